This design comes from an exercise in tuning for small area, a short achievable clock period and few clock cycles per item on the open sky130 flow, not from production work.
RTL that was checked went through simulation tests only; none was proved equivalent to the original.
Runs are listed by start time; runs that overlapped did not see each other's results, and the first one shown may already differ from the original design.
The series may have gaps, and a smaller design here may also do less where the tests do not look.
Function not checked in runs 2 to 6, 8, 10, 11, 13, 16 to 20 and 25: the RTL went through the layout flow alone.

## design.v

```verilog
typedef enum logic [2:0] {
  SEW8=0,
  SEW16=1,
  SEW32=2,
  SEW64=3
} RVVSEW;
typedef enum logic [2:0] {
  LMUL1=0,
  LMUL2=1,
  LMUL4=2,
  LMUL8=3,
  LMULRESERVED=4,
  LMUL1_8=5,  
  LMUL1_4=6,  
  LMUL1_2=7   
} RVVLMUL;
typedef enum logic [1:0] {
  RNU = 0,
  RNE = 1,
  RDN = 2,
  ROD = 3
} RVVXRM;
typedef struct packed {
  logic [$clog2(128)+1-1:0]         vl;        
  logic [$clog2(128)-1:0]     vstart;
  logic [1-1:0]  ma;         
  logic [1-1:0]  ta;         
  RVVXRM                        xrm;       
  RVVSEW                        sew;
  RVVLMUL                       lmul;
} RVVConfigState;
typedef enum logic [1:0] {
  LOAD=0,
  STORE=1,
  RVV=2
} RVVOpCode;
typedef struct packed {
  RVVOpCode             opcode;    
  logic [24:0]          bits;      
} RVVInstruction;
typedef struct packed {
  RVVOpCode             opcode;
  logic [24:0]          bits;
  logic [31:0]          rs1;
  RVVConfigState        arch_state;
} RVVCmd;
typedef enum logic [2:0] {
  ALU,
  MUL,
  MAC,
  PMT,
  RDT,
  CMP,
  DIV,
  LSU
} EXE_UNIT_e;
  parameter  OPIVV=3'b000;       
  parameter  OPFVV=3'b001;       
  parameter  OPMVV=3'b010;       
  parameter  OPIVI=3'b011;       
  parameter  OPIVX=3'b100;       
  parameter  OPFVF=3'b101;       
  parameter  OPMVX=3'b110;       
  parameter  OPCFG=3'b111;       
  parameter VADD            =   6'b000_000;
  parameter VSUB            =   6'b000_010;
  parameter VRSUB           =   6'b000_011;
  parameter VMINU           =   6'b000_100;
  parameter VMIN            =   6'b000_101;
  parameter VMAXU           =   6'b000_110;
  parameter VMAX            =   6'b000_111;
  parameter VAND            =   6'b001_001;
  parameter VOR             =   6'b001_010;
  parameter VXOR            =   6'b001_011;
  parameter VRGATHER        =   6'b001_100;
  parameter VSLIDEUP_RGATHEREI16    =   6'b001_110;
  parameter VSLIDEDOWN      =   6'b001_111;
  parameter VADC            =   6'b010_000;
  parameter VMADC           =   6'b010_001;
  parameter VSBC            =   6'b010_010;
  parameter VMSBC           =   6'b010_011;
  parameter VMERGE_VMV      =   6'b010_111;      
  parameter VMSEQ           =   6'b011_000;
  parameter VMSNE           =   6'b011_001;
  parameter VMSLTU          =   6'b011_010;
  parameter VMSLT           =   6'b011_011;
  parameter VMSLEU          =   6'b011_100;
  parameter VMSLE           =   6'b011_101;
  parameter VMSGTU          =   6'b011_110;
  parameter VMSGT           =   6'b011_111;
  parameter VSADDU          =   6'b100_000;
  parameter VSADD           =   6'b100_001;
  parameter VSSUBU          =   6'b100_010;
  parameter VSSUB           =   6'b100_011;
  parameter VSLL            =   6'b100_101;
  parameter VSMUL_VMVNRR    =   6'b100_111;      
  parameter VSRL            =   6'b101_000;
  parameter VSRA            =   6'b101_001;
  parameter VSSRL           =   6'b101_010;
  parameter VSSRA           =   6'b101_011;
  parameter VNSRL           =   6'b101_100;
  parameter VNSRA           =   6'b101_101;
  parameter VNCLIPU         =   6'b101_110;
  parameter VNCLIP          =   6'b101_111;
  parameter VWREDSUMU       =   6'b110_000;
  parameter VWREDSUM        =   6'b110_001;   
  parameter VREDSUM         =   6'b000_000;
  parameter VREDAND         =   6'b000_001;
  parameter VREDOR          =   6'b000_010;
  parameter VREDXOR         =   6'b000_011;
  parameter VREDMINU        =   6'b000_100;
  parameter VREDMIN         =   6'b000_101;
  parameter VREDMAXU        =   6'b000_110;
  parameter VREDMAX         =   6'b000_111;
  parameter VAADDU          =   6'b001_000;
  parameter VAADD           =   6'b001_001;
  parameter VASUBU          =   6'b001_010;
  parameter VASUB           =   6'b001_011;
  parameter VSLIDE1UP       =   6'b001_110;
  parameter VSLIDE1DOWN     =   6'b001_111;
  parameter VWXUNARY0       =   6'b010_000;      
  parameter VXUNARY0        =   6'b010_010;      
  parameter VMUNARY0        =   6'b010_100;      
  parameter VCOMPRESS       =   6'b010_111;
  parameter VMANDN          =   6'b011_000;
  parameter VMAND           =   6'b011_001;
  parameter VMOR            =   6'b011_010;
  parameter VMXOR           =   6'b011_011;
  parameter VMORN           =   6'b011_100;
  parameter VMNAND          =   6'b011_101;
  parameter VMNOR           =   6'b011_110;
  parameter VMXNOR          =   6'b011_111;
  parameter VDIVU           =   6'b100_000;
  parameter VDIV            =   6'b100_001;
  parameter VREMU           =   6'b100_010;
  parameter VREM            =   6'b100_011;
  parameter VMULHU          =   6'b100_100;
  parameter VMUL            =   6'b100_101;
  parameter VMULHSU         =   6'b100_110;
  parameter VMULH           =   6'b100_111;
  parameter VMADD           =   6'b101_001;
  parameter VNMSUB          =   6'b101_011;
  parameter VMACC           =   6'b101_101;
  parameter VNMSAC          =   6'b101_111;
  parameter VWADDU          =   6'b110_000;
  parameter VWADD           =   6'b110_001;
  parameter VWSUBU          =   6'b110_010;
  parameter VWSUB           =   6'b110_011;
  parameter VWADDU_W        =   6'b110_100;
  parameter VWADD_W         =   6'b110_101;
  parameter VWSUBU_W        =   6'b110_110;
  parameter VWSUB_W         =   6'b110_111;
  parameter VWMULU          =   6'b111_000;
  parameter VWMULSU         =   6'b111_010;
  parameter VWMUL           =   6'b111_011;
  parameter VWMACCU         =   6'b111_100;
  parameter VWMACC          =   6'b111_101;
  parameter VWMACCUS        =   6'b111_110;
  parameter VWMACCSU        =   6'b111_111;  
  parameter VMV_X_S         =   5'b00000;
  parameter VCPOP           =   5'b10000;
  parameter VFIRST          =   5'b10001;
  parameter VMV_S_X         =   5'b00000;   
  parameter VZEXT_VF4       =   5'b00100;
  parameter VSEXT_VF4       =   5'b00101;
  parameter VZEXT_VF2       =   5'b00110;
  parameter VSEXT_VF2       =   5'b00111;
  parameter VMSBF           =   5'b00001;
  parameter VMSOF           =   5'b00010;
  parameter VMSIF           =   5'b00011;
  parameter VIOTA           =   5'b10000;
  parameter VID             =   5'b10001;
typedef enum logic [1:0] {
  US,          
  IU,          
  CS,          
  IO           
} LSU_MOP_e;
typedef enum logic [1:0] {
  US_US,          
  US_WR,          
  US_MK,          
  US_FF           
} LSU_UMOP_e;
  parameter  UNIT_STRIDE       = 3'b000;
  parameter  UNORDERED_INDEX   = 3'b001;
  parameter  CONSTANT_STRIDE   = 3'b010;
  parameter  ORDERED_INDEX     = 3'b011;
  parameter  US_REGULAR        = 5'b00000;
  parameter  US_WHOLE_REGISTER = 5'b01000;
  parameter  US_MASK           = 5'b01011;
  parameter  US_FAULT_FIRST    = 5'b10000;
typedef enum logic [0:0] {
  IS_LOAD,        
  IS_STORE        
} LSU_IS_STORE_e;
typedef enum logic [0:0] {
  IS_SEGMENT,
  NONE      
} LSU_IS_SEG_e;
typedef struct packed {
  LSU_MOP_e         lsu_mop;
  LSU_UMOP_e        lsu_umop;
  LSU_IS_STORE_e    lsu_is_store;
  LSU_IS_SEG_e      lsu_is_seg;
} LSU_TYPE_t;
typedef union packed {
  logic   [6-1:0]         ari_funct6;
  LSU_TYPE_t                          lsu_funct6;
} FUNCT6_u;
typedef enum logic [2:0] {
  VVV,
  XVV,
  VVX,
  VXX,
  XVX,
  XXV,
  XXX
} UOP_CLASS_e;
typedef enum logic [3:0] {
  EMUL1,
  EMUL2,
  EMUL3,
  EMUL4,
  EMUL5,
  EMUL6,
  EMUL7,
  EMUL8,
  EMUL_NONE      
} EMUL_e;
typedef enum logic [2:0] {
  EEW_NONE,     
  EEW1,
  EEW8, 
  EEW16,
  EEW32
} EEW_e;
  parameter NREG1 = 3'b000;  
  parameter NREG2 = 3'b001;
  parameter NREG4 = 3'b011;
  parameter NREG8 = 3'b111;
  parameter NF1 = 3'b000;  
  parameter NF2 = 3'b001;
  parameter NF3 = 3'b010;
  parameter NF4 = 3'b011;
  parameter NF5 = 3'b100;
  parameter NF6 = 3'b101;
  parameter NF7 = 3'b110;
  parameter NF8 = 3'b111;
typedef struct packed {
  logic   [3-1:0]         uop_funct3;
  FUNCT6_u                            uop_funct6;
  EXE_UNIT_e                          uop_exe_unit; 
  UOP_CLASS_e                         uop_class;   
  RVVConfigState                      vector_csr;  
  logic   [$clog2(128)+1-1:0]             vs_evl;              
  logic                               ignore_vma;
  logic                               ignore_vta;
  logic                               force_vma_agnostic;  
  logic                               force_vta_agnostic;  
  logic                               vm;                  
  logic                               v0_valid;            
  logic   [5-1:0]  vd_index;            
  EEW_e                               vd_eew;  
  logic                               vd_valid;
  logic                               vs3_valid;           
  logic   [5-1:0]  vs1;              
  EEW_e                               vs1_eew;            
  logic                               vs1_index_valid;
  logic                               vs1_opcode_valid;
  logic   [5-1:0]  vs2_index; 	         
  EEW_e                               vs2_eew;
  logic                               vs2_valid;
  logic   [5-1:0]  rd_index; 	         
  logic                               rd_index_valid; 
  logic   [32-1:0] 	              rs1_data;            
  logic        	                      rs1_data_valid;                                
  logic   [$clog2(8)-1:0]      uop_index;           
  logic                               first_uop_valid;     
  logic                               last_uop_valid;      
  logic   [$clog2(8)-1:0]      seg_field_index;     
} UOP_QUEUE_t;    
typedef enum logic [1:0] {
  NOT_CHANGE = 2'b00,          
  TAIL       = 2'b01,          
  BODY_INACTIVE = 2'b10,       
  BODY_ACTIVE   = 2'b11        
} BYTE_TYPE_e;
typedef enum logic [0:0] {
  VRF,
  XRF
} W_DATA_TYPE_e;
typedef enum logic [1:0] {
  TRAP_DECODE,              
  TRAP_LSU,                 
  TRAP_LSU_FF               
} TRAP_INFO_e;
typedef BYTE_TYPE_e [(128/8)-1:0]      BYTE_TYPE_t;
typedef struct packed {
  logic   [$clog2(8)-1:0]      rob_entry;
  FUNCT6_u                            uop_funct6;  
  logic   [3-1:0]         uop_funct3;
  logic   [$clog2(128)-1:0]         vstart;
  logic   [$clog2(128)+1-1:0]             vl;       
  logic                               vm;               
  RVVXRM                              vxrm;       
  logic   [128-1:0]                 v0_data;
  logic                               v0_data_valid;
  logic   [128-1:0]                 vd_data;
  logic                               vd_data_valid;
  EEW_e                               vd_eew;  
  logic   [5-1:0]  vs1;              
  logic   [128-1:0]                 vs1_data;           
  logic                               vs1_data_valid; 
  logic   [128-1:0]                 vs2_data;	        
  logic                               vs2_data_valid;  
  EEW_e                               vs2_eew;
  logic   [32-1:0] 	              rs1_data;        
  logic        	                      rs1_data_valid;                                   
  logic   [$clog2(8)-1:0]      uop_index;      
} ALU_RS_t;    
typedef struct packed {
  logic   [$clog2(8)-1:0]      rob_entry;
  FUNCT6_u                            uop_funct6;
  logic   [3-1:0]         uop_funct3;
  logic   [128-1:0]                 vs1_data;           
  logic                               vs1_data_valid; 
  logic   [128-1:0]                 vs2_data;	        
  logic                               vs2_data_valid;  
  EEW_e                               vs2_eew;
  logic   [32-1:0] 	              rs1_data;     
  logic        	                      rs1_data_valid;                                   
} DIV_RS_t; 
typedef struct packed {   
  logic   [$clog2(8)-1:0]      rob_entry;
  FUNCT6_u                            uop_funct6;
  logic   [3-1:0]         uop_funct3;
  RVVXRM                              vxrm;       
  logic   [128-1:0]                 vs1_data;           
  logic                               vs1_data_valid; 
  logic   [128-1:0]                 vs2_data;	        
  logic                               vs2_data_valid; 
  EEW_e                               vs2_eew;  
  logic   [128-1:0]                 vs3_data;	 
  logic                               vs3_data_valid; 
  logic   [32-1:0] 	              rs1_data;          
  logic          	                    rs1_data_valid;   
  logic   [$clog2(8)-1:0]      uop_index; 
} MUL_RS_t;    
typedef struct packed {   
  logic   [$clog2(8)-1:0]      rob_entry;
  EXE_UNIT_e                          uop_exe_unit; 
  FUNCT6_u                            uop_funct6;
  logic   [3-1:0]         uop_funct3;
  logic   [$clog2(128)-1:0]         vstart;
  logic   [$clog2(128)+1-1:0]             vl;       
  logic   [$clog2(128)+1-1:0]             vlmax;       
  logic                               vm;               
  logic   [128-1:0]                 v0_data;
  logic                               v0_data_valid;
  logic   [128-1:0]                 vs1_data;          
  EEW_e                               vs1_eew;
  logic                               vs1_data_valid; 
  logic   [128-1:0]                 vs2_data;	        
  EEW_e                               vs2_eew;
  BYTE_TYPE_t                         vs2_type;
  logic                               vs2_data_valid; 
  logic   [128-1:0]                 vs3_data;	 
  logic                               vs3_data_valid; 
  logic   [32-1:0] 	              rs1_data;         
  logic        	                      rs1_data_valid;
  logic                               first_uop_valid;     
  logic                               last_uop_valid;     
  logic   [$clog2(8)-1:0]      uop_index;      
} PMT_RDT_RS_t;    
typedef struct packed {   
  logic                               vidx_valid; 
  logic   [5-1:0]  vidx_addr;
  logic   [128-1:0]                 vidx_data;             
  logic                               vregfile_read_valid; 
  logic   [5-1:0]  vregfile_read_addr;
  logic   [128-1:0]                 vregfile_read_data;    
  logic                               v0_valid;
  logic   [(128/8)-1:0]                v0_data;               
} UOP_RVV2LSU_t;    
typedef struct packed {
  logic   [$clog2(8)-1:0]      rob_entry;
  logic   [128-1:0]                 w_data;              
  logic                               w_valid;
  logic   [(128/8)-1:0]                vsaturate;
} PU2ROB_t;  
typedef struct packed {   
  logic                               valid;
  logic   [$clog2(8)-1:0]      rob_entry;
  LSU_IS_STORE_e                      lsu_class; 
  logic	[5-1:0] 	  vregfile_write_addr;  
} LSU_MAP_INFO_t; 
typedef struct packed {   
  logic                               vregfile_write_valid;
  logic	[5-1:0] 	  vregfile_write_addr;  
  logic	[128-1:0] 			          	vregfile_write_data;  	 
  logic                               lsu_vstore_last;
} UOP_LSU2RVV_t;  
typedef struct packed {
  logic                               w_valid;             
  logic [128-1:0]                   w_data;              
  logic [(128/8)-1:0]                  vsaturate;
} RES_ROB_t;
typedef struct packed {
  logic   [5-1:0]  w_index;             
  W_DATA_TYPE_e                       w_type;              
  BYTE_TYPE_t                         byte_type;           
  RVVConfigState                      vector_csr;          
  logic                               last_uop_valid;
} DP2ROB_t;
typedef struct packed {
  logic                               valid;               
  logic                               w_valid;             
  logic   [5-1:0]  w_index;             
  W_DATA_TYPE_e                       w_type;              
  logic   [128-1:0]                 w_data;              
  BYTE_TYPE_t                         byte_type;           
  RVVConfigState                      vector_csr;          
} ROB2DP_t;
typedef struct packed {
  logic                               w_valid;             
  logic   [5-1:0]  w_index;             
  logic   [128-1:0]                 w_data;              
  W_DATA_TYPE_e                       w_type;              
  BYTE_TYPE_t                         vd_type;             
  logic                               trap_flag;           
  RVVConfigState                      vector_csr;          
  logic   [(128/8)-1:0]                vxsaturate;          
} ROB2RT_t;  
typedef struct packed {
  logic                               valid;               
  DP2ROB_t                            uop_info;            
  RES_ROB_t                           uop_res;             
  logic                               uop_done;            
  logic                               trap;
} ROB_t;
typedef struct packed {
  logic   [5-1:0]  rt_index; 
  logic   [32-1:0]                 rt_data; 
}RT2XRF_t;
typedef struct packed {
  logic   [5-1:0]  rt_index; 
  logic   [128-1:0]                 rt_data;
  logic   [(128/8)-1:0]                rt_strobe; 
}RT2VRF_t;
typedef struct packed {
  logic   [$clog2(8)-1:0]      trap_uop_rob_entry;
} TRAP_t;  
typedef enum logic [0:0]{
  DIV_SIGN, 
  DIV_ZERO
} DIV_SIGN_SRC_e;   
module edff (q, en, d, clk, rst_n
);
  parameter WIDTH = 1;
  parameter INIT  = '0;
  output logic [WIDTH-1:0] q;
  input  logic             en;
  input  logic [WIDTH-1:0] d;
  input  logic             clk;
  input  logic             rst_n;
  always @(posedge clk or negedge rst_n)
    if (!rst_n)   q <= INIT;
    else if (en)  q <= d;
endmodule
module rvv_backend_div_unit_divider
(
  clk,
  rst_n,
  div_valid,
  opcode,
  src2_dividend,
  src1_divisor,
  result_quotient,
  result_remainder,
  result_valid,
  result_ready
);
  parameter DIV_WIDTH = 32;
  input   logic                 clk;
  input   logic                 rst_n;
  input   DIV_SIGN_SRC_e        opcode;
  input   logic                 div_valid;
  input   logic [DIV_WIDTH-1:0] src2_dividend;
  input   logic [DIV_WIDTH-1:0] src1_divisor;
  output  logic [DIV_WIDTH-1:0] result_quotient;
  output  logic [DIV_WIDTH-1:0] result_remainder;
  output  logic                 result_valid;
  input   logic                 result_ready;
  enum  logic [1:0] {DIV_IDLE, DIV_WORKING, DIV_PRINT, DIV_UNREACHABLE}
      state, next_state;
  logic [$clog2(DIV_WIDTH):0]   cnt_clzb;
  logic [$clog2(DIV_WIDTH):0]   clzb;
  logic [$clog2(DIV_WIDTH):0]   count_shift;
  logic [DIV_WIDTH-1:0]         quotient_r1;
  logic [DIV_WIDTH-1:0]         quotient_r2;
  logic [DIV_WIDTH-1:0]         quotient_r3;
  logic [DIV_WIDTH-1:0]         remainder_r1;
  logic [DIV_WIDTH-1:0]         remainder_r2;
  logic [DIV_WIDTH-1:0]         remainder_r3;
  logic [$clog2(DIV_WIDTH):0]   count_r1;
  logic [$clog2(DIV_WIDTH):0]   count_r2;
  logic [$clog2(DIV_WIDTH):0]   count_r3;
  logic                         dividend_en;
  logic [DIV_WIDTH-1:0]         dividend_d;
  logic [DIV_WIDTH-1:0]         dividend_q;
  logic                         divisor_en;
  logic [DIV_WIDTH-1:0]         divisor_d;
  logic [DIV_WIDTH-1:0]         divisor_q;
  logic                         quotient_en;
  logic [DIV_WIDTH-1:0]         quotient_d;
  logic [DIV_WIDTH-1:0]         quotient_q;
  logic                         remainder_en;
  logic [DIV_WIDTH-1:0]         remainder_d;
  logic [DIV_WIDTH-1:0]         remainder_q;
  logic                         count_en;
  logic [$clog2(DIV_WIDTH):0]   count_d;
  logic [$clog2(DIV_WIDTH):0]   count_q;
  logic                         q_sgn_en;
  logic                         q_sgn_d;
  logic                         q_sgn_q;
  logic                         r_sgn_en;
  logic                         r_sgn_d;
  logic                         r_sgn_q;
  edff
  #(
  .WIDTH    (DIV_WIDTH)
  )
  dividend
  (
    .clk    (clk),
    .rst_n  (rst_n),
    .en     (dividend_en),
    .d      (dividend_d),
    .q      (dividend_q)
  );
  edff
  #(
  .WIDTH    (DIV_WIDTH)
  )
  divisor
  (
    .clk    (clk),
    .rst_n  (rst_n),
    .en     (divisor_en),
    .d      (divisor_d),
    .q      (divisor_q)
  );
  edff
  #(
  .WIDTH    (DIV_WIDTH)
  )
  quotient
  (
    .clk    (clk),
    .rst_n  (rst_n),
    .en     (quotient_en),
    .d      (quotient_d),
    .q      (quotient_q)
  );
  edff
  #(
  .WIDTH    (DIV_WIDTH)
  )
  remainder
  (
    .clk    (clk),
    .rst_n  (rst_n),
    .en     (remainder_en),
    .d      (remainder_d),
    .q      (remainder_q)
  );
  edff
  #(
  .WIDTH    ($clog2(DIV_WIDTH)+1)
  )
  count
  (
    .clk    (clk),
    .rst_n  (rst_n),
    .en     (count_en),
    .d      (count_d),
    .q      (count_q)
  );
  edff
  #(
  .WIDTH    (1)
  )
  q_sgn
  (
    .clk    (clk),
    .rst_n  (rst_n),
    .en     (q_sgn_en),
    .d      (q_sgn_d),
    .q      (q_sgn_q)
  );
  edff
  #(
  .WIDTH    (1)
  )
  r_sgn
  (
    .clk    (clk),
    .rst_n  (rst_n),
    .en     (r_sgn_en),
    .d      (r_sgn_d),
    .q      (r_sgn_q)
  );
  always_ff @(posedge clk, negedge rst_n) begin
    if (rst_n=='b0) 
      state <= DIV_IDLE;
    else 
      state <= next_state;
  end
  always_comb begin
    next_state = state;
    case(state)
      DIV_IDLE: begin
        if(div_valid) begin
          if ((count_en=='b1)&(count_d=='b1))
            next_state = DIV_PRINT;
          else
            next_state = DIV_WORKING;
        end
      end
      DIV_WORKING: begin
        if(div_valid) begin
          if ((count_en=='b1)&(count_d=='b1))
            next_state = DIV_PRINT;
          else
            next_state = DIV_WORKING;
        end
      end
      DIV_PRINT: begin
        if ((div_valid)&(result_ready))
          next_state = DIV_IDLE;
        else
          next_state = DIV_PRINT;
      end
      DIV_UNREACHABLE: begin
        next_state = DIV_IDLE;
      end
      default: begin
        next_state = DIV_IDLE;
      end
    endcase
  end
  generate 
    if (DIV_WIDTH==32) begin
      assign clzb = f_clzb32(dividend_d);
      assign count_shift = 'd33 - clzb;            
    end
    else if (DIV_WIDTH==16) begin
      assign clzb = f_clzb16(dividend_d);
      assign count_shift = 'd17 - clzb;            
    end
    else if (DIV_WIDTH==8) begin
      assign clzb = f_clzb8(dividend_d);
      assign count_shift = 'd9 - clzb;            
    end
  endgenerate
  always_comb begin
    dividend_en      = 'b0;
    dividend_d       = 'b0;
    divisor_en       = 'b0;
    divisor_d        = 'b0;
    quotient_en      = 'b0;
    quotient_d       = 'b0;
    remainder_en     = 'b0;
    remainder_d      = 'b0;
    count_en         = 'b0;
    count_d          = 'b0;
    q_sgn_en         = 'b0;
    q_sgn_d          = 'b0;         
    r_sgn_en         = 'b0;
    r_sgn_d          = 'b0;
    cnt_clzb         = 'b0;
    quotient_r1      = 'b0;
    quotient_r2      = 'b0;
    quotient_r3      = 'b0;
    remainder_r1     = 'b0;
    remainder_r2     = 'b0;
    remainder_r3     = 'b0;
    count_r1         = 'b0;
    count_r2         = 'b0;
    count_r3         = 'b0;
    result_quotient  = 'b0;
    result_remainder = 'b0;
    result_valid     = 'b0;
    case(state)
      DIV_IDLE: begin
        if(div_valid) begin
          if(src1_divisor=='b0) begin
            dividend_en = 'b1;
            dividend_d  = 'b0;
            divisor_en = 'b1;
            divisor_d  = 'b0;
            quotient_en = 'b1;
            quotient_d  = '1;
            remainder_en = 'b1;
            remainder_d  = src2_dividend;
            q_sgn_en = 'b1;
            q_sgn_d  = 'b0;
            r_sgn_en = 'b1;
            r_sgn_d  = 'b0;
            count_en = 'b1;
            count_d  = 'b1;
          end
          else if ((opcode==DIV_SIGN)&(src2_dividend=={1'b1,{(DIV_WIDTH-1){1'b0}}})&(src1_divisor=='1)) begin
            dividend_en = 'b1;
            dividend_d  = 'b0;
            divisor_en = 'b1;
            divisor_d  = 'b0;
            quotient_en = 'b1;
            quotient_d  = {1'b1,{(DIV_WIDTH-1){1'b0}}};
            remainder_en = 'b1;
            remainder_d  = 'b0;
            q_sgn_en = 'b1;
            q_sgn_d  = 'b0;
            r_sgn_en = 'b1;
            r_sgn_d  = 'b0;
            count_en = 'b1;
            count_d  = 'b1;
          end
          else begin
            if(opcode==DIV_SIGN) begin
              dividend_d  = src2_dividend[DIV_WIDTH-1] ? (~(src2_dividend)+1) : src2_dividend;
              divisor_d  = src1_divisor[DIV_WIDTH-1] ? (~(src1_divisor )+1) : src1_divisor;
              q_sgn_d   = src2_dividend[DIV_WIDTH-1]^src1_divisor[DIV_WIDTH-1];
              r_sgn_d   = src2_dividend[DIV_WIDTH-1];
            end
            else begin
              dividend_d  = src2_dividend;
              divisor_d  = src1_divisor;
              q_sgn_d  = 'b0;
              r_sgn_d  = 'b0;
            end
            if ((dividend_d==dividend_q)&(divisor_d==divisor_q)&(q_sgn_d==q_sgn_q)&(r_sgn_d==r_sgn_q)) begin
              dividend_en = 'b0; 
              divisor_en = 'b0;
              q_sgn_en  = 'b0;
              r_sgn_en  = 'b0;
              count_en = 'b1;
              count_d  = 'b1;
            end
            else begin
              dividend_en = 'b1; 
              divisor_en = 'b1;
              q_sgn_en  = 'b1;
              r_sgn_en  = 'b1;
              cnt_clzb  = clzb;
              count_en  = 'b1;
              count_d   = count_shift;            
              quotient_en = 'b1;   
              quotient_d  = dividend_d<<cnt_clzb;
              remainder_en = 'b1;
              remainder_d  = 'b0;
            end
          end
        end
      end
      DIV_WORKING: begin
        if(div_valid) begin
          f_div_step (remainder_q ,quotient_q ,divisor_q,remainder_r1,quotient_r1);
          f_div_step (remainder_r1,quotient_r1,divisor_q,remainder_r2,quotient_r2);
          f_div_step (remainder_r2,quotient_r2,divisor_q,remainder_r3,quotient_r3);
          count_r1 = count_q - 'd1;
          count_r2 = count_q - 'd2;
          count_r3 = count_q - 'd3;
          quotient_en = 'b1;   
          remainder_en = 'b1;
          count_en = 'b1;
          case({{($clog2(DIV_WIDTH)-1){1'b0}},1'b1})
            count_r1: begin
              quotient_d  = quotient_r1;
              remainder_d = remainder_r1;
              count_d     = 'b1; 
            end
            count_r2: begin
              quotient_d  = quotient_r2;
              remainder_d = remainder_r2;
              count_d     = 'b1;            
            end
            default: begin
              quotient_d  = quotient_r3;
              remainder_d = remainder_r3;
              count_d     = count_r3;            
            end
          endcase
        end  
      end
      DIV_PRINT: begin
        result_valid = 'b1;
        result_quotient  = q_sgn_q ? ((~quotient_q )+'d1) : quotient_q;
        result_remainder = r_sgn_q ? ((~remainder_q)+'d1) : remainder_q;
        count_en = result_ready;
        count_d  = 'b0;
      end
    endcase
  end
  function [1:0] f_clzb2
  (   
    input logic [1:0] src
  );
    if (src==2'b00)
      f_clzb2 = 2'b10;
    else if (src==2'b01)
      f_clzb2 = 2'b01;
    else
      f_clzb2 = 2'b00;
  endfunction
  function [2:0] f_clzb4
  (
    input logic [3:0] src
  );
    logic [1:0] hi;
    logic [1:0] lo;
    hi = f_clzb2(src[3:2]);
    lo = f_clzb2(src[1:0]);
    if ((hi[1]==1'b1)&(lo[1]==1'b1))
      f_clzb4 = 3'b100;
    else if (hi[1]==1'b0)
      f_clzb4 = {1'b0,hi};
    else
      f_clzb4 = {2'b01,lo[0]};
  endfunction
  function [3:0] f_clzb8
  (
    input logic [7:0] src
  );
    logic [2:0] hi;
    logic [2:0] lo;
    hi = f_clzb4(src[7:4]);
    lo = f_clzb4(src[3:0]);
    if ((hi[2]==1'b1)&(lo[2]==1'b1))
      f_clzb8 = 4'b1000;
    else if (hi[2]==1'b0)
      f_clzb8 = {1'b0,hi};
    else
      f_clzb8 = {2'b01,lo[1:0]};
  endfunction
  function [4:0] f_clzb16
  (
    input logic [15:0] src
  );
    logic [3:0] hi;
    logic [3:0] lo;
    hi = f_clzb8(src[15:8]);
    lo = f_clzb8(src[7:0]);
    if ((hi[3]==1'b1)&(lo[3]==1'b1))
      f_clzb16 = 5'b1_0000;
    else if (hi[3]==1'b0)
      f_clzb16 = {1'b0,hi};
    else
      f_clzb16 = {2'b01,lo[2:0]};
  endfunction
  function [5:0] f_clzb32  
  (
    input logic [31:0] src
  );
    logic [4:0] hi;
    logic [4:0] lo;
    hi = f_clzb16(src[31:16]);
    lo = f_clzb16(src[15:0]);
    if ((hi[4]==1'b1)&(lo[4]==1'b1))
      f_clzb32 = 6'b10_0000;
    else if (hi[4]==1'b0)
      f_clzb32 = {1'b0,hi};
    else
      f_clzb32 = {2'b01,lo[3:0]};
  endfunction
  function void f_div_step
  (
    input  logic [DIV_WIDTH-1:0] remainder_in,
    input  logic [DIV_WIDTH-1:0] quotient_in,
    input  logic [DIV_WIDTH-1:0] divisor_in,
    output logic [DIV_WIDTH-1:0] remainder_out,
    output logic [DIV_WIDTH-1:0] quotient_out
  );
    logic [DIV_WIDTH-1:0] remainder_tmp;
    logic [DIV_WIDTH  :0] diff;
    remainder_tmp = {remainder_in[DIV_WIDTH-2:0],quotient_in[DIV_WIDTH-1]};
    diff = {1'b0,remainder_tmp} - {1'b0,divisor_in};
    if (diff[DIV_WIDTH]) begin
      remainder_out = remainder_tmp;
      quotient_out  = {quotient_in[DIV_WIDTH-2:0],1'b0};
    end
    else begin
      remainder_out = diff[DIV_WIDTH-1:0];
      quotient_out  = {quotient_in[DIV_WIDTH-2:0],1'b1};
    end
  endfunction
endmodule
module rvv_backend_div_unit
(
  clk,
  rst_n,
  div_uop_valid,
  div_uop,
  result_valid,
  result,
  result_ready
);
  input   logic     clk;
  input   logic     rst_n;
  input   logic     div_uop_valid;
  input   DIV_RS_t  div_uop;
  output  logic     result_valid;
  output  PU2ROB_t  result;
  input   logic     result_ready;
  logic   [$clog2(8)-1:0]  rob_entry;
  FUNCT6_u                        uop_funct6;
  logic   [3-1:0]     uop_funct3;
  logic   [128-1:0]             vs1_data;           
  logic                           vs1_data_valid; 
  logic   [128-1:0]             vs2_data;	        
  logic                           vs2_data_valid;  
  EEW_e                           vs2_eew;
  logic   [32-1:0] 	          rs1_data;        
  logic        	                  rs1_data_valid;
  logic                                                 uop_valid;
  logic   [(128/8)/2-1:0][8-1:0]               src2_data8;
  logic   [128/16/2-1:0][16-1:0]  src2_data16;
  logic   [128/32-1:0][32-1:0]      src2_data32;
  logic   [(128/8)/2-1:0][8-1:0]               src1_data8;
  logic   [128/16/2-1:0][16-1:0]  src1_data16;
  logic   [128/32-1:0][32-1:0]      src1_data32;
  logic   [(128/8)/2-1:0][8-1:0]               quotient8;
  logic   [128/16/2-1:0][16-1:0]  quotient16;
  logic   [128/32-1:0][32-1:0]      quotient32;
  logic   [(128/8)/2-1:0][8-1:0]               remainder8;
  logic   [128/16/2-1:0][16-1:0]  remainder16;
  logic   [128/32-1:0][32-1:0]      remainder32;
  logic   [(128/8)/2-1:0]                                result_valid8;
  logic   [128/16/2-1:0]                    result_valid16;
  logic   [128/32-1:0]                       result_valid32;
  logic   [128-1:0]                                   result_data; 
  logic                                                 result_all_valid; 
  DIV_SIGN_SRC_e                                        opcode;
  genvar                                                j;
  assign  rob_entry      = div_uop.rob_entry;
  assign  uop_funct6     = div_uop.uop_funct6;
  assign  uop_funct3     = div_uop.uop_funct3;
  assign  vs1_data       = div_uop.vs1_data;
  assign  vs1_data_valid = div_uop.vs1_data_valid;
  assign  vs2_data       = div_uop.vs2_data;
  assign  vs2_data_valid = div_uop.vs2_data_valid;
  assign  vs2_eew        = div_uop.vs2_eew;
  assign  rs1_data       = div_uop.rs1_data;
  assign  rs1_data_valid = div_uop.rs1_data_valid;
  always_comb begin
    uop_valid = 'b0;
    case(uop_funct3) 
      OPMVV: begin
        case(uop_funct6.ari_funct6)
          VDIVU,
          VDIV,
          VREMU,
          VREM: begin
            uop_valid = div_uop_valid&vs2_data_valid&vs1_data_valid;
          end
        endcase
      end
      OPMVX: begin
        case(uop_funct6.ari_funct6)
          VDIVU,
          VDIV,
          VREMU,
          VREM: begin
            uop_valid = div_uop_valid&vs2_data_valid&rs1_data_valid;
          end
        endcase
      end
    endcase
  end
  always_comb begin
    src2_data8   = 'b0;
    src2_data16  = 'b0;
    src2_data32  = 'b0;
    src1_data8   = 'b0;
    src1_data16  = 'b0;
    src1_data32  = 'b0;
    case(uop_funct3) 
      OPMVV: begin
        case(uop_funct6.ari_funct6)
          VDIVU,
          VREMU: begin
            case(vs2_eew)
              EEW8: begin
                for (int i=0;i<(128/8)/2;i++) begin
                  src2_data8[i] = vs2_data[i*8 +: 8];
                  src1_data8[i] = vs1_data[i*8 +: 8];
                end
                for (int i=(128/8)/2;i<(128/8)*3/4;i++) begin
                  src2_data16[i-(128/8)/2] = {8'b0,vs2_data[i*8 +: 8]};
                  src1_data16[i-(128/8)/2] = {8'b0,vs1_data[i*8 +: 8]};
                end
                for (int i=(128/8)*3/4;i<(128/8);i++) begin
                  src2_data32[i-(128/8)*3/4] = {24'b0,vs2_data[i*8 +: 8]};
                  src1_data32[i-(128/8)*3/4] = {24'b0,vs1_data[i*8 +: 8]};
                end
              end
              EEW16: begin
                for (int i=0;i<128/16/2;i++) begin
                  src2_data16[i] = vs2_data[i*16 +: 16];
                  src1_data16[i] = vs1_data[i*16 +: 16];
                end
                for (int i=128/16/2;i<128/16;i++) begin
                  src2_data32[i-128/16/2] = {16'b0,vs2_data[i*16 +: 16]};
                  src1_data32[i-128/16/2] = {16'b0,vs1_data[i*16 +: 16]};
                end
              end             
              EEW32: begin
                for (int i=0;i<128/32;i++) begin
                  src2_data32[i] = vs2_data[i*32 +: 32];
                  src1_data32[i] = vs1_data[i*32 +: 32];
                end             
              end
            endcase
          end
          VDIV,
          VREM: begin
            case(vs2_eew)
              EEW8: begin
                for (int i=0;i<(128/8)/2;i++) begin
                  src2_data8[i] = vs2_data[i*8 +: 8];
                  src1_data8[i] = vs1_data[i*8 +: 8];
                end
                for (int i=(128/8)/2;i<(128/8)*3/4;i++) begin
                  src2_data16[i-(128/8)/2] = {{8{vs2_data[(i+1)*8-1]}},vs2_data[i*8 +: 8]};
                  src1_data16[i-(128/8)/2] = {{8{vs1_data[(i+1)*8-1]}},vs1_data[i*8 +: 8]};
                end
                for (int i=(128/8)*3/4;i<(128/8);i++) begin
                  src2_data32[i-(128/8)*3/4] = {{24{vs2_data[(i+1)*8-1]}},vs2_data[i*8 +: 8]};
                  src1_data32[i-(128/8)*3/4] = {{24{vs1_data[(i+1)*8-1]}},vs1_data[i*8 +: 8]};
                end
              end
              EEW16: begin
                for (int i=0;i<128/16/2;i++) begin
                  src2_data16[i] = vs2_data[i*16 +: 16];
                  src1_data16[i] = vs1_data[i*16 +: 16];
                end
                for (int i=128/16/2;i<128/16;i++) begin
                  src2_data32[i-128/16/2] = {{16{vs2_data[(i+1)*16-1]}},vs2_data[i*16 +: 16]};
                  src1_data32[i-128/16/2] = {{16{vs1_data[(i+1)*16-1]}},vs1_data[i*16 +: 16]};
                end
              end             
              EEW32: begin
                for (int i=0;i<128/32;i++) begin
                  src2_data32[i] = vs2_data[i*32 +: 32];
                  src1_data32[i] = vs1_data[i*32 +: 32];
                end             
              end
            endcase
          end
        endcase
      end
      OPMVX: begin
        case(uop_funct6.ari_funct6)
          VDIVU,
          VREMU: begin
            case(vs2_eew)
              EEW8: begin
                for (int i=0;i<(128/8)/2;i++) begin
                  src2_data8[i] = vs2_data[i*8 +: 8];
                  src1_data8[i] = rs1_data[0             +: 8];
                end
                for (int i=(128/8)/2;i<(128/8)*3/4;i++) begin
                  src2_data16[i-(128/8)/2] = {8'b0,vs2_data[i*8 +: 8]};
                  src1_data16[i-(128/8)/2] = {8'b0,rs1_data[0             +: 8]};
                end
                for (int i=(128/8)*3/4;i<(128/8);i++) begin
                  src2_data32[i-(128/8)*3/4] = {24'b0,vs2_data[i*8 +: 8]};
                  src1_data32[i-(128/8)*3/4] = {24'b0,rs1_data[0             +: 8]};
                end
              end
              EEW16: begin
                for (int i=0;i<128/16/2;i++) begin
                  src2_data16[i] = vs2_data[i*16 +: 16];
                  src1_data16[i] = rs1_data[0              +: 16];
                end
                for (int i=128/16/2;i<128/16;i++) begin
                  src2_data32[i-128/16/2] = {16'b0,vs2_data[i*16 +: 16]};
                  src1_data32[i-128/16/2] = {16'b0,rs1_data[0              +: 16]};
                end
              end             
              EEW32: begin
                for (int i=0;i<128/32;i++) begin
                  src2_data32[i] = vs2_data[i*32 +: 32];
                  src1_data32[i] = rs1_data[0             +: 32];
                end             
              end
            endcase
          end
          VDIV,
          VREM: begin
            case(vs2_eew)
              EEW8: begin
                for (int i=0;i<(128/8)/2;i++) begin
                  src2_data8[i] = vs2_data[i*8 +: 8];
                  src1_data8[i] = rs1_data[0             +: 8];
                end
                for (int i=(128/8)/2;i<(128/8)*3/4;i++) begin
                  src2_data16[i-(128/8)/2] = {{8{vs2_data[(i+1)*8-1]}},vs2_data[i*8 +: 8]};
                  src1_data16[i-(128/8)/2] = {{8{rs1_data[      8-1]}},rs1_data[0             +: 8]};
                end
                for (int i=(128/8)*3/4;i<(128/8);i++) begin
                  src2_data32[i-(128/8)*3/4] = {{24{vs2_data[(i+1)*8-1]}},vs2_data[i*8 +: 8]};
                  src1_data32[i-(128/8)*3/4] = {{24{rs1_data[      8-1]}},rs1_data[0             +: 8]};
                end
              end
              EEW16: begin
                for (int i=0;i<128/16/2;i++) begin
                  src2_data16[i] = vs2_data[i*16 +: 16];
                  src1_data16[i] = rs1_data[0              +: 16];
                end
                for (int i=128/16/2;i<128/16;i++) begin
                  src2_data32[i-128/16/2] = {{16{vs2_data[(i+1)*16-1]}},vs2_data[i*16 +: 16]};
                  src1_data32[i-128/16/2] = {{16{rs1_data[      16-1]}},rs1_data[0              +: 16]};
                end
              end             
              EEW32: begin
                for (int i=0;i<128/32;i++) begin
                  src2_data32[i] = vs2_data[i*32 +: 32];
                  src1_data32[i] = rs1_data[0             +: 32];
                end             
              end
            endcase
          end
        endcase
      end
    endcase
  end
  always_comb begin
    opcode = DIV_SIGN;
    case(uop_funct3) 
      OPMVV,
      OPMVX: begin
        case(uop_funct6.ari_funct6)    
          VDIV,
          VREM: begin
            opcode = DIV_SIGN;
          end
          VDIVU,
          VREMU: begin
            opcode = DIV_ZERO;
          end
        endcase
      end
    endcase
  end
  generate
    for(j=0;j<(128/8)/2;j++) begin: DIVIDER8
      rvv_backend_div_unit_divider
      #(
        .DIV_WIDTH          (8)
      )
      divider_8bit
      (
        .clk                (clk),
        .rst_n              (rst_n),
        .div_valid          (uop_valid&(vs2_eew==EEW8)),
        .opcode             (opcode), 
        .src2_dividend      (src2_data8[j]),
        .src1_divisor       (src1_data8[j]),
        .result_quotient    (quotient8[j]),
        .result_remainder   (remainder8[j]),
        .result_valid       (result_valid8[j]),
        .result_ready       (result_ready&result_valid)
      );     
    end
  endgenerate 
  generate
    for(j=0;j<128/16/2;j++) begin: DIVIDER16
      rvv_backend_div_unit_divider
      #(
        .DIV_WIDTH          (16)
      )
      divider_16bit
      (
        .clk                (clk),
        .rst_n              (rst_n),
        .div_valid          (uop_valid&(vs2_eew!=EEW32)),
        .opcode             (opcode), 
        .src2_dividend      (src2_data16[j]),
        .src1_divisor       (src1_data16[j]),
        .result_quotient    (quotient16[j]),
        .result_remainder   (remainder16[j]),
        .result_valid       (result_valid16[j]),
        .result_ready       (result_ready&result_valid)
      );     
    end
  endgenerate 
  generate
    for(j=0;j<128/32;j++) begin: DIVIDER32
      rvv_backend_div_unit_divider
      #(
        .DIV_WIDTH          (32)
      )
      divider_32bit
      (
        .clk                (clk),
        .rst_n              (rst_n),
        .div_valid          (uop_valid),
        .opcode             (opcode), 
        .src2_dividend      (src2_data32[j]),
        .src1_divisor       (src1_data32[j]),
        .result_quotient    (quotient32[j]),
        .result_remainder   (remainder32[j]),
        .result_valid       (result_valid32[j]),
        .result_ready       (result_ready&result_valid)
      );     
    end
  endgenerate
  always_comb begin
    result_all_valid = 'b0;
    case(vs2_eew)
      EEW8: begin
        result_all_valid = ({result_valid8,result_valid16,result_valid32}=='1);
      end
      EEW16: begin
        result_all_valid = ({result_valid16,result_valid32}=='1);
      end
      EEW32: begin
        result_all_valid = (result_valid32=='1);
      end
    endcase
  end
  always_comb begin
    result_data = 'b0;
    case(uop_funct3) 
      OPMVV,
      OPMVX: begin
        case(uop_funct6.ari_funct6)
          VDIVU,
          VDIV: begin
            case(vs2_eew)
              EEW8: begin
                for (int i=0;i<(128/8)/2;i++) begin
                  result_data[i*8 +: 8] = quotient8[i];
                end
                for (int i=(128/8)/2;i<(128/8)*3/4;i++) begin
                  result_data[i*8 +: 8] = quotient16[i-(128/8)/2][0 +: 8];
                end
                for (int i=(128/8)*3/4;i<(128/8);i++) begin
                  result_data[i*8 +: 8] = quotient32[i-(128/8)*3/4][0 +: 8];
                end
              end
              EEW16: begin
                for (int i=0;i<128/16/2;i++) begin
                  result_data[i*16 +: 16] = quotient16[i];
                end
                for (int i=128/16/2;i<128/16;i++) begin
                  result_data[i*16 +: 16] = quotient32[i-128/16/2][0 +: 16];
                end
              end             
              EEW32: begin
                for (int i=0;i<128/32;i++) begin
                  result_data[i*32 +: 32] = quotient32[i];
                end             
              end
            endcase
          end
          VREMU,
          VREM: begin
            case(vs2_eew)
              EEW8: begin
                for (int i=0;i<(128/8)/2;i++) begin
                  result_data[i*8 +: 8] = remainder8[i];
                end
                for (int i=(128/8)/2;i<(128/8)*3/4;i++) begin
                  result_data[i*8 +: 8] = remainder16[i-(128/8)/2][0 +: 8];
                end
                for (int i=(128/8)*3/4;i<(128/8);i++) begin
                  result_data[i*8 +: 8] = remainder32[i-(128/8)*3/4][0 +: 8];
                end
              end
              EEW16: begin
                for (int i=0;i<128/16/2;i++) begin
                  result_data[i*16 +: 16] = remainder16[i];
                end
                for (int i=128/16/2;i<128/16;i++) begin
                  result_data[i*16 +: 16] = remainder32[i-128/16/2][0 +: 16];
                end
              end             
              EEW32: begin
                for (int i=0;i<128/32;i++) begin
                  result_data[i*32 +: 32] = remainder32[i];
                end             
              end
            endcase
          end
        endcase
      end
    endcase
  end
  assign result.rob_entry = rob_entry;
  assign result.w_data = result_data;
  assign result_valid = result_all_valid;
  assign result.w_valid = result_all_valid;
  assign result.vsaturate = 'b0;
endmodule
module rvv_div (
  input  logic         clk,
  input  logic         rst_n,
  input  logic         in_valid,
  input  logic [2:0]   in_rob_entry,
  input  logic [5:0]   in_funct6,
  input  logic [2:0]   in_funct3,
  input  logic [2:0]   in_eew,
  input  logic [127:0] in_vs1,
  input  logic [127:0] in_vs2,
  input  logic [31:0]  in_rs1,
  output logic         out_valid,
  output logic [2:0]   out_rob_entry,
  output logic [127:0] out_data,
  input  logic         out_ready
);
  DIV_RS_t uop;
  PU2ROB_t res;
  always_comb begin
    uop = '0;
    uop.rob_entry             = in_rob_entry;
    uop.uop_funct6.ari_funct6 = in_funct6;
    uop.uop_funct3            = in_funct3;
    uop.vs1_data              = in_vs1;
    uop.vs1_data_valid        = 1'b1;
    uop.vs2_data              = in_vs2;
    uop.vs2_data_valid        = 1'b1;
    uop.vs2_eew               = EEW_e'(in_eew);
    uop.rs1_data              = in_rs1;
    uop.rs1_data_valid        = 1'b1;
  end
  rvv_backend_div_unit u_div (
    .clk           (clk),
    .rst_n         (rst_n),
    .div_uop_valid (in_valid),
    .div_uop       (uop),
    .result_valid  (out_valid),
    .result        (res),
    .result_ready  (out_ready)
  );
  assign out_rob_entry = res.rob_entry;
  assign out_data      = res.w_data;
endmodule
```

## run.sh

```bash
#!/bin/bash
# synth_recipe.tcl (not shown) runs the flow's synth.tcl, then flattens the netlist and writes it again
# the make line also repeats each setting of config.mk as NAME=value (left out here)
make -C /OpenROAD-flow-scripts/flow DESIGN_CONFIG=/design/flow/config.mk WORK_HOME=/design/flow/orfs CLKGATE_MAP_FILE= SYNTH_SCRIPT=/design/flow/synth_recipe.tcl finish
```

## config.mk

```make
export PLATFORM = sky130hd
export DESIGN_NAME = rvv_div
export DESIGN_NICKNAME = rvv_div
export VERILOG_FILES = /design/flow/design.v
export SDC_FILE = /design/flow/constraint.sdc
export NUM_CORES = 8
export LEC_CHECK = 0
export CAP_MARGIN = 40
export CORE_MARGIN = 2
export CORE_UTILIZATION = 45
export SETUP_SLACK_MARGIN = 0.5
export SLEW_MARGIN = 40
```

## constraint.sdc

```tcl
create_clock -name core_clock -period 11.5 [get_ports {clk}]
set_input_delay 2.3000 -clock core_clock [delete_from_list [all_inputs] [get_ports {clk}]]
set_output_delay 2.3000 -clock core_clock [all_outputs]
set_load 0.01 [all_outputs]
```

==> out/qor.txt, run 1 <==
FF+latch count, synth - 1164
total grt overflow - 0
Finished Layout Cells - 28900
vias per cell - 7.09
sequential share of the synthesized area - 17.5%
post-synthesis async set-or-reset flop share - 100%
number of synthesized flops with an enable pin - 0
core area - 369000 sq um
slowest CP cell - a221o_2
Hold Crit Depth - 2
Post-DP Area - 183000 sq um
WP data arrival - 11.47 ns
Synth Instances - 23100
Initial Util - 45.1%
cts bufs inserted - 166
Skew-Pair Late Insertion Delay - 1.01 ns
layout filler cell count - 36800
register area - 29100 sq um
DR iter-0 viols - 34100
fmax - 94.0 MHz
vias - 205000
clk sinks - 1164
area added between synthesis and finish - 14.6%
CTS tree - built
H-Tree Depth - 4
die height - 612 um
post-DR wirelength/cell - 36.6 um
post-layout instance area - 191000 sq um
Root Buffer - clkbuf_16
Final Hold Vio Count - 0
largest cells by area after synthesis - dfrtp_1 (18%), ha_1 (7.2%), xnor2_1 (6.6%)
die width - 612 um
share of cells above drive strength 1 - 11.3%
I/O pin count - 439
initial antenna violation count - 217
Synth cell types - 132
port bufs - 432
RePlAce Congestion - 1.16
Synthesized Nets - 24400
first-pass iteration count of the detailed router - 11
min Tclk post-route - 10.64 ns
dominant synthesized flop cell - dfrtp_1
fin nets - 24900
Warnings, synthesis - 12
Worst R2R Path Depth - 51
total track usage - 53.8%
Yosys top cell by area - dfrtp_1
drt drc - 0
placed cell count - 28400
RSZ-0062 raised after global routing - true
vias in the first global route - 183000
Final Skew - 0.0910 ns
Slew @ Worst Pin - 1.13 ns
final setup vio count - 0
final wirelength - 1060 mm
top cell type's share of synthesized area - 17.5%
detailed placement HPWL - 841 mm
Max FO, Critical Path - 11
startpoint types - flip-flop
Final period util - 92.5%
Hold Buf Count CTS - 0
area used by multi-input combinational logic - 129000 sq um
Worst EP required - 12.33 ns
setup ws final - 0.860 ns
die area - 375000 sq um
largest net degree at the start of global routing - 124
DP Worst Slack - -0.653 ns
worst hold path class - reg2reg
Util after Layout - 51.7%
first-pass GRT wire length - 1440 mm
Slew Limit Headroom - 24.7%
Worst path max stage delay - 0.48 ns
most frequent CP cell - buf_4
average size of a mapped cell - 7.19 sq um
synthesized cell area - 166000 sq um
row cnt - 223
Final Max Tran Viols - 0
Clock Pin Slew Worst Setup and Hold Paths - 0.06 ns
Longest Clk Path Bufs - 4
CP Class - reg2reg
CP Capture Type - flip-flop
max_cap viols - 0
outcome - finished clean
Detail Route Antenna Nets - 0
## cells in the mapped netlist, types with 58 or more instances
master / instances
nand2_1: 2814
nor2_1: 1997
o21ai_0: 1982
a21oi_1: 1860
xnor2_1: 1260
dfrtp_1: 1164
clkbuf_1: 1109
inv_1: 985
ha_1: 952
xor2_1: 692
mux2i_1: 578
nor3_1: 522
nand3_1: 467
o31ai_1: 371
a31oi_1: 358
a21o_1: 321
o211ai_1: 310
nand2b_1: 283
mux2_2: 269
a221oi_1: 259
a22oi_1: 254
o22ai_1: 233
a211oi_1: 230
buf_2: 223
nand4_1: 219
or3_1: 211
nor4_1: 206
nor2b_1: 202
and3_1: 157
and2_1: 155
o21a_1: 136
a22o_1: 133
buf_1: 118
o221ai_1: 113
a21boi_0: 102
or4_1: 99
o41ai_1: 96
o21bai_1: 91
or2_2: 87
a311oi_1: 76
a221o_1: 74
a222oi_1: 66
a32oi_1: 63
a2111oi_0: 58
## final timing paths
check,startpoint,endpoint,slack (ns)
hold reg to reg,u_div.DIVIDER8[7].divider_8bit.divisor.q[2],u_div.DIVIDER8[7].divider_8bit.divisor.q[2],0.48
hold / removal,u_div.DIVIDER8[7].divider_8bit.divisor.q[2],u_div.DIVIDER8[7].divider_8bit.divisor.q[2],0.48
setup / recovery,u_div.DIVIDER32[3].divider_32bit.quotient.q[31],u_div.DIVIDER32[3].divider_32bit.remainder.q[0],0.86
min in group asynchronous,rst_n,u_div.DIVIDER32[0].divider_32bit.remainder.q[21],1.22
setup reg to reg,u_div.DIVIDER32[3].divider_32bit.quotient.q[31],u_div.DIVIDER32[3].divider_32bit.remainder.q[0],0.86
max in group asynchronous,rst_n,u_div.DIVIDER8[5].divider_8bit.count.q[3],8.10
## worst max-delay path, delay by kind of cell (launching register included)
kind	cells	cell delay [ns]
AOI/OAI and AO/OA	28	5.66
adders and majority gates	4	1.10
buffers and inverters	11	1.57
DFF	1	0.38
muxes	2	0.46
and+or+nand+nor	6	1.34
## routing by layer
layer	vias up	GRT usage, %	routed length [um]	part of all wire, %
li1	86100	-	-	-
met1	98100	64.0	381000	36
met2	16300	72.6	404000	38
met3	4239	24.9	161000	15
met4	90	45.4	111000	11
met5	-	1.33	1200	0.11
## layout by cell type (no fill, tap or decap), types with 168 or more instances in the layout
master | synthesis | layout
a22oi_1 | 254 | 253
o22ai_1 | 233 | 227
nand2_1 | 2814 | 2795
xor2_1 | 692 | 672
clkbuf_16 | 0 | 168
a21oi_1 | 1860 | 1797
nand3_1 | 467 | 456
ha_1 | 952 | 952
a211oi_1 | 230 | 218
nor3_1 | 522 | 499
or3_1 | 211 | 206
inv_1 | 985 | 982
nor4_1 | 206 | 192
a31oi_1 | 358 | 346
nor2b_1 | 202 | 193
diode_2 | 0 | 186
dfrtp_1 | 1164 | 1163
o21ai_0 | 1982 | 1927
clkdlybuf4s50_1 | 0 | 413
a21o_1 | 321 | 320
xnor2_1 | 1260 | 1233
buf_4 | 47 | 1336
nand4_1 | 219 | 219
mux2_2 | 269 | 269
o211ai_1 | 310 | 310
nor2_1 | 1997 | 1954
o31ai_1 | 371 | 366
a221oi_1 | 259 | 257
nand2b_1 | 283 | 279
mux2i_1 | 578 | 566
## cell families after synthesis
logic type,synth area share (%)
compound gates,30.7
buf+inv,6.24
xor+xnor,10.8
fa+ha+maj,7.74
mux,5.39
simple gates,21.6
flops,17.5
## through the flow
stage	hold slack [ns]	setup TNS (ns)
after floorplan	0.449	0
after global placement	0.460	-2.25
after detailed placement	0.468	-3.75
after CTS	0.482	0
after global routing	0.501	0
final	0.477	0
## flip-flops by register name (all words and copies together), names as in the netlist, 64 cells and up
register and count:
u_div.DIVIDER8.divider_8bit.dividend.q 64, u_div.DIVIDER16.divider_16bit.dividend.q 64, u_div.DIVIDER32.divider_32bit.quotient.q 128, u_div.DIVIDER32.divider_32bit.divisor.q 128, u_div.DIVIDER32.divider_32bit.dividend.q 128, u_div.DIVIDER16.divider_16bit.remainder.q 64
u_div.DIVIDER8.divider_8bit.quotient.q 64, u_div.DIVIDER16.divider_16bit.divisor.q 64, u_div.DIVIDER16.divider_16bit.quotient.q 64, u_div.DIVIDER8.divider_8bit.remainder.q 64, u_div.DIVIDER8.divider_8bit.divisor.q 64, u_div.DIVIDER32.divider_32bit.remainder.q 128
## cell type report
class | instances | area share, %
Multi-Input combinational cell | 19400 | 67.9
Antenna cell | 186 | 0.244
Sequential cell | 1164 | 15.3
Inverter | 999 | 1.97
Tap cell | 4950 | 3.25
Clock inverter | 79 | 0.578
Clock buffer | 215 | 2.45
Timing Repair Buffer | 1868 | 8.34
## repair_timing
action / 4_1_cts / 5_1_grt
endpoints found under the setup margin: 132 / 200
cloned: 0 / 2
hold endpoints to repair: 0 / 0
buffers inserted: 8 / 15
pin swaps: 13 / 47
gates resized for setup: 28 / 151
Testbench counts, summed over its fixed seeds: cycles 268,954, uops 32,000.
Power of run 1 is not shown: the default activity estimate is doubtful for this run.
==> run 2, diff against run 1 <==
==> design.v (replaced) <==
typedef enum logic [2:0] {
  SEW8=0,
  SEW16=1,
  SEW32=2,
  SEW64=3
} RVVSEW;
typedef enum logic [2:0] {
  LMUL1=0,
  LMUL2=1,
  LMUL4=2,
  LMUL8=3,
  LMULRESERVED=4,
  LMUL1_8=5,  
  LMUL1_4=6,  
  LMUL1_2=7   
} RVVLMUL;
typedef enum logic [1:0] {
  RNU = 0,
  RNE = 1,
  RDN = 2,
  ROD = 3
} RVVXRM;
typedef struct packed {
  logic [$clog2(128)+1-1:0]         vl;        
  logic [$clog2(128)-1:0]     vstart;
  logic [1-1:0]  ma;         
  logic [1-1:0]  ta;         
  RVVXRM                        xrm;       
  RVVSEW                        sew;
  RVVLMUL                       lmul;
} RVVConfigState;
typedef enum logic [1:0] {
  LOAD=0,
  STORE=1,
  RVV=2
} RVVOpCode;
typedef struct packed {
  RVVOpCode             opcode;    
  logic [24:0]          bits;      
} RVVInstruction;
typedef struct packed {
  RVVOpCode             opcode;
  logic [24:0]          bits;
  logic [31:0]          rs1;
  RVVConfigState        arch_state;
} RVVCmd;
typedef enum logic [2:0] {
  ALU,
  MUL,
  MAC,
  PMT,
  RDT,
  CMP,
  DIV,
  LSU
} EXE_UNIT_e;
  parameter  OPIVV=3'b000;       
  parameter  OPFVV=3'b001;       
  parameter  OPMVV=3'b010;       
  parameter  OPIVI=3'b011;       
  parameter  OPIVX=3'b100;       
  parameter  OPFVF=3'b101;       
  parameter  OPMVX=3'b110;       
  parameter  OPCFG=3'b111;       
  parameter VADD            =   6'b000_000;
  parameter VSUB            =   6'b000_010;
  parameter VRSUB           =   6'b000_011;
  parameter VMINU           =   6'b000_100;
  parameter VMIN            =   6'b000_101;
  parameter VMAXU           =   6'b000_110;
  parameter VMAX            =   6'b000_111;
  parameter VAND            =   6'b001_001;
  parameter VOR             =   6'b001_010;
  parameter VXOR            =   6'b001_011;
  parameter VRGATHER        =   6'b001_100;
  parameter VSLIDEUP_RGATHEREI16    =   6'b001_110;
  parameter VSLIDEDOWN      =   6'b001_111;
  parameter VADC            =   6'b010_000;
  parameter VMADC           =   6'b010_001;
  parameter VSBC            =   6'b010_010;
  parameter VMSBC           =   6'b010_011;
  parameter VMERGE_VMV      =   6'b010_111;      
  parameter VMSEQ           =   6'b011_000;
  parameter VMSNE           =   6'b011_001;
  parameter VMSLTU          =   6'b011_010;
  parameter VMSLT           =   6'b011_011;
  parameter VMSLEU          =   6'b011_100;
  parameter VMSLE           =   6'b011_101;
  parameter VMSGTU          =   6'b011_110;
  parameter VMSGT           =   6'b011_111;
  parameter VSADDU          =   6'b100_000;
  parameter VSADD           =   6'b100_001;
  parameter VSSUBU          =   6'b100_010;
  parameter VSSUB           =   6'b100_011;
  parameter VSLL            =   6'b100_101;
  parameter VSMUL_VMVNRR    =   6'b100_111;      
  parameter VSRL            =   6'b101_000;
  parameter VSRA            =   6'b101_001;
  parameter VSSRL           =   6'b101_010;
  parameter VSSRA           =   6'b101_011;
  parameter VNSRL           =   6'b101_100;
  parameter VNSRA           =   6'b101_101;
  parameter VNCLIPU         =   6'b101_110;
  parameter VNCLIP          =   6'b101_111;
  parameter VWREDSUMU       =   6'b110_000;
  parameter VWREDSUM        =   6'b110_001;   
  parameter VREDSUM         =   6'b000_000;
  parameter VREDAND         =   6'b000_001;
  parameter VREDOR          =   6'b000_010;
  parameter VREDXOR         =   6'b000_011;
  parameter VREDMINU        =   6'b000_100;
  parameter VREDMIN         =   6'b000_101;
  parameter VREDMAXU        =   6'b000_110;
  parameter VREDMAX         =   6'b000_111;
  parameter VAADDU          =   6'b001_000;
  parameter VAADD           =   6'b001_001;
  parameter VASUBU          =   6'b001_010;
  parameter VASUB           =   6'b001_011;
  parameter VSLIDE1UP       =   6'b001_110;
  parameter VSLIDE1DOWN     =   6'b001_111;
  parameter VWXUNARY0       =   6'b010_000;      
  parameter VXUNARY0        =   6'b010_010;      
  parameter VMUNARY0        =   6'b010_100;      
  parameter VCOMPRESS       =   6'b010_111;
  parameter VMANDN          =   6'b011_000;
  parameter VMAND           =   6'b011_001;
  parameter VMOR            =   6'b011_010;
  parameter VMXOR           =   6'b011_011;
  parameter VMORN           =   6'b011_100;
  parameter VMNAND          =   6'b011_101;
  parameter VMNOR           =   6'b011_110;
  parameter VMXNOR          =   6'b011_111;
  parameter VDIVU           =   6'b100_000;
  parameter VDIV            =   6'b100_001;
  parameter VREMU           =   6'b100_010;
  parameter VREM            =   6'b100_011;
  parameter VMULHU          =   6'b100_100;
  parameter VMUL            =   6'b100_101;
  parameter VMULHSU         =   6'b100_110;
  parameter VMULH           =   6'b100_111;
  parameter VMADD           =   6'b101_001;
  parameter VNMSUB          =   6'b101_011;
  parameter VMACC           =   6'b101_101;
  parameter VNMSAC          =   6'b101_111;
  parameter VWADDU          =   6'b110_000;
  parameter VWADD           =   6'b110_001;
  parameter VWSUBU          =   6'b110_010;
  parameter VWSUB           =   6'b110_011;
  parameter VWADDU_W        =   6'b110_100;
  parameter VWADD_W         =   6'b110_101;
  parameter VWSUBU_W        =   6'b110_110;
  parameter VWSUB_W         =   6'b110_111;
  parameter VWMULU          =   6'b111_000;
  parameter VWMULSU         =   6'b111_010;
  parameter VWMUL           =   6'b111_011;
  parameter VWMACCU         =   6'b111_100;
  parameter VWMACC          =   6'b111_101;
  parameter VWMACCUS        =   6'b111_110;
  parameter VWMACCSU        =   6'b111_111;  
  parameter VMV_X_S         =   5'b00000;
  parameter VCPOP           =   5'b10000;
  parameter VFIRST          =   5'b10001;
  parameter VMV_S_X         =   5'b00000;   
  parameter VZEXT_VF4       =   5'b00100;
  parameter VSEXT_VF4       =   5'b00101;
  parameter VZEXT_VF2       =   5'b00110;
  parameter VSEXT_VF2       =   5'b00111;
  parameter VMSBF           =   5'b00001;
  parameter VMSOF           =   5'b00010;
  parameter VMSIF           =   5'b00011;
  parameter VIOTA           =   5'b10000;
  parameter VID             =   5'b10001;
typedef enum logic [1:0] {
  US,          
  IU,          
  CS,          
  IO           
} LSU_MOP_e;
typedef enum logic [1:0] {
  US_US,          
  US_WR,          
  US_MK,          
  US_FF           
} LSU_UMOP_e;
  parameter  UNIT_STRIDE       = 3'b000;
  parameter  UNORDERED_INDEX   = 3'b001;
  parameter  CONSTANT_STRIDE   = 3'b010;
  parameter  ORDERED_INDEX     = 3'b011;
  parameter  US_REGULAR        = 5'b00000;
  parameter  US_WHOLE_REGISTER = 5'b01000;
  parameter  US_MASK           = 5'b01011;
  parameter  US_FAULT_FIRST    = 5'b10000;
typedef enum logic [0:0] {
  IS_LOAD,        
  IS_STORE        
} LSU_IS_STORE_e;
typedef enum logic [0:0] {
  IS_SEGMENT,
  NONE      
} LSU_IS_SEG_e;
typedef struct packed {
  LSU_MOP_e         lsu_mop;
  LSU_UMOP_e        lsu_umop;
  LSU_IS_STORE_e    lsu_is_store;
  LSU_IS_SEG_e      lsu_is_seg;
} LSU_TYPE_t;
typedef union packed {
  logic   [6-1:0]         ari_funct6;
  LSU_TYPE_t                          lsu_funct6;
} FUNCT6_u;
typedef enum logic [2:0] {
  VVV,
  XVV,
  VVX,
  VXX,
  XVX,
  XXV,
  XXX
} UOP_CLASS_e;
typedef enum logic [3:0] {
  EMUL1,
  EMUL2,
  EMUL3,
  EMUL4,
  EMUL5,
  EMUL6,
  EMUL7,
  EMUL8,
  EMUL_NONE      
} EMUL_e;
typedef enum logic [2:0] {
  EEW_NONE,     
  EEW1,
  EEW8, 
  EEW16,
  EEW32
} EEW_e;
  parameter NREG1 = 3'b000;  
  parameter NREG2 = 3'b001;
  parameter NREG4 = 3'b011;
  parameter NREG8 = 3'b111;
  parameter NF1 = 3'b000;  
  parameter NF2 = 3'b001;
  parameter NF3 = 3'b010;
  parameter NF4 = 3'b011;
  parameter NF5 = 3'b100;
  parameter NF6 = 3'b101;
  parameter NF7 = 3'b110;
  parameter NF8 = 3'b111;
typedef struct packed {
  logic   [3-1:0]         uop_funct3;
  FUNCT6_u                            uop_funct6;
  EXE_UNIT_e                          uop_exe_unit; 
  UOP_CLASS_e                         uop_class;   
  RVVConfigState                      vector_csr;  
  logic   [$clog2(128)+1-1:0]             vs_evl;              
  logic                               ignore_vma;
  logic                               ignore_vta;
  logic                               force_vma_agnostic;  
  logic                               force_vta_agnostic;  
  logic                               vm;                  
  logic                               v0_valid;            
  logic   [5-1:0]  vd_index;            
  EEW_e                               vd_eew;  
  logic                               vd_valid;
  logic                               vs3_valid;           
  logic   [5-1:0]  vs1;              
  EEW_e                               vs1_eew;            
  logic                               vs1_index_valid;
  logic                               vs1_opcode_valid;
  logic   [5-1:0]  vs2_index; 	         
  EEW_e                               vs2_eew;
  logic                               vs2_valid;
  logic   [5-1:0]  rd_index; 	         
  logic                               rd_index_valid; 
  logic   [32-1:0] 	              rs1_data;            
  logic        	                      rs1_data_valid;                                
  logic   [$clog2(8)-1:0]      uop_index;           
  logic                               first_uop_valid;     
  logic                               last_uop_valid;      
  logic   [$clog2(8)-1:0]      seg_field_index;     
} UOP_QUEUE_t;    
typedef enum logic [1:0] {
  NOT_CHANGE = 2'b00,          
  TAIL       = 2'b01,          
  BODY_INACTIVE = 2'b10,       
  BODY_ACTIVE   = 2'b11        
} BYTE_TYPE_e;
typedef enum logic [0:0] {
  VRF,
  XRF
} W_DATA_TYPE_e;
typedef enum logic [1:0] {
  TRAP_DECODE,              
  TRAP_LSU,                 
  TRAP_LSU_FF               
} TRAP_INFO_e;
typedef BYTE_TYPE_e [(128/8)-1:0]      BYTE_TYPE_t;
typedef struct packed {
  logic   [$clog2(8)-1:0]      rob_entry;
  FUNCT6_u                            uop_funct6;  
  logic   [3-1:0]         uop_funct3;
  logic   [$clog2(128)-1:0]         vstart;
  logic   [$clog2(128)+1-1:0]             vl;       
  logic                               vm;               
  RVVXRM                              vxrm;       
  logic   [128-1:0]                 v0_data;
  logic                               v0_data_valid;
  logic   [128-1:0]                 vd_data;
  logic                               vd_data_valid;
  EEW_e                               vd_eew;  
  logic   [5-1:0]  vs1;              
  logic   [128-1:0]                 vs1_data;           
  logic                               vs1_data_valid; 
  logic   [128-1:0]                 vs2_data;	        
  logic                               vs2_data_valid;  
  EEW_e                               vs2_eew;
  logic   [32-1:0] 	              rs1_data;        
  logic        	                      rs1_data_valid;                                   
  logic   [$clog2(8)-1:0]      uop_index;      
} ALU_RS_t;    
typedef struct packed {
  logic   [$clog2(8)-1:0]      rob_entry;
  FUNCT6_u                            uop_funct6;
  logic   [3-1:0]         uop_funct3;
  logic   [128-1:0]                 vs1_data;           
  logic                               vs1_data_valid; 
  logic   [128-1:0]                 vs2_data;	        
  logic                               vs2_data_valid;  
  EEW_e                               vs2_eew;
  logic   [32-1:0] 	              rs1_data;     
  logic        	                      rs1_data_valid;                                   
} DIV_RS_t; 
typedef struct packed {   
  logic   [$clog2(8)-1:0]      rob_entry;
  FUNCT6_u                            uop_funct6;
  logic   [3-1:0]         uop_funct3;
  RVVXRM                              vxrm;       
  logic   [128-1:0]                 vs1_data;           
  logic                               vs1_data_valid; 
  logic   [128-1:0]                 vs2_data;	        
  logic                               vs2_data_valid; 
  EEW_e                               vs2_eew;  
  logic   [128-1:0]                 vs3_data;	 
  logic                               vs3_data_valid; 
  logic   [32-1:0] 	              rs1_data;          
  logic          	                    rs1_data_valid;   
  logic   [$clog2(8)-1:0]      uop_index; 
} MUL_RS_t;    
typedef struct packed {   
  logic   [$clog2(8)-1:0]      rob_entry;
  EXE_UNIT_e                          uop_exe_unit; 
  FUNCT6_u                            uop_funct6;
  logic   [3-1:0]         uop_funct3;
  logic   [$clog2(128)-1:0]         vstart;
  logic   [$clog2(128)+1-1:0]             vl;       
  logic   [$clog2(128)+1-1:0]             vlmax;       
  logic                               vm;               
  logic   [128-1:0]                 v0_data;
  logic                               v0_data_valid;
  logic   [128-1:0]                 vs1_data;          
  EEW_e                               vs1_eew;
  logic                               vs1_data_valid; 
  logic   [128-1:0]                 vs2_data;	        
  EEW_e                               vs2_eew;
  BYTE_TYPE_t                         vs2_type;
  logic                               vs2_data_valid; 
  logic   [128-1:0]                 vs3_data;	 
  logic                               vs3_data_valid; 
  logic   [32-1:0] 	              rs1_data;         
  logic        	                      rs1_data_valid;
  logic                               first_uop_valid;     
  logic                               last_uop_valid;     
  logic   [$clog2(8)-1:0]      uop_index;      
} PMT_RDT_RS_t;    
typedef struct packed {   
  logic                               vidx_valid; 
  logic   [5-1:0]  vidx_addr;
  logic   [128-1:0]                 vidx_data;             
  logic                               vregfile_read_valid; 
  logic   [5-1:0]  vregfile_read_addr;
  logic   [128-1:0]                 vregfile_read_data;    
  logic                               v0_valid;
  logic   [(128/8)-1:0]                v0_data;               
} UOP_RVV2LSU_t;    
typedef struct packed {
  logic   [$clog2(8)-1:0]      rob_entry;
  logic   [128-1:0]                 w_data;              
  logic                               w_valid;
  logic   [(128/8)-1:0]                vsaturate;
} PU2ROB_t;  
typedef struct packed {   
  logic                               valid;
  logic   [$clog2(8)-1:0]      rob_entry;
  LSU_IS_STORE_e                      lsu_class; 
  logic	[5-1:0] 	  vregfile_write_addr;  
} LSU_MAP_INFO_t; 
typedef struct packed {   
  logic                               vregfile_write_valid;
  logic	[5-1:0] 	  vregfile_write_addr;  
  logic	[128-1:0] 			          	vregfile_write_data;  	 
  logic                               lsu_vstore_last;
} UOP_LSU2RVV_t;  
typedef struct packed {
  logic                               w_valid;             
  logic [128-1:0]                   w_data;              
  logic [(128/8)-1:0]                  vsaturate;
} RES_ROB_t;
typedef struct packed {
  logic   [5-1:0]  w_index;             
  W_DATA_TYPE_e                       w_type;              
  BYTE_TYPE_t                         byte_type;           
  RVVConfigState                      vector_csr;          
  logic                               last_uop_valid;
} DP2ROB_t;
typedef struct packed {
  logic                               valid;               
  logic                               w_valid;             
  logic   [5-1:0]  w_index;             
  W_DATA_TYPE_e                       w_type;              
  logic   [128-1:0]                 w_data;              
  BYTE_TYPE_t                         byte_type;           
  RVVConfigState                      vector_csr;          
} ROB2DP_t;
typedef struct packed {
  logic                               w_valid;             
  logic   [5-1:0]  w_index;             
  logic   [128-1:0]                 w_data;              
  W_DATA_TYPE_e                       w_type;              
  BYTE_TYPE_t                         vd_type;             
  logic                               trap_flag;           
  RVVConfigState                      vector_csr;          
  logic   [(128/8)-1:0]                vxsaturate;          
} ROB2RT_t;  
typedef struct packed {
  logic                               valid;               
  DP2ROB_t                            uop_info;            
  RES_ROB_t                           uop_res;             
  logic                               uop_done;            
  logic                               trap;
} ROB_t;
typedef struct packed {
  logic   [5-1:0]  rt_index; 
  logic   [32-1:0]                 rt_data; 
}RT2XRF_t;
typedef struct packed {
  logic   [5-1:0]  rt_index; 
  logic   [128-1:0]                 rt_data;
  logic   [(128/8)-1:0]                rt_strobe; 
}RT2VRF_t;
typedef struct packed {
  logic   [$clog2(8)-1:0]      trap_uop_rob_entry;
} TRAP_t;  
typedef enum logic [0:0]{
  DIV_SIGN, 
  DIV_ZERO
} DIV_SIGN_SRC_e;   
module rvv_div #(
  parameter int K = 2             
) (
  input  logic         clk,
  input  logic         rst_n,
  input  logic         in_valid,
  input  logic [2:0]   in_rob_entry,
  input  logic [5:0]   in_funct6,
  input  logic [2:0]   in_funct3,
  input  logic [2:0]   in_eew,
  input  logic [127:0] in_vs1,
  input  logic [127:0] in_vs2,
  input  logic [31:0]  in_rs1,
  output logic         out_valid,
  output logic [2:0]   out_rob_entry,
  output logic [127:0] out_data,
  input  logic         out_ready
);
  localparam int CW = 5;          
  function automatic logic [127:0] seg_neg(input logic [127:0] x,
                                           input logic [15:0]  neg,
                                           input logic [15:0]  st);
    logic [15:0] lo;
    logic        p;
    for (int j = 0; j < 16; j++) begin
      if (st[j] || j == 0) lo[j] = 1'b0;
      else                 lo[j] = lo[j-1] | (|x[8*(j-1) +: 8]);
    end
    for (int j = 0; j < 16; j++) begin
      p = lo[j];
      for (int b = 0; b < 8; b++) begin
        seg_neg[8*j+b] = x[8*j+b] ^ (neg[j] & p);
        p = p | x[8*j+b];
      end
    end
  endfunction
  logic        i_e8, i_e16, i_sgn, i_rem, i_vx;
  logic [15:0] i_st;              
  logic [7:0]  i_b  [16];         
  logic [15:0] i_bnz;             
  logic [15:0] i_sa, i_sb;        
  logic [15:0] i_bz;              
  logic [15:0] i_ci, i_neg;
  logic [127:0] i_d, i_q;
  assign i_e8  = (in_eew == 3'd2);
  assign i_e16 = (in_eew == 3'd3);
  assign i_sgn = in_funct6[0];
  assign i_rem = in_funct6[1];
  assign i_vx  = in_funct3[2];
  always_comb begin
    for (int j = 0; j < 16; j++) begin
      i_st[j] = i_e8 | (i_e16 & (j % 2 == 0)) | (j % 4 == 0);
      if (i_vx) i_b[j] = i_e8 ? in_rs1[7:0] : i_e16 ? in_rs1[8*(j%2) +: 8] : in_rs1[8*(j%4) +: 8];
      else      i_b[j] = in_vs1[8*j +: 8];
      i_bnz[j] = |i_b[j];
    end
    for (int j = 0; j < 16; j++) begin
      i_sa[j] = i_sgn & (i_e8 ? in_vs2[8*j+7] : i_e16 ? in_vs2[8*(j|1)+7] : in_vs2[8*(j|3)+7]);
      i_sb[j] = i_sgn & (i_e8 ? i_b[j][7]     : i_e16 ? i_b[j|1][7]       : i_b[j|3][7]);
      i_bz[j] = i_e8  ? ~i_bnz[j] :
                i_e16 ? ~(i_bnz[j & ~1] | i_bnz[j | 1]) :
                        ~(|i_bnz[(j & ~3) +: 4]);
      i_ci[j]  = ~i_sb[j];
      i_neg[j] = i_rem ? i_sa[j] : (i_sa[j] ^ i_sb[j]) & ~i_bz[j];
      i_d[8*j +: 8] = i_sb[j] ? i_b[j] : ~i_b[j];
    end
  end
  assign i_q = seg_neg(in_vs2, i_sa, i_st);
  logic [127:0]  d_q;             
  logic [15:0]   ci_q;            
  logic [15:0]   neg_q;           
  logic          e8_q, e16_q, rem_q;
  logic [2:0]    rob_q;
  always_ff @(posedge clk) begin
    d_q   <= i_d;
    ci_q  <= i_ci;
    neg_q <= i_neg;
    e8_q  <= i_e8;
    e16_q <= i_e16;
    rem_q <= i_rem;
    rob_q <= in_rob_entry;
  end
  logic          run_q, done_q;
  logic [CW-1:0] cnt_q;
  logic [127:0]  q_q, r_q;        
  logic [127:0]  q_it, r_it;
  always_ff @(posedge clk or negedge rst_n) begin
    if (!rst_n) begin
      run_q  <= 1'b0;
      done_q <= 1'b0;
      cnt_q  <= '0;
    end else if (run_q) begin
      cnt_q <= cnt_q - 1'b1;
      if (cnt_q == '0) begin
        run_q  <= 1'b0;
        done_q <= 1'b1;
      end
    end else if (done_q) begin
      if (out_ready) done_q <= 1'b0;
    end else if (in_valid) begin
      run_q <= 1'b1;
      cnt_q <= i_e8 ? CW'(8/K - 1) : i_e16 ? CW'(16/K - 1) : CW'(32/K - 1);
    end
  end
  always_ff @(posedge clk) begin
    if (run_q) begin
      q_q <= q_it;
      r_q <= r_it;
    end else if (!done_q) begin
      q_q <= i_q;
      r_q <= '0;
    end
  end
  logic [15:0] st;
  always_comb
    for (int j = 0; j < 16; j++)
      st[j] = e8_q | (e16_q & (j % 2 == 0)) | (j % 4 == 0);
  logic [127:0] r, rt, sm;
  logic [15:0]  qin, co, acc;
  logic [15:0]  qb [K];
  logic [36:0]  ga, gb, gs;
  logic         x, y;
  always_comb begin
    r = r_q;
    for (int s = 0; s < K; s++) begin
      for (int j = 0; j < 16; j++)
        qin[j] = e8_q  ? q_q[8*j+7-s] :
                 e16_q ? q_q[8*(j|1)+7-s] : q_q[8*(j|3)+7-s];
      for (int i = 0; i < 128; i++)
        if (i % 8 == 0 && (i == 0 || st[i/8])) rt[i] = qin[i/8];
        else                                   rt[i] = r[i-1];
      for (int g = 0; g < 4; g++) begin
        ga = '0;
        gb = '0;
        ga[0] = 1'b1;
        gb[0] = ci_q[4*g];
        for (int k = 0; k < 4; k++) begin
          ga[1+9*k +: 8] = rt[32*g+8*k +: 8];
          gb[1+9*k +: 8] = d_q[32*g+8*k +: 8];
          if (k > 0) begin
            ga[9*k] = st[4*g+k] ? ci_q[4*g+k] : 1'b1;
            gb[9*k] = st[4*g+k] ? ci_q[4*g+k] : 1'b0;
          end
        end
        gs = ga + gb;
        for (int k = 0; k < 4; k++) begin
          sm[32*g+8*k +: 8] = gs[1+9*k +: 8];
          if (k < 3) co[4*g+k] = gs[9*(k+1)] ^ ga[9*(k+1)] ^ gb[9*(k+1)];
          else       co[4*g+k] = gs[36];
        end
      end
      for (int j = 0; j < 16; j++) begin
        acc[j] = e8_q ? co[j] : e16_q ? co[j|1] : co[j|3];
        r[8*j +: 8] = acc[j] ? sm[8*j +: 8] : rt[8*j +: 8];
      end
      qb[s] = acc;
    end
    r_it = r;
    for (int i = 0; i < 128; i++)
      if (i % 8 < K && (i < 8 || st[i/8])) q_it[i] = qb[K-1-(i%8)][i/8];
      else                                 q_it[i] = q_q[i-K];
  end
  assign out_valid     = done_q;
  assign out_rob_entry = rob_q;
  assign out_data      = seg_neg(rem_q ? r_q : q_q, neg_q, st);
endmodule
==> out/qor.txt, run 2 <==
most frequent cells in the layout - nand2_1 (580), o21ai_0 (447), clkdlybuf4s50_1 (428), a21oi_1 (389), nor2_1 (375)
commonest non-fill, non-tap cell in the layout - nand2_1
Final period util - 79.3%
clk sinks - 429
post-DR wirelength/cell - 26.0 um
final wirelength - 178 mm
fmax - 110 MHz
placed cell count - 6716
Warnings, synthesis - 11
Finished Layout Cells - 6836
Final Hold Vio Count - 0
Final Skew - 0.0171 ns
sequential share of the synthesized area - 26.5%
Root Buffer - clkbuf_16
total track usage - 35.8%
Final Max Tran Viols - 0
Synth Instances - 5175
die height - 310 um
vias - 42300
Max FO, Critical Path - 15
vias per cell - 6.19
post-synthesis async set-or-reset flop share - 1.63%
Yosys top cell by area - edfxtp_1
critical-path cell list - buf_4 > mux2i_1 > o21ai_0 > fa_1 > a211oi_1 > o21ai_0 > nand3_1 > a211oi_1 > o211ai_1 > a31oi_1 > or2_2 > mux2i_1 > mux2_2 > ha_1 > a21oi_1 > o21ai_0 > a311oi_1 > o2bb2ai_1 > a41oi_1 > o21ai_0 > and2_1 > o21ai_0 > and2_0 > a21o_1
row cnt - 112
Post-CTS Setup Inserts - 0
vias in the first global route - 39300
RePlAce Congestion - 0.994
Worst EP required - 11.89 ns
CP Class - reg2reg
Synthesized Nets - 5752
die width - 310 um
Hold Buf Count CTS - 0
DR iter-0 viols - 4518
min Tclk post-route - 9.12 ns
setup TNS - 0 ns
detailed placement HPWL - 139 mm
final setup vio count - 0
total grt overflow - 0
area added between synthesis and finish - 18.0%
slowest CP cell - dfxtp_2
core area - 93200 sq um
fin nets - 6097
count leader, synth - nand2_1
Initial Util - 45.4%
FF+latch count, synth - 429
first-pass GRT wire length - 256 mm
I/O pin count - 439
Slew @ Worst Pin - 0.962 ns
most frequent CP cell - o21ai_0
top cell type's share of synthesized area - 18.2%
Clock Pin Slew Worst Setup and Hold Paths - 0.07 ns
Post-synth top cells - nand2_1 (582), o21ai_0 (448), a21oi_1 (391)
Worst Hold Slack - 0.548 ns
Skew-Pair Late Insertion Delay - 0.63 ns
Slew Limit Headroom - 35.7%
port bufs - 432
Worst path max stage delay - 0.83 ns
DP Worst Slack - 2.58 ns
CTS tree - built
CP Capture Type - flip-flop
cts bufs inserted - 55
worst hold path class - reg2reg
startpoint types - flip-flop
number of synthesized flops with an enable pin - 256
die area - 96400 sq um
share of cells above drive strength 1 - 7.31%
max_cap viols - 0
synthesized cell area - 42300 sq um
dominant synthesized flop cell - edfxtp_1
post-CTS sizing - 0
outcome - finished clean
largest cells by area after synthesis - edfxtp_1 (18%), dfxtp_1 (7.9%), ha_1 (7.8%)
average size of a mapped cell - 8.17 sq um
Longest Clk Path Bufs - 3
drt drc - 0
setup ws final - 2.38 ns
largest net degree at the start of global routing - 129
H-Tree Depth - 2
RSZ-0062 raised after global routing - false
first-pass iteration count of the detailed router - 6
WP data arrival - 9.52 ns
Synth cell types - 98
Top Registers - d_q x128, q_q x128, r_q x128
initial antenna violation count - 20
Detail Route Antenna Nets - 0
run 2: cell count changes after synthesis, sizes merged, moves of 359 or more:
cell	previous run	this run
a21oi	1867	400
mux2i	580	221
buf	436	60
clkbuf	1111	159
xor2	694	292
nor2	2001	382
dfrtp	1164	7
ha	952	262
nor3	526	132
xnor2	1263	280
o21ai	2043	465
nand2	2816	582
inv	992	143
run 2: routing by layer:
layer / up-vias / global-route usage (%) / part of all wire [%] / wire length, um
li1: 19800 / - / - / -
met1: 20000 / 48.0 / 42 / 74900
met2: 2074 / 54.7 / 43 / 76000
met3: 339 / 9.82 / 11 / 19900
met4: 16 / 13.1 / 3.8 / 6780
met5: - / 0 / 0.059 / 105
run 2: cell families after synthesis:
group	after synthesis	synth area share, %
simple gates	1600	17.6
mux	327	8.08
xor+xnor	572	11.9
fa+ha+maj	270	8.13
buf+inv	364	3.40
compound gates	1613	24.5
flops	429	26.5
run 2: path summary, 6_finish.rpt:
check | startpoint | endpoint | slack, ns | depth (start not counted)
min | q_q[18] | q_q[20] | 0.55 | 2
min reg2reg | q_q[18] | q_q[20] | 0.55 | 2
min in group asynchronous | rst_n | cnt_q[0] | 1.94 | 1
max in group asynchronous | rst_n | run_q | 9.28 | 1
max | e16_q | r_q[85] | 2.38 | 24
max reg2reg | e16_q | r_q[85] | 2.38 | 24
run 2: critical path: cells and delay by family (launching register included):
kind / cells / cell delay, ns
compound gates: 14 / 4.16
simple gates: 4 / 1.80
flops: 1 / 0.83
mux: 3 / 0.82
fa+ha+maj: 2 / 0.81
buf+inv: 1 / 0.41
run 2: final cells by class:
cell class | instances | area, sq um
diodes | 16 | 40.0
clock buffers | 80 | 1640
clock inverters | 23 | 224
fillers | 8938 | 43300
inverters | 145 | 546
multi-input cells | 4382 | 29700
flip-flops and latches | 429 | 11200
well taps | 1254 | 1570
repair buffers | 507 | 4920
run 2: stage by stage:
stage | cell area [sq um] | util [%]
3_3_place_gp | 47900 | 51.3
3_5_place_dp | 47900 | 51.4
5_1_grt | 49800 | 53.5
4_1_cts | 49800 | 53.4
2_1_floorplan | 42300 | -
6_report | 49900 | 53.5
Power of run 2 is not shown: the default activity estimate is doubtful for this run.
==> run 3, diff against run 2 <==
--- a/design.v
+++ b/design.v
@@ -456,7 +456,8 @@
   DIV_ZERO
 } DIV_SIGN_SRC_e;   
 module rvv_div #(
-  parameter int K = 2             
+  parameter int K   = 2,          
+  parameter int ADD = 1           
 ) (
   input  logic         clk,
   input  logic         rst_n,
@@ -491,6 +492,40 @@
       end
     end
   endfunction
+  function automatic logic [71:0] add36(input logic [35:0] a, input logic [35:0] b);
+    logic [35:0] g, p, c;
+    if (ADD == 0) begin
+      logic [36:0] t;
+      t = {1'b0, a} + {1'b0, b};
+      c = {t[36], t[35:1] ^ a[35:1] ^ b[35:1]};
+      add36 = {c, t[35:0]};
+    end else begin
+      g = a & b;
+      p = a ^ b;
+      if (ADD == 1) begin
+        for (int l = 1; l < 36; l = l * 2)
+          for (int i = 2*l-1; i < 36; i = i + 2*l) begin
+            g[i] = g[i] | (p[i] & g[i-l]);
+            p[i] = p[i] & p[i-l];
+          end
+        for (int l = 16; l >= 1; l = l / 2)
+          for (int i = 3*l-1; i < 36; i = i + 2*l) begin
+            g[i] = g[i] | (p[i] & g[i-l]);
+            p[i] = p[i] & p[i-l];
+          end
+      end else if (ADD == 2) begin
+        for (int k = 0; k < 6; k++)
+          for (int i = 0; i < 36; i++)
+            if ((i >> k) & 1) begin
+              g[i] = g[i] | (p[i] & g[((i >> k) << k) - 1]);
+              p[i] = p[i] & p[((i >> k) << k) - 1];
+            end
+      end else begin
+        for (int i = 1; i < 36; i++) g[i] = g[i] | (p[i] & g[i-1]);
+      end
+      add36 = {g, a ^ b ^ {g[34:0], 1'b0}};
+    end
+  endfunction
   logic        i_e8, i_e16, i_sgn, i_rem, i_vx;
   logic [15:0] i_st;              
   logic [7:0]  i_b  [16];         
@@ -575,7 +610,8 @@
   logic [127:0] r, rt, sm;
   logic [15:0]  qin, co, acc;
   logic [15:0]  qb [K];
-  logic [36:0]  ga, gb, gs;
+  logic [35:0]  ga, gb;
+  logic [71:0]  gs;
   logic         x, y;
   always_comb begin
     r = r_q;
@@ -599,11 +635,10 @@
             gb[9*k] = st[4*g+k] ? ci_q[4*g+k] : 1'b0;
           end
         end
-        gs = ga + gb;
+        gs = add36(ga, gb);
         for (int k = 0; k < 4; k++) begin
           sm[32*g+8*k +: 8] = gs[1+9*k +: 8];
-          if (k < 3) co[4*g+k] = gs[9*(k+1)] ^ ga[9*(k+1)] ^ gb[9*(k+1)];
-          else       co[4*g+k] = gs[36];
+          co[4*g+k] = gs[36 + 9*(k+1) - 1];
         end
       end
       for (int j = 0; j < 16; j++) begin
--- a/config.mk
+++ b/config.mk
@@ -8,5 +8,5 @@
 export CAP_MARGIN = 40
 export CORE_MARGIN = 2
 export CORE_UTILIZATION = 45
-export SETUP_SLACK_MARGIN = 0.5
+export SETUP_SLACK_MARGIN = 5
 export SLEW_MARGIN = 40
==> out/qor.txt, run 3 <==
average size of a mapped cell - 8.78 sq um
I/O pin count - 439
Top Registers - d_q x128, q_q x128, r_q x128
number of synthesized flops with an enable pin - 256
RSZ-0062 raised after global routing - true
Clock Pin Slew Worst Setup and Hold Paths - 0.06 ns
post-synthesis async set-or-reset flop share - 1.63%
H-Tree Depth - 2
slowest CP cell - a221o_1
Final Max Tran Viols - 0
Synth cell types - 117
largest net degree at the start of global routing - 86
setup TNS - 0 ns
FF+latch count, synth - 429
worst hold path class - reg2reg
Worst path max stage delay - 0.40 ns
startpoint types - flip-flop
count leader, synth - nand2_1
DR iter-0 viols - 3549
drt drc - 0
die width - 304 um
sequential share of the synthesized area - 27.6%
Worst EP required - 12.01 ns
post-DR wirelength/cell - 25.6 um
vias per cell - 5.99
fin nets - 5931
initial antenna violation count - 17
Yosys top cell by area - edfxtp_1
Root Buffer - clkbuf_16
Final Hold Vio Count - 0
detailed placement HPWL - 119 mm
Slew @ Worst Pin - 0.884 ns
outcome - finished clean
largest cells by area after synthesis - edfxtp_1 (19%), dfxtp_1 (8.2%), ha_1 (7.7%)
Detail Route Antenna Nets - 0
Slew Limit Headroom - 40.9%
DP Worst Slack - 3.33 ns
fmax - 154 MHz
register area - 11200 sq um
Final period util - 56.4%
total track usage - 33.7%
dominant synthesized flop cell - edfxtp_1
Worst path top cell family by delay - compound AO/OA/AOI/OAI gates
total grt overflow - 0
Longest Clk Path Bufs - 3
share of cells above drive strength 1 - 17.4%
Util after Layout - 59.6%
die area - 92300 sq um
RePlAce Congestion - 0.963
setup ws final - 5.01 ns
port bufs - 432
vias in the first global route - 36500
final wirelength - 165 mm
CP Capture Type - flip-flop
Max FO, Critical Path - 9
die height - 304 um
clk sinks - 429
first-pass GRT wire length - 235 mm
Post-synth top cells - nand2_1 (453), o21ai_0 (365), nor2_1 (334)
final setup vio count - 0
layout filler cell count - 7801
synthesized cell area - 40500 sq um
Warnings, synthesis - 11
flop-to-flop setup slack - 5.01 ns
CTS tree - built
row cnt - 109
Skew-Pair Late Insertion Delay - 0.64 ns
core area - 88800 sq um
commonest non-fill, non-tap cell in the layout - nand2_1
Synth Instances - 4610
worst path buffer plus inverter count - 7
vias - 38700
Final Skew - 0.0186 ns
min Tclk post-route - 6.49 ns
first-pass iteration count of the detailed router - 9
most frequent cells in the layout - nand2_1 (439), clkdlybuf4s50_1 (412), o21ai_0 (320), nor2_1 (318), buf_4 (271)
WP data arrival - 7.00 ns
top cell type's share of synthesized area - 19.0%
max_cap viols - 0
Initial Util - 45.6%
cts bufs inserted - 53
area used by multi-input combinational logic - 29800 sq um
Synthesized Nets - 5299
CP Class - reg2reg
area added between synthesis and finish - 30.8%
==> run 3: changes by cell type after synthesis, sizes merged, moves of 43 or more <==
cell	change
a21o	-43
a21oi	-122
fa	+124
inv	+129
nand2	-128
nand3	-53
nor2	-47
o21ai	-78
xnor2	-54
==> run 3: kinds of logic (layout without fill, tap and decap cells) <==
group / after synthesis / in the layout / share of synthesized area, %
adders and majority gates: 382 / 382 / 14.3
buffers and inverters: 481 / 1152 / 4.81
xor gates and xnor gates: 479 / 479 / 10.4
other: 0 / 5 / 0
DFF: 429 / 429 / 27.6
AOI/OAI and AO/OA: 1231 / 1236 / 19.6
muxes: 315 / 316 / 8.07
and+or+nand+nor: 1293 / 1293 / 15.3
==> run 3: worst paths after layout <==
path,startpoint,endpoint,depth (start not counted)
setup / recovery,e16_q,r_q[79],29
hold / removal,cnt_q[0],cnt_q[0],1
setup reg to reg,e16_q,r_q[79],29
hold reg to reg,cnt_q[0],cnt_q[0],1
max in group asynchronous,rst_n,run_q,1
min in group asynchronous,rst_n,cnt_q[3],1
==> run 3: final cells by class <==
type                            instances  share of cell area, %
Inverter                              274                   1.95
Clock inverter                         23                  0.461
Sequential cell                       429                   21.2
Timing Repair Buffer                  778                   14.4
Multi-Input combinational cell       3706                   56.3
Clock buffer                           77                   2.87
Tap cell                             1165                   2.75
Antenna cell                            5                 0.0236
==> run 3: repair_timing <==
| item | in CTS | in global routing |
|---|---|---|
| cloned | 8 | 9 |
| pin swaps | 68 | 157 |
| buffers inserted | 102 | 164 |
| resized for setup | 188 | 321 |
| endpoints found under the setup margin | 235 | 168 |
| hold buffers | 0 | 0 |
==> run 3: through the flow <==
stage / cell area, sq um / std cells / hold slack, ns
2_1_floorplan: 40700 / 4610 / 0.470
3_3_place_gp: 46100 / 6069 / 0.492
3_5_place_dp: 46200 / 6069 / 0.498
4_1_cts: 50000 / 6279 / 0.510
5_1_grt: 52900 / 6453 / 0.536
6_report: 52900 / 6457 / 0.511
==> run 3: per-layer routing <==
metal  track usage (%)  wire [um]  vias to the layer above
met1              44.5      68300                    18800
met5                 0        171                        -
met2              52.7      72500                     1720
li1                  -          -                    17800
met3              7.78      16000                      381
met4              14.6       8360                       26
Power of run 3 is not shown: the default activity estimate is doubtful for this run.
==> run 4, diff against run 3 <==
--- a/design.v
+++ b/design.v
@@ -533,7 +533,7 @@
   logic [15:0] i_sa, i_sb;        
   logic [15:0] i_bz;              
   logic [15:0] i_ci, i_neg;
-  logic [127:0] i_d, i_q;
+  logic [127:0] i_d;
   assign i_e8  = (in_eew == 3'd2);
   assign i_e16 = (in_eew == 3'd3);
   assign i_sgn = in_funct6[0];
@@ -557,7 +557,6 @@
       i_d[8*j +: 8] = i_sb[j] ? i_b[j] : ~i_b[j];
     end
   end
-  assign i_q = seg_neg(in_vs2, i_sa, i_st);
   logic [127:0]  d_q;             
   logic [15:0]   ci_q;            
   logic [15:0]   neg_q;           
@@ -599,7 +598,7 @@
       q_q <= q_it;
       r_q <= r_it;
     end else if (!done_q) begin
-      q_q <= i_q;
+      q_q <= nx;
       r_q <= '0;
     end
   end
@@ -652,7 +651,12 @@
       if (i % 8 < K && (i < 8 || st[i/8])) q_it[i] = qb[K-1-(i%8)][i/8];
       else                                 q_it[i] = q_q[i-K];
   end
+  logic         idle;
+  logic [127:0] nx;
+  assign idle = ~run_q & ~done_q;
+  assign nx   = seg_neg(idle ? in_vs2 : rem_q ? r_q : q_q,
+                        idle ? i_sa : neg_q, idle ? i_st : st);
   assign out_valid     = done_q;
   assign out_rob_entry = rob_q;
-  assign out_data      = seg_neg(rem_q ? r_q : q_q, neg_q, st);
+  assign out_data      = nx;
 endmodule
==> out/qor.txt, run 4 <==
Slew Limit Headroom - 32.0%
synthesized cell area - 39300 sq um
drt drc - 0
total track usage - 35.4%
vias - 38800
Worst path max stage delay - 0.41 ns
final wirelength - 171 mm
number of synthesized flops with an enable pin - 256
largest net degree at the start of global routing - 109
first-pass iteration count of the detailed router - 7
slowest CP cell - or3b_4
Met3 Routed Length - 16.7 mm
post-synthesis async set-or-reset flop share - 1.63%
port bufs - 432
setup TNS - 0 ns
post-DR wirelength/cell - 26.8 um
share of cells above drive strength 1 - 30.6%
Warnings, synthesis - 9
outcome - finished clean
RSZ-0062 raised after global routing - true
count leader, synth - a21oi_1
Final Hold Vio Count - 0
fmax - 141 MHz
total grt overflow - 0
sequential share of the synthesized area - 28.5%
top cell type's share of synthesized area - 19.6%
commonest non-fill, non-tap cell in the layout - buf_4
die area - 89600 sq um
Synth Instances - 4336
WP data arrival - 4.78 ns
CTS tree - built
most frequent cells in the layout - buf_4 (417), nor2_1 (314), a21oi_1 (307), nand2_1 (304), inv_1 (263)
DR iter-0 viols - 3970
first-pass GRT wire length - 237 mm
CP Class - in2out
Top Registers - d_q x128, q_q x128, r_q x128
area added between synthesis and finish - 40.3%
Worst path top cell family by delay - buffers and inverters
Initial Util - 45.3%
critical-path cell list - buf_6 > buf_12 > or3b_4 > inv_8 > a21boi_4 > buf_12 > o21ai_4 > a21oi_4 > o31ai_4 > buf_4 > and4_4 > a21oi_2 > xnor2_2 > buf_2
metal1 wirelength - 70.6 mm
Hold Buf Count CTS - 0
Root Buffer - clkbuf_16
Post-synth top cells - a21oi_1 (401), nor2_1 (355), nand2_1 (345)
detailed placement HPWL - 116 mm
min Tclk post-route - 7.08 ns
Worst EP required - 9.20 ns
startpoint types - primary input
dominant synthesized flop cell - edfxtp_1
Slew @ Worst Pin - 1.02 ns
core area - 86600 sq um
Final Skew - 0.0289 ns
Clock Pin Slew Worst Setup and Hold Paths - 0.06 ns
vias in the first global route - 35800
Synthesized Nets - 5025
cts bufs inserted - 55
Yosys top cell by area - edfxtp_1
Synth cell types - 105
vias per cell - 6.07
largest cells by area after synthesis - edfxtp_1 (20%), dfxtp_1 (8.5%), ha_1 (8.0%)
row cnt - 108
layout filler cell count - 7146
Final period util - 61.5%
initial antenna violation count - 21
Detail Route Antenna Nets - 0
max_cap viols - 0
final setup vio count - 0
Longest Clk Path Bufs - 3
die height - 299 um
fin nets - 5855
H-Tree Depth - 2
I/O pin count - 439
FF+latch count, synth - 429
average size of a mapped cell - 9.05 sq um
met2 routed WL - 74.7 mm
clk sinks - 429
worst hold path class - reg2reg
worst path buffer plus inverter count - 6
Skew-Pair Late Insertion Delay - 0.66 ns
most frequent CP cell - buf_12
Max FO, Critical Path - 4
Max Used Layer - met5
RePlAce Congestion - 0.950
Final Max Tran Viols - 0
CP Capture Type - primary output
die width - 299 um
## run 4: cell count changes after synthesis, moves of 27 or more
| cell | before | now |
|---|---|---|
| nand2_1 | 453 | 345 |
| o21bai_1 | 46 | 19 |
| o21ai_0 | 365 | 250 |
| buf_2 | 32 | 61 |
| a21oi_1 | 274 | 401 |
| xor2_1 | 253 | 112 |
| nor3_1 | 106 | 78 |
| o31ai_1 | 42 | 8 |
| clkbuf_1 | 122 | 94 |
| mux2_2 | 64 | 185 |
## run 4: area by class of cell
type                    instances  area [sq um]  share of cell area (%)
multi-input cells            3428         30400                    55.2
clock buffers                  80          1640                    2.97
repair buffers                975          9040                    16.4
well taps                    1155          1450                    2.62
flip-flops and latches        429         11200                    20.3
diodes                         19          47.5                  0.0863
inverters                     277          1060                    1.93
clock inverters                24           236                   0.429
## run 4: worst register-to-register path, delay by kind of cell (launching register included)
family                     cells  cell delay (ns)
AOI/OAI and AO/OA             13             2.48
buffers and inverters          8             1.14
adders and majority gates      3             1.07
and+or+nand+nor                7             0.76
DFF                            1             0.42
muxes                          1             0.25
xor gates and xnor gates       1             0.16
## run 4: logic make-up after synthesis
| family | synth area share, % |
|---|---|
| compound gates | 18.2 |
| fa+ha+maj | 14.7 |
| flops | 28.5 |
| buf+inv | 5.09 |
| xor+xnor | 7.99 |
| simple gates | 12.7 |
| mux | 12.9 |
## run 4: timing repair
item                       4_1_cts  5_1_grt
hold endpoints to repair         0        0
setup endpoints to repair      268      254
gates resized for setup        909      624
gates cloned                    13        8
setup buffers                  237      237
pin swaps                      178      292
## run 4: worst paths after layout
path,start,cells past startpoint,to,slack (ns)
max,in_eew[0],14,out_data[61],4.42
min,cnt_q[0],1,cnt_q[0],0.51
max reg2reg,e16_q,33,r_q[123],4.95
min reg2reg,cnt_q[0],1,cnt_q[0],0.51
max in group asynchronous,rst_n,1,run_q,9.30
min in group asynchronous,rst_n,1,cnt_q[0],1.92
## run 4: layer usage
metal,vias up,track usage (%)
li1,17200,-
met1,19100,49.2
met2,1982,53.4
met3,429,7.07
met4,12,15.2
met5,-,0
## run 4: metrics by stage
| stage | setup slack, ns | cells | instance area (sq um) | hold WS (ns) | utilization, % |
|---|---|---|---|---|---|
| 3_5_place_dp | 2.96 | 5769 | 44800 | 0.495 | 51.8 |
| 4_1_cts | 4.34 | 6123 | 50600 | 0.509 | 58.4 |
| 2_1_floorplan | 4.34 | 4336 | 39500 | 0.470 | - |
| 3_3_place_gp | 2.95 | 5767 | 44700 | 0.493 | 51.6 |
| 6_report | 4.42 | 6387 | 55100 | 0.507 | 63.6 |
| 5_1_grt | 4.37 | 6378 | 55100 | 0.534 | 63.6 |
Power of run 4 is not shown: the default activity estimate is doubtful for this run.
==> run 5, diff against run 4 <==
--- a/design.v
+++ b/design.v
@@ -456,8 +456,9 @@
   DIV_ZERO
 } DIV_SIGN_SRC_e;   
 module rvv_div #(
-  parameter int K   = 2,          
-  parameter int ADD = 1           
+  parameter int K   = 1,          
+  parameter int ADD = 1,          
+  parameter int FIX = 1           
 ) (
   input  logic         clk,
   input  logic         rst_n,
@@ -571,21 +572,28 @@
     rem_q <= i_rem;
     rob_q <= in_rob_entry;
   end
-  logic          run_q, done_q;
+  logic          run_q, fix_q, done_q;
   logic [CW-1:0] cnt_q;
   logic [127:0]  q_q, r_q;        
   logic [127:0]  q_it, r_it;
+  logic          need_fix;
+  assign need_fix = (FIX != 0) & (rem_q | (|neg_q));
   always_ff @(posedge clk or negedge rst_n) begin
     if (!rst_n) begin
       run_q  <= 1'b0;
+      fix_q  <= 1'b0;
       done_q <= 1'b0;
       cnt_q  <= '0;
     end else if (run_q) begin
       cnt_q <= cnt_q - 1'b1;
       if (cnt_q == '0) begin
         run_q  <= 1'b0;
-        done_q <= 1'b1;
+        fix_q  <= need_fix;
+        done_q <= ~need_fix;
       end
+    end else if (fix_q) begin
+      fix_q  <= 1'b0;
+      done_q <= 1'b1;
     end else if (done_q) begin
       if (out_ready) done_q <= 1'b0;
     end else if (in_valid) begin
@@ -599,7 +607,7 @@
       r_q <= r_it;
     end else if (!done_q) begin
       q_q <= nx;
-      r_q <= '0;
+      if (!fix_q) r_q <= '0;
     end
   end
   logic [15:0] st;
@@ -653,10 +661,10 @@
   end
   logic         idle;
   logic [127:0] nx;
-  assign idle = ~run_q & ~done_q;
+  assign idle = ~run_q & ~fix_q & ~done_q;
   assign nx   = seg_neg(idle ? in_vs2 : rem_q ? r_q : q_q,
                         idle ? i_sa : neg_q, idle ? i_st : st);
   assign out_valid     = done_q;
   assign out_rob_entry = rob_q;
-  assign out_data      = nx;
+  assign out_data      = (FIX != 0) ? q_q : nx;
 endmodule
==> out/qor.txt, run 5 <==
CP Class - in2reg
outcome - finished clean
Critical Path End - q_q[29]
fin nets - 4323
cts bufs inserted - 54
min Tclk post-route - 6.21 ns
clk sinks - 430
share of cells above drive strength 1 - 7.91%
Slew Limit Headroom - 36.5%
Final Max Tran Viols - 0
Yosys top cell by area - edfxtp_1
setup TNS - 0 ns
total track usage - 31.8%
final setup vio count - 0
first-pass GRT wire length - 177 mm
Detail Route Antenna Nets - 0
Root Buffer - clkbuf_16
final wirelength - 119 mm
CTS tree - built
top cell type's share of synthesized area - 24.2%
Final Hold Vio Count - 0
detailed placement HPWL - 90.4 mm
Final period util - 54.0%
H-Tree Depth - 2
crit path from - in_eew[2]
RR Endpoint - q_q[125]
Slew @ Worst Pin - 0.952 ns
initial antenna violation count - 7
max_cap viols - 0
Skew-Pair Late Insertion Delay - 0.63 ns
port bufs - 432
Clock Pin Slew Worst Setup and Hold Paths - 0.05 ns
vias in the first global route - 28300
FF+latch count, synth - 430
startpoint types - primary input
Hold Buf Count CTS - 0
commonest non-fill, non-tap cell in the layout - clkdlybuf4s50_1
Worst R2R Path Depth - 12
Worst EP required - 11.86 ns
post-synthesis async set-or-reset flop share - 1.86%
WP data arrival - 6.57 ns
die height - 270 um
first-pass iteration count of the detailed router - 6
Post-CTS Setup Inserts - 0
vias - 28600
Post-synth top cells - nand2_1 (329), nor2_1 (320), mux2i_1 (261)
Synth Instances - 3463
synthesized cell area - 31700 sq um
area added between synthesis and finish - 22.4%
RSZ-0062 raised after global routing - false
count leader, synth - nand2_1
dominant synthesized flop cell - edfxtp_1
post-DR wirelength/cell - 24.8 um
Final Skew - 0.0290 ns
drt drc - 0
RePlAce Congestion - 0.943
most frequent cells in the layout - clkdlybuf4s50_1 (429), nand2_1 (327), nor2_1 (315), o21ai_0 (259), edfxtp_1 (256)
CP Capture Type - flip-flop
Synth cell types - 83
Synthesized Nets - 3964
largest net degree at the start of global routing - 84
fmax - 161 MHz
die width - 270 um
Warnings, synthesis - 7
number of synthesized flops with an enable pin - 256
Top Registers - d_q x128, q_q x128, r_q x128
total grt overflow - 0
sequential share of the synthesized area - 35.3%
worst r2r src - run_q
largest cells by area after synthesis - edfxtp_1 (24%), dfxtp_1 (10%), mux2i_1 (8.2%)
core area - 69900 sq um
die area - 72600 sq um
worst hold path class - reg2reg
row cnt - 97
flop-to-flop setup slack - 5.99 ns
I/O pin count - 439
Initial Util - 45.4%
Max FO, Critical Path - 35
vias per cell - 5.95
Longest Clk Path Bufs - 3
average size of a mapped cell - 9.16 sq um
post-CTS sizing - 0
Hold Crit Depth - 1
DR iter-0 viols - 2348
[run 5: changes by cell type after synthesis, moves of 35 or more]
cell,change
inv_1,-176
a21oi_1,-164
ha_1,-124
mux2_2,-88
fa_1,-64
xnor2_1,-38
nor2_1,-35
[run 5: worst max-delay path: stages]
cell             delay (ns)
clkdlybuf4s50_1        0.56
or3b_1                 0.42
buf_4                  0.24
inv_2                  0.07
buf_4                  0.41
mux2i_2                0.31
buf_4                  0.26
o211ai_1               0.10
o211ai_1               0.26
o21ai_0                0.61
a21o_1                 0.39
a31oi_1                0.16
xor2_1                 0.18
mux2_2                 0.27
[run 5: worst min path at each step]
stage / from / endpoint / slack, ns
5_1_grt: cnt_q[0] / cnt_q[0] / 0.52
3_3_place_gp: cnt_q[0] / cnt_q[0] / 0.48
4_1_cts: cnt_q[0] / cnt_q[0] / 0.51
6_report: cnt_q[0] / cnt_q[0] / 0.51
2_1_floorplan: cnt_q[0] / cnt_q[0] / 0.46
3_5_place_dp: cnt_q[0] / cnt_q[0] / 0.50
[run 5: metal layers]
layer | vias to the layer above | GRT usage [%] | wire length [um]
met5 | - | 0 | 27
met4 | 4 | 11.9 | 4640
met3 | 227 | 4.80 | 8310
met2 | 1191 | 52.4 | 56000
met1 | 14000 | 42.1 | 50300
li1 | 13200 | - | -
[run 5: layout make-up]
class | count | area (sq um)
well taps | 940 | 1180
fillers | 6356 | 31100
inverters | 103 | 392
clock buffers | 77 | 1570
multi-input cells | 2736 | 19400
flip-flops and latches | 430 | 11200
diodes | 4 | 10.0
repair buffers | 497 | 4810
clock inverters | 24 | 204
[run 5: cells by family after synthesis]
group	share of synthesized area, %
simple gates	14.8
xor+xnor	7.90
flops	35.3
compound gates	17.3
buf+inv	3.77
mux	11.7
fa+ha+maj	9.26
[run 5: metrics by stage]
step | utilization, % | setup WS, ns | instance area [sq um] | hold slack [ns] | instances
after global routing | 55.5 | 5.09 | 38800 | 0.522 | 4810
after floorplan | - | 6.32 | 31700 | 0.461 | 3463
after detailed placement | 53.0 | 4.71 | 37000 | 0.501 | 4706
final | 55.5 | 5.29 | 38800 | 0.510 | 4811
after CTS | 55.5 | 5.37 | 38800 | 0.506 | 4807
after global placement | 52.8 | 4.56 | 36900 | 0.481 | 4701
Power of run 5 is not shown: the default activity estimate is doubtful for this run.
==> run 6, diff against run 5 <==
--- a/design.v
+++ b/design.v
@@ -457,8 +457,7 @@
 } DIV_SIGN_SRC_e;   
 module rvv_div #(
   parameter int K   = 1,          
-  parameter int ADD = 1,          
-  parameter int FIX = 1           
+  parameter int ADD = 1           
 ) (
   input  logic         clk,
   input  logic         rst_n,
@@ -514,15 +513,13 @@
             g[i] = g[i] | (p[i] & g[i-l]);
             p[i] = p[i] & p[i-l];
           end
-      end else if (ADD == 2) begin
+      end else begin
         for (int k = 0; k < 6; k++)
           for (int i = 0; i < 36; i++)
             if ((i >> k) & 1) begin
               g[i] = g[i] | (p[i] & g[((i >> k) << k) - 1]);
               p[i] = p[i] & p[((i >> k) << k) - 1];
             end
-      end else begin
-        for (int i = 1; i < 36; i++) g[i] = g[i] | (p[i] & g[i-1]);
       end
       add36 = {g, a ^ b ^ {g[34:0], 1'b0}};
     end
@@ -534,7 +531,7 @@
   logic [15:0] i_sa, i_sb;        
   logic [15:0] i_bz;              
   logic [15:0] i_ci, i_neg;
-  logic [127:0] i_d;
+  logic [127:0] i_d, i_na;
   assign i_e8  = (in_eew == 3'd2);
   assign i_e16 = (in_eew == 3'd3);
   assign i_sgn = in_funct6[0];
@@ -558,26 +555,31 @@
       i_d[8*j +: 8] = i_sb[j] ? i_b[j] : ~i_b[j];
     end
   end
+  assign i_na = seg_neg(in_vs2, i_sa, i_st);
   logic [127:0]  d_q;             
   logic [15:0]   ci_q;            
+  logic [15:0]   sa_q;            
   logic [15:0]   neg_q;           
   logic          e8_q, e16_q, rem_q;
   logic [2:0]    rob_q;
   always_ff @(posedge clk) begin
     d_q   <= i_d;
     ci_q  <= i_ci;
+    sa_q  <= i_sa;
     neg_q <= i_neg;
     e8_q  <= i_e8;
     e16_q <= i_e16;
     rem_q <= i_rem;
     rob_q <= in_rob_entry;
   end
-  logic          run_q, fix_q, done_q;
+  logic          run_q, fix_q, done_q, first_q;
   logic [CW-1:0] cnt_q;
   logic [127:0]  q_q, r_q;        
-  logic [127:0]  q_it, r_it;
-  logic          need_fix;
-  assign need_fix = (FIX != 0) & (rem_q | (|neg_q));
+  logic [127:0]  q_it, r_it, nx;
+  logic          idle, need_fix;
+  logic [15:0]   qn_q [K];        
+  assign idle = ~run_q & ~fix_q & ~done_q;
+  assign need_fix = rem_q | (|neg_q);
   always_ff @(posedge clk or negedge rst_n) begin
     if (!rst_n) begin
       run_q  <= 1'b0;
@@ -602,30 +604,40 @@
     end
   end
   always_ff @(posedge clk) begin
-    if (run_q) begin
+    first_q <= idle;
+    if (idle) begin
+      q_q <= in_vs2;
+      r_q <= '0;
+    end else if (run_q) begin
       q_q <= q_it;
       r_q <= r_it;
-    end else if (!done_q) begin
+    end else if (fix_q) begin
       q_q <= nx;
-      if (!fix_q) r_q <= '0;
     end
+    for (int s = 0; s < K; s++)
+      for (int j = 0; j < 16; j++)
+        if (idle)
+          qn_q[s][j] <= i_e8  ? i_na[8*j+7-s] :
+                        i_e16 ? i_na[8*(j|1)+7-s] : i_na[8*(j|3)+7-s];
+        else
+          qn_q[s][j] <= e8_q  ? nx[8*j+7-K-s] :
+                        e16_q ? nx[8*(j|1)+7-K-s] : nx[8*(j|3)+7-K-s];
   end
   logic [15:0] st;
   always_comb
     for (int j = 0; j < 16; j++)
       st[j] = e8_q | (e16_q & (j % 2 == 0)) | (j % 4 == 0);
+  assign nx = seg_neg((fix_q & rem_q) ? r_q : q_q,
+                      fix_q ? neg_q : first_q ? sa_q : 16'h0, st);
   logic [127:0] r, rt, sm;
   logic [15:0]  qin, co, acc;
   logic [15:0]  qb [K];
   logic [35:0]  ga, gb;
   logic [71:0]  gs;
-  logic         x, y;
   always_comb begin
     r = r_q;
     for (int s = 0; s < K; s++) begin
-      for (int j = 0; j < 16; j++)
-        qin[j] = e8_q  ? q_q[8*j+7-s] :
-                 e16_q ? q_q[8*(j|1)+7-s] : q_q[8*(j|3)+7-s];
+      qin = qn_q[s];
       for (int i = 0; i < 128; i++)
         if (i % 8 == 0 && (i == 0 || st[i/8])) rt[i] = qin[i/8];
         else                                   rt[i] = r[i-1];
@@ -657,14 +669,9 @@
     r_it = r;
     for (int i = 0; i < 128; i++)
       if (i % 8 < K && (i < 8 || st[i/8])) q_it[i] = qb[K-1-(i%8)][i/8];
-      else                                 q_it[i] = q_q[i-K];
+      else                                 q_it[i] = nx[i-K];
   end
-  logic         idle;
-  logic [127:0] nx;
-  assign idle = ~run_q & ~fix_q & ~done_q;
-  assign nx   = seg_neg(idle ? in_vs2 : rem_q ? r_q : q_q,
-                        idle ? i_sa : neg_q, idle ? i_st : st);
   assign out_valid     = done_q;
   assign out_rob_entry = rob_q;
-  assign out_data      = (FIX != 0) ? q_q : nx;
+  assign out_data      = q_q;
 endmodule
==> flow/run.sh (new file) <==
#!/bin/bash
set -euo pipefail
bash standard.sh SETUP_SLACK_MARGIN=7.7 > standard.log 2>&1
==> standard.sh (new file) <==
#!/bin/bash
# synth_recipe.tcl (not shown) runs the flow's synth.tcl, then flattens the netlist and writes it again
# the make line also repeats each setting of config.mk as NAME=value (left out here)
make -C /OpenROAD-flow-scripts/flow DESIGN_CONFIG=/design/flow/config.mk WORK_HOME=/design/flow/orfs CLKGATE_MAP_FILE= SYNTH_SCRIPT=/design/flow/synth_recipe.tcl "${@:-finish}"
--- a/config.mk
+++ b/config.mk
@@ -8,5 +8,4 @@
 export CAP_MARGIN = 40
 export CORE_MARGIN = 2
 export CORE_UTILIZATION = 45
-export SETUP_SLACK_MARGIN = 5
 export SLEW_MARGIN = 40
removed: run.sh
==> out/qor.txt, run 6 <==
max_cap viols - 0
Final period util - 35.5%
slowest CP cell - a211oi_1
total track usage - 35.0%
WP data arrival - 4.60 ns
core area - 71700 sq um
fin nets - 4758
synthesized cell area - 32800 sq um
Max FO, Critical Path - 5
final wirelength - 139 mm
Final Skew - 0.0177 ns
Top Registers - d_q x128, q_q x128, r_q x128
most frequent cells in the layout - nand2_1 (365), dfxtp_1 (324), mux2i_1 (273), nor2_1 (264), a21oi_1 (259)
total grt overflow - 0
Worst path max stage delay - 0.36 ns
FF+latch count, synth - 463
detailed placement HPWL - 95.5 mm
Worst Hold Slack - 0.459 ns
CTS tree - built
number of synthesized flops with an enable pin - 128
clk sinks - 463
top cell type's share of synthesized area - 20.0%
Final Hold Vio Count - 0
count leader, synth - nand2_1
vias in the first global route - 29800
average size of a mapped cell - 8.77 sq um
RSZ-0062 raised after global routing - true
setup TNS - 0 ns
Warnings, synthesis - 10
Hold Buf Count CTS - 0
Slew @ Worst Pin - 0.887 ns
sequential share of the synthesized area - 32.3%
Worst EP required - 12.01 ns
Clock Pin Slew Worst Setup and Hold Paths - 0.06 ns
fmax - 245 MHz
vias - 32500
Post-synth top cells - nand2_1 (378), dfxtp_1 (327), mux2i_1 (296)
row cnt - 98
Synth cell types - 99
RePlAce Congestion - 0.940
cts bufs inserted - 56
Longest Clk Path Bufs - 3
Hold Crit Depth - 2
Detail Route Antenna Nets - 0
RR Endpoint - r_q[9]
final setup vio count - 0
initial antenna violation count - 3
Final Max Tran Viols - 0
HP Start - r_q[127]
drt drc - 0
H-Tree Depth - 2
Initial Util - 45.7%
post-DR wirelength/cell - 26.5 um
Slew Limit Headroom - 40.3%
DR iter-0 viols - 3686
largest net degree at the start of global routing - 74
commonest non-fill, non-tap cell in the layout - nand2_1
I/O pin count - 439
largest cells by area after synthesis - dfxtp_1 (20%), edfxtp_1 (12%), mux2i_1 (9.0%)
die height - 274 um
CP Capture Type - flip-flop
min Tclk post-route - 4.09 ns
Synthesized Nets - 4236
Yosys top cell by area - dfxtp_1
dominant synthesized flop cell - dfxtp_1
Hold Path End - r_q[127]
outcome - finished clean
flop-to-flop setup slack - 7.72 ns
critical-path cell list - buf_12 > buf_12 > buf_4 > buf_4 > mux2_2 > mux2_4 > a211oi_1 > a31o_2 > nand3_1 > o21ai_1 > nand2_2 > a221o_1
vias per cell - 6.18
Skew-Pair Late Insertion Delay - 0.63 ns
worst hold path class - reg2reg
Root Buffer - clkbuf_16
post-synthesis async set-or-reset flop share - 1.73%
startpoint types - primary input
share of cells above drive strength 1 - 15.5%
area added between synthesis and finish - 32.8%
CP Class - in2reg
layout filler cell count - 6304
Worst R2R Path Depth - 13
first-pass GRT wire length - 196 mm
worst r2r src - e8_q
die width - 274 um
die area - 75000 sq um
first-pass iteration count of the detailed router - 6
port bufs - 432
Synth Instances - 3735
-- run 6: logic make-up after synthesis --
logic type                 share of synthesized area (%)
AOI/OAI and AO/OA                                   21.6
and+or+nand+nor                                     14.5
DFF                                                 32.3
buffers and inverters                               4.48
muxes                                               9.87
xor gates and xnor gates                            8.28
adders and majority gates                           8.97
-- run 6: layer usage --
layer	global-route usage, %	part of all wire, %	wire (um)
met1	48.8	41	57500
met2	52.6	43	59900
met3	7.39	11	15200
met4	14.4	4.9	6830
met5	0	0.0072	10
-- run 6: worst max-delay path by stage --
stage              start   endpoint  slack [ns]  depth (start not counted)
2_1_floorplan  in_eew[0]   neg_q[0]        7.11                         10
3_3_place_gp   in_eew[1]   neg_q[9]        5.08                         10
3_5_place_dp   in_eew[1]  neg_q[13]        5.15                         10
4_1_cts        in_eew[0]  neg_q[15]        7.47                         11
5_1_grt        in_eew[0]  neg_q[15]        7.39                         11
6_report       in_eew[0]   neg_q[9]        7.41                         12
-- run 6: cell type report --
class	instances	area, sq um	share of cell area [%]
tap	950	1190	2.73
clock buffer	79	1660	3.80
sequential	463	10600	24.4
inverter	134	537	1.23
multi-input combinational	2917	22300	51.3
antenna	2	5.00	0.0115
timing repair buffer	685	6950	16.0
clock inverter	25	235	0.541
-- run 6: repair_timing --
item                                    CTS  global route
endpoints found under the setup margin  555           188
buffers inserted                         96            75
gates resized for setup                 396           196
pin swaps                                45            71
gates cloned                             10             9
-- run 6: stage by stage --
| step | worst slack (ns) | area, sq um | std cells | util (%) |
|---|---|---|---|---|
| final | 7.41 | 43500 | 5255 | 60.7 |
| after global routing | 7.39 | 43500 | 5253 | 60.7 |
| after CTS | 7.47 | 41900 | 5166 | 58.4 |
| after detailed placement | 5.15 | 38200 | 4956 | 53.2 |
| after global placement | 5.08 | 38000 | 4948 | 53.0 |
| after floorplan | 7.11 | 33200 | 3735 | - |
-- run 6: critical path, delay by kind of cell --
| kind | cells | cell delay (ns) |
|---|---|---|
| buffers and inverters | 4 | 0.48 |
| AOI/OAI and AO/OA | 4 | 1.03 |
| muxes | 2 | 0.58 |
| and+or+nand+nor | 2 | 0.21 |
Power of run 6 is not shown: the default activity estimate is doubtful for this run.
==> run 7, diff against run 6 <==
--- a/design.v
+++ b/design.v
@@ -526,47 +526,41 @@
   endfunction
   logic        i_e8, i_e16, i_sgn, i_rem, i_vx;
   logic [15:0] i_st;              
-  logic [7:0]  i_b  [16];         
-  logic [15:0] i_bnz;             
   logic [15:0] i_sa, i_sb;        
-  logic [15:0] i_bz;              
-  logic [15:0] i_ci, i_neg;
+  logic [15:0] i_sv;              
+  logic        i_sr;              
+  logic [31:0] i_rx;              
   logic [127:0] i_d, i_na;
   assign i_e8  = (in_eew == 3'd2);
   assign i_e16 = (in_eew == 3'd3);
   assign i_sgn = in_funct6[0];
   assign i_rem = in_funct6[1];
   assign i_vx  = in_funct3[2];
+  assign i_sr = i_sgn & (i_e8 ? in_rs1[7] : i_e16 ? in_rs1[15] : in_rs1[31]);
+  assign i_rx = in_rs1 ^ {32{~i_sr}};
   always_comb begin
     for (int j = 0; j < 16; j++) begin
       i_st[j] = i_e8 | (i_e16 & (j % 2 == 0)) | (j % 4 == 0);
-      if (i_vx) i_b[j] = i_e8 ? in_rs1[7:0] : i_e16 ? in_rs1[8*(j%2) +: 8] : in_rs1[8*(j%4) +: 8];
-      else      i_b[j] = in_vs1[8*j +: 8];
-      i_bnz[j] = |i_b[j];
-    end
-    for (int j = 0; j < 16; j++) begin
       i_sa[j] = i_sgn & (i_e8 ? in_vs2[8*j+7] : i_e16 ? in_vs2[8*(j|1)+7] : in_vs2[8*(j|3)+7]);
-      i_sb[j] = i_sgn & (i_e8 ? i_b[j][7]     : i_e16 ? i_b[j|1][7]       : i_b[j|3][7]);
-      i_bz[j] = i_e8  ? ~i_bnz[j] :
-                i_e16 ? ~(i_bnz[j & ~1] | i_bnz[j | 1]) :
-                        ~(|i_bnz[(j & ~3) +: 4]);
-      i_ci[j]  = ~i_sb[j];
-      i_neg[j] = i_rem ? i_sa[j] : (i_sa[j] ^ i_sb[j]) & ~i_bz[j];
-      i_d[8*j +: 8] = i_sb[j] ? i_b[j] : ~i_b[j];
+      i_sv[j] = i_sgn & (i_e8 ? in_vs1[8*j+7] : i_e16 ? in_vs1[8*(j|1)+7] : in_vs1[8*(j|3)+7]);
+      i_sb[j] = i_vx ? i_sr : i_sv[j];
+      i_d[8*j +: 8] = i_vx ? (i_e8  ? i_rx[7:0] :
+                              i_e16 ? i_rx[8*(j%2) +: 8] : i_rx[8*(j%4) +: 8])
+                           : in_vs1[8*j +: 8] ^ {8{~i_sv[j]}};
     end
   end
   assign i_na = seg_neg(in_vs2, i_sa, i_st);
   logic [127:0]  d_q;             
   logic [15:0]   ci_q;            
   logic [15:0]   sa_q;            
-  logic [15:0]   neg_q;           
+  logic [15:0]   st_q;            
   logic          e8_q, e16_q, rem_q;
   logic [2:0]    rob_q;
   always_ff @(posedge clk) begin
     d_q   <= i_d;
-    ci_q  <= i_ci;
+    ci_q  <= ~i_sb;
     sa_q  <= i_sa;
-    neg_q <= i_neg;
+    st_q  <= i_st;
     e8_q  <= i_e8;
     e16_q <= i_e16;
     rem_q <= i_rem;
@@ -579,7 +573,7 @@
   logic          idle, need_fix;
   logic [15:0]   qn_q [K];        
   assign idle = ~run_q & ~fix_q & ~done_q;
-  assign need_fix = rem_q | (|neg_q);
+  assign need_fix = rem_q | (|neg);
   always_ff @(posedge clk or negedge rst_n) begin
     if (!rst_n) begin
       run_q  <= 1'b0;
@@ -623,12 +617,17 @@
           qn_q[s][j] <= e8_q  ? nx[8*j+7-K-s] :
                         e16_q ? nx[8*(j|1)+7-K-s] : nx[8*(j|3)+7-K-s];
   end
-  logic [15:0] st;
-  always_comb
-    for (int j = 0; j < 16; j++)
-      st[j] = e8_q | (e16_q & (j % 2 == 0)) | (j % 4 == 0);
+  logic [15:0] st, d1, bz, neg;
+  assign st = st_q;
+  always_comb begin
+    for (int j = 0; j < 16; j++) d1[j] = &d_q[8*j +: 8];
+    for (int j = 0; j < 16; j++) begin
+      bz[j]  = ci_q[j] & (e8_q ? d1[j] : e16_q ? d1[j & ~1] & d1[j | 1] : &d1[(j & ~3) +: 4]);
+      neg[j] = rem_q ? sa_q[j] : (sa_q[j] ^ ~ci_q[j]) & ~bz[j];
+    end
+  end
   assign nx = seg_neg((fix_q & rem_q) ? r_q : q_q,
-                      fix_q ? neg_q : first_q ? sa_q : 16'h0, st);
+                      fix_q ? neg : first_q ? sa_q : 16'h0, st);
   logic [127:0] r, rt, sm;
   logic [15:0]  qin, co, acc;
   logic [15:0]  qb [K];
==> flow/run.sh (replaced) <==
#!/bin/bash
set -euo pipefail
bash standard.sh SETUP_SLACK_MARGIN=7.9 finish > standard.log 2>&1
==> out/qor.txt, run 7 <==
outcome - finished clean
Worst EP required - 12.06 ns
die width - 270 um
row cnt - 97
FF+latch count, synth - 448
most frequent cells in the layout - nand2_1 (346), dfxtp_1 (302), mux2i_1 (258), buf_4 (258), clkdlybuf4s50_1 (257)
crit path from - in_eew[2]
top cell type's share of synthesized area - 19.7%
post-synthesis async set-or-reset flop share - 1.79%
I/O pin count - 439
WP data arrival - 4.41 ns
largest family of logic cells by synthesized area - compound AO/OA/AOI/OAI gates
Clock Pin Slew Worst Setup and Hold Paths - 0.06 ns
placed cell count - 4831
synthesized cell area - 31800 sq um
Yosys top cell by area - dfxtp_1
die area - 72800 sq um
Synthesized Nets - 4129
count leader, synth - nand2_1
Post-Synth Adder-Cell Area - 9.24%
slowest CP cell - or3b_4
clk sinks - 448
detailed placement HPWL - 100 mm
startpoint types - primary input
vias per cell - 6.14
fin nets - 4734
mux cell area share after synthesis - 9.11%
final setup vio count - 0
Synth cell types - 97
largest net degree at the start of global routing - 149
number of synthesized flops with an enable pin - 128
RSZ-0062 raised after global routing - true
Final Skew - 0.0177 ns
most frequent CP cell - buf_4
n_diodes - 0
Longest Clk Path Bufs - 3
Top Registers - d_q x128, q_q x128, r_q x128
Final period util - 33.5%
Critical Path End - qn_q[0][14]
H-Tree Depth - 2
Synth Area in XOR/XNOR - 9.23%
flop-to-flop setup slack - 7.71 ns
Final Hold Vio Count - 0
Slew Limit Headroom - 41.5%
Detail Route Antenna Nets - 0
final wirelength - 139 mm
Max FO, Critical Path - 7
vias in the first global route - 29700
min Tclk post-route - 3.85 ns
port bufs - 432
Slew @ Worst Pin - 0.878 ns
drt drc - 0
largest cells by area after synthesis - dfxtp_1 (20%), edfxtp_1 (12%), mux2i_1 (8.5%)
post-DR wirelength/cell - 26.7 um
core area - 70000 sq um
CTS tree - built
share of cells above drive strength 1 - 20.1%
fmax - 260 MHz
Root Buffer - clkbuf_16
Post-synth top cells - nand2_1 (388), o21ai_0 (337), dfxtp_1 (312)
Finished Layout Cells - 5218
critical-path cell list - buf_6 > or3b_4 > buf_16 > buf_4 > o31ai_4 > and3_4 > a21oi_1 > o21ai_2 > buf_4 > buf_4 > buf_4 > nand2_2 > o21ai_2 > nand2_1 > nand3_1
CP Capture Type - flip-flop
average size of a mapped cell - 8.76 sq um
setup TNS - 0 ns
CP Class - in2reg
Final Max Tran Viols - 0
worst hold path class - reg2reg
worst r2r src - st_q[13]
Worst path max stage delay - 0.42 ns
RePlAce Congestion - 0.941
die height - 270 um
RR Endpoint - r_q[55]
Worst R2R Path Depth - 18
commonest non-fill, non-tap cell in the layout - nand2_1
cts bufs inserted - 53
HP Start - r_q[63]
total track usage - 36.3%
Synth Instances - 3628
area added between synthesis and finish - 34.6%
initial antenna violation count - 1
compound-gate portion of the synthesized area - 21.7%
first-pass GRT wire length - 199 mm
dominant synthesized flop cell - dfxtp_1
Initial Util - 45.4%
max_cap viols - 0
Skew-Pair Late Insertion Delay - 0.62 ns
first-pass iteration count of the detailed router - 6
Warnings, synthesis - 9
vias - 32000
total grt overflow - 0
simple-gate share of the synthesized area - 14.1%
DR iter-0 viols - 3899
sequential share of the synthesized area - 32.4%
[run 7: logic make-up (layout without fill, tap and decap cells)]
| family | count (synthesis) | after routing |
|---|---|---|
| AOI/OAI and AO/OA | 1082 | 1085 |
| and+or+nand+nor | 960 | 962 |
| DFF | 448 | 448 |
| xor gates and xnor gates | 334 | 334 |
| buffers and inverters | 323 | 968 |
| muxes | 287 | 287 |
| adders and majority gates | 194 | 194 |
[run 7: per-stage QoR]
| stage | setup WS [ns] | hold slack (ns) | instance area, sq um | utilization, % |
|---|---|---|---|---|
| after floorplan | 7.27 | 0.424 | 32300 | - |
| after detailed placement | 6.12 | 0.449 | 37200 | 53.1 |
| final | 7.65 | 0.446 | 42800 | 61.1 |
| after global routing | 7.60 | 0.484 | 42800 | 61.1 |
| after global placement | 6.14 | 0.436 | 37100 | 52.9 |
| after CTS | 7.64 | 0.457 | 41300 | 59.0 |
[run 7: worst max-delay path: cells and delay by family]
family                 cells  cell delay, ns
AO/OA/AOI/OAI              4            0.48
AND/OR/NAND/NOR            5            0.84
buffers and inverters      6            0.78
[run 7: worst min-delay path by stage]
stage                     slack, ns  endpoint  depth (start not counted)
after detailed placement       0.45   r_q[63]                          2
after CTS                      0.46   r_q[63]                          2
after floorplan                0.42  r_q[127]                          2
after global routing           0.48   r_q[63]                          2
after global placement         0.44   r_q[63]                          2
final                          0.45   r_q[63]                          2
[run 7: cell type report]
cell class / count / area [sq um]
sequential: 448 / 10300
clock inverter: 22 / 282
tap: 940 / 1180
multi-input combinational: 2862 / 21900
fill: 6079 / 27200
inverter: 114 / 452
timing repair buffer: 754 / 7070
clock buffer: 78 / 1550
[run 7: what timing repair did]
action	in CTS	in global routing
gates cloned	8	6
pin swaps	73	85
setup buffers	199	74
endpoints found under the setup margin	551	325
resized for setup	637	256
hold buffers	0	0
[run 7: per-layer routing]
| metal | GRT usage, % | wire length [um] |
|---|---|---|
| met1 | 51.3 | 58500 |
| met2 | 53.7 | 58500 |
| met3 | 9.14 | 16900 |
| met4 | 12.3 | 5460 |
| met5 | 0 | 11 |
Testbench counts for the RTL of run 7, summed over its fixed seeds: cycles 693,362, uops 32,000.
Power of run 7 is not shown: the default activity estimate is doubtful for this run.
==> run 8, diff against run 7 <==
--- a/design.v
+++ b/design.v
@@ -530,7 +530,7 @@
   logic [15:0] i_sv;              
   logic        i_sr;              
   logic [31:0] i_rx;              
-  logic [127:0] i_d, i_na;
+  logic [127:0] i_d;
   assign i_e8  = (in_eew == 3'd2);
   assign i_e16 = (in_eew == 3'd3);
   assign i_sgn = in_funct6[0];
@@ -549,7 +549,20 @@
                            : in_vs1[8*j +: 8] ^ {8{~i_sv[j]}};
     end
   end
-  assign i_na = seg_neg(in_vs2, i_sa, i_st);
+  function automatic logic mag_bit(input logic [127:0] a, input logic sgn,
+                                   input int lsb, input int w, input int s);
+    logic below;
+    below = 1'b0;
+    for (int i = lsb; i < lsb + w - 1 - s; i++) below = below | a[i];
+    mag_bit = a[lsb+w-1-s] ^ (sgn & a[lsb+w-1] & below);
+  endfunction
+  logic [15:0] i_qn [K];
+  always_comb
+    for (int s = 0; s < K; s++)
+      for (int j = 0; j < 16; j++)
+        i_qn[s][j] = i_e8  ? mag_bit(in_vs2, i_sgn, 8*j, 8, s) :
+                     i_e16 ? mag_bit(in_vs2, i_sgn, 16*(j/2), 16, s) :
+                             mag_bit(in_vs2, i_sgn, 32*(j/4), 32, s);
   logic [127:0]  d_q;             
   logic [15:0]   ci_q;            
   logic [15:0]   sa_q;            
@@ -599,20 +612,14 @@
   end
   always_ff @(posedge clk) begin
     first_q <= idle;
-    if (idle) begin
-      q_q <= in_vs2;
-      r_q <= '0;
-    end else if (run_q) begin
-      q_q <= q_it;
-      r_q <= r_it;
-    end else if (fix_q) begin
-      q_q <= nx;
-    end
+    r_q <= idle ? '0 : r_it;
+    if (idle)       q_q <= in_vs2;
+    else if (run_q) q_q <= q_it;
+    else if (fix_q) q_q <= nx;
     for (int s = 0; s < K; s++)
       for (int j = 0; j < 16; j++)
         if (idle)
-          qn_q[s][j] <= i_e8  ? i_na[8*j+7-s] :
-                        i_e16 ? i_na[8*(j|1)+7-s] : i_na[8*(j|3)+7-s];
+          qn_q[s][j] <= i_qn[s][j];
         else
           qn_q[s][j] <= e8_q  ? nx[8*j+7-K-s] :
                         e16_q ? nx[8*(j|1)+7-K-s] : nx[8*(j|3)+7-K-s];
==> flow/run.sh (replaced) <==
#!/bin/bash
set -euo pipefail
bash standard.sh SETUP_SLACK_MARGIN=7.9 "BUFFER_PORTS_ARGS=-buffer_cell sky130_fd_sc_hd__buf_1" finish > standard.log 2>&1
==> out/qor.txt, run 8 <==
Final Max Tran Viols - 0
Slew @ Worst Pin - 0.858 ns
Synth cell types - 102
Post-synth top cells - nand2_1 (374), dfxtp_1 (312), o21ai_0 (278)
Final Skew - 0.0235 ns
fmax - 261 MHz
commonest non-fill, non-tap cell in the layout - buf_1
cts bufs inserted - 52
die width - 268 um
synthesized cell area - 31300 sq um
FF+latch count, synth - 448
Yosys top cell by area - dfxtp_1
Detail Route Antenna Nets - 0
core area - 68700 sq um
Skew-Pair Late Insertion Delay - 0.62 ns
CTS tree - built
top cell type's share of synthesized area - 19.9%
row cnt - 96
initial antenna violation count - 14
Slew Limit Headroom - 42.8%
vias per cell - 6.19
startpoint types - primary input
die area - 71700 sq um
I/O pin count - 439
post-synthesis async set-or-reset flop share - 1.79%
share of cells above drive strength 1 - 13.1%
worst hold path class - reg2reg
H-Tree Depth - 2
Synth Instances - 3553
Finished Layout Cells - 4993
final setup vio count - 0
largest net degree at the start of global routing - 86
Worst path max stage delay - 0.56 ns
Final period util - 33.3%
fin nets - 4512
average size of a mapped cell - 8.82 sq um
first-pass GRT wire length - 187 mm
Initial Util - 45.6%
outcome - finished clean
Root Buffer - clkbuf_16
Synthesized Nets - 4054
CP Class - in2reg
Max FO, Critical Path - 2
Top Registers - d_q x128, q_q x128, r_q x128
post-DR wirelength/cell - 26.4 um
max_cap viols - 0
die height - 268 um
drt drc - 0
final wirelength - 132 mm
largest cells by area after synthesis - dfxtp_1 (20%), edfxtp_1 (12%), mux2i_1 (7.8%)
detailed placement HPWL - 97.0 mm
area added between synthesis and finish - 22.7%
DR iter-0 viols - 3069
flop-to-flop setup slack - 7.86 ns
total track usage - 35.3%
most frequent cells in the layout - buf_1 (407), nand2_1 (358), dfxtp_1 (300), mux2i_1 (241), o21ai_0 (237)
WP data arrival - 4.39 ns
first-pass iteration count of the detailed router - 6
sequential share of the synthesized area - 32.8%
worst r2r src - fix_q
clk sinks - 448
worst path buffer plus inverter count - 1
crit path from - in_vs2[2]
Worst path top cell family by delay - compound AO/OA/AOI/OAI gates
number of synthesized flops with an enable pin - 128
Warnings, synthesis - 8
min Tclk post-route - 3.83 ns
dominant synthesized flop cell - dfxtp_1
count leader, synth - nand2_1
Clock Pin Slew Worst Setup and Hold Paths - 0.07 ns
RePlAce Congestion - 0.971
slowest CP cell - or4_4
critical-path cell list - buf_1 > or4_4 > o41ai_4 > nand2_1 > a211o_1 > a21oi_4 > nor3_2 > a31oi_1 > a21boi_2
CP Capture Type - flip-flop
placed cell count - 4753
total grt overflow - 0
Longest Clk Path Bufs - 3
Hold Crit Depth - 1
vias in the first global route - 29000
vias - 30900
Final Hold Vio Count - 0
RSZ-0062 raised after global routing - true
Worst R2R Path Depth - 13
setup TNS - 0 ns
Worst EP required - 12.06 ns
CP Depth - 9
HP Start - cnt_q[0]
port bufs - 432
[run 8: cell count changes after synthesis, moves of 16 or more]
cell | previous run | this run
or3_1 | 10 | 27
a21oi_1 | 233 | 252
a22o_1 | 22 | 3
o21ai_0 | 337 | 278
inv_1 | 111 | 55
mux2i_1 | 270 | 245
a211oi_1 | 61 | 89
o21ai_1 | 10 | 26
[run 8: timing repair]
action,in CTS,in global routing
cloned,8,4
setup buffers,75,48
hold endpoints to repair,0,0
setup endpoints to repair,413,225
pin swaps,33,47
hold buffers,0,0
resized for setup,130,135
[run 8: path summary, 6_finish.rpt]
path	endpoint
min in group asynchronous	cnt_q[0]
worst max-delay path	qn_q[0][2]
worst max register to register	qn_q[0][8]
worst min-delay path	cnt_q[0]
worst min register to register	cnt_q[0]
max in group asynchronous	run_q
[run 8: stage by stage]
stage | setup slack (ns) | hold slack, ns | utilization, % | area [sq um]
2_1_floorplan | 7.59 | 0.432 | - | 31900
3_3_place_gp | 6.50 | 0.462 | 49.6 | 34100
3_5_place_dp | 6.53 | 0.460 | 49.7 | 34200
4_1_cts | 7.69 | 0.475 | 54.4 | 37400
5_1_grt | 7.67 | 0.510 | 55.9 | 38400
6_report | 7.67 | 0.474 | 56.0 | 38400
[run 8: area by class of cell]
| class | instances | area [sq um] |
|---|---|---|
| inverters | 59 | 274 |
| diodes | 9 | 22.5 |
| fillers | 6502 | 30300 |
| clock inverters | 11 | 63.8 |
| repair inverters | 1 | 11.3 |
| well taps | 931 | 1160 |
| multi-input cells | 2845 | 21400 |
| repair buffers | 604 | 3590 |
| clock buffers | 85 | 1590 |
| flip-flops and latches | 448 | 10300 |
[run 8: cells by family after synthesis]
group	count (synthesis)	synth area share (%)
buffers and inverters	263	3.44
muxes	261	8.40
xor gates and xnor gates	326	9.16
DFF	448	32.8
adders and majority gates	194	9.38
AOI/OAI and AO/OA	1061	21.8
and+or+nand+nor	1000	15.0
[run 8: layer usage]
| metal | wire (um) | track usage [%] |
|---|---|---|
| met5 | 53 | 0 |
| met4 | 6090 | 14.5 |
| met1 | 52800 | 46.3 |
| met3 | 13900 | 8.09 |
| met2 | 59200 | 56.1 |
Power of run 8 is not shown: the default activity estimate is doubtful for this run.
==> run 9, diff against run 8 <==
--- a/design.v
+++ b/design.v
@@ -530,7 +530,7 @@
   logic [15:0] i_sv;              
   logic        i_sr;              
   logic [31:0] i_rx;              
-  logic [127:0] i_d;
+  logic [127:0] i_d, i_na;
   assign i_e8  = (in_eew == 3'd2);
   assign i_e16 = (in_eew == 3'd3);
   assign i_sgn = in_funct6[0];
@@ -549,20 +549,7 @@
                            : in_vs1[8*j +: 8] ^ {8{~i_sv[j]}};
     end
   end
-  function automatic logic mag_bit(input logic [127:0] a, input logic sgn,
-                                   input int lsb, input int w, input int s);
-    logic below;
-    below = 1'b0;
-    for (int i = lsb; i < lsb + w - 1 - s; i++) below = below | a[i];
-    mag_bit = a[lsb+w-1-s] ^ (sgn & a[lsb+w-1] & below);
-  endfunction
-  logic [15:0] i_qn [K];
-  always_comb
-    for (int s = 0; s < K; s++)
-      for (int j = 0; j < 16; j++)
-        i_qn[s][j] = i_e8  ? mag_bit(in_vs2, i_sgn, 8*j, 8, s) :
-                     i_e16 ? mag_bit(in_vs2, i_sgn, 16*(j/2), 16, s) :
-                             mag_bit(in_vs2, i_sgn, 32*(j/4), 32, s);
+  assign i_na = seg_neg(in_vs2, i_sa, i_st);
   logic [127:0]  d_q;             
   logic [15:0]   ci_q;            
   logic [15:0]   sa_q;            
@@ -612,14 +599,20 @@
   end
   always_ff @(posedge clk) begin
     first_q <= idle;
-    r_q <= idle ? '0 : r_it;
-    if (idle)       q_q <= in_vs2;
-    else if (run_q) q_q <= q_it;
-    else if (fix_q) q_q <= nx;
+    if (idle) begin
+      q_q <= in_vs2;
+      r_q <= '0;
+    end else if (run_q) begin
+      q_q <= q_it;
+      r_q <= r_it;
+    end else if (fix_q) begin
+      q_q <= nx;
+    end
     for (int s = 0; s < K; s++)
       for (int j = 0; j < 16; j++)
         if (idle)
-          qn_q[s][j] <= i_qn[s][j];
+          qn_q[s][j] <= i_e8  ? i_na[8*j+7-s] :
+                        i_e16 ? i_na[8*(j|1)+7-s] : i_na[8*(j|3)+7-s];
         else
           qn_q[s][j] <= e8_q  ? nx[8*j+7-K-s] :
                         e16_q ? nx[8*(j|1)+7-K-s] : nx[8*(j|3)+7-K-s];
==> out/qor.txt, run 9 <==
outcome - finished clean
cts bufs inserted - 53
Final Skew - 0.0367 ns
worst hold path class - reg2reg
final wirelength - 138 mm
largest net degree at the start of global routing - 139
fin nets - 4649
I/O pin count - 439
FF+latch count, synth - 448
Final period util - 34.3%
flop-to-flop setup slack - 7.64 ns
fmax - 254 MHz
Skew-Pair Late Insertion Delay - 0.63 ns
row cnt - 97
Detail Route Antenna Nets - 0
largest cells by area after synthesis - dfxtp_1 (20%), edfxtp_1 (12%), mux2i_1 (8.5%)
Clock Pin Slew Worst Setup and Hold Paths - 0.06 ns
Synth cell types - 97
DR iter-0 viols - 4203
CTS tree - built
port bufs - 432
sequential share of the synthesized area - 32.4%
total grt overflow - 0
first-pass iteration count of the detailed router - 6
initial antenna violation count - 9
RePlAce Congestion - 0.961
worst path buffer plus inverter count - 4
average size of a mapped cell - 8.76 sq um
Slew Limit Headroom - 41.0%
vias in the first global route - 29100
Slew @ Worst Pin - 0.884 ns
Max FO, Critical Path - 5
dominant synthesized flop cell - dfxtp_1
startpoint types - primary input
Final Hold Vio Count - 0
Final Max Tran Viols - 0
detailed placement HPWL - 99.4 mm
critical-path cell list - clkbuf_16 > buf_12 > or3b_4 > buf_16 > o31ai_4 > and3_4 > nor2b_4 > o2111ai_2 > a21boi_2 > nand2_1 > buf_4 > a32o_1 > nor2_1
post-DR wirelength/cell - 26.8 um
total track usage - 35.9%
post-synthesis async set-or-reset flop share - 1.79%
Yosys top cell by area - dfxtp_1
RSZ-0062 raised after global routing - true
count leader, synth - nand2_1
Warnings, synthesis - 9
first-pass GRT wire length - 195 mm
Worst path top cell family by delay - simple AND/OR/NAND/NOR gates
area added between synthesis and finish - 26.1%
Worst EP required - 12.06 ns
most frequent cells in the layout - buf_1 (424), nand2_1 (355), dfxtp_1 (306), mux2i_1 (257), o21ai_0 (254)
die width - 270 um
Top Registers - d_q x128, q_q x128, r_q x128
Synth Instances - 3628
Synthesized Nets - 4129
setup TNS - 0 ns
CP Class - in2reg
min Tclk post-route - 3.94 ns
synthesized cell area - 31800 sq um
drt drc - 0
slowest CP cell - or3b_4
top cell type's share of synthesized area - 19.7%
die height - 270 um
H-Tree Depth - 2
Worst path max stage delay - 0.42 ns
core area - 70000 sq um
clk sinks - 448
Post-synth top cells - nand2_1 (388), o21ai_0 (337), dfxtp_1 (312)
number of synthesized flops with an enable pin - 128
commonest non-fill, non-tap cell in the layout - buf_1
Longest Clk Path Bufs - 3
share of cells above drive strength 1 - 15.8%
Initial Util - 45.4%
vias - 31900
max_cap viols - 0
final setup vio count - 0
CP Capture Type - flip-flop
Root Buffer - clkbuf_16
vias per cell - 6.21
die area - 72800 sq um
WP data arrival - 4.50 ns
==> run 9: timing repair <==
action | 4_1_cts | 5_1_grt
cloned | 14 | 4
gates resized for setup | 192 | 218
endpoints found under the setup margin | 408 | 294
pin swaps | 60 | 107
hold buffers | 0 | 0
buffers inserted | 105 | 74
==> run 9: cell families after synthesis <==
family / Yosys count / synth area share [%]
xor+xnor: 334 / 9.23
fa+ha+maj: 194 / 9.24
mux: 287 / 9.11
simple gates: 960 / 14.1
compound gates: 1082 / 21.7
buf+inv: 323 / 4.24
flops: 448 / 32.4
==> run 9: tightest hold or removal path: cells and delay by family, from the launching register on <==
family           cells  cell delay, ns
flip-flops           1            0.31
AND/OR/NAND/NOR      1            0.05
AO/OA/AOI/OAI        1            0.05
==> run 9: metrics by stage <==
step / hold slack (ns) / cells / utilization, % / instance area (sq um) / setup slack, ns
global route: 0.468 / 5131 / 57.2 / 40100 / 7.50
detailed placement: 0.450 / 4835 / 49.2 / 34500 / 6.29
CTS: 0.452 / 5051 / 54.8 / 38400 / 7.58
global placement: 0.442 / 4834 / 49.2 / 34400 / 6.31
finish: 0.452 / 5134 / 57.2 / 40100 / 7.56
floorplan: 0.424 / 3628 / - / 32300 / 7.27
==> run 9: worst paths after layout <==
kind                       depth (start not counted)  startpoint    endpoint
max in group asynchronous                          1       rst_n       fix_q
setup / recovery                                  13   in_eew[0]  qn_q[0][9]
setup reg to reg                                  20    st_q[13]     r_q[52]
hold reg to reg                                    2     r_q[63]     r_q[63]
hold / removal                                     2     r_q[63]     r_q[63]
min in group asynchronous                          1       rst_n    cnt_q[1]
==> run 9: final cells by class <==
class | instances | area (sq um)
fillers | 6423 | 30000
multi-input cells | 2860 | 21900
flip-flops and latches | 448 | 10300
repair buffers | 671 | 4450
clock buffers | 79 | 1570
well taps | 940 | 1180
inverters | 114 | 448
clock inverters | 18 | 224
diodes | 4 | 10.0
==> run 9: per-layer routing <==
metal / GRT usage (%) / share of wire [%]
met1: 51.0 / 42
met2: 53.6 / 43
met3: 8.40 / 12
met4: 11.4 / 3.5
met5: 0 / 0.037
Testbench counts for the RTL of run 9, summed over its fixed seeds: cycles 693,362, uops 32,000.
Power of run 9 is not shown: the default activity estimate is doubtful for this run.
==> run 10, diff against run 9 <==
--- a/design.v
+++ b/design.v
@@ -456,7 +456,7 @@
   DIV_ZERO
 } DIV_SIGN_SRC_e;   
 module rvv_div #(
-  parameter int K   = 1,          
+  parameter int K   = 2,          
   parameter int ADD = 1           
 ) (
   input  logic         clk,
@@ -530,7 +530,7 @@
   logic [15:0] i_sv;              
   logic        i_sr;              
   logic [31:0] i_rx;              
-  logic [127:0] i_d, i_na;
+  logic [127:0] i_d;
   assign i_e8  = (in_eew == 3'd2);
   assign i_e16 = (in_eew == 3'd3);
   assign i_sgn = in_funct6[0];
@@ -549,7 +549,20 @@
                            : in_vs1[8*j +: 8] ^ {8{~i_sv[j]}};
     end
   end
-  assign i_na = seg_neg(in_vs2, i_sa, i_st);
+  function automatic logic mag_bit(input logic [127:0] a, input logic sgn,
+                                   input int lsb, input int w, input int s);
+    logic below;
+    below = 1'b0;
+    for (int i = lsb; i < lsb + w - 1 - s; i++) below = below | a[i];
+    mag_bit = a[lsb+w-1-s] ^ (sgn & a[lsb+w-1] & below);
+  endfunction
+  logic [15:0] i_qn [K];
+  always_comb
+    for (int s = 0; s < K; s++)
+      for (int j = 0; j < 16; j++)
+        i_qn[s][j] = i_e8  ? mag_bit(in_vs2, i_sgn, 8*j, 8, s) :
+                     i_e16 ? mag_bit(in_vs2, i_sgn, 16*(j/2), 16, s) :
+                             mag_bit(in_vs2, i_sgn, 32*(j/4), 32, s);
   logic [127:0]  d_q;             
   logic [15:0]   ci_q;            
   logic [15:0]   sa_q;            
@@ -599,20 +612,14 @@
   end
   always_ff @(posedge clk) begin
     first_q <= idle;
-    if (idle) begin
-      q_q <= in_vs2;
-      r_q <= '0;
-    end else if (run_q) begin
-      q_q <= q_it;
-      r_q <= r_it;
-    end else if (fix_q) begin
-      q_q <= nx;
-    end
+    r_q <= idle ? '0 : r_it;
+    if (idle)       q_q <= in_vs2;
+    else if (run_q) q_q <= q_it;
+    else if (fix_q) q_q <= nx;
     for (int s = 0; s < K; s++)
       for (int j = 0; j < 16; j++)
         if (idle)
-          qn_q[s][j] <= i_e8  ? i_na[8*j+7-s] :
-                        i_e16 ? i_na[8*(j|1)+7-s] : i_na[8*(j|3)+7-s];
+          qn_q[s][j] <= i_qn[s][j];
         else
           qn_q[s][j] <= e8_q  ? nx[8*j+7-K-s] :
                         e16_q ? nx[8*(j|1)+7-K-s] : nx[8*(j|3)+7-K-s];
==> flow/run.sh (replaced) <==
#!/bin/bash
set -euo pipefail
bash standard.sh SETUP_SLACK_MARGIN=5.7 "BUFFER_PORTS_ARGS=-buffer_cell sky130_fd_sc_hd__buf_1" finish > standard.log 2>&1
==> out/qor.txt, run 10 <==
outcome - finished clean
Warnings, synthesis - 10
RSZ-0062 raised after global routing - true
Synth Instances - 4975
die height - 310 um
Hold Buf Count CTS - 0
Final Skew - 0.0154 ns
DR iter-0 viols - 5166
final setup vio count - 0
sequential share of the synthesized area - 25.2%
Skew-Pair Late Insertion Delay - 0.66 ns
Slew Limit Headroom - 36.4%
startpoint types - flip-flop
simple-gate share of the synthesized area - 14.3%
Yosys top cell by area - dfxtp_1
Post-synth top cells - nand2_1 (448), a21oi_1 (391), o21ai_0 (358)
FF+latch count, synth - 464
average size of a mapped cell - 8.45 sq um
Final period util - 53.3%
area added between synthesis and finish - 25.0%
I/O pin count - 439
Post-Synth Adder-Cell Area - 13.7%
Root Buffer - clkbuf_16
WP data arrival - 6.69 ns
Slew @ Worst Pin - 0.951 ns
RePlAce Congestion - 1.00
vias per cell - 6.38
Top Registers - d_q x128, q_q x128, r_q x128
top cell type's share of synthesized area - 15.6%
mux cell area share after synthesis - 8.60%
die width - 310 um
dominant synthesized flop cell - dfxtp_1
post-synthesis async set-or-reset flop share - 1.72%
post-DR wirelength/cell - 27.8 um
CP Capture Type - flip-flop
Initial Util - 45.2%
total track usage - 38.2%
port bufs - 432
slowest CP cell - fa_2
count leader, synth - nand2_1
total grt overflow - 0
Final Hold Vio Count - 0
Detail Route Antenna Nets - 0
commonest non-fill, non-tap cell in the layout - buf_1
vias - 43900
initial antenna violation count - 36
placed cell count - 6456
cts bufs inserted - 57
core area - 92900 sq um
largest family of logic cells by synthesized area - compound AO/OA/AOI/OAI gates
die area - 95900 sq um
detailed placement HPWL - 136 mm
Max FO, Critical Path - 7
Clock Pin Slew Worst Setup and Hold Paths - 0.06 ns
compound-gate portion of the synthesized area - 24.4%
most frequent cells in the layout - buf_1 (429), nand2_1 (405), a21oi_1 (335), dfxtp_1 (318), o21ai_0 (302)
first-pass iteration count of the detailed router - 8
fmax - 163 MHz
first-pass GRT wire length - 269 mm
Finished Layout Cells - 6882
Final Max Tran Viols - 0
Synth Area in XOR/XNOR - 8.64%
share of cells above drive strength 1 - 18.2%
largest cells by area after synthesis - dfxtp_1 (16%), edfxtp_1 (9.1%), ha_1 (7.4%)
Synth cell types - 110
max_cap viols - 0
fin nets - 6226
Longest Clk Path Bufs - 3
synthesized cell area - 42000 sq um
number of synthesized flops with an enable pin - 128
setup TNS - 0 ns
vias in the first global route - 39900
drt drc - 0
clk sinks - 464
H-Tree Depth - 2
largest net degree at the start of global routing - 163
CTS tree - built
final wirelength - 191 mm
CP Class - reg2reg
worst hold path class - reg2reg
Worst path max stage delay - 0.54 ns
most frequent CP cell - a21o_1
Synthesized Nets - 5664
row cnt - 112
Worst EP required - 12.05 ns
min Tclk post-route - 6.13 ns
run 10: kinds of logic (layout without fill, tap and decap cells):
group | Yosys count | count (layout)
other cells | 0 | 46
fa+ha+maj | 382 | 382
mux | 352 | 352
flops | 464 | 464
xor+xnor | 414 | 414
compound gates | 1547 | 1549
simple gates | 1278 | 1278
buf+inv | 538 | 1143
run 10: timing repair:
| action | 4_1_cts | 5_1_grt |
|---|---|---|
| buffers inserted | 167 | 93 |
| pin swaps | 122 | 159 |
| endpoints found under the hold margin | 0 | 0 |
| resized for setup | 244 | 318 |
| cloned | 11 | 5 |
| setup endpoints to repair | 144 | 140 |
run 10: path summary, 6_finish.rpt:
check | startpoint | endpoint | slack, ns | depth (start not counted)
hold / removal | cnt_q[0] | cnt_q[0] | 0.48 | 1
hold reg to reg | cnt_q[0] | cnt_q[0] | 0.48 | 1
setup reg to reg | st_q[13] | r_q[120] | 5.37 | 30
setup / recovery | st_q[13] | r_q[120] | 5.37 | 30
min in group asynchronous | rst_n | cnt_q[1] | 1.58 | 1
max in group asynchronous | rst_n | run_q | 9.53 | 1
run 10: final cells by class:
cell class | instances | area [sq um]
Fill cell | 8394 | 40400
Sequential cell | 464 | 10600
Clock buffer | 79 | 1690
Multi-Input combinational cell | 3975 | 32200
Antenna cell | 46 | 115
Timing Repair Buffer | 775 | 5090
Inverter | 264 | 1010
Tap cell | 1254 | 1570
Clock inverter | 25 | 241
run 10: through the flow:
stage | hold WS, ns | area, sq um | setup slack (ns) | util (%)
global route | 0.521 | 52500 | 5.26 | 56.5
CTS | 0.481 | 50100 | 5.58 | 54.0
global placement | 0.466 | 45200 | 4.02 | 48.6
floorplan | 0.442 | 42700 | 5.18 | -
detailed placement | 0.468 | 45400 | 4.10 | 48.8
finish | 0.484 | 52500 | 5.37 | 56.5
run 10: critical path, delay by kind of cell, from the launching register on:
kind / cells / cell delay [ns]
compound gates: 16 / 3.25
fa+ha+maj: 3 / 0.98
buf+inv: 8 / 1.01
flops: 1 / 0.40
mux: 2 / 0.31
simple gates: 1 / 0.05
run 10: metal layers:
layer | wire, um | share of wire (%) | GRT usage (%) | vias up
met5 | 114 | 0.060 | 0 | -
met4 | 14500 | 7.6 | 25.6 | 18
met3 | 21300 | 11 | 9.19 | 630
met2 | 81300 | 42 | 56.4 | 2746
met1 | 74200 | 39 | 49.3 | 21100
li1 | - | - | - | 19400
Power of run 10 is not shown: the default activity estimate is doubtful for this run.
==> run 11, diff against run 10 <==
--- a/design.v
+++ b/design.v
@@ -456,7 +456,7 @@
   DIV_ZERO
 } DIV_SIGN_SRC_e;   
 module rvv_div #(
-  parameter int K   = 2,          
+  parameter int K   = 1,          
   parameter int ADD = 1           
 ) (
   input  logic         clk,
@@ -556,13 +556,28 @@
     for (int i = lsb; i < lsb + w - 1 - s; i++) below = below | a[i];
     mag_bit = a[lsb+w-1-s] ^ (sgn & a[lsb+w-1] & below);
   endfunction
+  function automatic logic or_bits(input logic [127:0] a, input int lo, input int n);
+    or_bits = 1'b0;
+    for (int i = lo; i < lo + n; i++) or_bits = or_bits | a[i];
+  endfunction
   logic [15:0] i_qn [K];
-  always_comb
+  logic [15:0] i_bo;              
+  always_comb begin
+    for (int j = 0; j < 16; j++) i_bo[j] = |in_vs2[8*j +: 8];
     for (int s = 0; s < K; s++)
       for (int j = 0; j < 16; j++)
-        i_qn[s][j] = i_e8  ? mag_bit(in_vs2, i_sgn, 8*j, 8, s) :
-                     i_e16 ? mag_bit(in_vs2, i_sgn, 16*(j/2), 16, s) :
-                             mag_bit(in_vs2, i_sgn, 32*(j/4), 32, s);
+        if (j % 2 == 1)
+          i_qn[s][j] = mag_bit(in_vs2, i_sgn, 8*j, 8, s);
+        else if (j % 4 == 2)
+          i_qn[s][j] = i_e8 ? mag_bit(in_vs2, i_sgn, 8*j, 8, s) :
+                       mag_bit(in_vs2, i_sgn, 8*j, 16, s);
+        else
+          i_qn[s][j] = i_e8  ? mag_bit(in_vs2, i_sgn, 8*j, 8, s) :
+                       i_e16 ? mag_bit(in_vs2, i_sgn, 8*j, 16, s) :
+                       in_vs2[8*j+31-s] ^ (i_sgn & in_vs2[8*j+31] &
+                                           (i_bo[j] | i_bo[j+1] | i_bo[j+2] |
+                                            or_bits(in_vs2, 8*j+24, 7-s)));
+  end
   logic [127:0]  d_q;             
   logic [15:0]   ci_q;            
   logic [15:0]   sa_q;            
@@ -579,14 +594,17 @@
     rem_q <= i_rem;
     rob_q <= in_rob_entry;
   end
-  logic          run_q, fix_q, done_q, first_q;
+  logic          run_q, fix_q, done_q;
+  logic          nsel_q;          
+  logic [15:0]   nflag_q;         
   logic [CW-1:0] cnt_q;
   logic [127:0]  q_q, r_q;        
   logic [127:0]  q_it, r_it, nx;
-  logic          idle, need_fix;
+  logic          idle, need_fix, to_fix;
   logic [15:0]   qn_q [K];        
   assign idle = ~run_q & ~fix_q & ~done_q;
   assign need_fix = rem_q | (|neg);
+  assign to_fix   = run_q & (cnt_q == '0) & need_fix;
   always_ff @(posedge clk or negedge rst_n) begin
     if (!rst_n) begin
       run_q  <= 1'b0;
@@ -611,7 +629,8 @@
     end
   end
   always_ff @(posedge clk) begin
-    first_q <= idle;
+    nsel_q  <= to_fix & rem_q;
+    nflag_q <= idle ? i_sa : to_fix ? neg : 16'h0;
     r_q <= idle ? '0 : r_it;
     if (idle)       q_q <= in_vs2;
     else if (run_q) q_q <= q_it;
@@ -633,8 +652,7 @@
       neg[j] = rem_q ? sa_q[j] : (sa_q[j] ^ ~ci_q[j]) & ~bz[j];
     end
   end
-  assign nx = seg_neg((fix_q & rem_q) ? r_q : q_q,
-                      fix_q ? neg : first_q ? sa_q : 16'h0, st);
+  assign nx = seg_neg(nsel_q ? r_q : q_q, nflag_q, st);
   logic [127:0] r, rt, sm;
   logic [15:0]  qin, co, acc;
   logic [15:0]  qb [K];
==> flow/run.sh (replaced) <==
#!/bin/bash
set -euo pipefail
bash standard.sh SETUP_SLACK_MARGIN=7.9 "BUFFER_PORTS_ARGS=-buffer_cell sky130_fd_sc_hd__buf_1" finish > standard.log 2>&1
==> out/qor.txt, run 11 <==
outcome - finished clean
die width - 267 um
Slew Limit Headroom - 37.7%
Post-DP Area - 33600 sq um
post-DR wirelength/cell - 24.8 um
Top Registers - d_q x128, q_q x128, r_q x128
average size of a mapped cell - 8.82 sq um
max_cap viols - 0
Root Buffer - clkbuf_16
CP Class - reg2reg
min Tclk post-route - 3.68 ns
placed cell count - 4676
vias per cell - 6.03
most frequent cells in the layout - buf_1 (426), dfxtp_1 (325), nand2_1 (316), o21ai_0 (277), nor2_1 (262)
RSZ-0062 raised after global routing - true
FF+latch count, synth - 464
Synthesized Nets - 4020
Detail Route Antenna Nets - 0
RePlAce Congestion - 0.933
area added between synthesis and finish - 20.0%
fin nets - 4429
clk sinks - 464
first-pass GRT wire length - 173 mm
detailed placement HPWL - 87.2 mm
Slew @ Worst Pin - 0.922 ns
post-synthesis async set-or-reset flop share - 1.72%
commonest non-fill, non-tap cell in the layout - buf_1
startpoint types - flip-flop
register area - 10600 sq um
CTS tree - built
Warnings, synthesis - 8
largest cells by area after synthesis - dfxtp_1 (21%), edfxtp_1 (12%), mux2i_1 (6.4%)
WP data arrival - 4.21 ns
Post-synth top cells - nand2_1 (336), dfxtp_1 (328), o21ai_0 (288)
setup TNS - 0 ns
DP Worst Slack - 6.21 ns
H-Tree Depth - 2
top cell type's share of synthesized area - 21.2%
fmax - 272 MHz
setup ws final - 7.82 ns
Clock Pin Slew Worst Setup and Hold Paths - 0.06 ns
first-pass iteration count of the detailed router - 5
cts bufs inserted - 56
CP Capture Type - flip-flop
Skew-Pair Late Insertion Delay - 0.62 ns
total grt overflow - 0
post-layout instance area - 37200 sq um
Final Max Tran Viols - 0
final wirelength - 121 mm
die area - 71100 sq um
vias in the first global route - 26600
drt drc - 0
worst hold path class - reg2reg
Synth Instances - 3519
final setup vio count - 0
row cnt - 96
number of synthesized flops with an enable pin - 128
synthesized cell area - 31000 sq um
I/O pin count - 439
count leader, synth - nand2_1
Worst EP required - 12.04 ns
sequential share of the synthesized area - 34.2%
total track usage - 32.5%
layout filler cell count - 6495
Initial Util - 45.3%
Finished Layout Cells - 4863
Synth cell types - 90
die height - 267 um
dominant synthesized flop cell - dfxtp_1
Yosys top cell by area - dfxtp_1
DR iter-0 viols - 2942
Final Skew - 0.0137 ns
Final Hold Vio Count - 0
Final period util - 32.0%
initial antenna violation count - 15
core area - 68500 sq um
share of cells above drive strength 1 - 11.0%
area used by multi-input combinational logic - 20200 sq um
vias - 29300
largest net degree at the start of global routing - 131
Longest Clk Path Bufs - 3
port bufs - 432
Max FO, Critical Path - 7
run 11: cell type report:
class | count | share of cell area [%]
Multi-Input combinational cell | 2745 | 54.3
Clock inverter | 25 | 0.783
Tap cell | 882 | 2.96
Timing Repair Buffer | 533 | 7.60
Antenna cell | 7 | 0.0470
Inverter | 128 | 1.35
Sequential cell | 464 | 28.5
Clock buffer | 79 | 4.47
run 11: metrics by stage:
stage / hold WS (ns) / util [%]
after CTS: 0.474 / 53.3
final: 0.472 / 54.4
after detailed placement: 0.460 / 49.1
after global routing: 0.490 / 54.4
after global placement: 0.455 / 49.0
after floorplan: 0.435 / -
run 11: final timing paths:
| kind | startpoint | endpoint | slack, ns | depth (start not counted) |
|---|---|---|---|---|
| setup / recovery | st_q[14] | r_q[33] | 7.82 | 12 |
| hold / removal | qn_q[0][4] | r_q[32] | 0.47 | 2 |
| setup reg to reg | st_q[14] | r_q[33] | 7.82 | 12 |
| hold reg to reg | qn_q[0][4] | r_q[32] | 0.47 | 2 |
| max in group asynchronous | rst_n | run_q | 9.52 | 1 |
| min in group asynchronous | rst_n | done_q | 1.61 | 1 |
run 11: metal layers:
metal / part of all wire, % / global-route usage, %
met1: 43 / 45.9
met2: 44 / 49.7
met3: 10 / 6.34
met4: 3.6 / 10.4
met5: 0.065 / 0
run 11: worst max-delay path, cell delays in order (launching register included):
cell and delay (ns):
dfxtp_2 0.35, buf_12 0.15, buf_4 0.16, inv_1 0.55, nand4_1 0.24, a311o_2 0.52, buf_4 0.17, nand2_2 0.12
o311ai_4 0.13, a31oi_4 0.42, or2_4 0.23, o221a_4 0.26, mux2i_2 0.25
run 11: kinds of logic after synthesis:
kind of cell / after synthesis / synth area share, %
AO/OA/AOI/OAI: 1018 / 20.7
XOR/XNOR: 332 / 9.39
adder cells (fa/ha/maj): 194 / 9.46
buffers and inverters: 316 / 4.13
flip-flops: 464 / 34.2
multiplexers: 246 / 8.13
AND/OR/NAND/NOR: 949 / 14.0
run 11: what timing repair did:
item | CTS | global route
pin swaps | 20 | 29
cloned | 5 | 6
gates resized for setup | 93 | 89
hold buffers | 0 | 0
setup buffers | 45 | 20
setup endpoints to repair | 398 | 194
Power of run 11 is not shown: the default activity estimate is doubtful for this run.
==> run 12, diff against run 11 <==
--- a/design.v
+++ b/design.v
@@ -582,6 +582,7 @@
   logic [15:0]   ci_q;            
   logic [15:0]   sa_q;            
   logic [15:0]   st_q;            
+  logic [15:0]   sx_q, sy_q;      
   logic          e8_q, e16_q, rem_q;
   logic [2:0]    rob_q;
   always_ff @(posedge clk) begin
@@ -589,6 +590,10 @@
     ci_q  <= ~i_sb;
     sa_q  <= i_sa;
     st_q  <= i_st;
+    for (int j = 0; j < 16; j++) begin
+      sx_q[j] <= i_st[j] ? ~i_sb[j] : 1'b1;
+      sy_q[j] <= i_st[j] ? ~i_sb[j] : 1'b0;
+    end
     e8_q  <= i_e8;
     e16_q <= i_e16;
     rem_q <= i_rem;
@@ -598,10 +603,12 @@
   logic          nsel_q;          
   logic [15:0]   nflag_q;         
   logic [CW-1:0] cnt_q;
-  logic [127:0]  q_q, r_q;        
-  logic [127:0]  q_it, r_it, nx;
+  logic [127:0]  q_q;             
+  logic [127:0]  t_q;             
+  logic [15:0]   rm_q;            
+  logic [127:0]  q_it, t_it, r_it, rf, nx;
+  logic [15:0]   qn;              
   logic          idle, need_fix, to_fix;
-  logic [15:0]   qn_q [K];        
   assign idle = ~run_q & ~fix_q & ~done_q;
   assign need_fix = rem_q | (|neg);
   assign to_fix   = run_q & (cnt_q == '0) & need_fix;
@@ -631,18 +638,21 @@
   always_ff @(posedge clk) begin
     nsel_q  <= to_fix & rem_q;
     nflag_q <= idle ? i_sa : to_fix ? neg : 16'h0;
-    r_q <= idle ? '0 : r_it;
+    for (int i = 0; i < 128; i++)
+      if (idle) t_q[i] <= (i % 8 == 0) & i_st[i/8] & i_qn[0][i/8];
+      else      t_q[i] <= t_it[i];
+    for (int j = 0; j < 16; j++) rm_q[j] <= r_it[8*j+7];
     if (idle)       q_q <= in_vs2;
     else if (run_q) q_q <= q_it;
     else if (fix_q) q_q <= nx;
-    for (int s = 0; s < K; s++)
-      for (int j = 0; j < 16; j++)
-        if (idle)
-          qn_q[s][j] <= i_qn[s][j];
-        else
-          qn_q[s][j] <= e8_q  ? nx[8*j+7-K-s] :
-                        e16_q ? nx[8*(j|1)+7-K-s] : nx[8*(j|3)+7-K-s];
   end
+  always_comb
+    for (int i = 0; i < 128; i++)
+      if (i % 8 == 7 && (i == 127 || st[i/8+1])) rf[i] = rm_q[i/8];
+      else                                       rf[i] = t_q[i+1];
+  always_comb
+    for (int j = 0; j < 16; j++)
+      qn[j] = e8_q ? nx[8*j+6] : e16_q ? nx[8*(j|1)+6] : nx[8*(j|3)+6];
   logic [15:0] st, d1, bz, neg;
   assign st = st_q;
   always_comb begin
@@ -652,48 +662,41 @@
       neg[j] = rem_q ? sa_q[j] : (sa_q[j] ^ ~ci_q[j]) & ~bz[j];
     end
   end
-  assign nx = seg_neg(nsel_q ? r_q : q_q, nflag_q, st);
-  logic [127:0] r, rt, sm;
-  logic [15:0]  qin, co, acc;
-  logic [15:0]  qb [K];
+  assign nx = seg_neg(nsel_q ? rf : q_q, nflag_q, st);
+  logic [127:0] sm;
+  logic [15:0]  co, acc;
   logic [35:0]  ga, gb;
   logic [71:0]  gs;
   always_comb begin
-    r = r_q;
-    for (int s = 0; s < K; s++) begin
-      qin = qn_q[s];
-      for (int i = 0; i < 128; i++)
-        if (i % 8 == 0 && (i == 0 || st[i/8])) rt[i] = qin[i/8];
-        else                                   rt[i] = r[i-1];
-      for (int g = 0; g < 4; g++) begin
-        ga = '0;
-        gb = '0;
-        ga[0] = 1'b1;
-        gb[0] = ci_q[4*g];
-        for (int k = 0; k < 4; k++) begin
-          ga[1+9*k +: 8] = rt[32*g+8*k +: 8];
-          gb[1+9*k +: 8] = d_q[32*g+8*k +: 8];
-          if (k > 0) begin
-            ga[9*k] = st[4*g+k] ? ci_q[4*g+k] : 1'b1;
-            gb[9*k] = st[4*g+k] ? ci_q[4*g+k] : 1'b0;
-          end
-        end
-        gs = add36(ga, gb);
-        for (int k = 0; k < 4; k++) begin
-          sm[32*g+8*k +: 8] = gs[1+9*k +: 8];
-          co[4*g+k] = gs[36 + 9*(k+1) - 1];
+    for (int g = 0; g < 4; g++) begin
+      ga = '0;
+      gb = '0;
+      ga[0] = 1'b1;
+      gb[0] = ci_q[4*g];
+      for (int k = 0; k < 4; k++) begin
+        ga[1+9*k +: 8] = t_q[32*g+8*k +: 8];
+        gb[1+9*k +: 8] = d_q[32*g+8*k +: 8];
+        if (k > 0) begin
+          ga[9*k] = sx_q[4*g+k];
+          gb[9*k] = sy_q[4*g+k];
         end
       end
-      for (int j = 0; j < 16; j++) begin
-        acc[j] = e8_q ? co[j] : e16_q ? co[j|1] : co[j|3];
-        r[8*j +: 8] = acc[j] ? sm[8*j +: 8] : rt[8*j +: 8];
+      gs = add36(ga, gb);
+      for (int k = 0; k < 4; k++) begin
+        sm[32*g+8*k +: 8] = gs[1+9*k +: 8];
+        co[4*g+k] = gs[36 + 9*(k+1) - 1];
       end
-      qb[s] = acc;
     end
-    r_it = r;
+    for (int j = 0; j < 16; j++) begin
+      acc[j] = e8_q ? co[j] : e16_q ? co[j|1] : co[j|3];
+      r_it[8*j +: 8] = acc[j] ? sm[8*j +: 8] : t_q[8*j +: 8];
+    end
+    for (int i = 0; i < 128; i++)
+      if (i % 8 == 0 && (i == 0 || st[i/8])) t_it[i] = qn[i/8];
+      else                                   t_it[i] = r_it[i-1];
     for (int i = 0; i < 128; i++)
-      if (i % 8 < K && (i < 8 || st[i/8])) q_it[i] = qb[K-1-(i%8)][i/8];
-      else                                 q_it[i] = nx[i-K];
+      if (i % 8 == 0 && (i == 0 || st[i/8])) q_it[i] = acc[i/8];
+      else                                   q_it[i] = nx[i-1];
   end
   assign out_valid     = done_q;
   assign out_rob_entry = rob_q;
--- a/config.mk
+++ b/config.mk
@@ -7,5 +7,5 @@
 export LEC_CHECK = 0
 export CAP_MARGIN = 40
 export CORE_MARGIN = 2
-export CORE_UTILIZATION = 45
+export CORE_UTILIZATION = 60
 export SLEW_MARGIN = 40
==> out/qor.txt, run 12 <==
CTS tree - built
setup ws final - 7.87 ns
first-pass GRT wire length - 179 mm
FF+latch count, synth - 488
critical-path cell list - buf_1
Detail Route Antenna Nets - 0
Synth Instances - 3593
placed cell count - 4563
startpoint types - flip-flop
Top Registers - d_q x128, q_q x128, t_q x128
sequential share of the synthesized area - 34.9%
post-synthesis async set-or-reset flop share - 1.64%
RSZ-0062 raised after global routing - true
Hold Crit Depth - 1
Final Hold Vio Count - 0
detailed placement HPWL - 90.2 mm
Clock Pin Slew Worst Setup and Hold Paths - 0.06 ns
row cnt - 84
port bufs - 432
number of synthesized flops with an enable pin - 128
most frequent cells in the layout - buf_1 (422), dfxtp_1 (337), nand2_1 (301), nor2_1 (285), o21ai_0 (281)
worst hold path class - reg2reg
Longest Clk Path Bufs - 3
Initial Util - 60.7%
Final period util - 31.6%
die width - 234 um
die area - 54900 sq um
Synth cell types - 88
Worst path max stage delay - 0.52 ns
Final Skew - 0.0235 ns
DR iter-0 viols - 3728
Final Max Tran Viols - 0
Yosys top cell by area - dfxtp_1
Post-synth top cells - dfxtp_1 (352), o21ai_0 (316), nand2_1 (312)
Worst path top cell family by delay - flip-flops
post-DR wirelength/cell - 26.0 um
total grt overflow - 0
flop-to-flop setup slack - 7.96 ns
CP Depth - 1
WP data arrival - 1.33 ns
dominant synthesized flop cell - dfxtp_1
area added between synthesis and finish - 17.1%
commonest non-fill, non-tap cell in the layout - buf_1
slowest CP cell - edfxtp_1
min Tclk post-route - 3.63 ns
average size of a mapped cell - 8.86 sq um
synthesized cell area - 31800 sq um
Worst R2R Path Depth - 10
CP Class - reg2out
total track usage - 43.5%
Slew Limit Headroom - 32.4%
clk sinks - 488
H-Tree Depth - 2
Finished Layout Cells - 4717
initial antenna violation count - 5
core area - 52400 sq um
outcome - finished clean
largest cells by area after synthesis - dfxtp_1 (22%), edfxtp_1 (12%), mux2i_1 (6.5%)
fin nets - 4494
count leader, synth - dfxtp_1
Synthesized Nets - 4106
Warnings, synthesis - 15
CP Capture Type - primary output
vias - 31100
largest net degree at the start of global routing - 105
final wirelength - 122 mm
die height - 234 um
vias per cell - 6.59
first-pass iteration count of the detailed router - 6
worst path buffer plus inverter count - 1
share of cells above drive strength 1 - 10.4%
Root Buffer - clkbuf_16
Slew @ Worst Pin - 1.01 ns
Worst EP required - 9.20 ns
Max FO, Critical Path - 2
Skew-Pair Late Insertion Delay - 0.64 ns
drt drc - 0
I/O pin count - 439
fmax - 275 MHz
max_cap viols - 0
top cell type's share of synthesized area - 22.1%
vias in the first global route - 29200
RePlAce Congestion - 0.986
DP Worst Slack - 6.30 ns
setup TNS - 0 ns
final setup vio count - 0
cts bufs inserted - 53
==> run 12: changes by cell type after synthesis, moves of 13 or more <==
| cell | change |
|---|---|
| o21a_1 | -13 |
| nand2_1 | -24 |
| o31ai_1 | +36 |
| o21ai_0 | +28 |
| clkbuf_1 | +14 |
| nand3_1 | +16 |
| dfxtp_1 | +24 |
| or3_1 | +18 |
| a211oi_1 | -24 |
| nor2_1 | +26 |
| a21oi_1 | -35 |
| inv_1 | +14 |
==> run 12: logic make-up after synthesis <==
logic type               synth area share (%)
adder cells (fa/ha/maj)                  9.70
multiplexers                             8.29
AND/OR/NAND/NOR                          14.1
flip-flops                               34.9
XOR/XNOR                                 9.28
AO/OA/AOI/OAI                            19.7
buffers and inverters                    4.03
==> run 12: what timing repair did <==
item,CTS,global route
gates cloned,3,0
setup endpoints to repair,376,253
setup buffers,30,17
resized for setup,79,102
hold buffers,0,0
pin swaps,6,19
==> run 12: metal layers <==
metal	vias to the layer above	GRT usage (%)	share of wire, %
met5	-	1.96	0.13
met4	5	24.4	6.4
met3	423	11.5	13
met2	2127	63.4	42
met1	14800	58.3	39
li1	13800	-	-
==> run 12: layout make-up <==
| cell class | count | area (sq um) |
|---|---|---|
| sequential | 488 | 11100 |
| fill | 4094 | 15200 |
| antenna | 4 | 10.0 |
| timing repair buffer | 519 | 2610 |
| multi-input combinational | 2777 | 20300 |
| clock buffer | 78 | 1640 |
| inverter | 142 | 556 |
| clock inverter | 21 | 196 |
| tap | 688 | 861 |
==> run 12: path summary, 6_finish.rpt <==
kind | endpoint | from
worst max-delay path | out_data[104] | q_q[104]
min in group asynchronous | cnt_q[4] | rst_n
worst max register to register | rm_q[12] | t_q[118]
max in group asynchronous | run_q | rst_n
worst min register to register | cnt_q[0] | cnt_q[0]
worst min-delay path | cnt_q[0] | cnt_q[0]
==> run 12: metrics by stage <==
step | hold WS [ns] | instance area (sq um) | utilization [%]
after global placement | 0.443 | 34000 | 64.7
final | 0.483 | 37300 | 71.0
after detailed placement | 0.467 | 34100 | 64.9
after floorplan | 0.432 | 32000 | -
after global routing | 0.515 | 37300 | 71.0
after CTS | 0.476 | 36600 | 69.8
Testbench counts for the RTL of run 12, summed over its fixed seeds: cycles 693,362, uops 32,000.
Power of run 12 is not shown: the default activity estimate is doubtful for this run.
==> run 13, diff against run 12 <==
--- a/design.v
+++ b/design.v
@@ -457,7 +457,7 @@
 } DIV_SIGN_SRC_e;   
 module rvv_div #(
   parameter int K   = 1,          
-  parameter int ADD = 1           
+  parameter int ADD = 2           
 ) (
   input  logic         clk,
   input  logic         rst_n,
--- a/config.mk
+++ b/config.mk
@@ -7,5 +7,5 @@
 export LEC_CHECK = 0
 export CAP_MARGIN = 40
 export CORE_MARGIN = 2
-export CORE_UTILIZATION = 60
+export CORE_UTILIZATION = 45
 export SLEW_MARGIN = 40
==> out/qor.txt, run 13 <==
outcome - finished clean
fmax - 272 MHz
WP data arrival - 4.21 ns
row cnt - 97
largest net degree at the start of global routing - 87
I/O pin count - 439
Warnings, synthesis - 15
number of synthesized flops with an enable pin - 128
H-Tree Depth - 2
vias per cell - 5.91
first-pass GRT wire length - 177 mm
sequential share of the synthesized area - 35.0%
Post-synth top cells - nand2_1 (356), dfxtp_1 (352), o21ai_0 (327)
Worst path max stage delay - 0.40 ns
Max FO, Critical Path - 2
layout filler cell count - 6589
Synth cell types - 108
Worst Hold Slack - 0.486 ns
Final Max Tran Viols - 0
commonest non-fill, non-tap cell in the layout - buf_1
detailed placement HPWL - 88.1 mm
Synthesized Nets - 4081
port bufs - 432
average size of a mapped cell - 8.77 sq um
min Tclk post-route - 3.67 ns
die area - 72500 sq um
dominant synthesized flop cell - dfxtp_1
Synth Instances - 3612
worst hold path class - reg2reg
first-pass iteration count of the detailed router - 6
post-synthesis async set-or-reset flop share - 1.64%
Finished Layout Cells - 5027
CP Class - in2reg
vias - 29700
Final Skew - 0.0155 ns
final setup vio count - 0
die width - 269 um
count leader, synth - nand2_1
CP Capture Type - flip-flop
Final Hold Vio Count - 0
Hold Buf Count CTS - 0
Longest Clk Path Bufs - 3
RSZ-0062 raised after global routing - true
setup TNS - 0 ns
total grt overflow - 0
Worst EP required - 12.03 ns
startpoint types - primary input
DR iter-0 viols - 2739
top cell type's share of synthesized area - 22.3%
vias in the first global route - 27900
placed cell count - 4839
FF+latch count, synth - 488
RePlAce Congestion - 0.935
synthesized cell area - 31700 sq um
Final period util - 31.9%
DP Worst Slack - 6.04 ns
initial antenna violation count - 22
most frequent cells in the layout - buf_1 (417), dfxtp_1 (347), nand2_1 (321), o21ai_0 (319), nor2_1 (294)
share of cells above drive strength 1 - 11.0%
fin nets - 4499
Root Buffer - clkbuf_16
CTS tree - built
area added between synthesis and finish - 19.2%
Top Registers - d_q x128, q_q x128, t_q x128
die height - 269 um
max_cap viols - 0
drt drc - 0
core area - 69900 sq um
Yosys top cell by area - dfxtp_1
Skew-Pair Late Insertion Delay - 0.63 ns
slowest CP cell - or3_4
final wirelength - 123 mm
Detail Route Antenna Nets - 0
critical-path cell list - buf_1 > nor4_2 > nand2_1 > or3_4 > nor2_1 > nor2_1 > nor3_1 > o21ai_1 > a21oi_1 > o211ai_1 > a21oi_1
total track usage - 32.3%
Slew Limit Headroom - 44.8%
setup ws final - 7.83 ns
clk sinks - 488
largest cells by area after synthesis - dfxtp_1 (22%), edfxtp_1 (12%), mux2i_1 (8.0%)
Initial Util - 45.3%
post-DR wirelength/cell - 24.4 um
Slew @ Worst Pin - 0.828 ns
cts bufs inserted - 57
Clock Pin Slew Worst Setup and Hold Paths - 0.06 ns
[run 13: through the flow]
step,utilization [%],instance area [sq um]
2_1_floorplan,-,31800
6_report,54.0,37800
4_1_cts,52.9,37000
5_1_grt,54.0,37700
3_5_place_dp,48.8,34100
3_3_place_gp,48.7,34100
[run 13: area by class of cell]
| type | count | area (sq um) | area share (%) |
|---|---|---|---|
| repair buffers | 534 | 2820 | 7.46 |
| repair inverters | 3 | 33.8 | 0.0895 |
| multi-input cells | 2849 | 20300 | 53.8 |
| clock inverters | 14 | 100 | 0.265 |
| diodes | 14 | 35.0 | 0.0928 |
| inverters | 97 | 425 | 1.13 |
| well taps | 940 | 1180 | 3.11 |
| flip-flops and latches | 488 | 11100 | 29.4 |
| clock buffers | 88 | 1740 | 4.60 |
[run 13: path summary, 6_finish.rpt]
check | from | endpoint | slack (ns) | cells after the start
max in group asynchronous | rst_n | run_q | 9.51 | 1
min in group asynchronous | rst_n | cnt_q[0] | 1.61 | 1
worst min-delay path | t_q[0] | t_q[1] | 0.49 | 2
worst min register to register | t_q[0] | t_q[1] | 0.49 | 2
worst max register to register | st_q[13] | q_q[94] | 7.96 | 11
worst max-delay path | in_vs2[51] | t_q[32] | 7.83 | 11
[run 13: worst max-delay path: cells and delay by family]
kind                   cells  cell delay [ns]
buffers and inverters      1             0.10
AND/OR/NAND/NOR            6             1.20
AO/OA/AOI/OAI              4             0.60
[run 13: cell families (layout without fill, tap and decap cells)]
family / Yosys count / count (layout) / synth area share (%)
DFF: 488 / 488 / 35.0
and+or+nand+nor: 1030 / 1030 / 15.1
other: 0 / 14 / 0
AOI/OAI and AO/OA: 987 / 988 / 19.3
adders and majority gates: 162 / 162 / 6.97
muxes: 308 / 308 / 10.0
buffers and inverters: 276 / 736 / 3.60
xor gates and xnor gates: 361 / 361 / 10.1
[run 13: routing by layer]
metal	global-route usage [%]	wire length (um)
met5	0	84
met4	16.2	6840
met3	5.88	10400
met2	50.3	53800
met1	42.8	51600
[run 13: repair_timing]
item / 4_1_cts / 5_1_grt
resized for setup: 144 / 67
setup endpoints to repair: 340 / 163
gates cloned: 3 / 4
pin swaps: 7 / 20
buffers inserted: 29 / 36
Power of run 13 is not shown: the default activity estimate is doubtful for this run.
==> run 14, diff against run 13 <==
--- a/design.v
+++ b/design.v
@@ -457,7 +457,7 @@
 } DIV_SIGN_SRC_e;   
 module rvv_div #(
   parameter int K   = 1,          
-  parameter int ADD = 2           
+  parameter int ADD = 1           
 ) (
   input  logic         clk,
   input  logic         rst_n,
==> out/qor.txt, run 14 <==
fin nets - 4496
post-layout instance area - 37500 sq um
detailed placement HPWL - 88.3 mm
final wirelength - 125 mm
fmax - 277 MHz
die height - 270 um
Synth Instances - 3593
number of synthesized flops with an enable pin - 128
Clock Pin Slew Worst Setup and Hold Paths - 0.06 ns
vias in the first global route - 28200
die width - 270 um
largest net degree at the start of global routing - 197
Slew Limit Headroom - 42.0%
max_cap viols - 0
Longest Clk Path Bufs - 3
dominant synthesized flop cell - dfxtp_1
Post-DP Area - 34400 sq um
worst r2r src - st_q[13]
row cnt - 97
Skew-Pair Late Insertion Delay - 0.63 ns
post-synthesis async set-or-reset flop share - 1.64%
Yosys top cell by area - dfxtp_1
share of cells above drive strength 1 - 10.4%
top cell type's share of synthesized area - 22.1%
Warnings, synthesis - 15
metal1 wirelength - 51.9 mm
area added between synthesis and finish - 17.8%
post-DR wirelength/cell - 25.1 um
Synth Area in XOR/XNOR - 9.28%
worst hold path class - reg2reg
simple-gate share of the synthesized area - 14.1%
largest cells by area after synthesis - dfxtp_1 (22%), edfxtp_1 (12%), mux2i_1 (6.5%)
total track usage - 33.1%
CTS tree - built
Top Registers - d_q x128, q_q x128, t_q x128
Hold Crit Depth - 1
Slew @ Worst Pin - 0.870 ns
final setup vio count - 0
sequential share of the synthesized area - 34.9%
Finished Layout Cells - 4979
crit path from - in_eew[0]
min Tclk post-route - 3.61 ns
Synthesized Nets - 4106
vias per cell - 5.99
die area - 72900 sq um
outcome - finished clean
Final Skew - 0.0147 ns
Post-synth top cells - dfxtp_1 (352), o21ai_0 (316), nand2_1 (312)
Initial Util - 45.4%
vias - 29800
Root Buffer - clkbuf_16
startpoint types - primary input
Met3 Routed Length - 11.0 mm
flop-to-flop setup slack - 7.96 ns
H-Tree Depth - 2
Final Max Tran Viols - 0
Final Hold Vio Count - 0
setup TNS - 0 ns
most frequent cells in the layout - buf_1 (421), dfxtp_1 (340), o21ai_0 (295), nor2_1 (286), nand2_1 (277)
first-pass GRT wire length - 182 mm
Detail Route Antenna Nets - 0
met2 routed WL - 54.6 mm
drt drc - 0
initial antenna violation count - 23
clk sinks - 488
FF+latch count, synth - 488
mux cell area share after synthesis - 8.29%
WP data arrival - 4.09 ns
first-pass iteration count of the detailed router - 5
core area - 70000 sq um
Synth cell types - 88
commonest non-fill, non-tap cell in the layout - buf_1
Worst EP required - 11.98 ns
largest family of logic cells by synthesized area - compound AO/OA/AOI/OAI gates
Hold Path End - cnt_q[0]
DR iter-0 viols - 2778
port bufs - 432
Final period util - 31.4%
synthesized cell area - 31800 sq um
HP Start - cnt_q[0]
CP Capture Type - flip-flop
RePlAce Congestion - 0.940
I/O pin count - 439
Max Used Layer - met5
CP Class - in2reg
total grt overflow - 0
Max FO, Critical Path - 31
RSZ-0062 raised after global routing - true
count leader, synth - dfxtp_1
cts bufs inserted - 57
Worst R2R Path Depth - 10
RR Endpoint - fix_q
average size of a mapped cell - 8.86 sq um
Post-Synth Adder-Cell Area - 9.70%
Hold Buf Count CTS - 0
placed cell count - 4815
compound-gate portion of the synthesized area - 19.7%
-- run 14: cell count changes in the layout (fill, tap and decap cells not counted), moves of 24 or more --
cell | before | now
inv_1 | 89 | 136
fa_1 | 23 | 68
nand2_1 | 321 | 277
mux2i_1 | 242 | 199
o31ai_1 | 34 | 76
xor2_1 | 153 | 120
a21oi_1 | 268 | 237
nor3_1 | 83 | 58
o21ai_0 | 319 | 295
-- run 14: stage by stage --
| step | hold WS (ns) | worst slack, ns | utilization, % |
|---|---|---|---|
| detailed placement | 0.461 | 6.19 | 49.1 |
| finish | 0.467 | 7.89 | 53.5 |
| CTS | 0.469 | 7.88 | 52.7 |
| floorplan | 0.432 | 7.77 | - |
| global placement | 0.456 | 6.21 | 49.0 |
| global route | 0.484 | 7.83 | 53.5 |
-- run 14: metal layers --
metal | global-route usage (%) | up-vias
li1 | - | 13700
met1 | 43.7 | 14400
met2 | 50.7 | 1410
met3 | 6.89 | 298
met4 | 17.9 | 18
met5 | 0 | -
-- run 14: cell families (layout without fill, tap and decap cells) --
group,Yosys count,in the layout
adder cells (fa/ha/maj),206,206
XOR/XNOR,337,337
AND/OR/NAND/NOR,974,975
multiplexers,257,257
AO/OA/AOI/OAI,1002,1002
flip-flops,488,488
buffers and inverters,329,764
other,0,10
-- run 14: repair_timing --
item | in CTS | in global routing
cloned | 4 | 1
buffers inserted | 26 | 16
resized for setup | 101 | 75
pin swaps | 6 | 12
endpoints found under the setup margin | 351 | 270
-- run 14: cell type report --
type	count	area, sq um
clock inverters	13	93.8
fillers	6663	32500
repair buffers	516	2550
multi-input cells	2777	20200
flip-flops and latches	488	11100
clock buffers	92	1760
well taps	940	1180
inverters	142	556
repair inverters	1	6.26
diodes	10	25.0
-- run 14: how the worst max path moves through the flow --
| stage | endpoint | slack (ns) |
|---|---|---|
| after global placement | d_q[44] | 6.21 |
| after detailed placement | d_q[45] | 6.19 |
| after global routing | q_q[127] | 7.83 |
| after floorplan | d_q[112] | 7.77 |
| final | d_q[123] | 7.89 |
| after CTS | q_q[126] | 7.88 |
-- run 14: critical path, stage by stage --
cell and delay, ns:
clkbuf_2 0.10, buf_12 0.23, mux2i_1 0.12, o21ai_2 0.22, nand2_1 0.09, clkbuf_8 0.30, xnor2_1 0.20, nand2_2 0.34
o21ai_0 0.15
Testbench counts for the RTL of run 14, summed over its fixed seeds: cycles 693,362, uops 32,000.
Power of run 14 is not shown: the default activity estimate is doubtful for this run.
==> run 15, diff against run 14 <==
==> flow/run.sh (replaced) <==
#!/bin/bash
set -euo pipefail
bash standard.sh SETUP_SLACK_MARGIN=7.5 "BUFFER_PORTS_ARGS=-buffer_cell sky130_fd_sc_hd__buf_1" finish > standard.log 2>&1
==> out/qor.txt, run 15 <==
DP Worst Slack - 6.12 ns
Detail Route Antenna Nets - 0
DR iter-0 viols - 2749
Yosys top cell by area - dfxtp_1
detailed placement HPWL - 87.3 mm
Final Hold Vio Count - 0
area added between synthesis and finish - 15.6%
Slew Limit Headroom - 39.3%
Max FO, Critical Path - 36
Warnings, synthesis - 15
drt drc - 0
I/O pin count - 439
WP data arrival - 4.40 ns
Synth cell types - 88
count leader, synth - dfxtp_1
RePlAce Congestion - 0.944
Longest Clk Path Bufs - 3
Root Buffer - clkbuf_16
setup TNS - 0 ns
startpoint types - primary input
Clock Pin Slew Worst Setup and Hold Paths - 0.06 ns
die width - 270 um
post-DR wirelength/cell - 24.3 um
Post-synth top cells - dfxtp_1 (352), o21ai_0 (316), nand2_1 (312)
Initial Util - 45.4%
initial antenna violation count - 22
worst hold path class - reg2reg
row cnt - 97
Synth Instances - 3593
final setup vio count - 0
worst r2r src - st_q[13]
Worst EP required - 11.98 ns
CP Class - in2reg
Synthesized Nets - 4106
commonest non-fill, non-tap cell in the layout - buf_1
Hold Buf Count CTS - 0
share of cells above drive strength 1 - 8.01%
final wirelength - 120 mm
average size of a mapped cell - 8.86 sq um
RSZ-0062 raised after global routing - false
setup ws final - 7.58 ns
flop-to-flop setup slack - 7.64 ns
crit path from - in_eew[2]
total track usage - 31.9%
Top Registers - d_q x128, q_q x128, t_q x128
vias per cell - 5.87
synthesized cell area - 31800 sq um
fin nets - 4460
Final Max Tran Viols - 0
max_cap viols - 0
fmax - 255 MHz
number of synthesized flops with an enable pin - 128
port bufs - 432
clk sinks - 488
largest cells by area after synthesis - dfxtp_1 (22%), edfxtp_1 (12%), mux2i_1 (6.5%)
FF+latch count, synth - 488
vias - 29000
vias in the first global route - 27400
sequential share of the synthesized area - 34.9%
first-pass iteration count of the detailed router - 6
CTS tree - built
Final Skew - 0.0134 ns
Worst R2R Path Depth - 10
die height - 270 um
Final period util - 34.1%
post-synthesis async set-or-reset flop share - 1.64%
H-Tree Depth - 2
top cell type's share of synthesized area - 22.1%
Slew @ Worst Pin - 0.909 ns
total grt overflow - 0
min Tclk post-route - 3.92 ns
Critical Path End - d_q[80]
CP Capture Type - flip-flop
first-pass GRT wire length - 176 mm
RR Endpoint - q_q[26]
Skew-Pair Late Insertion Delay - 0.63 ns
core area - 70000 sq um
dominant synthesized flop cell - dfxtp_1
most frequent cells in the layout - buf_1 (429), dfxtp_1 (349), o21ai_0 (314), nor2_1 (288), nand2_1 (282)
outcome - finished clean
largest net degree at the start of global routing - 188
die area - 72900 sq um
cts bufs inserted - 57
## run 15: timing repair
item	CTS	global route
setup buffers	5	3
resized for setup	48	42
gates cloned	0	0
pin swaps	0	2
setup endpoints to repair	224	207
## run 15: routing by layer
metal	GRT usage, %	wire (um)	vias up
met3	6.64	9810	254
met1	42.4	51100	13900
met4	15.2	5980	14
li1	-	-	13700
met5	0	98	-
met2	49.6	53100	1195
## run 15: layout make-up
cell class / instances / area (sq um)
Fill cell: 6653 / 33200
Multi-Input combinational cell: 2776 / 19800
Sequential cell: 488 / 11100
Timing Repair Buffer: 482 / 2170
Clock buffer: 88 / 1760
Tap cell: 940 / 1180
Inverter: 142 / 539
Clock inverter: 18 / 174
Antenna cell: 9 / 22.5
## run 15: how the worst min path moves through the flow
stage               startpoint  slack (ns)  cells past startpoint  endpoint
floorplan             cnt_q[0]        0.43                      1  cnt_q[0]
global placement      cnt_q[0]        0.46                      1  cnt_q[0]
detailed placement     t_q[64]        0.46                      2   t_q[65]
CTS                    t_q[64]        0.47                      2   t_q[65]
global route            t_q[0]        0.51                      2    t_q[1]
finish                  t_q[0]        0.48                      2    t_q[1]
## run 15: per-stage QoR
step                      hold WS, ns  utilization [%]  area, sq um  cells
after detailed placement        0.464             49.0        34300   4819
after global routing            0.507             52.5        36800   4940
after floorplan                 0.432                -        31900   3593
final                           0.479             52.5        36800   4943
after CTS                       0.474             52.1        36500   4930
after global placement          0.460             48.9        34300   4819
## run 15: kinds of logic (layout without fill, tap and decap cells)
kind of cell,after synthesis,in the layout,share of synthesized area (%)
other,0,9,0
AOI/OAI and AO/OA,1002,1002,19.7
xor gates and xnor gates,337,337,9.28
adders and majority gates,206,206,9.70
DFF,488,488,34.9
and+or+nand+nor,974,974,14.1
muxes,257,257,8.29
buffers and inverters,329,730,4.03
## run 15: worst max-delay path, cell delays in order
cell and delay, ns:
buf_1 0.06, nand2b_2 0.11, buf_6 0.23, buf_12 0.26
nand2_1 0.11, o21ai_2 0.12, nand2_1 0.14, buf_6 0.29
xnor2_1 0.18, nand2_2 0.36, o21ai_0 0.16
Power of run 15 is not shown: the default activity estimate is doubtful for this run.
==> run 16, diff against run 15 <==
--- a/design.v
+++ b/design.v
@@ -531,8 +531,8 @@
   logic        i_sr;              
   logic [31:0] i_rx;              
   logic [127:0] i_d;
-  assign i_e8  = (in_eew == 3'd2);
-  assign i_e16 = (in_eew == 3'd3);
+  assign i_e8  = ~in_eew[2] & ~in_eew[0];
+  assign i_e16 = ~in_eew[2] &  in_eew[0];
   assign i_sgn = in_funct6[0];
   assign i_rem = in_funct6[1];
   assign i_vx  = in_funct3[2];
@@ -549,12 +549,12 @@
                            : in_vs1[8*j +: 8] ^ {8{~i_sv[j]}};
     end
   end
-  function automatic logic mag_bit(input logic [127:0] a, input logic sgn,
+  function automatic logic mag_bit(input logic [127:0] a, input logic neg,
                                    input int lsb, input int w, input int s);
     logic below;
     below = 1'b0;
     for (int i = lsb; i < lsb + w - 1 - s; i++) below = below | a[i];
-    mag_bit = a[lsb+w-1-s] ^ (sgn & a[lsb+w-1] & below);
+    mag_bit = a[lsb+w-1-s] ^ (neg & below);
   endfunction
   function automatic logic or_bits(input logic [127:0] a, input int lo, input int n);
     or_bits = 1'b0;
@@ -564,19 +564,17 @@
   logic [15:0] i_bo;              
   always_comb begin
     for (int j = 0; j < 16; j++) i_bo[j] = |in_vs2[8*j +: 8];
-    for (int s = 0; s < K; s++)
-      for (int j = 0; j < 16; j++)
-        if (j % 2 == 1)
-          i_qn[s][j] = mag_bit(in_vs2, i_sgn, 8*j, 8, s);
-        else if (j % 4 == 2)
-          i_qn[s][j] = i_e8 ? mag_bit(in_vs2, i_sgn, 8*j, 8, s) :
-                       mag_bit(in_vs2, i_sgn, 8*j, 16, s);
-        else
-          i_qn[s][j] = i_e8  ? mag_bit(in_vs2, i_sgn, 8*j, 8, s) :
-                       i_e16 ? mag_bit(in_vs2, i_sgn, 8*j, 16, s) :
-                       in_vs2[8*j+31-s] ^ (i_sgn & in_vs2[8*j+31] &
-                                           (i_bo[j] | i_bo[j+1] | i_bo[j+2] |
-                                            or_bits(in_vs2, 8*j+24, 7-s)));
+    for (int j = 0; j < 16; j++)
+      if (j % 2 == 1)
+        i_qn[0][j] = mag_bit(in_vs2, i_sa[j], 8*j, 8, 0);
+      else if (j % 4 == 2)
+        i_qn[0][j] = i_e8 ? mag_bit(in_vs2, i_sa[j], 8*j, 8, 0) :
+                            mag_bit(in_vs2, i_sa[j], 8*j, 16, 0);
+      else
+        i_qn[0][j] = i_e8  ? mag_bit(in_vs2, i_sa[j], 8*j, 8, 0) :
+                     i_e16 ? mag_bit(in_vs2, i_sa[j], 8*j, 16, 0) :
+                     in_vs2[8*j+31] & ~(i_sa[j] & (i_bo[j] | i_bo[j+1] | i_bo[j+2] |
+                                                   or_bits(in_vs2, 8*j+24, 7)));
   end
   logic [127:0]  d_q;             
   logic [15:0]   ci_q;            
@@ -608,9 +606,9 @@
   logic [15:0]   rm_q;            
   logic [127:0]  q_it, t_it, r_it, rf, nx;
   logic [15:0]   qn;              
-  logic          idle, need_fix, to_fix;
+  logic          idle, need_fix, to_fix, fixn_q;
   assign idle = ~run_q & ~fix_q & ~done_q;
-  assign need_fix = rem_q | (|neg);
+  assign need_fix = fixn_q;
   assign to_fix   = run_q & (cnt_q == '0) & need_fix;
   always_ff @(posedge clk or negedge rst_n) begin
     if (!rst_n) begin
@@ -636,6 +634,7 @@
     end
   end
   always_ff @(posedge clk) begin
+    fixn_q  <= rem_q | (|neg);    
     nsel_q  <= to_fix & rem_q;
     nflag_q <= idle ? i_sa : to_fix ? neg : 16'h0;
     for (int i = 0; i < 128; i++)
==> flow/run.sh (replaced) <==
#!/bin/bash
set -euo pipefail
bash standard.sh SETUP_SLACK_MARGIN=7.9 "BUFFER_PORTS_ARGS=-buffer_cell sky130_fd_sc_hd__buf_1" finish > standard.log 2>&1
--- a/config.mk
+++ b/config.mk
@@ -8,4 +8,6 @@
 export CAP_MARGIN = 40
 export CORE_MARGIN = 2
 export CORE_UTILIZATION = 45
+export CTS_CLUSTER_DIAMETER = 100
+export CTS_CLUSTER_SIZE = 30
 export SLEW_MARGIN = 40
==> out/qor.txt, run 16 <==
I/O pin count - 439
Synthesized Nets - 4169
vias in the first global route - 28500
setup TNS - 0 ns
HP Start - t_q[32]
initial antenna violation count - 15
most frequent cells in the layout - buf_1 (422), dfxtp_1 (337), nand2_1 (320), o21ai_0 (295), nor2_1 (288)
RR Endpoint - t_q[32]
Met3 Routed Length - 9.02 mm
vias - 29800
worst r2r src - nsel_q
max_cap viols - 0
port bufs - 431
final wirelength - 123 mm
metal1 wirelength - 50.5 mm
fin nets - 4530
Initial Util - 45.6%
Hold Path End - t_q[33]
simple-gate share of the synthesized area - 14.5%
die width - 271 um
Synth cell types - 89
Hold Buf Count CTS - 0
row cnt - 97
Post-synth top cells - dfxtp_1 (353), nand2_1 (345), o21ai_0 (314)
top cell type's share of synthesized area - 22.0%
Max Used Layer - met5
area added between synthesis and finish - 14.7%
CP Capture Type - flip-flop
Root Buffer - clkbuf_16
outcome - finished clean
dominant synthesized flop cell - dfxtp_1
critical-path cell list - clkbuf_4 > buf_12 > or2_4 > buf_4 > nor2_2 > buf_4 > nand2_1 > a21oi_1 > a31oi_1 > o21ai_0
Hold Crit Depth - 2
final setup vio count - 0
startpoint types - primary input
first-pass iteration count of the detailed router - 6
synthesized cell area - 32100 sq um
mux cell area share after synthesis - 8.32%
Synth Instances - 3656
Yosys top cell by area - dfxtp_1
Skew-Pair Late Insertion Delay - 0.63 ns
Slew Limit Headroom - 39.8%
slowest CP cell - or2_4
Detail Route Antenna Nets - 0
Longest Clk Path Bufs - 3
sequential share of the synthesized area - 34.6%
count leader, synth - dfxtp_1
Clock Pin Slew Worst Setup and Hold Paths - 0.11 ns
commonest non-fill, non-tap cell in the layout - buf_1
largest cells by area after synthesis - dfxtp_1 (22%), edfxtp_1 (12%), xnor2_1 (7.7%)
most frequent CP cell - buf_4
Warnings, synthesis - 15
total grt overflow - 0
CP Class - in2reg
cts bufs inserted - 28
die height - 271 um
Worst path max stage delay - 0.30 ns
RePlAce Congestion - 0.954
Worst EP required - 12.01 ns
Final Max Tran Viols - 0
largest net degree at the start of global routing - 82
min Tclk post-route - 3.60 ns
fmax - 278 MHz
Top Registers - d_q x128, q_q x128, t_q x128
FF+latch count, synth - 489
area used by multi-input combinational logic - 20300 sq um
vias per cell - 5.98
CTS tree - built
drt drc - 0
average size of a mapped cell - 8.79 sq um
compound-gate portion of the synthesized area - 19.4%
die area - 73600 sq um
core area - 70400 sq um
met2 routed WL - 57.8 mm
H-Tree Depth - 1
clk sinks - 489
post-DR wirelength/cell - 24.6 um
Worst R2R Path Depth - 10
Slew @ Worst Pin - 0.901 ns
Final period util - 31.3%
register area - 11100 sq um
RSZ-0062 raised after global routing - true
total track usage - 32.2%
layout filler cell count - 6831
Post-Synth Adder-Cell Area - 9.61%
worst hold path class - reg2reg
Final Skew - 0.0282 ns
Final Hold Vio Count - 0
Max FO, Critical Path - 11
number of synthesized flops with an enable pin - 128
share of cells above drive strength 1 - 9.31%
flop-to-flop setup slack - 7.97 ns
post-synthesis async set-or-reset flop share - 1.64%
largest family of logic cells by synthesized area - compound AO/OA/AOI/OAI gates
detailed placement HPWL - 92.6 mm
WP data arrival - 4.11 ns
DR iter-0 viols - 2588
Synth Area in XOR/XNOR - 9.46%
first-pass GRT wire length - 180 mm
==> run 16: what timing repair did <==
action | 4_1_cts | 5_1_grt
pin swaps | 4 | 11
endpoints found under the setup margin | 349 | 143
gates cloned | 3 | 1
buffers inserted | 23 | 22
resized for setup | 85 | 71
==> run 16: final cells by class <==
class | count | area share, %
well taps | 940 | 3.19
multi-input cells | 2831 | 55.2
diodes | 9 | 0.0611
clock inverters | 22 | 0.804
flip-flops and latches | 489 | 30.2
clock buffers | 30 | 2.04
repair buffers | 517 | 6.89
inverters | 150 | 1.63
==> run 16: cells by family (layout without fill, tap and decap cells) <==
logic type,count (synthesis),in the layout
XOR/XNOR,346,346
multiplexers,259,259
AO/OA/AOI/OAI,1008,1008
AND/OR/NAND/NOR,1011,1012
other,0,9
buffers and inverters,337,719
flip-flops,489,489
adder cells (fa/ha/maj),206,206
==> run 16: how the worst max path moves through the flow <==
stage / start / to / slack (ns) / depth (start not counted)
2_1_floorplan: in_vs2[11] / t_q[0] / 7.70 / 8
3_3_place_gp: in_eew[2] / t_q[48] / 6.30 / 9
3_5_place_dp: in_eew[0] / d_q[56] / 6.32 / 8
4_1_cts: d_q[3] / t_q[21] / 7.89 / 13
5_1_grt: d_q[3] / q_q[16] / 7.80 / 14
6_report: in_eew[2] / t_q[120] / 7.90 / 10
==> run 16: critical path, delay by kind of cell <==
kind	cells	cell delay, ns
buf+inv	4	0.80
compound gates	3	0.37
simple gates	3	0.62
==> run 16: layer usage <==
layer | GRT usage (%) | vias to the layer above
met3 | 4.18 | 239
li1 | - | 13800
met5 | 0 | -
met4 | 12.8 | 6
met1 | 42.2 | 14500
met2 | 53.9 | 1233
==> run 16: metrics by stage <==
stage          cell area [sq um]  std cells  hold WS, ns  setup slack, ns  util (%)
2_1_floorplan              32300       3656        0.438             7.70         -
3_3_place_gp               34600       4877        0.462             6.30      49.2
3_5_place_dp               34700       4878        0.460             6.32      49.3
4_1_cts                    36300       4956        0.467             7.89      51.6
5_1_grt                    36900       4983        0.488             7.80      52.3
6_report                   36900       4988        0.466             7.90      52.4
Power of run 16 is not shown: the default activity estimate is doubtful for this run.
==> run 17, diff against run 16 <==
--- a/config.mk
+++ b/config.mk
@@ -5,9 +5,8 @@
 export SDC_FILE = /design/flow/constraint.sdc
 export NUM_CORES = 8
 export LEC_CHECK = 0
+export ABC_AREA = 1
 export CAP_MARGIN = 40
 export CORE_MARGIN = 2
 export CORE_UTILIZATION = 45
-export CTS_CLUSTER_DIAMETER = 100
-export CTS_CLUSTER_SIZE = 30
 export SLEW_MARGIN = 40
==> out/qor.txt, run 17 <==
outcome - finished clean
min Tclk post-route - 3.72 ns
total grt overflow - 0
share of cells above drive strength 1 - 10.4%
Root Buffer - clkbuf_16
vias - 30500
Worst path top cell family by delay - simple AND/OR/NAND/NOR gates
dominant synthesized flop cell - dfxtp_1
total track usage - 33.1%
fin nets - 4960
synthesized cell area - 31100 sq um
post-synthesis async set-or-reset flop share - 1.64%
core area - 68500 sq um
DR iter-0 viols - 3006
clk sinks - 489
largest cells by area after synthesis - dfxtp_1 (23%), edfxtp_1 (12%), nand2_1 (10%)
slowest CP cell - o21ai_2
RePlAce Congestion - 0.964
Worst Hold Slack - 0.502 ns
critical-path cell list - buf_6 > buf_12 > nor2_4 > clkinv_8 > o221ai_4 > nor2_4 > buf_12 > buf_16 > xor2_2 > nor2_1 > a21oi_2 > o21ai_2 > nand2_4 > nand2_1
DP Worst Slack - 6.24 ns
die area - 71100 sq um
I/O pin count - 439
CP Capture Type - flip-flop
count leader, synth - nand2_1
FF+latch count, synth - 489
Max FO, Critical Path - 5
first-pass iteration count of the detailed router - 6
Worst EP required - 12.07 ns
CP Class - in2reg
startpoint types - primary input
Slew @ Worst Pin - 0.822 ns
Hold Crit Depth - 1
Worst path max stage delay - 0.28 ns
Final Hold Vio Count - 0
drt drc - 0
Synth cell types - 59
sequential share of the synthesized area - 35.8%
setup TNS - 0 ns
max_cap viols - 0
setup ws final - 7.78 ns
RSZ-0062 raised after global routing - true
vias in the first global route - 28300
initial antenna violation count - 15
CP Depth - 14
die width - 267 um
area added between synthesis and finish - 19.4%
CTS tree - built
Final Max Tran Viols - 0
Synth Instances - 4016
Skew-Pair Late Insertion Delay - 0.64 ns
Final period util - 32.4%
Yosys top cell by area - dfxtp_1
Warnings, synthesis - 15
port bufs - 431
average size of a mapped cell - 7.73 sq um
top cell type's share of synthesized area - 22.8%
Clock Pin Slew Worst Setup and Hold Paths - 0.06 ns
detailed placement HPWL - 87.6 mm
Final Skew - 0.0196 ns
die height - 267 um
Detail Route Antenna Nets - 0
number of synthesized flops with an enable pin - 128
final setup vio count - 0
H-Tree Depth - 2
Slew Limit Headroom - 44.7%
final wirelength - 121 mm
Longest Clk Path Bufs - 3
most frequent cells in the layout - nand2_1 (800), buf_1 (424), inv_1 (367), dfxtp_1 (350), o21ai_0 (311)
cts bufs inserted - 57
Synthesized Nets - 4529
Util after Layout - 54.2%
Top Registers - d_q x128, q_q x128, t_q x128
commonest non-fill, non-tap cell in the layout - nand2_1
fmax - 269 MHz
post-DR wirelength/cell - 22.4 um
Initial Util - 45.4%
Worst R2R Path Depth - 15
row cnt - 96
vias per cell - 5.67
worst hold path class - reg2reg
WP data arrival - 4.29 ns
Post-synth top cells - nand2_1 (867), o21ai_0 (393), inv_1 (384)
largest net degree at the start of global routing - 73
first-pass GRT wire length - 175 mm
worst path buffer plus inverter count - 5
run 17: cell types whose count changed after synthesis, moves of 72 or more:
cell / before / now
a21oi_1: 287 / 215
mux2i_1: 201 / 29
xor2_1: 64 / 213
o21ai_0: 314 / 393
nand3_1: 62 / 165
xnor2_1: 281 / 73
nand2_1: 345 / 867
inv_1: 147 / 384
run 17: cell type report:
class / count / area, sq um
Multi-Input combinational cell: 2967 / 18500
Fill cell: 6646 / 31400
Tap cell: 882 / 1100
Sequential cell: 489 / 11100
Clock buffer: 88 / 1790
Timing Repair Buffer: 528 / 2730
Inverter: 399 / 1620
Clock inverter: 18 / 130
Timing Repair inverter: 5 / 45.0
Antenna cell: 6 / 15.0
run 17: what timing repair did:
| action | 4_1_cts | 5_1_grt |
|---|---|---|
| cloned | 6 | 3 |
| buffers inserted | 31 | 33 |
| setup endpoints to repair | 339 | 272 |
| endpoints found under the hold margin | 0 | 0 |
| pin swaps | 9 | 21 |
| gates resized for setup | 87 | 136 |
| hold buffers | 0 | 0 |
run 17: final timing paths:
kind	startpoint	end	slack, ns
worst max-delay path	in_eew[2]	d_q[25]	7.78
min in group asynchronous	rst_n	fix_q	1.60
max in group asynchronous	rst_n	run_q	9.54
worst max register to register	nsel_q	t_q[0]	8.06
worst min register to register	cnt_q[0]	cnt_q[0]	0.50
worst min-delay path	cnt_q[0]	cnt_q[0]	0.50
run 17: through the flow:
stage	std cells	cell area (sq um)
after floorplan	4016	31300
after global placement	5195	33500
after detailed placement	5196	33500
after CTS	5339	36200
after global routing	5381	37100
final	5382	37100
run 17: metal layers:
layer | share of wire, % | global-route usage, %
met1 | 42 | 44.0
met2 | 44 | 51.9
met3 | 9.4 | 7.75
met4 | 4.1 | 13.3
met5 | 0.089 | 0
run 17: worst register-to-register path, delay by kind of cell, from the launching register on:
family                 cells  cell delay (ns)
buffers and inverters      1             0.50
flip-flops                 1             0.48
AO/OA/AOI/OAI              2             0.35
AND/OR/NAND/NOR           12             2.02
run 17: logic make-up after synthesis:
logic type,after synthesis,synth area share (%)
buffers and inverters,560,7.14
adder cells (fa/ha/maj),206,9.94
AND/OR/NAND/NOR,1554,21.5
AO/OA/AOI/OAI,892,16.7
flip-flops,489,35.8
XOR/XNOR,286,8.07
multiplexers,29,0.935
Power of run 17 is not shown: the default activity estimate is doubtful for this run.
==> run 18, diff against run 17 <==
--- a/config.mk
+++ b/config.mk
@@ -5,8 +5,9 @@
 export SDC_FILE = /design/flow/constraint.sdc
 export NUM_CORES = 8
 export LEC_CHECK = 0
-export ABC_AREA = 1
 export CAP_MARGIN = 40
 export CORE_MARGIN = 2
 export CORE_UTILIZATION = 45
+export CTS_CLUSTER_DIAMETER = 80
+export CTS_CLUSTER_SIZE = 20
 export SLEW_MARGIN = 40
==> out/qor.txt, run 18 <==
Slew @ Worst Pin - 0.866 ns
RePlAce Congestion - 0.954
Synth cell types - 89
average size of a mapped cell - 8.79 sq um
detailed placement HPWL - 92.6 mm
number of synthesized flops with an enable pin - 128
top cell type's share of synthesized area - 22.0%
outcome - finished clean
largest net degree at the start of global routing - 82
total grt overflow - 0
Top Registers - d_q x128, q_q x128, t_q x128
Post-synth top cells - dfxtp_1 (353), nand2_1 (345), o21ai_0 (314)
cts bufs inserted - 37
I/O pin count - 439
total track usage - 32.5%
first-pass iteration count of the detailed router - 6
Final Hold Vio Count - 0
Initial Util - 45.6%
DR iter-0 viols - 2617
min Tclk post-route - 3.62 ns
Clock Pin Slew Worst Setup and Hold Paths - 0.09 ns
core area - 70400 sq um
Skew-Pair Late Insertion Delay - 0.62 ns
post-synthesis async set-or-reset flop share - 1.64%
dominant synthesized flop cell - dfxtp_1
die height - 271 um
area added between synthesis and finish - 15.1%
vias in the first global route - 28600
CP Class - in2reg
Longest Clk Path Bufs - 3
die area - 73600 sq um
setup TNS - 0 ns
count leader, synth - dfxtp_1
synthesized cell area - 32100 sq um
area used by multi-input combinational logic - 20400 sq um
vias per cell - 5.98
Synth Instances - 3656
layout filler cell count - 6823
first-pass GRT wire length - 180 mm
Final Skew - 0.0288 ns
H-Tree Depth - 2
Warnings, synthesis - 15
RSZ-0062 raised after global routing - true
Final period util - 31.5%
largest cells by area after synthesis - dfxtp_1 (22%), edfxtp_1 (12%), xnor2_1 (7.7%)
fmax - 276 MHz
WP data arrival - 4.09 ns
Util after Layout - 52.5%
clk sinks - 489
Post-DP Area - 34700 sq um
Slew Limit Headroom - 42.2%
startpoint types - primary input
fin nets - 4526
CTS tree - built
post-DR wirelength/cell - 24.9 um
Max FO, Critical Path - 2
drt drc - 0
Root Buffer - clkbuf_16
placed cell count - 4878
Synthesized Nets - 4169
worst hold path class - reg2reg
row cnt - 97
final wirelength - 124 mm
Final Max Tran Viols - 0
Worst EP required - 11.97 ns
initial antenna violation count - 17
share of cells above drive strength 1 - 9.20%
port bufs - 431
sequential share of the synthesized area - 34.6%
register area - 11100 sq um
post-layout instance area - 37000 sq um
FF+latch count, synth - 489
die width - 271 um
commonest non-fill, non-tap cell in the layout - buf_1
final setup vio count - 0
max_cap viols - 0
most frequent cells in the layout - buf_1 (424), dfxtp_1 (341), nand2_1 (318), o21ai_0 (296), nor2_1 (289)
Yosys top cell by area - dfxtp_1
Finished Layout Cells - 4990
Detail Route Antenna Nets - 0
CP Capture Type - flip-flop
vias - 29900
[run 18: metrics by stage]
stage | setup slack, ns | hold slack, ns
after detailed placement | 6.32 | 0.460
after CTS | 7.88 | 0.462
after global routing | 7.78 | 0.482
after floorplan | 7.70 | 0.438
after global placement | 6.30 | 0.462
final | 7.88 | 0.466
[run 18: cell families (layout without fill, tap and decap cells)]
| family | count (synthesis) | after routing | share of synthesized area [%] |
|---|---|---|---|
| fa+ha+maj | 206 | 206 | 9.61 |
| xor+xnor | 346 | 346 | 9.46 |
| compound gates | 1008 | 1008 | 19.4 |
| mux | 259 | 259 | 8.32 |
| flops | 489 | 489 | 34.6 |
| other cells | 0 | 8 | 0 |
| simple gates | 1011 | 1012 | 14.5 |
| buf+inv | 337 | 722 | 4.18 |
[run 18: final timing paths]
| check | start | to | slack, ns | cells after the start |
|---|---|---|---|---|
| setup / recovery | in_vs2[11] | t_q[0] | 7.88 | 9 |
| hold / removal | t_q[32] | t_q[33] | 0.47 | 2 |
| setup reg to reg | nsel_q | t_q[32] | 7.92 | 10 |
| hold reg to reg | t_q[32] | t_q[33] | 0.47 | 2 |
| max in group asynchronous | rst_n | run_q | 9.47 | 1 |
| min in group asynchronous | rst_n | cnt_q[1] | 1.63 | 1 |
[run 18: worst max-delay path, stage by stage]
cell and delay, ns:
buf_1 0.10, or4_4 0.55, nor4_4 0.26, nand3_1 0.14
o21ai_2 0.19, xor2_1 0.17, o21ai_1 0.08, o31ai_1 0.24
a21oi_1 0.06
[run 18: cell type report]
cell class                 count  share of cell area, %
multi-input combinational   2831                   55.1
clock inverter                20                  0.504
clock buffer                  48                   2.90
sequential                   489                   30.1
antenna                        8                 0.0541
timing repair buffer         504                   6.61
inverter                     150                   1.58
tap                          940                   3.18
[run 18: timing repair]
| item | CTS | global route |
|---|---|---|
| pin swaps | 6 | 14 |
| hold endpoints to repair | 0 | 0 |
| resized for setup | 87 | 67 |
| hold buffers | 0 | 0 |
| endpoints found under the setup margin | 340 | 169 |
| gates cloned | 3 | 3 |
| buffers inserted | 15 | 15 |
[run 18: metal layers]
| metal | GRT usage, % | share of wire, % |
|---|---|---|
| met2 | 54.3 | 47 |
| met4 | 13.8 | 4.5 |
| met1 | 42.3 | 41 |
| met5 | 0 | 0.027 |
| met3 | 4.22 | 7.1 |
Power of run 18 is not shown: the default activity estimate is doubtful for this run.
==> run 19, diff against run 18 <==
==> flow/run.sh (replaced) <==
#!/bin/bash
set -euo pipefail
bash standard.sh SETUP_SLACK_MARGIN=8.05 "BUFFER_PORTS_ARGS=-buffer_cell sky130_fd_sc_hd__buf_1" finish > standard.log 2>&1
==> out/qor.txt, run 19 <==
CP Class - reg2out
Longest Clk Path Bufs - 3
Final Hold Vio Count - 0
CP Capture Type - primary output
Worst path max stage delay - 0.59 ns
top cell type's share of synthesized area - 22.0%
HP Start - t_q[32]
setup TNS - 0 ns
most frequent cells in the layout - buf_1 (323), dfxtp_1 (318), nand2_1 (301), nor2_1 (288), xnor2_1 (278)
crit path from - q_q[103]
worst path buffer plus inverter count - 1
Skew-Pair Late Insertion Delay - 0.60 ns
Final Skew - 0.0294 ns
largest net degree at the start of global routing - 80
I/O pin count - 439
fmax - 271 MHz
RePlAce Congestion - 0.959
Slew Limit Headroom - 42.7%
drt drc - 0
first-pass iteration count of the detailed router - 6
vias per cell - 5.92
total grt overflow - 0
count leader, synth - dfxtp_1
Slew @ Worst Pin - 0.850 ns
post-DR wirelength/cell - 24.7 um
Top Registers - d_q x128, q_q x128, t_q x128
Synth cell types - 89
final setup vio count - 0
RSZ-0062 raised after global routing - true
sequential share of the synthesized area - 34.6%
fin nets - 4723
post-synthesis async set-or-reset flop share - 1.64%
dominant synthesized flop cell - dfxtp_1
register area - 11200 sq um
Clock Pin Slew Worst Setup and Hold Paths - 0.09 ns
Initial Util - 45.6%
area added between synthesis and finish - 22.7%
worst hold path class - reg2reg
row cnt - 97
Warnings, synthesis - 15
Max FO, Critical Path - 2
initial antenna violation count - 28
Synth Instances - 3656
worst r2r src - done_q
die width - 271 um
Root Buffer - clkbuf_16
layout filler cell count - 6607
commonest non-fill, non-tap cell in the layout - buf_1
area used by multi-input combinational logic - 21000 sq um
largest cells by area after synthesis - dfxtp_1 (22%), edfxtp_1 (12%), xnor2_1 (7.7%)
detailed placement HPWL - 92.7 mm
Synthesized Nets - 4169
synthesized cell area - 32100 sq um
total track usage - 33.2%
slowest CP cell - edfxtp_1
outcome - finished clean
final wirelength - 128 mm
cts bufs inserted - 36
Worst EP required - 9.20 ns
Post-synth top cells - dfxtp_1 (353), nand2_1 (345), o21ai_0 (314)
H-Tree Depth - 2
Hold Buf Count CTS - 0
die height - 271 um
first-pass GRT wire length - 184 mm
startpoint types - flip-flop
DR iter-0 viols - 2895
FF+latch count, synth - 489
share of cells above drive strength 1 - 18.0%
Final Max Tran Viols - 0
Yosys top cell by area - dfxtp_1
CTS tree - built
vias - 30700
min Tclk post-route - 3.69 ns
number of synthesized flops with an enable pin - 128
critical-path cell list - buf_1
WP data arrival - 1.39 ns
die area - 73600 sq um
Detail Route Antenna Nets - 0
average size of a mapped cell - 8.79 sq um
vias in the first global route - 29200
clk sinks - 489
core area - 70400 sq um
port bufs - 431
Worst path top cell family by delay - flip-flops
Final period util - 32.1%
max_cap viols - 0
==> run 19: cells by family (layout without fill, tap and decap cells) <==
logic type | after synthesis | in the layout | synth area share, %
buffers and inverters | 337 | 915 | 4.18
AOI/OAI and AO/OA | 1008 | 1008 | 19.4
and+or+nand+nor | 1011 | 1013 | 14.5
muxes | 259 | 259 | 8.32
other | 0 | 16 | 0
DFF | 489 | 489 | 34.6
xor gates and xnor gates | 346 | 346 | 9.46
adders and majority gates | 206 | 206 | 9.61
==> run 19: tightest hold or removal path, delay by kind of cell, from the launching register on <==
kind          cells  cell delay, ns
mux               1            0.06
simple gates      1            0.06
flops             1            0.33
==> run 19: worst paths after layout <==
check	to	slack [ns]	cells past startpoint
worst max-delay path	out_data[103]	7.81	1
worst min-delay path	t_q[33]	0.49	2
worst max register to register	t_q[16]	8.03	7
worst min register to register	t_q[33]	0.49	2
max in group asynchronous	run_q	9.49	1
min in group asynchronous	cnt_q[1]	1.63	1
==> run 19: cell type report <==
class	instances	share of cell area [%]
repair inverters	1	0.0413
inverters	150	1.52
clock buffers	49	2.51
multi-input cells	2832	53.3
diodes	16	0.102
flip-flops and latches	489	28.4
clock inverters	15	0.397
repair buffers	700	10.8
well taps	940	2.98
==> run 19: layer usage <==
layer | routed length [um] | vias up | share of wire [%] | global-route usage (%)
met5 | 42 | - | 0.033 | 0
met2 | 59600 | 1325 | 47 | 54.6
met4 | 6850 | 6 | 5.3 | 16.8
li1 | - | 14200 | - | -
met1 | 52200 | 14900 | 41 | 42.9
met3 | 9290 | 322 | 7.3 | 4.27
==> run 19: through the flow <==
stage | setup WS [ns] | std cells | hold slack, ns | area [sq um] | utilization, %
after floorplan | 7.70 | 3656 | 0.438 | 32600 | -
after global placement | 6.27 | 4875 | 0.476 | 34700 | 49.3
after detailed placement | 6.40 | 4875 | 0.469 | 34800 | 49.4
after CTS | 7.83 | 5086 | 0.489 | 37900 | 53.8
after global routing | 7.74 | 5188 | 0.501 | 39400 | 56.0
final | 7.81 | 5192 | 0.488 | 39400 | 56.0
==> run 19: repair_timing <==
| item | 4_1_cts | 5_1_grt |
|---|---|---|
| gates resized for setup | 170 | 239 |
| cloned | 6 | 4 |
| pin swaps | 13 | 46 |
| endpoints found under the setup margin | 527 | 282 |
| setup buffers | 141 | 86 |
Power of run 19 is not shown: the default activity estimate is doubtful for this run.
==> run 20, diff against run 19 <==
==> flow/run.sh (replaced) <==
#!/bin/bash
set -euo pipefail
bash standard.sh SETUP_SLACK_MARGIN=7.75 "BUFFER_PORTS_ARGS=-buffer_cell sky130_fd_sc_hd__buf_1" finish > standard.log 2>&1
==> out/qor.txt, run 20 <==
outcome - finished clean
Util after Layout - 51.9%
startpoint types - primary input
RePlAce Congestion - 0.952
total grt overflow - 0
die area - 73600 sq um
Slew @ Worst Pin - 0.906 ns
met3 Usage GRT - 5.76%
CP Capture Type - flip-flop
Worst Hold Slack - 0.489 ns
top cell type's share of synthesized area - 22.0%
Clock Pin Slew Worst Setup and Hold Paths - 0.09 ns
WP data arrival - 4.20 ns
RSZ-0062 raised after global routing - true
count leader, synth - dfxtp_1
final wirelength - 123 mm
vias - 29500
cts bufs inserted - 36
worst hold path class - reg2reg
row cnt - 97
sequential share of the synthesized area - 34.6%
Final Max Tran Viols - 0
vias per cell - 5.95
fmax - 269 MHz
Detail Route Antenna Nets - 0
layout filler cell count - 6918
final setup vio count - 0
Skew-Pair Late Insertion Delay - 0.61 ns
Final period util - 32.3%
first-pass iteration count of the detailed router - 6
Root Buffer - clkbuf_16
Final Skew - 0.0439 ns
drt drc - 0
Max FO, Critical Path - 2
number of synthesized flops with an enable pin - 128
Warnings, synthesis - 15
Top Registers - d_q x128, q_q x128, t_q x128
max_cap viols - 0
largest net degree at the start of global routing - 82
busiest grt layer - met2
most frequent cells in the layout - buf_1 (425), dfxtp_1 (342), nand2_1 (328), o21ai_0 (300), nor2_1 (290)
dominant synthesized flop cell - dfxtp_1
placed cell count - 4872
core area - 70400 sq um
min Tclk post-route - 3.72 ns
first-pass GRT wire length - 180 mm
post-synthesis async set-or-reset flop share - 1.64%
total track usage - 32.4%
Synth cell types - 89
Final Hold Vio Count - 0
Synthesized Nets - 4169
CTS tree - built
Longest Clk Path Bufs - 3
detailed placement HPWL - 92.0 mm
Yosys top cell by area - dfxtp_1
H-Tree Depth - 2
FF+latch count, synth - 489
Finished Layout Cells - 4964
Slew Limit Headroom - 39.2%
Post-synth top cells - dfxtp_1 (353), nand2_1 (345), o21ai_0 (314)
Initial Util - 45.6%
die height - 271 um
initial antenna violation count - 18
setup TNS - 0 ns
synthesized cell area - 32100 sq um
clk sinks - 489
die width - 271 um
routing usage on met2 - 53.2%
vias in the first global route - 28300
Worst EP required - 11.99 ns
share of cells above drive strength 1 - 7.57%
DR iter-0 viols - 2418
post-DR wirelength/cell - 24.9 um
area added between synthesis and finish - 13.8%
port bufs - 431
largest cells by area after synthesis - dfxtp_1 (22%), edfxtp_1 (12%), xnor2_1 (7.7%)
met1 global-route usage - 41.7%
I/O pin count - 439
commonest non-fill, non-tap cell in the layout - buf_1
average size of a mapped cell - 8.79 sq um
fin nets - 4501
CP Class - in2reg
Synth Instances - 3656
==> run 20: logic make-up (layout without fill, tap and decap cells) <==
logic type	count (synthesis)	count (layout)	synth area share, %
and+or+nand+nor	1011	1012	14.5
AOI/OAI and AO/OA	1008	1008	19.4
DFF	489	489	34.6
xor gates and xnor gates	346	346	9.46
buffers and inverters	337	694	4.18
muxes	259	259	8.32
adders and majority gates	206	206	9.61
other	0	10	0
==> run 20: critical path, cell delays in order <==
cell	delay, ns
buf_1	0.09
nor4_1	0.34
nand2_1	0.21
nor3_1	0.55
nor2_1	0.11
xor2_1	0.16
a211o_1	0.32
o311a_1	0.12
==> run 20: final timing paths <==
| check | startpoint | end | slack, ns | depth (start not counted) |
|---|---|---|---|---|
| max in group asynchronous | rst_n | run_q | 9.46 | 1 |
| setup reg to reg | st_q[13] | t_q[112] | 7.86 | 11 |
| hold reg to reg | t_q[86] | t_q[87] | 0.49 | 2 |
| min in group asynchronous | rst_n | cnt_q[1] | 1.65 | 1 |
| hold / removal | t_q[86] | t_q[87] | 0.49 | 2 |
| setup / recovery | in_vs2[91] | t_q[80] | 7.78 | 8 |
==> run 20: layer usage <==
metal  up-vias  share of wire (%)  wire (um)
met5         -                  0          0
met4         0                4.6       5630
met1     14400                 41      50800
li1      13800                  -          -
met2      1186                 47      57600
met3       246                7.6       9360
==> run 20: cell type report <==
type / instances / area [sq um] / share of cell area, %
multi-input combinational: 2831 / 20200 / 55.2
sequential: 489 / 11100 / 30.5
timing repair buffer: 479 / 2250 / 6.15
tap: 940 / 1180 / 3.22
clock buffer: 49 / 1040 / 2.86
inverter: 150 / 597 / 1.63
clock inverter: 15 / 144 / 0.394
antenna: 10 / 25.0 / 0.0685
timing repair inverter: 1 / 11.3 / 0.0308
==> run 20: timing repair <==
item / in CTS / in global routing
setup endpoints to repair: 312 / 133
gates resized for setup: 59 / 57
pin swaps: 4 / 11
gates cloned: 3 / 2
hold buffers: 0 / 0
setup buffers: 8 / 4
==> run 20: through the flow <==
stage	setup WS (ns)	cell area [sq um]
global placement	6.00	34500
global route	7.62	36500
detailed placement	5.99	34600
CTS	7.60	36200
floorplan	7.67	32200
finish	7.78	36600
Power of run 20 is not shown: the default activity estimate is doubtful for this run.
==> run 21, diff against run 20 <==
--- a/design.v
+++ b/design.v
@@ -643,7 +643,7 @@
     for (int j = 0; j < 16; j++) rm_q[j] <= r_it[8*j+7];
     if (idle)       q_q <= in_vs2;
     else if (run_q) q_q <= q_it;
-    else if (fix_q) q_q <= nx;
+    else            q_q <= nx;
   end
   always_comb
     for (int i = 0; i < 128; i++)
==> flow/run.sh (replaced) <==
#!/bin/bash
set -euo pipefail
bash standard.sh SETUP_SLACK_MARGIN=7.9 "BUFFER_PORTS_ARGS=-buffer_cell sky130_fd_sc_hd__buf_1" finish > standard.log 2>&1
==> out/qor.txt, run 21 <==
clk sinks - 489
fin nets - 4586
total grt overflow - 0
Post-DP Area - 34100 sq um
I/O pin count - 439
vias per cell - 5.95
largest net degree at the start of global routing - 108
Yosys top cell by area - dfxtp_1
Final Skew - 0.0267 ns
outcome - finished clean
fmax - 275 MHz
die width - 270 um
core area - 69900 sq um
most frequent cells in the layout - dfxtp_1 (465), buf_1 (412), nand2_1 (346), a21oi_1 (273), xnor2_1 (269)
Clock Pin Slew Worst Setup and Hold Paths - 0.09 ns
first-pass iteration count of the detailed router - 6
commonest non-fill, non-tap cell in the layout - dfxtp_1
Final period util - 31.6%
cts bufs inserted - 35
dominant synthesized flop cell - dfxtp_1
Warnings, synthesis - 15
max_cap viols - 0
die area - 72600 sq um
Slew @ Worst Pin - 0.974 ns
Worst EP required - 11.92 ns
vias in the first global route - 27100
final wirelength - 125 mm
DR iter-0 viols - 3249
worst r2r src - st_q[13]
slowest CP cell - or4_4
CTS tree - built
Longest Clk Path Bufs - 3
FF+latch count, synth - 489
synthesized cell area - 31700 sq um
CP Depth - 8
Max FO, Critical Path - 2
Synthesized Nets - 4241
Synth cell types - 106
first-pass GRT wire length - 182 mm
Skew-Pair Late Insertion Delay - 0.59 ns
area added between synthesis and finish - 14.4%
Slew Limit Headroom - 34.8%
vias - 30000
layout filler cell count - 6803
met3 Usage GRT - 5.47%
HP Start - fixn_q
initial antenna violation count - 5
sequential share of the synthesized area - 31.0%
drt drc - 0
min Tclk post-route - 3.63 ns
Top Registers - d_q x128, q_q x128, t_q x128
CP Class - in2reg
post-DR wirelength/cell - 24.8 um
Detail Route Antenna Nets - 0
H-Tree Depth - 2
Worst R2R Path Depth - 8
detailed placement HPWL - 95.6 mm
Post-synth top cells - dfxtp_1 (481), nand2_1 (376), o21ai_0 (322)
RR Endpoint - fixn_q
post-synthesis async set-or-reset flop share - 1.64%
Hold Path End - fix_q
Initial Util - 45.4%
port bufs - 431
final setup vio count - 0
share of cells above drive strength 1 - 9.53%
total track usage - 33.0%
Final Max Tran Viols - 0
Synth Instances - 3728
worst path buffer plus inverter count - 1
critical-path cell list - buf_8 > or4_4 > or3_1 > o21bai_1 > xor2_1 > o21ai_1 > o32ai_1 > a21oi_1
Root Buffer - clkbuf_16
RSZ-0062 raised after global routing - true
setup TNS - 0 ns
startpoint types - primary input
average size of a mapped cell - 8.51 sq um
post-layout instance area - 36300 sq um
Final Hold Vio Count - 0
row cnt - 97
CP Capture Type - flip-flop
Worst path max stage delay - 0.55 ns
die height - 270 um
WP data arrival - 4.06 ns
RePlAce Congestion - 0.966
worst hold path class - reg2reg
number of synthesized flops with an enable pin - 0
largest cells by area after synthesis - dfxtp_1 (30%), xnor2_1 (7.5%), mux2i_1 (6.8%)
Worst path top cell family by delay - simple AND/OR/NAND/NOR gates
Hold Crit Depth - 2
flop-to-flop setup slack - 7.99 ns
count leader, synth - dfxtp_1
routing usage on met2 - 47.6%
busiest grt layer - met1
top cell type's share of synthesized area - 30.4%
met1 global-route usage - 49.6%
==> run 21: cells by family (layout without fill, tap and decap cells) <==
family          after synthesis  count (layout)  share of synthesized area [%]
xor+xnor                    346             346                           9.60
buf+inv                     336             700                           4.56
compound gates             1077            1078                           21.6
other cells                   0               3                              0
fa+ha+maj                   206             206                           9.73
simple gates               1004            1005                           14.8
mux                         270             270                           8.76
flops                       489             489                           31.0
==> run 21: cell type report <==
class | count | area [sq um] | share of cell area (%)
Tap cell | 940 | 1180 | 3.24
Antenna cell | 3 | 7.51 | 0.0207
Multi-Input combinational cell | 2905 | 21100 | 58.3
Clock inverter | 17 | 185 | 0.510
Inverter | 150 | 586 | 1.61
Timing Repair Buffer | 491 | 2390 | 6.58
Clock buffer | 41 | 938 | 2.59
Sequential cell | 489 | 9860 | 27.2
Timing Repair inverter | 1 | 11.3 | 0.0310
==> run 21: metal layers <==
metal,routed length (um),vias up
met5,8,-
met4,4270,2
met3,12000,195
met2,51700,1469
met1,57000,14200
li1,-,14100
==> run 21: worst max path at each step <==
| stage | slack, ns | startpoint | end |
|---|---|---|---|
| 4_1_cts | 7.80 | in_vs2[112] | t_q[112] |
| 3_3_place_gp | 6.07 | in_eew[2] | t_q[80] |
| 3_5_place_dp | 6.06 | in_eew[2] | t_q[80] |
| 2_1_floorplan | 7.54 | in_vs2[11] | t_q[0] |
| 5_1_grt | 7.82 | in_eew[2] | t_q[80] |
| 6_report | 7.87 | in_vs2[9] | t_q[0] |
==> run 21: metrics by stage <==
| stage | setup slack, ns | cells | utilization (%) | hold WS (ns) |
|---|---|---|---|---|
| 2_1_floorplan | 7.54 | 3728 | - | 0.438 |
| 6_report | 7.87 | 5037 | 51.9 | 0.478 |
| 3_3_place_gp | 6.07 | 4942 | 48.8 | 0.459 |
| 4_1_cts | 7.80 | 5017 | 51.2 | 0.478 |
| 5_1_grt | 7.82 | 5034 | 51.9 | 0.518 |
| 3_5_place_dp | 6.06 | 4942 | 48.8 | 0.466 |
==> run 21: repair_timing <==
action,in CTS,in global routing
pin swaps,17,16
resized for setup,88,81
setup endpoints to repair,297,171
hold buffers,0,0
gates cloned,4,2
setup buffers,13,15
==> run 21: worst reg2reg max path, stage by stage (launching register included) <==
cell      delay [ns]
dfxtp_4         0.58
buf_8           0.36
inv_2           0.24
clkbuf_8        0.39
o311ai_0        0.61
nand2_1         0.11
a21oi_1         0.25
nand4_1         0.17
or4_1           0.65
Testbench counts for the RTL of run 21, summed over its fixed seeds: cycles 693,362, uops 32,000.
Power of run 21 is not shown: the default activity estimate is doubtful for this run.
==> run 22, diff against run 21 <==
--- a/design.v
+++ b/design.v
@@ -579,7 +579,6 @@
   logic [127:0]  d_q;             
   logic [15:0]   ci_q;            
   logic [15:0]   sa_q;            
-  logic [15:0]   st_q;            
   logic [15:0]   sx_q, sy_q;      
   logic          e8_q, e16_q, rem_q;
   logic [2:0]    rob_q;
@@ -587,7 +586,6 @@
     d_q   <= i_d;
     ci_q  <= ~i_sb;
     sa_q  <= i_sa;
-    st_q  <= i_st;
     for (int j = 0; j < 16; j++) begin
       sx_q[j] <= i_st[j] ? ~i_sb[j] : 1'b1;
       sy_q[j] <= i_st[j] ? ~i_sb[j] : 1'b0;
@@ -653,7 +651,9 @@
     for (int j = 0; j < 16; j++)
       qn[j] = e8_q ? nx[8*j+6] : e16_q ? nx[8*(j|1)+6] : nx[8*(j|3)+6];
   logic [15:0] st, d1, bz, neg;
-  assign st = st_q;
+  always_comb
+    for (int j = 0; j < 16; j++)
+      st[j] = (j % 4 == 0) | sy_q[j] | ~sx_q[j];
   always_comb begin
     for (int j = 0; j < 16; j++) d1[j] = &d_q[8*j +: 8];
     for (int j = 0; j < 16; j++) begin
==> out/qor.txt, run 22 <==
startpoint types - primary input
total track usage - 31.9%
Root Buffer - clkbuf_16
post-DR wirelength/cell - 23.4 um
Skew-Pair Late Insertion Delay - 0.60 ns
Longest Clk Path Bufs - 3
Synth cell types - 84
min Tclk post-route - 3.59 ns
DP Worst Slack - 6.00 ns
port bufs - 431
CP Capture Type - flip-flop
setup ws final - 7.91 ns
vias per cell - 5.80
final wirelength - 115 mm
share of cells above drive strength 1 - 10.2%
dominant synthesized flop cell - dfxtp_1
WP data arrival - 4.10 ns
drt drc - 0
outcome - finished clean
Detail Route Antenna Nets - 0
worst hold path class - reg2reg
vias - 28400
Yosys top cell by area - dfxtp_1
FF+latch count, synth - 488
first-pass GRT wire length - 168 mm
most frequent CP cell - nand2_4
most frequent cells in the layout - dfxtp_1 (463), buf_1 (426), nor2_1 (365), nand2_1 (297), a21oi_1 (271)
Clock Pin Slew Worst Setup and Hold Paths - 0.09 ns
die width - 264 um
largest cells by area after synthesis - dfxtp_1 (31%), xnor2_1 (7.8%), mux2i_1 (7.3%)
clk sinks - 488
count leader, synth - dfxtp_1
initial antenna violation count - 13
top cell type's share of synthesized area - 31.5%
setup TNS - 0 ns
fmax - 279 MHz
cts bufs inserted - 37
Worst path max stage delay - 0.34 ns
Final Skew - 0.0286 ns
row cnt - 95
largest net degree at the start of global routing - 112
Worst EP required - 12.01 ns
Final period util - 31.2%
sequential share of the synthesized area - 32.2%
DR iter-0 viols - 2101
Synth Instances - 3603
Initial Util - 45.4%
commonest non-fill, non-tap cell in the layout - dfxtp_1
post-synthesis async set-or-reset flop share - 1.64%
slowest CP cell - xnor2_1
Hold Buf Count CTS - 0
die area - 69900 sq um
average size of a mapped cell - 8.47 sq um
synthesized cell area - 30500 sq um
Synthesized Nets - 4128
CTS tree - built
area added between synthesis and finish - 17.9%
first-pass iteration count of the detailed router - 7
Slew @ Worst Pin - 0.849 ns
Final Max Tran Viols - 0
max_cap viols - 0
Warnings, synthesis - 15
detailed placement HPWL - 81.1 mm
Post-synth top cells - dfxtp_1 (480), nor2_1 (369), nand2_1 (334)
core area - 67200 sq um
final setup vio count - 0
Max FO, Critical Path - 15
worst path buffer plus inverter count - 2
die height - 264 um
CP Class - in2reg
Final Hold Vio Count - 0
number of synthesized flops with an enable pin - 0
I/O pin count - 439
Slew Limit Headroom - 42.7%
H-Tree Depth - 2
RSZ-0062 raised after global routing - true
fin nets - 4531
Worst path top cell family by delay - simple AND/OR/NAND/NOR gates
Top Registers - d_q x128, q_q x128, t_q x128
total grt overflow - 0
critical-path cell list - buf_6 > buf_12 > mux2i_1 > o21ai_4 > nand2_4 > xnor2_1 > nand2_4 > o21ai_0
vias in the first global route - 27000
RePlAce Congestion - 0.896
## run 22: cell types whose count changed after synthesis, sizes merged, moves of 17 or more
cell,before,now
a211oi,72,97
a21o,51,71
a31oi,26,9
buf,78,58
clkbuf,108,125
inv,147,109
nand2,376,334
nor2,241,369
nor3,84,66
o21ai,351,303
## run 22: final timing paths
kind	to	start	slack, ns	cells past startpoint
max in group asynchronous	run_q	rst_n	9.50	1
setup reg to reg	t_q[80]	ci_q[8]	7.97	20
hold / removal	t_q[65]	t_q[64]	0.51	2
hold reg to reg	t_q[65]	t_q[64]	0.51	2
setup / recovery	d_q[104]	in_eew[0]	7.91	8
min in group asynchronous	cnt_q[1]	rst_n	1.63	1
## run 22: kinds of logic (layout without fill, tap and decap cells)
group                      after synthesis  after routing  share of synthesized area [%]
xor gates and xnor gates               344            344                           9.88
adders and majority gates              218            218                           10.6
muxes                                  272            272                           9.14
AOI/OAI and AO/OA                      945            945                           19.0
and+or+nand+nor                       1042           1043                           15.4
buffers and inverters                  294            719                           3.83
other                                    0              2                              0
DFF                                    488            488                           32.2
## run 22: layer usage
metal	wire (um)	up-vias	GRT usage (%)	part of all wire [%]
li1	-	13600	-	-
met1	49300	13700	42.6	43
met2	52500	993	52.0	46
met3	7480	207	4.12	6.5
met4	5260	8	13.1	4.6
met5	52	-	0	0.045
## run 22: layout make-up
class | instances | area [sq um]
diodes | 2 | 5.00
clock buffers | 42 | 976
clock inverters | 20 | 280
fillers | 6503 | 31200
inverters | 111 | 443
multi-input cells | 2822 | 20400
flip-flops and latches | 488 | 9840
well taps | 873 | 1090
repair buffers | 545 | 2920
repair inverters | 1 | 16.3
## run 22: stage by stage
step	std cells	hold slack, ns	area [sq um]	util [%]
final	4904	0.507	36000	53.6
after global routing	4902	0.533	36000	53.6
after CTS	4872	0.496	35400	52.7
after detailed placement	4761	0.478	33000	49.1
after global placement	4759	0.467	32900	49.0
after floorplan	3603	0.445	30700	-
## run 22: worst register-to-register path: stages, from the launching register on
cell	delay, ns
dfxtp_4	0.35
inv_1	0.07
fa_2	0.24
nor2b_4	0.05
o31ai_2	0.24
buf_4	0.17
a211oi_2	0.07
o31ai_2	0.29
nand2_1	0.15
buf_4	0.16
buf_4	0.12
buf_4	0.12
buf_4	0.12
buf_4	0.12
buf_4	0.12
buf_4	0.12
buf_4	0.13
fa_2	0.33
xnor2_1	0.13
and2_4	0.16
o41ai_2	0.18
## run 22: timing repair
action,CTS,global route
endpoints found under the setup margin,326,197
resized for setup,119,81
pin swaps,15,32
gates cloned,8,2
buffers inserted,41,28
Testbench counts for the RTL of run 22, summed over its fixed seeds: cycles 693,362, uops 32,000.
Power of run 22 is not shown: the default activity estimate is doubtful for this run.
==> run 23, diff against run 22 <==
--- a/config.mk
+++ b/config.mk
@@ -10,4 +10,5 @@
 export CORE_UTILIZATION = 45
 export CTS_CLUSTER_DIAMETER = 80
 export CTS_CLUSTER_SIZE = 20
+export PLACE_DENSITY = 0.75
 export SLEW_MARGIN = 40
==> out/qor.txt, run 23 <==
WP data arrival - 4.07 ns
outcome - finished clean
sequential share of the synthesized area - 32.2%
drt drc - 0
post-synthesis async set-or-reset flop share - 1.64%
die width - 264 um
RSZ-0062 raised after global routing - true
first-pass GRT wire length - 163 mm
H-Tree Depth - 2
FF+latch count, synth - 488
row cnt - 95
detailed placement HPWL - 80.3 mm
Warnings, synthesis - 15
initial antenna violation count - 18
area added between synthesis and finish - 16.9%
max_cap viols - 0
Worst R2R Path Depth - 11
most frequent cells in the layout - dfxtp_1 (466), buf_1 (426), nor2_1 (365), nand2_1 (293), o21ai_0 (273)
min Tclk post-route - 3.61 ns
clk sinks - 488
Worst EP required - 11.96 ns
share of cells above drive strength 1 - 9.52%
Clock Pin Slew Worst Setup and Hold Paths - 0.08 ns
commonest non-fill, non-tap cell in the layout - dfxtp_1
Final Skew - 0.0232 ns
setup TNS - 0 ns
Util after Layout - 53.1%
die area - 69900 sq um
first-pass iteration count of the detailed router - 6
Final Max Tran Viols - 0
Post-synth top cells - dfxtp_1 (480), nor2_1 (369), nand2_1 (334)
Worst Hold Slack - 0.487 ns
final setup vio count - 0
Detail Route Antenna Nets - 0
die height - 264 um
Initial Util - 45.4%
Synth cell types - 84
Critical Path End - t_q[80]
Max FO, Critical Path - 15
CTS tree - built
fmax - 277 MHz
Top Registers - d_q x128, q_q x128, t_q x128
post-layout instance area - 35700 sq um
CP Class - in2reg
vias - 28900
CP Capture Type - flip-flop
DR iter-0 viols - 2623
port bufs - 431
I/O pin count - 439
Synthesized Nets - 4128
largest net degree at the start of global routing - 110
RR Endpoint - t_q[80]
core area - 67200 sq um
vias per cell - 5.91
Slew @ Worst Pin - 0.862 ns
Skew-Pair Late Insertion Delay - 0.59 ns
count leader, synth - dfxtp_1
number of synthesized flops with an enable pin - 0
Yosys top cell by area - dfxtp_1
RePlAce Congestion - 0.955
total track usage - 30.7%
fin nets - 4516
Synth Instances - 3603
cts bufs inserted - 35
flop-to-flop setup slack - 7.90 ns
vias in the first global route - 26800
average size of a mapped cell - 8.47 sq um
Slew Limit Headroom - 42.5%
largest cells by area after synthesis - dfxtp_1 (31%), xnor2_1 (7.8%), mux2i_1 (7.3%)
worst r2r src - nsel_q
worst hold path class - reg2reg
dominant synthesized flop cell - dfxtp_1
crit path from - in_eew[2]
synthesized cell area - 30500 sq um
top cell type's share of synthesized area - 31.5%
total grt overflow - 0
final wirelength - 113 mm
Post-DP Area - 32900 sq um
Final period util - 31.4%
post-DR wirelength/cell - 23.0 um
Longest Clk Path Bufs - 3
startpoint types - primary input
Root Buffer - clkbuf_16
Final Hold Vio Count - 0
-- run 23: cell counts after synthesis --
No cell type changed its count.
-- run 23: timing repair --
| item | in CTS | in global routing |
|---|---|---|
| hold buffers | 0 | 0 |
| pin swaps | 14 | 26 |
| gates resized for setup | 123 | 72 |
| setup buffers | 41 | 21 |
| gates cloned | 3 | 3 |
| endpoints found under the setup margin | 335 | 162 |
-- run 23: area by class of cell --
cell class                      count  area (sq um)
Multi-Input combinational cell   2821         20300
Sequential cell                   488          9840
Timing Repair inverter              1          16.3
Clock buffer                       41           941
Inverter                          111           447
Fill cell                        6277         31500
Timing Repair Buffer              533          2740
Tap cell                          873          1090
Clock inverter                     17           225
Antenna cell                        8          20.0
-- run 23: routing by layer --
layer / GRT usage (%) / share of wire (%) / up-vias
met3: 5.06 / 8.7 / 261
met1: 40.5 / 41 / 13800
met2: 49.0 / 45 / 1328
li1: - / - / 13500
met5: 0 / 0.060 / -
met4: 14.5 / 5.0 / 8
-- run 23: logic make-up (layout without fill, tap and decap cells) --
group | after synthesis | in the layout | share of synthesized area, %
compound gates | 945 | 945 | 19.0
buf+inv | 294 | 703 | 3.83
xor+xnor | 344 | 344 | 9.88
flops | 488 | 488 | 32.2
other cells | 0 | 8 | 0
mux | 272 | 272 | 9.14
fa+ha+maj | 218 | 218 | 10.6
simple gates | 1042 | 1042 | 15.4
-- run 23: critical path, stage by stage --
cell and delay (ns):
clkbuf_16 0.18, or2_4 0.30, buf_6 0.19, nand2_2 0.06, a21oi_2 0.18, o31ai_2 0.09, xnor2_1 0.14, a21oi_1 0.19
nor2_1 0.06, a31oi_1 0.23, o41ai_2 0.11
-- run 23: through the flow --
stage / instances / setup slack (ns)
global placement: 4759 / 6.48
floorplan: 3603 / 7.75
CTS: 4861 / 7.85
global route: 4885 / 7.72
detailed placement: 4759 / 6.44
finish: 4893 / 7.89
-- run 23: worst min-delay path by stage --
stage,from,depth (start not counted),slack [ns],to
6_report,t_q[96],2,0.49,t_q[97]
5_1_grt,t_q[64],2,0.51,t_q[65]
4_1_cts,t_q[96],2,0.49,t_q[97]
3_5_place_dp,t_q[64],2,0.49,t_q[65]
3_3_place_gp,t_q[64],2,0.46,t_q[65]
2_1_floorplan,t_q[31],2,0.45,rm_q[3]
Power of run 23 is not shown: the default activity estimate is doubtful for this run.
==> run 24, diff against run 23 <==
==> config.mk (replaced) <==
export PLATFORM = sky130hd
export DESIGN_NAME = rvv_div
export DESIGN_NICKNAME = rvv_div
export VERILOG_FILES = /design/flow/design.v
export SDC_FILE = /design/flow/constraint.sdc
export NUM_CORES = 8
export LEC_CHECK = 0
export CAP_MARGIN = 30
export CORE_MARGIN = 2
export CORE_UTILIZATION = 55
export CTS_CLUSTER_DIAMETER = 80
export CTS_CLUSTER_SIZE = 20
export SLEW_MARGIN = 30
==> out/qor.txt, run 24 <==
vias - 29000
Clock Pin Slew Worst Setup and Hold Paths - 0.09 ns
die height - 240 um
total grt overflow - 0
CP Capture Type - flip-flop
Final period util - 32.0%
Initial Util - 55.5%
Detail Route Antenna Nets - 0
initial antenna violation count - 12
Hold Buf Count CTS - 0
port bufs - 431
Max FO, Critical Path - 8
mux cell area share after synthesis - 9.14%
vias per cell - 6.06
setup TNS - 0 ns
post-DR wirelength/cell - 23.3 um
final wirelength - 111 mm
final setup vio count - 0
synthesized cell area - 30500 sq um
fmax - 272 MHz
largest net degree at the start of global routing - 87
WP data arrival - 4.12 ns
Final Max Tran Viols - 0
dominant synthesized flop cell - dfxtp_1
register area - 9850 sq um
average size of a mapped cell - 8.47 sq um
Post-synth top cells - dfxtp_1 (480), nor2_1 (369), nand2_1 (334)
detailed placement HPWL - 80.0 mm
Longest Clk Path Bufs - 3
Worst EP required - 11.95 ns
share of cells above drive strength 1 - 10.7%
commonest non-fill, non-tap cell in the layout - dfxtp_1
Post-Synth Adder-Cell Area - 10.6%
Synth Instances - 3603
row cnt - 86
max_cap viols - 0
sequential share of the synthesized area - 32.2%
Top Registers - d_q x128, q_q x128, t_q x128
layout filler cell count - 4756
FF+latch count, synth - 488
top cell type's share of synthesized area - 31.5%
CTS tree - built
number of synthesized flops with an enable pin - 0
Final Skew - 0.0174 ns
Root Buffer - clkbuf_16
Slew Limit Headroom - 32.9%
vias in the first global route - 27400
Warnings, synthesis - 15
fin nets - 4532
Synth Area in XOR/XNOR - 9.88%
DR iter-0 viols - 2220
simple-gate share of the synthesized area - 15.4%
I/O pin count - 439
CP Class - in2reg
outcome - finished clean
core area - 55000 sq um
die width - 240 um
largest cells by area after synthesis - dfxtp_1 (31%), xnor2_1 (7.8%), mux2i_1 (7.3%)
cts bufs inserted - 36
RSZ-0062 raised after global routing - true
area used by multi-input combinational logic - 20400 sq um
Skew-Pair Late Insertion Delay - 0.59 ns
largest family of logic cells by synthesized area - compound AO/OA/AOI/OAI gates
Final Hold Vio Count - 0
clk sinks - 488
H-Tree Depth - 2
worst hold path class - reg2reg
die area - 57400 sq um
most frequent cells in the layout - dfxtp_1 (456), buf_1 (425), nor2_1 (365), nand2_1 (294), a21oi_1 (270)
flop-to-flop setup slack - 7.97 ns
count leader, synth - dfxtp_1
startpoint types - primary input
first-pass iteration count of the detailed router - 6
min Tclk post-route - 3.67 ns
Util after Layout - 65.1%
area added between synthesis and finish - 17.4%
drt drc - 0
Yosys top cell by area - dfxtp_1
Slew @ Worst Pin - 1.01 ns
Synthesized Nets - 4128
total track usage - 37.1%
Synth cell types - 84
post-synthesis async set-or-reset flop share - 1.64%
first-pass GRT wire length - 162 mm
RePlAce Congestion - 0.922
compound-gate portion of the synthesized area - 19.0%
==> run 24: changes by cell type in the layout (fill, tap and decap cells not counted), moves of 5 or more <==
cell | before | now
o21ai_2 | 7 | 14
dfxtp_2 | 10 | 22
mux2i_1 | 217 | 212
o21ai_0 | 273 | 267
buf_12 | 9 | 16
dfxtp_1 | 466 | 456
xnor2_2 | 4 | 9
buf_4 | 76 | 84
==> run 24: kinds of logic (layout without fill, tap and decap cells) <==
| kind of cell | Yosys count | count (layout) |
|---|---|---|
| other | 0 | 9 |
| DFF | 488 | 488 |
| muxes | 272 | 272 |
| AOI/OAI and AO/OA | 945 | 945 |
| buffers and inverters | 294 | 720 |
| and+or+nand+nor | 1042 | 1044 |
| xor gates and xnor gates | 344 | 344 |
| adders and majority gates | 218 | 218 |
==> run 24: cell type report <==
type	instances	share of cell area [%]
inverters	111	1.26
diodes	9	0.0629
repair buffers	546	8.15
clock inverters	21	0.615
clock buffers	41	2.71
flip-flops and latches	488	27.5
well taps	748	2.61
multi-input cells	2823	57.1
repair inverters	1	0.0314
==> run 24: metal layers <==
metal / GRT usage (%) / vias to the layer above / wire length [um]
met3: 6.74 / 272 / 9190
met4: 19.0 / 10 / 6090
met2: 61.4 / 1259 / 51700
li1: - / 13600 / -
met1: 46.3 / 13900 / 44300
met5: 0 / - / 62
==> run 24: what timing repair did <==
| item | 4_1_cts | 5_1_grt |
|---|---|---|
| endpoints found under the setup margin | 329 | 231 |
| gates resized for setup | 122 | 111 |
| gates cloned | 2 | 8 |
| pin swaps | 15 | 19 |
| buffers inserted | 42 | 32 |
==> run 24: path summary, 6_finish.rpt <==
path,depth (start not counted),start,end
max,10,in_eew[0],d_q[43]
max reg2reg,15,ci_q[12],t_q[123]
min reg2reg,2,t_q[64],t_q[65]
max in group asynchronous,1,rst_n,run_q
min,2,t_q[64],t_q[65]
min in group asynchronous,1,rst_n,run_q
==> run 24: metrics by stage <==
| stage | hold WS [ns] | worst slack [ns] | area [sq um] | instances |
|---|---|---|---|---|
| 3_3_place_gp | 0.477 | 6.32 | 32700 | 4633 |
| 6_report | 0.494 | 7.83 | 35800 | 4788 |
| 3_5_place_dp | 0.470 | 6.15 | 32700 | 4633 |
| 2_1_floorplan | 0.445 | 7.75 | 30700 | 3603 |
| 4_1_cts | 0.478 | 7.76 | 34900 | 4739 |
| 5_1_grt | 0.504 | 7.77 | 35800 | 4779 |
==> run 24: critical path, stage by stage <==
cell,delay (ns)
clkbuf_4,0.18
buf_12,0.15
or2_4,0.26
buf_12,0.15
clkinv_16,0.07
buf_4,0.22
mux2i_4,0.29
xnor2_2,0.10
nand2_4,0.21
o21ai_0,0.15
Power of run 24 is not shown: the default activity estimate is doubtful for this run.
==> run 25, diff against run 24 <==
--- a/design.v
+++ b/design.v
@@ -477,18 +477,22 @@
   localparam int CW = 5;          
   function automatic logic [127:0] seg_neg(input logic [127:0] x,
                                            input logic [15:0]  neg,
-                                           input logic [15:0]  st);
-    logic [15:0] lo;
-    logic        p;
+                                           input logic [15:0]  st,
+                                           input logic         skip);
+    logic [15:0]  lo;
+    logic [127:0] xo;
+    logic         p;
+    for (int i = 0; i < 128; i++)
+      xo[i] = x[i] & ~(skip & (i % 8 == 0) & (i == 0 || st[i/8]));
     for (int j = 0; j < 16; j++) begin
       if (st[j] || j == 0) lo[j] = 1'b0;
-      else                 lo[j] = lo[j-1] | (|x[8*(j-1) +: 8]);
+      else                 lo[j] = lo[j-1] | (|xo[8*(j-1) +: 8]);
     end
     for (int j = 0; j < 16; j++) begin
       p = lo[j];
       for (int b = 0; b < 8; b++) begin
         seg_neg[8*j+b] = x[8*j+b] ^ (neg[j] & p);
-        p = p | x[8*j+b];
+        p = p | xo[8*j+b];
       end
     end
   endfunction
@@ -561,7 +565,37 @@
     for (int i = lo; i < lo + n; i++) or_bits = or_bits | a[i];
   endfunction
   logic [15:0] i_qn [K];
+  logic [15:0] i_qm;              
   logic [15:0] i_bo;              
+  logic [15:0] i_da, i_dh;        
+  logic [15:0] i_d1, i_dz;        
+  logic [15:0] i_q1, i_r1;        
+  always_comb begin
+    for (int j = 0; j < 16; j++) begin
+      i_da[j] = &i_d[8*j +: 8];
+      i_dh[j] = &i_d[8*j+1 +: 7];
+    end
+    for (int j = 0; j < 16; j++) begin
+      logic hi;
+      hi = (j % 2 == 1) ? i_dh[j] :
+           (j % 4 == 2) ? i_dh[j] & (i_e8 | i_da[j+1]) :
+                          i_dh[j] & (i_e8 | i_da[j+1]) & (i_e8 | i_e16 | (i_da[j+2] & i_da[j+3]));
+      i_d1[j] = hi & (i_d[8*j] == i_sb[j]);
+      i_dz[j] = hi & i_d[8*j] & ~i_sb[j];
+      i_q1[j] = i_dz[j] | (i_d1[j] & i_qn[0][j]);
+      i_r1[j] = i_qn[0][j] & ~i_d1[j];
+    end
+    for (int j = 0; j < 16; j++)
+      if (j % 2 == 1)
+        i_qm[j] = mag_bit(in_vs2, i_sa[j], 8*j, 8, 1);
+      else if (j % 4 == 2)
+        i_qm[j] = i_e8 ? mag_bit(in_vs2, i_sa[j], 8*j, 8, 1) :
+                         mag_bit(in_vs2, i_sa[j], 8*j, 16, 1);
+      else
+        i_qm[j] = i_e8  ? mag_bit(in_vs2, i_sa[j], 8*j, 8, 1) :
+                  i_e16 ? mag_bit(in_vs2, i_sa[j], 8*j, 16, 1) :
+                          mag_bit(in_vs2, i_sa[j], 8*j, 32, 1);
+  end
   always_comb begin
     for (int j = 0; j < 16; j++) i_bo[j] = |in_vs2[8*j +: 8];
     for (int j = 0; j < 16; j++)
@@ -595,7 +629,7 @@
     rem_q <= i_rem;
     rob_q <= in_rob_entry;
   end
-  logic          run_q, fix_q, done_q;
+  logic          run_q, fix_q, done_q, first_q;
   logic          nsel_q;          
   logic [15:0]   nflag_q;         
   logic [CW-1:0] cnt_q;
@@ -628,7 +662,7 @@
       if (out_ready) done_q <= 1'b0;
     end else if (in_valid) begin
       run_q <= 1'b1;
-      cnt_q <= i_e8 ? CW'(8/K - 1) : i_e16 ? CW'(16/K - 1) : CW'(32/K - 1);
+      cnt_q <= i_e8 ? CW'(8 - 2) : i_e16 ? CW'(16 - 2) : CW'(32 - 2);
     end
   end
   always_ff @(posedge clk) begin
@@ -636,10 +670,14 @@
     nsel_q  <= to_fix & rem_q;
     nflag_q <= idle ? i_sa : to_fix ? neg : 16'h0;
     for (int i = 0; i < 128; i++)
-      if (idle) t_q[i] <= (i % 8 == 0) & i_st[i/8] & i_qn[0][i/8];
+      if (idle) t_q[i] <= (i % 8 == 0) & i_st[i/8] & i_qm[i/8] |
+                          (i % 8 == 1) & i_st[i/8] & i_r1[i/8];
       else      t_q[i] <= t_it[i];
     for (int j = 0; j < 16; j++) rm_q[j] <= r_it[8*j+7];
-    if (idle)       q_q <= in_vs2;
+    first_q <= idle;
+    if (idle)
+      for (int i = 0; i < 128; i++)
+        q_q[i] <= (i % 8 == 0 && (i == 0 || i_st[i/8])) ? i_q1[i/8] : in_vs2[i-1];
     else if (run_q) q_q <= q_it;
     else            q_q <= nx;
   end
@@ -661,7 +699,7 @@
       neg[j] = rem_q ? sa_q[j] : (sa_q[j] ^ ~ci_q[j]) & ~bz[j];
     end
   end
-  assign nx = seg_neg(nsel_q ? rf : q_q, nflag_q, st);
+  assign nx = seg_neg(nsel_q ? rf : q_q, nflag_q, st, first_q);
   logic [127:0] sm;
   logic [15:0]  co, acc;
   logic [35:0]  ga, gb;
==> config.mk (replaced) <==
export PLATFORM = sky130hd
export DESIGN_NAME = rvv_div
export DESIGN_NICKNAME = rvv_div
export VERILOG_FILES = /design/flow/design.v
export SDC_FILE = /design/flow/constraint.sdc
export NUM_CORES = 8
export LEC_CHECK = 0
export CAP_MARGIN = 40
export CORE_MARGIN = 2
export CORE_UTILIZATION = 45
export CTS_CLUSTER_DIAMETER = 80
export CTS_CLUSTER_SIZE = 20
export SLEW_MARGIN = 40
==> out/qor.txt, run 25 <==
Detail Route Antenna Nets - 0
largest net degree at the start of global routing - 155
critical-path cell list - clkbuf_16 > buf_12 > mux2_4 > buf_6 > buf_6 > buf_6 > a2111o_1 > o2111ai_2 > o31ai_2 > nor4_2 > o211ai_1 > buf_4 > nor4_4 > o221a_2 > nor2b_4 > o2bb2ai_2
initial antenna violation count - 8
cts bufs inserted - 36
FF+latch count, synth - 489
die width - 279 um
Warnings, synthesis - 16
core area - 74600 sq um
vias per cell - 6.23
CTS tree - built
fmax - 207 MHz
CP Capture Type - flip-flop
Hold Crit Depth - 2
die area - 77700 sq um
post-DR wirelength/cell - 26.7 um
final setup vio count - 0
worst hold path class - reg2reg
Slew Limit Headroom - 39.9%
startpoint types - primary input
H-Tree Depth - 2
die height - 279 um
post-synthesis async set-or-reset flop share - 1.64%
Final Hold Vio Count - 0
Worst R2R Path Depth - 8
final wirelength - 149 mm
total grt overflow - 0
Slew @ Worst Pin - 0.901 ns
largest cells by area after synthesis - dfxtp_1 (28%), mux2i_1 (6.9%), xnor2_1 (6.9%)
Synthesized Nets - 4575
Initial Util - 45.5%
RePlAce Congestion - 0.984
Worst path max stage delay - 0.46 ns
CP Class - in2reg
first-pass GRT wire length - 212 mm
commonest non-fill, non-tap cell in the layout - dfxtp_1
RSZ-0062 raised after global routing - true
slowest CP cell - a2111o_1
Max FO, Critical Path - 4
layout filler cell count - 6807
setup TNS - 0 ns
Skew-Pair Late Insertion Delay - 0.61 ns
Clock Pin Slew Worst Setup and Hold Paths - 0.08 ns
Post-synth top cells - dfxtp_1 (481), nor2_1 (367), nand2_1 (345)
drt drc - 0
area added between synthesis and finish - 27.1%
Worst EP required - 12.00 ns
Final Skew - 0.0314 ns
Final period util - 42.1%
vias - 34900
vias in the first global route - 31700
Final Max Tran Viols - 0
total track usage - 36.5%
Top Registers - d_q x128, q_q x128, t_q x128
outcome - finished clean
Longest Clk Path Bufs - 3
clk sinks - 489
top cell type's share of synthesized area - 28.4%
count leader, synth - dfxtp_1
I/O pin count - 439
Hold Buf Count CTS - 0
most frequent cells in the layout - dfxtp_1 (421), buf_1 (406), nor2_1 (340), nand2_1 (310), a21oi_1 (252)
Synth cell types - 107
synthesized cell area - 34000 sq um
average size of a mapped cell - 8.38 sq um
fin nets - 5123
setup ws final - 6.66 ns
dominant synthesized flop cell - dfxtp_1
sequential share of the synthesized area - 28.9%
DR iter-0 viols - 3855
max_cap viols - 0
min Tclk post-route - 4.84 ns
most frequent CP cell - buf_6
WP data arrival - 5.34 ns
Yosys top cell by area - dfxtp_1
share of cells above drive strength 1 - 20.7%
DP Worst Slack - 4.55 ns
first-pass iteration count of the detailed router - 8
Synth Instances - 4050
detailed placement HPWL - 110 mm
port bufs - 431
row cnt - 100
number of synthesized flops with an enable pin - 0
Root Buffer - clkbuf_16
[run 25: cell count changes after synthesis, moves of 20 or more]
cell / previous run / this run
a21boi_0: 5 / 32
a31oi_1: 9 / 29
clkbuf_1: 125 / 152
inv_1: 109 / 144
mux2_2: 48 / 69
nand4_1: 47 / 68
nor3_1: 65 / 85
o211ai_1: 22 / 47
[run 25: routing by layer]
layer	GRT usage (%)	share of wire, %	wire length, um	up-vias
met5	0	0.034	50	-
met1	51.0	41	61400	16800
met4	13.5	4.5	6710	8
met3	7.79	11	16700	352
met2	55.2	43	64400	1968
li1	-	-	-	15700
[run 25: stage by stage]
step / instance area (sq um) / std cells / hold WS (ns) / utilization (%)
finish: 43200 / 5597 / 0.488 / 57.9
global route: 43200 / 5596 / 0.512 / 57.9
CTS: 41200 / 5493 / 0.493 / 55.2
detailed placement: 36800 / 5277 / 0.477 / 49.4
global placement: 36700 / 5275 / 0.480 / 49.2
floorplan: 34800 / 4050 / 0.443 / -
[run 25: worst max-delay path, delay by kind of cell]
kind	cells	cell delay, ns
AND/OR/NAND/NOR	3	0.74
AO/OA/AOI/OAI	6	1.17
multiplexers	1	0.33
buffers and inverters	6	0.79
[run 25: final timing paths]
check,from,slack [ns],endpoint
max in group asynchronous,rst_n,9.54,run_q
min,t_q[96],0.49,t_q[97]
min reg2reg,t_q[96],0.49,t_q[97]
min in group asynchronous,rst_n,1.62,done_q
max reg2reg,e8_q,7.61,fixn_q
max,in_eew[0],6.66,t_q[1]
[run 25: kinds of logic after synthesis]
group,after synthesis,share of synthesized area [%]
AO/OA/AOI/OAI,1140,22.1
XOR/XNOR,354,9.13
adder cells (fa/ha/maj),229,9.86
buffers and inverters,367,4.44
flip-flops,489,28.9
multiplexers,308,9.37
AND/OR/NAND/NOR,1163,16.1
[run 25: repair_timing]
action	CTS	global route
pin swaps	106	147
setup endpoints to repair	351	187
cloned	11	2
buffers inserted	140	99
resized for setup	404	292
[run 25: area by class of cell]
class | count | area (sq um) | area share (%)
flip-flops and latches | 489 | 9960 | 23.1
clock buffers | 45 | 976 | 2.26
inverters | 148 | 607 | 1.41
diodes | 3 | 7.51 | 0.0174
well taps | 969 | 1210 | 2.81
repair buffers | 726 | 4700 | 10.9
clock inverters | 20 | 245 | 0.568
multi-input cells | 3196 | 25400 | 58.9
repair inverters | 1 | 8.76 | 0.0203
Power of run 25 is not shown: the default activity estimate is doubtful for this run.

==> separate check: timing with driven ports <==
In the flow no input, the clock included, has a driving cell. The finished layouts below were timed again as built, in two steps. Step 1 assumes that a clkbuf_16 drives the clock port and a buf_2 every other input. Step 2 moves the port delays by t, midway between the first and last clock arrival at a register: inputs arrive t later, outputs are due t later. That takes back most of the time a late clock gives input paths. Slacks: ideal ports / drivers / drivers and shift; pairs: ideal ports / drivers.
run | t (ns) | setup slack, ns | worst setup path at the end | worst register clock-pin slew, ns | worst data-port slew with drivers (ns)
run 1 | 1.093 | 0.860 / 0.860 / 0.490 | input to register | 0.08 / 0.08 | 0.42
run 2 | 0.702 | 2.376 / 2.376 / 2.376 | register to register | 0.07 / 0.07 | 0.23
run 3 | 0.698 | 5.010 / 5.010 / 4.424 | input to register | 0.07 / 0.07 | 0.18
run 4 | 0.720 | 4.422 / 4.388 / 4.392 | input to output | 0.06 / 0.06 | 0.18
run 5 | 0.686 | 5.289 / 5.331 / 4.644 | input to register | 0.06 / 0.06 | 0.11
run 6 | 0.692 | 7.415 / 7.321 / 6.629 | input to register | 0.07 / 0.07 | 0.33
run 7 | 0.685 | 7.651 / 7.587 / 6.902 | input to register | 0.07 / 0.07 | 0.22
run 8 | 0.675 | 7.665 / 7.690 / 7.015 | input to register | 0.07 / 0.07 | 0.16
run 9 | 0.684 | 7.559 / 7.585 / 6.901 | input to register | 0.07 / 0.07 | 0.17
run 10 | 0.728 | 5.368 / 5.368 / 5.368 | register to register | 0.07 / 0.07 | 0.18
run 11 | 0.681 | 7.825 / 7.825 / 7.193 | input to register | 0.07 / 0.07 | 0.14
run 12 | 0.686 | 7.870 / 7.804 / 7.237 | input to register | 0.07 / 0.07 | 0.11
run 13 | 0.684 | 7.826 / 7.844 / 7.185 | input to register | 0.07 / 0.07 | 0.14
run 14 | 0.695 | 7.888 / 7.843 / 7.237 | input to register | 0.07 / 0.07 | 0.16
run 15 | 0.693 | 7.584 / 7.630 / 6.937 | input to register | 0.07 / 0.07 | 0.14
run 16 | 0.683 | 7.904 / 7.851 / 7.265 | input to register | 0.12 / 0.12 | 0.12
run 17 | 0.692 | 7.777 / 7.800 / 7.121 | input to register | 0.06 / 0.06 | 0.16
run 18 | 0.672 | 7.882 / 7.817 / 7.248 | input to register | 0.10 / 0.10 | 0.12
run 19 | 0.655 | 7.808 / 7.737 / 7.229 | input to register | 0.09 / 0.09 | 0.18
run 20 | 0.653 | 7.784 / 7.783 / 7.163 | input to register | 0.10 / 0.10 | 0.12
run 21 | 0.647 | 7.865 / 7.866 / 7.237 | input to register | 0.09 / 0.09 | 0.10
run 22 | 0.653 | 7.912 / 7.786 / 7.133 | input to register | 0.09 / 0.09 | 0.19
run 23 | 0.641 | 7.890 / 7.739 / 7.099 | input to register | 0.09 / 0.09 | 0.20
run 24 | 0.646 | 7.825 / 7.830 / 7.184 | input to register | 0.09 / 0.09 | 0.11
run 25 | 0.655 | 6.659 / 6.682 / 6.028 | input to register | 0.10 / 0.10 | 0.16
After both steps setup and hold are still met in every run listed. The setup slack of run 23, which loses most, moves by -0.151 ns with the drivers and by -0.791 ns with both steps.
